This design comes from an exercise in tuning for small area, a short achievable clock period and few clock cycles on the open sky130 flow, not from production work.
Where RTL was checked, it was by simulation tests only, not by an equivalence proof against the original.
The runs stand in the order in which they began. Some may have run side by side, so a run need not build on the results above it, and the first need not be the original design.
The series may have gaps, and a smaller design here may also do less where the tests do not look.
Only the layout flow was run in runs 2 to 4; the RTL was not checked for function there.
Power figures rest on the tool's default switching activity, not on a simulated workload.

$ cat flow/run.sh
#!/bin/bash
# synth_recipe.tcl (not shown) runs the flow's synth.tcl, then flattens the netlist and writes it again
# the make line also repeats each setting of config.mk as NAME=value (left out here)
make -C /OpenROAD-flow-scripts/flow DESIGN_CONFIG=/design/flow/config.mk WORK_HOME=/design/flow/orfs CLKGATE_MAP_FILE= SYNTH_SCRIPT=/design/flow/synth_recipe.tcl finish
$ cat flow/config.mk
export PLATFORM = sky130hd
export DESIGN_NAME = RV32core
export DESIGN_NICKNAME = RV32core
export VERILOG_FILES = /design/flow/design.v
export SDC_FILE = /design/flow/constraint.sdc
export NUM_CORES = 8
export LEC_CHECK = 0
export CAP_MARGIN = 20
export CELL_PAD_IN_SITES_DETAIL_PLACEMENT = 1
export CORE_MARGIN = 2
export CORE_UTILIZATION = 35
export SETUP_SLACK_MARGIN = 0.2
export SLEW_MARGIN = 20
$ cat flow/constraint.sdc
create_clock -name core_clock -period 13.5 [get_ports {clk}]
set_input_delay 2.7000 -clock core_clock [delete_from_list [all_inputs] [get_ports {clk}]]
set_output_delay 2.7000 -clock core_clock [all_outputs]
set_load 0.01 [all_outputs]
$ cat flow/design.v
`timescale 1ns / 1ps
module REG32(
                    input clk,
					input rst,
					input CE,
					input [31:0]D,
					output reg[31:0]Q
					);
	always @(posedge clk or posedge rst)
		if (rst)  Q <= 32'h00000000;
		else if (CE) Q <= D;
endmodule
`timescale 1ns / 1ps
module add_32(    input [31:0] a, 
				  input [31:0] b, 
				  output [31:0]c
    );
    assign c=a+b;
endmodule
`timescale 1ns / 1ps
module MUX2T1_32(input[31:0]I0,
				 input[31:0]I1,
				 input s,
				 output[31:0]o
    );
    assign o = s ? I1 : I0;
endmodule
`timescale 1ns / 1ps
module MUX2T1_40(input[39:0]I0,
				 input[39:0]I1,
				 input s,
				 output[39:0]o
    );
    assign o = s ? I1 : I0;
endmodule
`timescale 1ns / 1ps
module cmp_32(  input [31:0] a,
                input [31:0] b,
                input [2:0] ctrl,
                output c
    );
    localparam cmp_EQ  = 3'b001;
    localparam cmp_NE  = 3'b010;
    localparam cmp_LT  = 3'b011;
    localparam cmp_LTU = 3'b101;
    localparam cmp_GE  = 3'b100;
    localparam cmp_GEU = 3'b110;
    wire res_EQ  = a == b;
    wire res_NE  = ~res_EQ;
    wire res_LT  = (a[31] & ~b[31]) || (~(a[31] ^ b[31]) && a < b);
    wire res_LTU = a < b;
    wire res_GE  = ~res_LT;
    wire res_GEU = ~res_LTU;
    wire EQ  = ctrl == cmp_EQ ; 
    wire NE  = ctrl == cmp_NE ; 
    wire LT  = ctrl == cmp_LT ; 
    wire LTU = ctrl == cmp_LTU;
    wire GE  = ctrl == cmp_GE ; 
    wire GEU = ctrl == cmp_GEU;
    assign c = EQ  & res_EQ  |
               NE  & res_NE  |
               LT  & res_LT  |
               LTU & res_LTU |
               GE  & res_GE  |
               GEU & res_GEU ;
endmodule
`timescale 1ns / 1ps
module ImmGen(
            input  wire [2:0] ImmSel,
            input  wire [31:0] inst_field,
            output[31:0] Imm_out
    );
    parameter Imm_type_I = 3'b001;
    parameter Imm_type_B = 3'b010;
    parameter Imm_type_J = 3'b011;
    parameter Imm_type_S = 3'b100;
    parameter Imm_type_U = 3'b101;
    wire I = ImmSel == Imm_type_I;
    wire B = ImmSel == Imm_type_B;
    wire J = ImmSel == Imm_type_J;
    wire S = ImmSel == Imm_type_S;
    wire U = ImmSel == Imm_type_U;
    wire[31:0] Imm_I = {{20{inst_field[31]}}, inst_field[31:20]};
    wire[31:0] Imm_B = {{20{inst_field[31]}}, inst_field[7], inst_field[30:25], inst_field[11:8], 1'b0};
    wire[31:0] Imm_J = {{12{inst_field[31]}}, inst_field[19:12], inst_field[20], inst_field[30:21],1'b0};
    wire[31:0] Imm_S = {{20{inst_field[31]}}, inst_field[31:25], inst_field[11:7]};
    wire[31:0] Imm_U = {inst_field[31:12], 12'b0};
    assign Imm_out = {32{I}} & Imm_I |
                     {32{B}} & Imm_B |
                     {32{J}} & Imm_J |
                     {32{S}} & Imm_S |
                     {32{U}} & Imm_U ;
endmodule
`timescale 1ns / 1ps
module DecodeDispatch(
	input[31:0] inst,
	output ALU_dispatch, mul_dispatch, div_dispatch, load_dispatch, store_dispatch,
	output ujump_dispatch, branch_dispatch,  
	output[2:0] ImmSel,
	output[3:0] ALU_op,
	output[3:0] JUMP_op,
	output ALUSrcA,
	output ALUSrcB,
	output FU_regWrite
);
	wire [6:0] funct7 = inst[31:25];
	wire [2:0] funct3 = inst[14:12];
	wire [6:0] opcode = inst[6:0];
	wire [4:0] rd = inst[11:7];
	wire [4:0] rs1 = inst[19:15];
	wire [4:0] rs2 = inst[24:20];
	wire Rop = opcode == 7'b0110011;
	wire Iop = opcode == 7'b0010011;
	wire Bop = opcode == 7'b1100011;
	wire Lop = opcode == 7'b0000011;
	wire Sop = opcode == 7'b0100011;
	wire funct7_0  = funct7 == 7'h0;
	wire funct7_1  = funct7 == 7'h1;
	wire funct7_32 = funct7 == 7'h20;
	wire funct3_0 = funct3 == 3'h0;
	wire funct3_1 = funct3 == 3'h1;
	wire funct3_2 = funct3 == 3'h2;
	wire funct3_3 = funct3 == 3'h3;
	wire funct3_4 = funct3 == 3'h4;
	wire funct3_5 = funct3 == 3'h5;
	wire funct3_6 = funct3 == 3'h6;
	wire funct3_7 = funct3 == 3'h7;
	wire ADD  = Rop & funct3_0 & funct7_0;
	wire SUB  = Rop & funct3_0 & funct7_32;
	wire SLL  = Rop & funct3_1 & funct7_0;
	wire SLT  = Rop & funct3_2 & funct7_0;
	wire SLTU = Rop & funct3_3 & funct7_0;
	wire XOR  = Rop & funct3_4 & funct7_0;
	wire SRL  = Rop & funct3_5 & funct7_0;
	wire SRA  = Rop & funct3_5 & funct7_32;
	wire OR   = Rop & funct3_6 & funct7_0;
	wire AND  = Rop & funct3_7 & funct7_0;
	wire MUL    = Rop & funct3_0 & funct7_1;
	wire MULH   = Rop & funct3_1 & funct7_1;
	wire MULHSU = Rop & funct3_2 & funct7_1;
	wire MULHU  = Rop & funct3_3 & funct7_1;
	wire DIV    = Rop & funct3_4 & funct7_1;
	wire DIVU   = Rop & funct3_5 & funct7_1;
	wire REM    = Rop & funct3_6 & funct7_1;
	wire REMU   = Rop & funct3_7 & funct7_1;
	wire ADDI  = Iop & funct3_0;
	wire SLTI  = Iop & funct3_2;
	wire SLTIU = Iop & funct3_3;
	wire XORI  = Iop & funct3_4;
	wire ORI   = Iop & funct3_6;
	wire ANDI  = Iop & funct3_7;
	wire SLLI  = Iop & funct3_1 & funct7_0;
	wire SRLI  = Iop & funct3_5 & funct7_0;
	wire SRAI  = Iop & funct3_5 & funct7_32;
	wire BEQ = Bop & funct3_0;
	wire BNE = Bop & funct3_1;
	wire BLT = Bop & funct3_4;
	wire BGE = Bop & funct3_5;
	wire BLTU = Bop & funct3_6;
	wire BGEU = Bop & funct3_7;
	wire LB =  Lop & funct3_0;
	wire LH =  Lop & funct3_1;
	wire LW =  Lop & funct3_2;
	wire LBU = Lop & funct3_4;
	wire LHU = Lop & funct3_5;
	wire SB = Sop & funct3_0;
	wire SH = Sop & funct3_1;
	wire SW = Sop & funct3_2;
	wire LUI   = opcode == 7'b0110111;
	wire AUIPC = opcode == 7'b0010111;
	wire JAL  =  opcode == 7'b1101111;
	wire JALR = (opcode == 7'b1100111) && funct3_0;
	wire R_valid = AND | OR | ADD | XOR | SLL | SRL | SRA | SUB | SLT | SLTU
		| MUL | MULH | MULHSU | MULHU | DIV | DIVU | REM | REMU;
	wire I_valid = ANDI | ORI | ADDI | XORI | SLLI | SRLI | SRAI | SLTI | SLTIU;
	wire B_valid = BEQ | BNE | BLT | BGE | BLTU | BGEU;
	wire L_valid = LW | LH | LB | LHU | LBU;
	wire S_valid = SW | SH | SB;
	assign ALU_dispatch = (AND | OR | ADD | XOR | SLL | SRL | SRA | SUB | SLT | SLTU
		| I_valid | LUI | AUIPC) & |rd;
	assign mul_dispatch = (MUL | MULH | MULHSU | MULHU) & |rd;
	assign div_dispatch = (DIV | DIVU | REM | REMU) & |rd;
	assign load_dispatch = L_valid & |rd;
	assign store_dispatch = S_valid;
	assign branch_dispatch = B_valid;
	assign ujump_dispatch = JAL | JALR;
	localparam Imm_type_I = 3'b001;
	localparam Imm_type_B = 3'b010;
	localparam Imm_type_J = 3'b011;
	localparam Imm_type_S = 3'b100;
	localparam Imm_type_U = 3'b101;
	assign ImmSel = {3{JALR | L_valid | I_valid}} & Imm_type_I |
					{3{B_valid}}                  & Imm_type_B |
					{3{JAL}}                      & Imm_type_J |
					{3{S_valid}}                  & Imm_type_S |
					{3{LUI | AUIPC}}              & Imm_type_U ;
	localparam JUMP_BEQ  = 4'b0_001;
	localparam JUMP_BNE  = 4'b0_010;
	localparam JUMP_BLT  = 4'b0_011;
	localparam JUMP_BGE  = 4'b0_100;
	localparam JUMP_BLTU = 4'b0_101;
	localparam JUMP_BGEU = 4'b0_110;
	localparam JUMP_JAL  = 4'b0_000;
	localparam JUMP_JALR = 4'b1_000;
	assign JUMP_op ={4{BEQ}}  & JUMP_BEQ  |
					{4{BNE}}  & JUMP_BNE  |
					{4{BLT}}  & JUMP_BLT  |
					{4{BGE}}  & JUMP_BGE  |
					{4{BLTU}} & JUMP_BLTU |
					{4{BGEU}} & JUMP_BGEU |
					{4{JAL}}  & JUMP_JAL  |
					{4{JALR}} & JUMP_JALR ;
	localparam ALU_ADD  = 4'b0001;
	localparam ALU_SUB  = 4'b0010;
	localparam ALU_AND  = 4'b0011;
	localparam ALU_OR   = 4'b0100;
	localparam ALU_XOR  = 4'b0101;
	localparam ALU_SLL  = 4'b0110;
	localparam ALU_SRL  = 4'b0111;
	localparam ALU_SLT  = 4'b1000;
	localparam ALU_SLTU = 4'b1001;
	localparam ALU_SRA  = 4'b1010;
	localparam ALU_Ap4  = 4'b1011;
	localparam ALU_Bout = 4'b1100;
	assign ALU_op = {4{ADD | ADDI | AUIPC}} & ALU_ADD  |
					{4{SUB}}                & ALU_SUB  |
					{4{AND | ANDI}}         & ALU_AND  |
					{4{OR | ORI}}           & ALU_OR   |
					{4{XOR | XORI}}         & ALU_XOR  |
					{4{SLL | SLLI}}         & ALU_SLL  |
					{4{SRL | SRLI}}         & ALU_SRL  |
					{4{SLT | SLTI}}         & ALU_SLT  |
					{4{SLTU | SLTIU}}       & ALU_SLTU |
					{4{SRA | SRAI}}         & ALU_SRA  |
					{4{LUI}}                & ALU_Bout ;
	assign ALUSrcA = AUIPC;
	assign ALUSrcB = I_valid | LUI | AUIPC;
	assign FU_regWrite = ALU_dispatch | mul_dispatch | div_dispatch | load_dispatch;
endmodule
`timescale 1ns / 1ps
module    REG_ID(
	input clk,
	input rst,
	input EN,
	input flush,
	input [31:0] PCOUT,
	input [31:0] IR,
	output reg[31:0] IR_ID,
	output reg[31:0] PCurrent_ID,
	output reg valid
);
    always @(posedge clk or posedge rst) begin
        if(rst) begin
            IR_ID <= 32'h00000013;                             
            PCurrent_ID <= 32'h00000000;                      
            valid <= 0;
        end
        else if(flush) begin
            PCurrent_ID <= PCOUT;                        
            IR_ID <= 32'h00000013;               
            valid <= 0;
        end
        else if(EN)begin
            IR_ID <= IR;                        
            PCurrent_ID <= PCOUT;              
            valid <= 1;
        end
    end
endmodule
`timescale 1ns / 1ps
module JumpHandle(
	input branch_issue, ujump_issue,
	input[3:0]JUMP_op,
	input[8-1:0] q_rs1_in, q_rs2_in,
	input[31:0] rs1_data_in, rs2_data_in, imm, PC,
	input[41-1:0] cdb,
	output[31:0] PC_jump,
	output to_jump,
	output jump_stall
);
	wire JALR = ujump_issue & JUMP_op[3];
	wire JAL = ujump_issue & ~JUMP_op[3];
	wire cdb_match1 = cdb[40] && q_rs1_in == cdb[39:32];
	wire cdb_match2 = cdb[40] && q_rs2_in == cdb[39:32];
	wire[31:0] rs1_data = cdb_match1 ? cdb[31:0] : rs1_data_in;
	wire[31:0] rs2_data = cdb_match2 ? cdb[31:0] : rs2_data_in;
	wire cmp_res;
	cmp_32 cmp(.a(rs1_data),.b(rs2_data),.ctrl(JUMP_op[2:0]),.c(cmp_res));
	add_32 a(.a(JALR ? rs1_data : PC),.b(imm),.c(PC_jump));
	assign jump_stall = |q_rs1_in & ~cdb_match1 & (branch_issue | JALR) |
						|q_rs2_in & ~cdb_match2 & branch_issue;
	assign to_jump = ujump_issue | branch_issue & cmp_res;
endmodule
`timescale 1ns / 1ps
module taggedRegs(
	input clk, rst, FU_regWrite, ujump_wb,
	input[4:0] raddr_A, raddr_B, waddr,
	input[8-1:0] w_tag,
	input[41-1:0] cdb,
	input[31:0] PC,
	output[41-2:0] rdata_A, rdata_B,
	input[4:0] Debug_addr,
	output[39:0] Debug_regs
);
	reg [31:0] register [1:31];
	reg[8-1:0] tags [1:31];
	assign rdata_A = (raddr_A == 0) ? 40'b0 : {tags[raddr_A], register[raddr_A]};
	assign rdata_B = (raddr_B == 0) ? 40'b0 : {tags[raddr_B], register[raddr_B]};
	wire addr_match[1:31];
	wire cdb_match[1:31];
	genvar i;
	generate
		for(i=1;i<32;i=i+1) begin
			assign addr_match[i] = waddr == i;
			assign cdb_match[i] = (cdb[40] && cdb[39:32] == tags[i]);
			always @(posedge clk or posedge rst) begin
				if(rst) tags[i] <= 8'b0;
				else if(FU_regWrite & addr_match[i]) tags[i] <= w_tag;
				else if(cdb_match[i] | ujump_wb & addr_match[i]) tags[i] <= 8'b0;
			end
			always @(posedge clk or posedge rst) begin
				if(rst) register[i] <= 32'b0;
				else if(ujump_wb & addr_match[i]) register[i] <= PC + 4;
				else if(cdb_match[i]) register[i] <= cdb[31:0];
			end
		end
	endgenerate
	assign Debug_regs = (Debug_addr == 0) ? 40'b0 : {tags[Debug_addr], register[Debug_addr]};
endmodule
`timescale 1ns / 1ps
module common_data_bus(
	input clk, rst,
	input ALU_cdb_request, mul_cdb_request, div_cdb_request, ls_cdb_request,
	input[39:0] ALU_cdb_in, mul_cdb_in, div_cdb_in, ls_cdb_in,
	output reg[40:0] cdb
);
	always @(posedge clk or posedge rst) begin
		if (rst) begin
			cdb <= {1'b0, 40'b0};
		end else if (ALU_cdb_request) begin
			cdb <= {1'b1, ALU_cdb_in};
		end else if (mul_cdb_request) begin
			cdb <= {1'b1, mul_cdb_in};
		end else if (div_cdb_request) begin
			cdb <= {1'b1, div_cdb_in};
		end else if (ls_cdb_request) begin
			cdb <= {1'b1, ls_cdb_in};
		end else begin
			cdb <= {1'b0, 40'b0};
		end
	end
endmodule
`timescale 1ns / 1ps
module RS_generic_line(
    input clk, rst, issue,                 
    input FU_result_taken,                 
    input[40:0] cdb,                       
    input[7:0]  q1_in, q2_in,              
    input[31:0] v1_in, v2_in,              
    output data_ready,                     
    output reg busy,                       
    output reg[31:0] v1, v2                
);
reg[7:0] q1, q2;
wire cdb_match_q1 = cdb[40] && cdb[39:32] == q1;
wire cdb_match_q2 = cdb[40] && cdb[39:32] == q2;
wire init_clk_cdb_match_q1 = cdb[40] && cdb[39:32] == q1_in;
wire init_clk_cdb_match_q2 = cdb[40] && cdb[39:32] == q2_in;
assign data_ready = busy && q1 == 8'b0 && q2 == 8'b0;
always @(posedge clk or posedge rst) begin
    if (rst)            busy <= 1'b0;
    else if (issue)     busy <= 1'b1;
    else if (FU_result_taken) busy <= 1'b0;
end
always @(posedge clk or posedge rst) begin
    if (rst) begin
        q1 <= 8'b0; v1 <= 32'b0;
    end else if (issue) begin
        if (init_clk_cdb_match_q1) begin
            q1 <= 8'b0;
            v1 <= cdb[31:0];
        end else begin
            q1 <= q1_in;
            v1 <= v1_in;
        end
    end else if (cdb_match_q1) begin
        q1 <= 8'b0;
        v1 <= cdb[31:0];
    end
end
always @(posedge clk or posedge rst) begin
    if (rst) begin
        q2 <= 8'b0; v2 <= 32'b0;
    end else if (issue) begin
        if (init_clk_cdb_match_q2) begin
            q2 <= 8'b0;
            v2 <= cdb[31:0];
        end else begin
            q2 <= q2_in;
            v2 <= v2_in;
        end
    end else if (cdb_match_q2) begin
        q2 <= 8'b0;
        v2 <= cdb[31:0];
    end
end
endmodule
`timescale 1ns / 1ps
module RS_ALU_line(
	input clk, rst, issue,
	input FU_result_taken,
	input[40:0] cdb,
	input[3:0] ALUControl_in,
	input[7:0]  q1_in, q2_in,
	input[31:0] v1_in, v2_in,
	output data_ready,
	output busy,
	output reg[3:0] ALUControl,
	output [31:0] v1, v2
);
	RS_generic_line rs_g(.clk(clk),.rst(rst),.issue(issue),.FU_result_taken(FU_result_taken),
		.cdb(cdb),.q1_in(q1_in),.q2_in(q2_in),.v1_in(v1_in),.v2_in(v2_in),
		.data_ready(data_ready),.busy(busy),.v1(v1),.v2(v2));
	always@(posedge clk or posedge rst)begin
		if(rst) ALUControl <= 4'b0;
		else if(issue) ALUControl <= ALUControl_in;
	end
endmodule
`timescale 1ns / 1ps
module RS_load_line(
	input clk, rst, issue,
	input FU_result_taken,
	input[40:0] cdb,
	input[31:0] addr_in,
	input[2:0] mem_u_b_h_w_in,
	output reg busy,
	output reg [31:0] addr,
	output reg[2:0] mem_u_b_h_w
);
always @(posedge clk or posedge rst) begin
    if (rst) begin
        busy <= 1'b0;
        addr <= 32'b0;
        mem_u_b_h_w <= 3'b0;
    end else if (issue) begin
        busy <= 1'b1;
        addr <= addr_in;
        mem_u_b_h_w <= mem_u_b_h_w_in;
    end else if (FU_result_taken) begin
        busy <= 1'b0;
    end
end
endmodule
`timescale 1ns / 1ps
module RS_store_line(
    input clk, rst, issue,           
    input result_taken,              
    input [40:0] cdb,                
    input [7:0] q_data_in,           
    input [31:0] addr_in, data_in,   
    input [2:0] mem_u_b_h_w_in,      
    output data_ready,               
    output reg busy,                 
    output reg [31:0] addr,          
    output reg [31:0] data,          
    output reg [2:0] mem_u_b_h_w     
);
reg [7:0] q_data;                  
wire cdb_match_q   = cdb[40] && cdb[39:32] == q_data;             
wire init_clk_cdb_match_q = cdb[40] && cdb[39:32] == q_data_in;    
assign data_ready = busy && q_data == 8'b0;    
always @(posedge clk or posedge rst) begin     
    if (rst) busy <= 1'b0;                     
    else if (issue) busy <= 1'b1;              
    else if (result_taken) busy <= 1'b0;       
end
always @(posedge clk or posedge rst) begin     
    if (rst) begin
        q_data <= 8'b0;                        
        data   <= 32'b0;                       
    end else if (issue) begin
        if (init_clk_cdb_match_q) begin        
            q_data <= 8'b0;
            data   <= cdb[31:0];
        end else begin
            q_data <= q_data_in;               
            data   <= data_in;                 
        end
    end else if (cdb_match_q) begin             
        q_data <= 8'b0;
        data   <= cdb[31:0];         
    end
end
always @(posedge clk or posedge rst) begin     
    if (rst) begin
        addr        <= 32'b0;                  
        mem_u_b_h_w <= 3'b0;                   
    end else if (issue) begin
        addr        <= addr_in;                
        mem_u_b_h_w <= mem_u_b_h_w_in;         
    end
end
endmodule
`timescale 1ns / 1ps
module FU_ALU(
    input clk, rst, EN,
    input[3:0] ALUControl,
    input[31:0] ALUA, ALUB,
    output[31:0] res,
    output zero, overflow,
    output finish
);
    reg state;
    reg[3:0] Control;
    reg[31:0] A, B;
    assign finish = state == 1'b1;
    always@(posedge clk or posedge rst) begin
        if(rst) begin
            state <= 0;
            A <= 0;
            B <= 0;
            Control <= 0;
        end
        else if(EN & ~state) begin  
            A <= ALUA;
            B <= ALUB;
            Control <= ALUControl;
            state <= 1;
        end
        else state <= 0;
    end
    localparam ALU_ADD  = 4'b0001;
    localparam ALU_SUB  = 4'b0010;
    localparam ALU_AND  = 4'b0011;
    localparam ALU_OR   = 4'b0100;
    localparam ALU_XOR  = 4'b0101;
    localparam ALU_SLL  = 4'b0110;
    localparam ALU_SRL  = 4'b0111;
    localparam ALU_SLT  = 4'b1000;
    localparam ALU_SLTU = 4'b1001;
    localparam ALU_SRA  = 4'b1010;
    localparam ALU_Ap4  = 4'b1011;
    localparam ALU_Bout = 4'b1100;
    wire[4:0] shamt = B[4:0];
    wire[32:0] res_subu = {1'b0,A} - {1'b0,B};
    wire[31:0] res_ADD  = A + B;
    wire[31:0] res_SUB  = A - B;
    wire[31:0] res_AND  = A & B;
    wire[31:0] res_OR   = A | B;
    wire[31:0] res_XOR  = A ^ B;
    wire[31:0] res_SLL  = A << shamt;
    wire[31:0] res_SRL  = A >> shamt;
    wire add_of = A[31] & B[31] & ~res_ADD[31] |  
                  ~A[31] & ~B[31] & res_ADD[31];  
    wire sub_of = ~A[31] & B[31] & res_SUB[31] |  
                  A[31] & ~B[31] & ~res_SUB[31];  
    wire[31:0] res_SLT  = {31'b0, res_SUB[31] ^ sub_of};
    wire[31:0] res_SLTU = {31'b0, res_subu[32]};
    wire[31:0] res_SRA  = {{32{A[31]}}, A} >> shamt;
    wire[31:0] res_Ap4  = A + 4;
    wire[31:0] res_Bout = B;
    wire ADD  = Control == ALU_ADD ;
    wire SUB  = Control == ALU_SUB ;
    wire AND  = Control == ALU_AND ;
    wire OR   = Control == ALU_OR  ;
    wire XOR  = Control == ALU_XOR ;
    wire SLL  = Control == ALU_SLL ;
    wire SRL  = Control == ALU_SRL ;
    wire SLT  = Control == ALU_SLT ;
    wire SLTU = Control == ALU_SLTU;
    wire SRA  = Control == ALU_SRA ;
    wire Ap4  = Control == ALU_Ap4 ;
    wire Bout = Control == ALU_Bout;
    assign zero = ~|res;
    assign overflow = (Control == ALU_ADD && add_of) |
                    (Control == ALU_SUB && sub_of);
    assign res = {32{ADD }} & res_ADD  |
                 {32{SUB }} & res_SUB  |
                 {32{AND }} & res_AND  |
                 {32{OR  }} & res_OR   |
                 {32{XOR }} & res_XOR  |
                 {32{SLL }} & res_SLL  |
                 {32{SRL }} & res_SRL  |
                 {32{SLT }} & res_SLT  |
                 {32{SLTU}} & res_SLTU |
                 {32{SRA }} & res_SRA  |
                 {32{Ap4 }} & res_Ap4  |
                 {32{Bout}} & res_Bout ;
endmodule
`timescale 1ns / 1ps
module FU_mul(
    input clk, rst, EN,
    input[1:0] op,
    input[31:0] A, B,
    output[31:0] res,
    output finish
);
    reg[6:0] state;
    assign finish = state[0] == 1'b1;
    reg[31:0] A_reg, B_reg;
    reg[1:0] op_reg;
    always@(posedge clk or posedge rst) begin
        if(rst) state <= 7'b0;
        else if(EN & ~|state) state <= 7'b100_0000;
        else state <= {1'b0, state[6:1]};
    end
    always@(posedge clk) begin
        if(EN & ~|state) begin
            A_reg <= A;
            B_reg <= B;
            op_reg <= op;
        end
    end
    wire a_signed = op_reg == 2'b01 || op_reg == 2'b10;
    wire b_signed = op_reg == 2'b01;
    wire signed[32:0] a_ext = {a_signed & A_reg[31], A_reg};
    wire signed[32:0] b_ext = {b_signed & B_reg[31], B_reg};
    wire signed[65:0] mulres = a_ext * b_ext;
    reg[31:0] res_reg;
    always@(posedge clk) begin
        res_reg <= op_reg == 2'b00 ? mulres[31:0] : mulres[63:32];
    end
    assign res = res_reg;
endmodule
`timescale 1ns / 1ps
module FU_div(
    input clk, rst, EN,
    input[1:0] op,
    input[31:0] A, B,
    output[31:0] res,
    output finish
);
    reg running, done;
    reg[5:0] cnt;
    reg[31:0] quo, rem, divisor;
    reg q_neg, r_neg, sel_rem, div_zero;
    assign finish = done;
    wire is_signed = ~op[0];
    wire a_neg = is_signed & A[31];
    wire b_neg = is_signed & B[31];
    wire[32:0] rem_sh = {rem, quo[31]};
    wire[32:0] rem_sub = rem_sh - {1'b0, divisor};
    wire fits = ~rem_sub[32];
    always@(posedge clk or posedge rst) begin
        if(rst) begin
            running <= 1'b0;
            done <= 1'b0;
            cnt <= 6'd0;
        end
        else if(EN & ~running & ~done) begin
            running <= 1'b1;
            cnt <= 6'd32;
        end
        else if(running) begin
            cnt <= cnt - 6'd1;
            if(cnt == 6'd1) begin
                running <= 1'b0;
                done <= 1'b1;
            end
        end
        else done <= 1'b0;
    end
    always@(posedge clk) begin
        if(EN & ~running & ~done) begin
            quo <= a_neg ? -A : A;
            divisor <= b_neg ? -B : B;
            rem <= 32'd0;
            div_zero <= B == 32'd0;
            q_neg <= a_neg ^ b_neg;
            r_neg <= a_neg;
            sel_rem <= op[1];
        end
        else if(running) begin
            rem <= fits ? rem_sub[31:0] : rem_sh[31:0];
            quo <= {quo[30:0], fits};
        end
    end
    wire[31:0] q_out = div_zero ? 32'hFFFF_FFFF : (q_neg ? -quo : quo);
    wire[31:0] r_out = r_neg ? -rem : rem;
    assign res = sel_rem ? r_out : q_out;
endmodule
`timescale 1ns / 1ps
module unit_ALU(
    input clk, rst, issue,
    input[41-1:0] cdb,              
    input[3:0]  ALUControl_in,                
    input[7:0]  q1_in, q2_in,                 
    input[31:0] v1_in, v2_in,                 
    output all_busy,                          
    output any_busy,                          
    output cdb_request,                       
    output[41-2:0] cdb_out,         
    output[8-1:0] issue_tag         
);
reg rs1_FU_result_taken, rs2_FU_result_taken, rs3_FU_result_taken;
wire rs1_data_ready, rs2_data_ready, rs3_data_ready;
wire rs1_busy, rs2_busy, rs3_busy;
wire[3:0]  rs1_ALUControl, rs2_ALUControl, rs3_ALUControl;
wire[31:0] rs1_v1, rs1_v2, rs2_v1, rs2_v2, rs3_v1, rs3_v2;
assign all_busy    = rs1_busy & rs2_busy & rs3_busy;
assign any_busy    = rs1_busy | rs2_busy | rs3_busy;
wire rs1_issue     = issue & ~rs1_busy;
wire rs2_issue     = issue &  rs1_busy & ~rs2_busy;
wire rs3_issue     = issue &  rs1_busy &  rs2_busy & ~rs3_busy;
assign issue_tag   = {5'b10000, rs1_issue, rs2_issue, rs3_issue}
                     & {8{issue}};
wire FU_result_taken = cdb[40]
                     && cdb[39:35] == 5'b10000;
RS_ALU_line rs1_alu(
    .clk(clk), .rst(rst), .issue(rs1_issue),
    .FU_result_taken(rs1_FU_result_taken),
    .cdb(cdb),
    .q1_in(q1_in), .q2_in(q2_in),
    .v1_in(v1_in), .v2_in(v2_in),
    .data_ready(rs1_data_ready), .busy(rs1_busy),
    .v1(rs1_v1), .v2(rs1_v2),
    .ALUControl_in(ALUControl_in), .ALUControl(rs1_ALUControl)
);
RS_ALU_line rs2_alu(.clk(clk),.rst(rst),.issue(rs2_issue),.FU_result_taken(rs2_FU_result_taken),
	.cdb(cdb),.q1_in(q1_in),.q2_in(q2_in),.v1_in(v1_in),.v2_in(v2_in),
	.data_ready(rs2_data_ready),.busy(rs2_busy),.v1(rs2_v1),.v2(rs2_v2),
	.ALUControl_in(ALUControl_in),.ALUControl(rs2_ALUControl));
RS_ALU_line rs3_alu(.clk(clk),.rst(rst),.issue(rs3_issue),.FU_result_taken(rs3_FU_result_taken),
	.cdb(cdb),.q1_in(q1_in),.q2_in(q2_in),.v1_in(v1_in),.v2_in(v2_in),
	.data_ready(rs3_data_ready),.busy(rs3_busy),.v1(rs3_v1),.v2(rs3_v2),
	.ALUControl_in(ALUControl_in),.ALUControl(rs3_ALUControl));
reg FU_ALU_EN;
reg[2:0] FU_poi;
reg[3:0]  FU_ALUControl;
reg[31:0] ALUA, ALUB;
wire FU_ALU_finish;
reg  FU_ALU_finish_reg;
wire[31:0] ALUout;
reg[31:0] ALUout_reg;
always @(negedge clk or posedge rst) begin
    if (rst) begin
        FU_poi         <= 3'b000;
        ALUA           <= 0; ALUB <= 0;
        FU_ALUControl  <= 0;
        FU_ALU_EN      <= 0;
    end else if (FU_result_taken || FU_poi == 3'b000) begin
        if (rs1_data_ready && ~FU_poi[2]) begin
            FU_poi        <= 3'b100;
            ALUA          <= rs1_v1; ALUB <= rs1_v2;
            FU_ALUControl <= rs1_ALUControl;
            FU_ALU_EN     <= 1;
        end
        else if (rs2_data_ready && ~FU_poi[1]) begin
            FU_poi        <= 3'b010;
            ALUA          <= rs2_v1; ALUB <= rs2_v2;
            FU_ALUControl <= rs2_ALUControl;
            FU_ALU_EN     <= 1;
        end
        else if (rs3_data_ready && ~FU_poi[0]) begin
            FU_poi        <= 3'b001;
            ALUA          <= rs3_v1; ALUB <= rs3_v2;
            FU_ALUControl <= rs3_ALUControl;
            FU_ALU_EN     <= 1;
        end
        else begin
            FU_poi    <= 3'b000;
            FU_ALU_EN <= 0;
        end
    end
    else FU_ALU_EN <= 0;
end
FU_ALU alu(
    .clk(clk), .rst(rst), .EN(FU_ALU_EN), .finish(FU_ALU_finish),
    .ALUControl(FU_ALUControl), .ALUA(ALUA), .ALUB(ALUB),
    .res(ALUout), .zero(), .overflow()
);
always @(negedge clk or posedge rst) begin
    if (rst) begin
        FU_ALU_finish_reg <= 0;
        ALUout_reg        <= 0;
    end else if (FU_ALU_finish && ~FU_result_taken) begin
        FU_ALU_finish_reg <= 1;
        ALUout_reg        <= ALUout;
    end else if (FU_result_taken) begin
        FU_ALU_finish_reg <= 0;
    end
end
assign cdb_request = FU_ALU_finish | FU_ALU_finish_reg;
assign cdb_out     = { 5'b10000,    
                       FU_poi,          
                       (FU_ALU_finish_reg ? ALUout_reg : ALUout)
                     };
always @(negedge clk or posedge rst) begin
	if(rst) begin
		rs1_FU_result_taken <= 1'b0;
		rs2_FU_result_taken <= 1'b0;
		rs3_FU_result_taken <= 1'b0;
	end else begin
		rs1_FU_result_taken <= cdb[34:32] == 3'b100 && FU_result_taken;
		rs2_FU_result_taken <= cdb[34:32] == 3'b010 && FU_result_taken;
		rs3_FU_result_taken <= cdb[34:32] == 3'b001 && FU_result_taken;
	end
end
endmodule
`timescale 1ns / 1ps
module unit_mul(
	input clk, rst, issue,
	input[41-1:0]cdb,
	input[1:0]  op_in,
	input[7:0]  q1_in, q2_in,
	input[31:0] v1_in, v2_in,
	output all_busy, any_busy,
	output cdb_request,
	output[41-2:0] cdb_out,
	output[8-1:0] issue_tag
);
    reg rs1_FU_result_taken, rs2_FU_result_taken, rs3_FU_result_taken;
    wire rs1_data_ready, rs2_data_ready, rs3_data_ready;
    wire rs1_busy, rs2_busy, rs3_busy;
    wire[31:0] rs1_v1, rs1_v2, rs2_v1, rs2_v2, rs3_v1, rs3_v2;
    wire[3:0] rs1_op, rs2_op, rs3_op;
    assign all_busy = rs1_busy & rs2_busy & rs3_busy;
    assign any_busy = rs1_busy | rs2_busy | rs3_busy;
    wire rs1_issue = issue & ~rs1_busy;
    wire rs2_issue = issue & rs1_busy & ~rs2_busy;
    wire rs3_issue = issue & rs1_busy & rs2_busy & ~rs3_busy;
    assign issue_tag = {5'b01000, rs1_issue, rs2_issue, rs3_issue} & {8{issue}};
    wire FU_result_taken = cdb[40] && cdb[39:35] == 5'b01000;
    RS_ALU_line rs1_mul(.clk(clk),.rst(rst),.issue(rs1_issue),.FU_result_taken(rs1_FU_result_taken),
        .cdb(cdb),.q1_in(q1_in),.q2_in(q2_in),.v1_in(v1_in),.v2_in(v2_in),
        .data_ready(rs1_data_ready),.busy(rs1_busy),.v1(rs1_v1),.v2(rs1_v2),
        .ALUControl_in({2'b00, op_in}), .ALUControl(rs1_op));
    RS_ALU_line rs2_mul(.clk(clk),.rst(rst),.issue(rs2_issue),.FU_result_taken(rs2_FU_result_taken),
        .cdb(cdb),.q1_in(q1_in),.q2_in(q2_in),.v1_in(v1_in),.v2_in(v2_in),
        .data_ready(rs2_data_ready),.busy(rs2_busy),.v1(rs2_v1),.v2(rs2_v2),
        .ALUControl_in({2'b00, op_in}), .ALUControl(rs2_op));
    RS_ALU_line rs3_mul(.clk(clk),.rst(rst),.issue(rs3_issue),.FU_result_taken(rs3_FU_result_taken),
        .cdb(cdb),.q1_in(q1_in),.q2_in(q2_in),.v1_in(v1_in),.v2_in(v2_in),
        .data_ready(rs3_data_ready),.busy(rs3_busy),.v1(rs3_v1),.v2(rs3_v2),
        .ALUControl_in({2'b00, op_in}), .ALUControl(rs3_op));
    reg FU_mul_EN;
    reg[2:0] FU_poi;
    wire FU_mul_finish;
    reg FU_mul_finish_reg;
    reg[31:0] ALUA, ALUB;
    reg[1:0] FU_op;
    wire[31:0] mul_out;
    reg[31:0] mul_out_reg;
    always @(negedge clk or posedge rst) begin
        if (rst) begin
            FU_poi <= 3'b0;
            ALUA <= 32'b0;
            ALUB <= 32'b0;
            FU_op <= 2'b0;
            FU_mul_EN <= 1'b0;
        end else if (FU_result_taken || FU_poi == 3'b0) begin
            if (rs1_data_ready & ~FU_poi[2]) begin
                FU_poi <= 3'b100;
                ALUA <= rs1_v1;
                ALUB <= rs1_v2;
                FU_op <= rs1_op[1:0];
                FU_mul_EN <= 1'b1;
            end else if (rs2_data_ready & ~FU_poi[1]) begin
                FU_poi <= 3'b010;
                ALUA <= rs2_v1;
                ALUB <= rs2_v2;
                FU_op <= rs2_op[1:0];
                FU_mul_EN <= 1'b1;
            end else if (rs3_data_ready & ~FU_poi[0]) begin
                FU_poi <= 3'b001;
                ALUA <= rs3_v1;
                ALUB <= rs3_v2;
                FU_op <= rs3_op[1:0];
                FU_mul_EN <= 1'b1;
            end else begin
                FU_poi <= 3'b0;
                FU_mul_EN <= 1'b0;
            end
        end else
            FU_mul_EN <= 1'b0;
    end
    FU_mul mul(.clk(clk), .rst(rst), .op(FU_op), .EN(FU_mul_EN),.A(ALUA),.B(ALUB),.res(mul_out),.finish(FU_mul_finish));
    always @(negedge clk or posedge rst) begin
        if (rst) begin
            FU_mul_finish_reg <= 1'b0;
            mul_out_reg <= 32'b0;
        end else if (FU_mul_finish & ~FU_result_taken) begin
            FU_mul_finish_reg <= 1'b1;
            mul_out_reg <= mul_out;
        end else if (FU_result_taken) begin
            FU_mul_finish_reg <= 1'b0;
        end
    end
    assign cdb_request = FU_mul_finish | FU_mul_finish_reg;
    assign cdb_out = {5'b01000, FU_poi, FU_mul_finish_reg ? mul_out_reg : mul_out};
    always @(negedge clk or posedge rst) begin
        if (rst) begin
            rs1_FU_result_taken <= 1'b0;
            rs2_FU_result_taken <= 1'b0;
            rs3_FU_result_taken <= 1'b0;
        end else begin
            rs1_FU_result_taken <= cdb[34:32] == 3'b100 && FU_result_taken;
            rs2_FU_result_taken <= cdb[34:32] == 3'b010 && FU_result_taken;
            rs3_FU_result_taken <= cdb[34:32] == 3'b001 && FU_result_taken;
        end
    end
endmodule
`timescale 1ns / 1ps
module unit_div(
	input clk, rst, issue,
	input[41-1:0]cdb,
	input[1:0]  op_in,
	input[7:0]  q1_in, q2_in,
	input[31:0] v1_in, v2_in,
	output all_busy, any_busy,
	output cdb_request,
	output[41-2:0] cdb_out,
	output[8-1:0] issue_tag
);
    reg rs1_FU_result_taken, rs2_FU_result_taken, rs3_FU_result_taken;
    wire rs1_data_ready, rs2_data_ready, rs3_data_ready;
    wire rs1_busy, rs2_busy, rs3_busy;
    wire[31:0] rs1_v1, rs1_v2, rs2_v1, rs2_v2, rs3_v1, rs3_v2;
    wire[3:0] rs1_op, rs2_op, rs3_op;
    assign all_busy = rs1_busy & rs2_busy & rs3_busy;
    assign any_busy = rs1_busy | rs2_busy | rs3_busy;
    wire rs1_issue = issue & ~rs1_busy;
    wire rs2_issue = issue & rs1_busy & ~rs2_busy;
    wire rs3_issue = issue & rs1_busy & rs2_busy & ~rs3_busy;
    assign issue_tag = {5'b00100, rs1_issue, rs2_issue, rs3_issue} & {8{issue}};
    wire FU_result_taken = cdb[40] && cdb[39:35] == 5'b00100;
    RS_ALU_line rs1_div(.clk(clk), .rst(rst), .issue(rs1_issue), .FU_result_taken(rs1_FU_result_taken),
        .cdb(cdb), .q1_in(q1_in), .q2_in(q2_in), .v1_in(v1_in), .v2_in(v2_in),
        .data_ready(rs1_data_ready), .busy(rs1_busy), .v1(rs1_v1), .v2(rs1_v2),
        .ALUControl_in({2'b00, op_in}), .ALUControl(rs1_op));
    RS_ALU_line rs2_div(.clk(clk), .rst(rst), .issue(rs2_issue), .FU_result_taken(rs2_FU_result_taken),
        .cdb(cdb), .q1_in(q1_in), .q2_in(q2_in), .v1_in(v1_in), .v2_in(v2_in),
        .data_ready(rs2_data_ready), .busy(rs2_busy), .v1(rs2_v1), .v2(rs2_v2),
        .ALUControl_in({2'b00, op_in}), .ALUControl(rs2_op));
    RS_ALU_line rs3_div(.clk(clk), .rst(rst), .issue(rs3_issue), .FU_result_taken(rs3_FU_result_taken),
        .cdb(cdb), .q1_in(q1_in), .q2_in(q2_in), .v1_in(v1_in), .v2_in(v2_in),
        .data_ready(rs3_data_ready), .busy(rs3_busy), .v1(rs3_v1), .v2(rs3_v2),
        .ALUControl_in({2'b00, op_in}), .ALUControl(rs3_op));
    reg FU_div_EN;
    reg[2:0] FU_poi;
    wire FU_div_finish;
    reg FU_div_finish_reg;
    reg[31:0] ALUA, ALUB;
    reg[1:0] FU_op;
    wire[31:0] div_out;
    reg[31:0] div_out_reg;
    always @(negedge clk or posedge rst) begin
        if (rst) begin
            FU_poi <= 3'b0;
            ALUA <= 32'b0;
            ALUB <= 32'b0;
            FU_op <= 2'b0;
            FU_div_EN <= 1'b0;
        end else if (FU_result_taken || FU_poi == 3'b0) begin
            if (rs1_data_ready & ~FU_poi[2]) begin
                FU_poi <= 3'b100;
                ALUA <= rs1_v1;
                ALUB <= rs1_v2;
                FU_op <= rs1_op[1:0];
                FU_div_EN <= 1'b1;
            end else if (rs2_data_ready & ~FU_poi[1]) begin
                FU_poi <= 3'b010;
                ALUA <= rs2_v1;
                ALUB <= rs2_v2;
                FU_op <= rs2_op[1:0];
                FU_div_EN <= 1'b1;
            end else if (rs3_data_ready & ~FU_poi[0]) begin
                FU_poi <= 3'b001;
                ALUA <= rs3_v1;
                ALUB <= rs3_v2;
                FU_op <= rs3_op[1:0];
                FU_div_EN <= 1'b1;
            end else begin
                FU_poi <= 3'b0;
                FU_div_EN <= 1'b0;
            end
        end else
            FU_div_EN <= 1'b0;
    end
    FU_div div(.clk(clk), .rst(rst), .op(FU_op), .EN(FU_div_EN), .A(ALUA), .B(ALUB), .res(div_out), .finish(FU_div_finish));
    always @(negedge clk or posedge rst) begin
        if (rst) begin
            FU_div_finish_reg <= 1'b0;
            div_out_reg <= 32'b0;
        end else if (FU_div_finish & ~FU_result_taken) begin
            FU_div_finish_reg <= 1'b1;
            div_out_reg <= div_out;
        end else if (FU_result_taken) begin
            FU_div_finish_reg <= 1'b0;
        end
    end
    assign cdb_request = FU_div_finish | FU_div_finish_reg;
    assign cdb_out = {5'b00100, FU_poi, FU_div_finish_reg ? div_out_reg : div_out};
    always @(negedge clk or posedge rst) begin
        if (rst) begin
            rs1_FU_result_taken <= 1'b0;
            rs2_FU_result_taken <= 1'b0;
            rs3_FU_result_taken <= 1'b0;
        end else begin
            rs1_FU_result_taken <= cdb[34:32] == 3'b100 && FU_result_taken;
            rs2_FU_result_taken <= cdb[34:32] == 3'b010 && FU_result_taken;
            rs3_FU_result_taken <= cdb[34:32] == 3'b001 && FU_result_taken;
        end
    end
endmodule
`timescale 1ns / 1ps
module unit_load_store(
	input clk, rst,
	input[41-1:0]cdb,
	output cdb_request,
	output[41-2:0] cdb_out,
	input[31:0] ls_addr_in,
	input[2:0] ls_u_b_h_w_in,
	input load_issue,
	output load_all_busy,
	output[8-1:0] load_issue_tag,
	input store_issue,
	input[7:0]  store_q_data_in,
	input[31:0] store_data_in,
	output store_all_busy,
	output store_conflict_stall,
	output any_busy,
	output[29:0] dmem_addr,
	output dmem_we,
	output[3:0] dmem_wstrb,
	output[31:0] dmem_wdata,
	input[31:0] dmem_rdata
);
	reg[2:0] load_finish;
	reg[2:0] load_wait [2:0];      
	reg[31:0] load_data [2:0];
	reg[2:0] store_written;        
	wire load_result_taken = cdb[40] && cdb[39:35] == 5'b00010;
	wire rs1_load_busy, rs2_load_busy, rs3_load_busy;
	wire rs1_store_busy, rs2_store_busy, rs3_store_busy;
	wire rs1_store_data_ready, rs2_store_data_ready, rs3_store_data_ready;
	reg rs1_load_result_taken, rs2_load_result_taken, rs3_load_result_taken;
	wire[31:0] rs1_load_addr, rs2_load_addr, rs3_load_addr;
	wire[2:0] rs1_load_u_b_h_w, rs2_load_u_b_h_w, rs3_load_u_b_h_w;
	wire[31:0] rs1_store_addr, rs2_store_addr, rs3_store_addr;
	wire[31:0] rs1_store_data, rs2_store_data, rs3_store_data;
	wire[2:0] rs1_store_u_b_h_w, rs2_store_u_b_h_w, rs3_store_u_b_h_w;
	wire rs1_load_issue = load_issue & ~rs1_load_busy;
	wire rs2_load_issue = load_issue & rs1_load_busy & ~rs2_load_busy;
	wire rs3_load_issue = load_issue & rs1_load_busy & rs2_load_busy & ~rs3_load_busy;
	assign load_all_busy = rs1_load_busy & rs2_load_busy & rs3_load_busy;
	assign load_issue_tag = {5'b00010, rs1_load_issue, rs2_load_issue, rs3_load_issue} &{8{load_issue}};
	RS_load_line rs1_load(.clk(clk),.rst(rst),.issue(rs1_load_issue),.cdb(cdb),
		.FU_result_taken(rs1_load_result_taken),.addr_in(ls_addr_in),.mem_u_b_h_w_in(ls_u_b_h_w_in),
		.busy(rs1_load_busy),.addr(rs1_load_addr),.mem_u_b_h_w(rs1_load_u_b_h_w));
	RS_load_line rs2_load(.clk(clk),.rst(rst),.issue(rs2_load_issue),.cdb(cdb),
		.FU_result_taken(rs2_load_result_taken),.addr_in(ls_addr_in),.mem_u_b_h_w_in(ls_u_b_h_w_in),
		.busy(rs2_load_busy),.addr(rs2_load_addr),.mem_u_b_h_w(rs2_load_u_b_h_w));
	RS_load_line rs3_load(.clk(clk),.rst(rst),.issue(rs3_load_issue),.cdb(cdb),
		.FU_result_taken(rs3_load_result_taken),.addr_in(ls_addr_in),.mem_u_b_h_w_in(ls_u_b_h_w_in),
		.busy(rs3_load_busy),.addr(rs3_load_addr),.mem_u_b_h_w(rs3_load_u_b_h_w));
	wire rs1_store_pending = rs1_store_busy & ~store_written[2];
	wire rs2_store_pending = rs2_store_busy & ~store_written[1];
	wire rs3_store_pending = rs3_store_busy & ~store_written[0];
	wire rs1_s_addr_match = rs1_store_pending && ls_addr_in[31:2] == rs1_store_addr[31:2];
	wire rs2_s_addr_match = rs2_store_pending && ls_addr_in[31:2] == rs2_store_addr[31:2];
	wire rs3_s_addr_match = rs3_store_pending && ls_addr_in[31:2] == rs3_store_addr[31:2];
	wire rs1_store_issue = store_issue & ~rs1_store_busy;
	wire rs2_store_issue = store_issue & rs1_store_busy & ~rs2_store_busy;
	wire rs3_store_issue = store_issue & rs1_store_busy & rs2_store_busy & ~rs3_store_busy;
	assign store_all_busy = rs1_store_busy & rs2_store_busy & rs3_store_busy;
	assign store_conflict_stall = rs1_s_addr_match | rs2_s_addr_match | rs3_s_addr_match;
	assign any_busy = rs1_load_busy | rs2_load_busy | rs3_load_busy |
					rs1_store_busy | rs2_store_busy | rs3_store_busy;
	RS_store_line rs1_store(.clk(clk),.rst(rst),.issue(rs1_store_issue),.result_taken(store_written[2]),
		.cdb(cdb),.q_data_in(store_q_data_in),.addr_in(ls_addr_in),.data_in(store_data_in),
		.mem_u_b_h_w_in(ls_u_b_h_w_in),.data_ready(rs1_store_data_ready),
		.busy(rs1_store_busy),.addr(rs1_store_addr),.data(rs1_store_data),.mem_u_b_h_w(rs1_store_u_b_h_w));
	RS_store_line rs2_store(.clk(clk),.rst(rst),.issue(rs2_store_issue),.result_taken(store_written[1]),
		.cdb(cdb),.q_data_in(store_q_data_in),.addr_in(ls_addr_in),.data_in(store_data_in),
		.mem_u_b_h_w_in(ls_u_b_h_w_in),.data_ready(rs2_store_data_ready),
		.busy(rs2_store_busy),.addr(rs2_store_addr),.data(rs2_store_data),.mem_u_b_h_w(rs2_store_u_b_h_w));
	RS_store_line rs3_store(.clk(clk),.rst(rst),.issue(rs3_store_issue),.result_taken(store_written[0]),
		.cdb(cdb),.q_data_in(store_q_data_in),.addr_in(ls_addr_in),.data_in(store_data_in),
		.mem_u_b_h_w_in(ls_u_b_h_w_in),.data_ready(rs3_store_data_ready),
		.busy(rs3_store_busy),.addr(rs3_store_addr),.data(rs3_store_data),.mem_u_b_h_w(rs3_store_u_b_h_w));
	wire rs1_load_ready = rs1_load_busy & ~load_finish[2] & ~|load_wait[2];
	wire rs2_load_ready = rs2_load_busy & ~load_finish[1] & ~|load_wait[1];
	wire rs3_load_ready = rs3_load_busy & ~load_finish[0] & ~|load_wait[0];
	wire any_load_ready = rs1_load_ready | rs2_load_ready | rs3_load_ready;
	wire rs1_load_out = rs1_load_ready;
	wire rs2_load_out = ~rs1_load_ready & rs2_load_ready;
	wire rs3_load_out = ~rs1_load_ready & ~rs2_load_ready & rs3_load_ready;
	wire rs1_store_ready = rs1_store_data_ready & ~store_written[2];
	wire rs2_store_ready = rs2_store_data_ready & ~store_written[1];
	wire rs3_store_ready = rs3_store_data_ready & ~store_written[0];
	wire rs1_store_out = ~any_load_ready & rs1_store_ready;
	wire rs2_store_out = ~any_load_ready & ~rs1_store_ready & rs2_store_ready;
	wire rs3_store_out = ~any_load_ready & ~rs1_store_ready & ~rs2_store_ready & rs3_store_ready;
	wire rs1_load_on_cdb = load_finish[2];
	wire rs2_load_on_cdb = ~load_finish[2] & load_finish[1];
	wire rs3_load_on_cdb = ~load_finish[2] & ~load_finish[1] & load_finish[0];
	assign cdb_request = |load_finish;
	assign cdb_out = {5'b00010, rs1_load_on_cdb, rs2_load_on_cdb, rs3_load_on_cdb,
					rs1_load_on_cdb ? load_data[2] : rs2_load_on_cdb ? load_data[1] : load_data[0]};
	wire[31:0] mem_addr = rs1_load_out ? rs1_load_addr :
						rs2_load_out ? rs2_load_addr :
						rs3_load_out ? rs3_load_addr :
						rs1_store_out ? rs1_store_addr :
						rs2_store_out ? rs2_store_addr : rs3_store_addr;
	wire[2:0] mem_bhw = rs1_load_out ? rs1_load_u_b_h_w :
						rs2_load_out ? rs2_load_u_b_h_w :
						rs3_load_out ? rs3_load_u_b_h_w :
						rs1_store_out ? rs1_store_u_b_h_w :
						rs2_store_out ? rs2_store_u_b_h_w : rs3_store_u_b_h_w;
	wire[31:0] mem_store_data = rs1_store_out ? rs1_store_data :
						rs2_store_out ? rs2_store_data : rs3_store_data;
	assign dmem_addr = mem_addr[31:2];
	assign dmem_we = rs1_store_out | rs2_store_out | rs3_store_out;
	assign dmem_wstrb = mem_bhw[1] ? 4'b1111 :
						mem_bhw[0] ? (4'b0011 << mem_addr[1:0]) : (4'b0001 << mem_addr[1:0]);
	assign dmem_wdata = mem_bhw[1] ? mem_store_data :
						mem_bhw[0] ? {2{mem_store_data[15:0]}} : {4{mem_store_data[7:0]}};
	wire[31:0] rdata_sh = dmem_rdata >> {mem_addr[1:0], 3'b000};
	wire[31:0] mem_load_data = mem_bhw[1] ? dmem_rdata :
		mem_bhw[0] ? {mem_bhw[2] ? 16'b0 : {16{rdata_sh[15]}}, rdata_sh[15:0]} :
		{mem_bhw[2] ? 24'b0 : {24{rdata_sh[7]}}, rdata_sh[7:0]};
	always@(posedge clk or posedge rst) begin
		if(rst) begin
			load_wait[2] <= 3'b0;
			load_wait[1] <= 3'b0;
			load_wait[0] <= 3'b0;
		end
		else begin
			if(rs1_load_issue)
				load_wait[2] <= {rs1_s_addr_match, rs2_s_addr_match, rs3_s_addr_match};
			else
				load_wait[2] <= load_wait[2] & ~store_written;
			if(rs2_load_issue)
				load_wait[1] <= {rs1_s_addr_match, rs2_s_addr_match, rs3_s_addr_match};
			else
				load_wait[1] <= load_wait[1] & ~store_written;
			if(rs3_load_issue)
				load_wait[0] <= {rs1_s_addr_match, rs2_s_addr_match, rs3_s_addr_match};
			else
				load_wait[0] <= load_wait[0] & ~store_written;
		end
	end
	always@(negedge clk or posedge rst) begin
		if(rst)
			store_written <= 3'b0;
		else
			store_written <= {rs1_store_out, rs2_store_out, rs3_store_out};
	end
	always@(negedge clk or posedge rst) begin
		if(rst) begin
			rs1_load_result_taken <= 1'b0;
			rs2_load_result_taken <= 1'b0;
			rs3_load_result_taken <= 1'b0;
		end
		else begin
			rs1_load_result_taken <= cdb[34:32] == 3'b100 && load_result_taken;
			rs2_load_result_taken <= cdb[34:32] == 3'b010 && load_result_taken;
			rs3_load_result_taken <= cdb[34:32] == 3'b001 && load_result_taken;
		end
	end
	always@(negedge clk or posedge rst) begin
		if(rst)
			load_finish <= 3'b0;
		else begin
			if(rs1_load_out)
				load_finish[2] <= 1'b1;
			else if(cdb[34:32] == 3'b100 && load_result_taken)
				load_finish[2] <= 1'b0;
			if(rs2_load_out)
				load_finish[1] <= 1'b1;
			else if(cdb[34:32] == 3'b010 && load_result_taken)
				load_finish[1] <= 1'b0;
			if(rs3_load_out)
				load_finish[0] <= 1'b1;
			else if(cdb[34:32] == 3'b001 && load_result_taken)
				load_finish[0] <= 1'b0;
		end
	end
	always@(negedge clk or posedge rst) begin
		if(rst) begin
			load_data[2] <= 32'b0;
			load_data[1] <= 32'b0;
			load_data[0] <= 32'b0;
		end
		else begin
			if(rs1_load_out) load_data[2] <= mem_load_data;
			if(rs2_load_out) load_data[1] <= mem_load_data;
			if(rs3_load_out) load_data[0] <= mem_load_data;
		end
	end
endmodule
`timescale 1ns / 1ps
module  RV32core(
		input clk,             
		input rst,             
		output[29:0] imem_addr,   
		input[31:0] imem_rdata,   
		output[29:0] dmem_addr,   
		output dmem_we,           
		output[3:0] dmem_wstrb,   
		output[31:0] dmem_wdata,  
		input[31:0] dmem_rdata,   
		input[4:0] dbg_addr,      
		output[31:0] dbg_data,    
		output halted             
	);
	wire ls_addr_unresolved;   
	wire struct_hazard;        
	wire waw_hazard;           
	wire normal_stall;         
	wire to_jump;              
	wire jump_stall;           
	wire halt_stall;           
	wire[31:0] PC_IF;           
	wire[31:0] next_PC_IF;      
	wire[31:0] PCp4_IF;         
	wire[31:0] PC_jump;         
	wire[31:0] inst_IF;         
	wire ALUSrcA;               
	wire ALUSrcB;               
	wire FU_regWrite;           
	wire ALU_issue;             
	wire mul_issue;             
	wire div_issue;             
	wire load_issue;            
	wire store_issue;           
	wire ujump_issue;           
	wire branch_issue;          
	wire[2:0] ImmSel;           
	wire[3:0] ALU_op;           
	wire[3:0] JUMP_op;          
	wire[31:0] inst_ID;         
	wire[31:0] PC_ID;           
	wire[31:0] Imm;             
	wire[31:0] ls_addr;         
	wire[39:0] rs1_data;        
	wire[39:0] rs2_data;        
	wire[39:0] ALUA;            
	wire[39:0] ALUB;            
	wire ALU_cdb_request;       
	wire mul_cdb_request;       
	wire div_cdb_request;       
	wire load_cdb_request;      
	wire ALU_all_busy;          
	wire mul_all_busy;          
	wire div_all_busy;          
	wire load_all_busy;         
	wire store_all_busy;        
	wire store_conflict_stall;  
	wire ALU_any_busy, mul_any_busy, div_any_busy, ls_any_busy;
	wire[7:0] ALU_issue_tag;    
	wire[7:0] mul_issue_tag;    
	wire[7:0] div_issue_tag;    
	wire[7:0] load_issue_tag;   
	wire[7:0] reg_w_tag;        
	wire[39:0] ALU_cdb_in;      
	wire[39:0] mul_cdb_in;      
	wire[39:0] div_cdb_in;      
	wire[39:0] load_cdb_in;     
	wire[40:0] cdb;             
	REG32 REG_PC(
		.clk(clk),
		.rst(rst),
		.CE(~normal_stall & ~jump_stall & ~halt_stall),   
		.D(next_PC_IF),                     
		.Q(PC_IF)                          
	);
	add_32 add_IF(
		.a(PC_IF),
		.b(32'd4),
		.c(PCp4_IF)                        
	);
	MUX2T1_32 mux_IF(
		.I0(PCp4_IF),                       
		.I1(PC_jump),                       
		.s(to_jump),                        
		.o(next_PC_IF)                      
	);
	assign imem_addr = PC_IF[31:2];
	assign inst_IF = imem_rdata;
	REG_ID reg_ID(
		.clk(clk),
		.rst(rst),
		.EN(~normal_stall & ~jump_stall & ~halt_stall),   
		.flush(to_jump & ~jump_stall),      
		.PCOUT(PC_IF),                      
		.IR(inst_IF),                       
		.IR_ID(inst_ID),                    
		.PCurrent_ID(PC_ID),                
		.valid()                            
	);
	DecodeDispatch dispatch(
		.inst(inst_ID),                     
		.ujump_dispatch(ujump_issue),        
		.branch_dispatch(branch_issue),      
		.ALU_dispatch(ALU_issue),           
		.mul_dispatch(mul_issue),           
		.div_dispatch(div_issue),           
		.load_dispatch(load_issue),         
		.store_dispatch(store_issue),       
		.ImmSel(ImmSel),                    
		.ALU_op(ALU_op),                    
		.JUMP_op(JUMP_op),                  
		.ALUSrcA(ALUSrcA),                 
		.ALUSrcB(ALUSrcB),                 
		.FU_regWrite(FU_regWrite)           
	);
	ImmGen imm_gen(
		.ImmSel(ImmSel),                    
		.inst_field(inst_ID),               
		.Imm_out(Imm)                       
	);
	wire[4:0] raddr_A = halt_stall ? dbg_addr : inst_ID[19:15];
	assign reg_w_tag = ALU_issue_tag | mul_issue_tag | div_issue_tag | load_issue_tag;
	taggedRegs tregs(
		.clk(clk),
		.rst(rst),
		.FU_regWrite(FU_regWrite & ~normal_stall),  
		.ujump_wb(ujump_issue & ~jump_stall),       
		.raddr_A(raddr_A),                  
		.rdata_A(rs1_data),                 
		.raddr_B(inst_ID[24:20]),           
		.rdata_B(rs2_data),                 
		.waddr(inst_ID[11:7]),              
		.w_tag(reg_w_tag),                  
		.cdb(cdb),                          
		.PC(PC_ID),                         
		.Debug_addr(5'd0),                  
		.Debug_regs()                       
	);
	MUX2T1_40 mux_imm_ALU_A(
		.I0(rs1_data),                      
		.I1({8'd0,PC_ID}),                  
		.s(ALUSrcA),                        
		.o(ALUA)                            
	);
	MUX2T1_40 mux_imm_ALU_B(
		.I0(rs2_data),                      
		.I1({8'd0,Imm}),                    
		.s(ALUSrcB),                        
		.o(ALUB)                            
	);
	JumpHandle jh(
		.branch_issue(branch_issue),         
		.ujump_issue(ujump_issue),           
		.JUMP_op(JUMP_op),                  
		.q_rs1_in(rs1_data[39:32]),         
		.q_rs2_in(rs2_data[39:32]),         
		.rs1_data_in(rs1_data[31:0]),       
		.rs2_data_in(rs2_data[31:0]),       
		.imm(Imm),                          
		.PC(PC_ID),                         
		.cdb(cdb),                          
		.PC_jump(PC_jump),                  
		.to_jump(to_jump),                  
		.jump_stall(jump_stall)             
	);
	add_32 add_addr(
		.a(rs1_data[31:0]),                
		.b(Imm),                            
		.c(ls_addr)                         
	);
	assign ls_addr_unresolved = |rs1_data[39:32] & (load_issue | store_issue);
	assign struct_hazard =  ALU_issue & ALU_all_busy |
							mul_issue & mul_all_busy |
							div_issue & div_all_busy |
							load_issue & load_all_busy |
							store_issue & store_all_busy;
	assign waw_hazard = store_issue & store_conflict_stall;
	assign normal_stall = ls_addr_unresolved | struct_hazard | waw_hazard;
	assign halt_stall = inst_ID == 32'h00100073;
	assign halted = halt_stall & ~(ALU_any_busy | mul_any_busy | div_any_busy | ls_any_busy);
	assign dbg_data = rs1_data[31:0];
	unit_ALU alu(
		.clk(clk),
		.rst(rst),
		.issue(ALU_issue & ~normal_stall),   
		.cdb(cdb),                          
		.ALUControl_in(ALU_op),             
		.q1_in(ALUA[39:32]),                
		.v1_in(ALUA[31:0]),                 
		.q2_in(ALUB[39:32]),                
		.v2_in(ALUB[31:0]),                 
		.all_busy(ALU_all_busy),            
		.any_busy(ALU_any_busy),            
		.cdb_request(ALU_cdb_request),      
		.cdb_out(ALU_cdb_in),               
		.issue_tag(ALU_issue_tag)            
	);
	unit_mul mul(
		.clk(clk),
		.rst(rst),
		.issue(mul_issue & ~normal_stall),   
		.cdb(cdb),                          
		.op_in(inst_ID[13:12]),             
		.q1_in(rs1_data[39:32]),            
		.v1_in(rs1_data[31:0]),             
		.q2_in(rs2_data[39:32]),            
		.v2_in(rs2_data[31:0]),             
		.all_busy(mul_all_busy),            
		.any_busy(mul_any_busy),            
		.cdb_request(mul_cdb_request),      
		.cdb_out(mul_cdb_in),               
		.issue_tag(mul_issue_tag)            
	);
	unit_div div(
		.clk(clk),
		.rst(rst),
		.issue(div_issue & ~normal_stall),   
		.cdb(cdb),                          
		.op_in(inst_ID[13:12]),             
		.q1_in(rs1_data[39:32]),            
		.v1_in(rs1_data[31:0]),             
		.q2_in(rs2_data[39:32]),            
		.v2_in(rs2_data[31:0]),             
		.all_busy(div_all_busy),            
		.any_busy(div_any_busy),            
		.cdb_request(div_cdb_request),      
		.cdb_out(div_cdb_in),               
		.issue_tag(div_issue_tag)            
	);
	unit_load_store ls(
		.clk(clk),
		.rst(rst),
		.cdb(cdb),                          
		.cdb_request(load_cdb_request),      
		.cdb_out(load_cdb_in),               
		.ls_addr_in(ls_addr),                
		.ls_u_b_h_w_in(inst_ID[14:12]),      
		.store_issue(store_issue & ~normal_stall),   
		.store_q_data_in(rs2_data[39:32]),   
		.store_data_in(rs2_data[31:0]),      
		.store_all_busy(store_all_busy),     
		.load_issue(load_issue & ~normal_stall),     
		.load_all_busy(load_all_busy),       
		.load_issue_tag(load_issue_tag),     
		.store_conflict_stall(store_conflict_stall),   
		.any_busy(ls_any_busy),              
		.dmem_addr(dmem_addr),
		.dmem_we(dmem_we),
		.dmem_wstrb(dmem_wstrb),
		.dmem_wdata(dmem_wdata),
		.dmem_rdata(dmem_rdata)
	);
	common_data_bus bus(
		.clk(clk),
		.rst(rst),
		.cdb(cdb),                          
		.ALU_cdb_request(ALU_cdb_request),   
		.ALU_cdb_in(ALU_cdb_in),            
		.mul_cdb_request(mul_cdb_request),   
		.mul_cdb_in(mul_cdb_in),            
		.div_cdb_request(div_cdb_request),   
		.div_cdb_in(div_cdb_in),            
		.ls_cdb_request(load_cdb_request),   
		.ls_cdb_in(load_cdb_in)             
	);
endmodule
==> impl_metrics.env, run 1 <==
export IMPL_ys_flop_type="dfrtp_1"
export IMPL_cp_arrival_ns=10.59
export IMPL_gp_congestion=1.088
export IMPL_cts_sinks=3129
export IMPL_h_tree_depth=5
export IMPL_synth_cells=24258
export IMPL_via_per_inst=6.613
export IMPL_synthDistinctLibCells=109
export IMPL_grt_usage_pct=36.08
export IMPL_clkTransAtPathRegs_ns=0.07
export IMPL_drt_wl_total_um=1178000
export IMPL_critPathLaunchType="flop"
export IMPL_reg_largest_list="tregs.register: 992 flops, tregs.tags: 217 flops, ls.load_data: 96 flops"
export IMPL_worstMarginPinSlew_ns=1.361
export IMPL_yosysTopAreaCell="dfrtp_1"
export IMPL_drive_gt1_share_pct=10.38
export IMPL_synthDominantCellAreaShare_pct=28.58
export IMPL_syn_to_final_growth_pct=12.44
export IMPL_io_pins=201
export IMPL_slew_viol_final=0
export IMPL_crit_slowest_cell="clkdlybuf4s50_1"
export IMPL_rsz0062_at_grt="true"
export IMPL_cp_common_cell="a21oi_1"
export IMPL_synthArstFlopShare_pct=93.67
export IMPL_drtIter0Drc=28765
export IMPL_path_delay_family="buffers and inverters"
export IMPL_cts_buffers=361
export IMPL_seq_power_share_pct=33.6
export IMPL_finalSetupViolations=0
export IMPL_synth_area_leaders="dfrtp_1, fa_1, nand2_1, a21oi_1, dfrtn_1"
export IMPL_synth_edff_count=134
export IMPL_peakVddDrop_mv=0.1488
export IMPL_swShare_pct=45.41
export IMPL_dp_hpwl_um=822700
export IMPL_die_y_um=795.3
export IMPL_setup_tns_ns=0
export IMPL_die_w_um=795.3
export IMPL_grt_pass1_wl_um=1655000
export IMPL_crit_path_max_fanout=21
export IMPL_antenna_found_initial=126
export IMPL_critPathBufInv=3
export IMPL_status="timing/DRC/antenna clean"
export IMPL_grt_pass1_vias=215302
export IMPL_clk_latency_ns=1.09
export IMPL_ys_warn_count=59
export IMPL_power_internal_mw=21.43
export IMPL_p_leak_nw=110.0
export IMPL_synth_seq_cells=3129
export IMPL_grt_max_degree=172
export IMPL_drtAntennaViolNets=0
export IMPL_fp_coreArea_um2=623700
export IMPL_netlist_area_um2=219100
export IMPL_syn_nets=25906
export IMPL_worstPathCellList="nor4b_2 > buf_4 > or3_1 > or2_4 > buf_12 > a211oi_1 > a21oi_1 > nor2_1 > a21oi_1 > o21ai_1 > clkdlybuf4s50_1"
export IMPL_dr_pass1_iters=12
export IMPL_combPwrFrac_pct=39.9
export IMPL_p_sw_mw=17.83
export IMPL_fin_worst_skew_ns=0.1542
export IMPL_cp_slowest_stage_delay_ns=0.59
export IMPL_ys_seq_area_share_pct=35.89
export IMPL_cts_tree="done"
export IMPL_clock_power_share_pct=26.6
export IMPL_cp_end_kind="primary output"
export IMPL_initial_core_util_pct=35.13
export IMPL_wl_per_cell_um=36.26
export IMPL_grt_ovfl_total=0
export IMPL_die_area_um2=632500
export IMPL_via_count=214829
export IMPL_cts_root_buf="clkbuf_16"
export IMPL_finalNetCount=25345
export IMPL_hold_violations=0
export IMPL_port_buffer_count=200
export IMPL_cts_hold_buf=0
export IMPL_worstPathRequired_ns=10.80
export IMPL_final_util_pct=39.51
export IMPL_fp_row_count=290
export IMPL_p_per_area_nw_per_um2=159.3
export IMPL_syn_area_per_cell_um2=9.034
export IMPL_drc=0
export IMPL_critical_path_class="reg2out"
export IMPL_hp_class="reg2reg"
export IMPL_largest_reg_flops=992
export IMPL_regMostFlops="tregs.register"
export IMPL_maxCapViolations=0
export IMPL_cts_buffer_depth=4
export IMPL_relSlewSlack_pct=8.554
synth_stat cells, types with 36 or more instances:
library cell,instances
a2111oi_0,45
a211oi_1,1170
a21o_1,107
a21oi_1,2158
a221oi_1,328
a222oi_1,92
a22o_1,437
a22oi_1,507
a31oi_1,52
and2_1,306
and3_1,95
buf_1,145
buf_2,161
buf_4,85
clkbuf_1,1744
dfrtn_1,425
dfrtp_1,2503
dfxtp_1,64
edfxtp_1,134
fa_1,1130
ha_1,447
inv_1,1351
mux2_2,316
mux2i_1,892
nand2_1,2894
nand2b_1,79
nand3_1,369
nand3b_1,95
nand4_1,309
nor2_1,1189
nor2b_1,943
nor3_1,207
nor4_1,110
o211ai_1,65
o21a_1,46
o21ai_0,1559
o21bai_1,36
o221ai_1,36
o22ai_1,151
o31ai_1,58
or2_2,67
or3_1,56
xnor2_1,547
xor2_1,234
worst reg2reg max path, cell delays in order (launching register included):
cell      delay, ns
dfrtp_2        0.39
clkinv_1       0.44
ha_1           0.55
o21bai_1       0.10
a21oi_1        0.32
o21bai_1       0.12
a21oi_1        0.26
o21bai_1       0.16
a211oi_1       0.43
a31oi_1        0.24
a21oi_1        0.53
o211ai_1       0.25
a311oi_1       0.62
nor2_1         0.12
nor3_1         0.21
nor3_1         0.07
or4_1          0.48
o31ai_1        0.19
o21ai_0        0.16
metal layers:
metal	track usage, %	part of all wire, %
met1	42.07	36
met2	52.04	42
met3	12.77	11
met4	32.23	11
met5	1.202	0.12
per-stage QoR:
| stage | total power, mW | cell area, um2 | std cells | setup WS [ns] | hold WS, ns |
|---|---|---|---|---|---|
| floorplan | 20.31 | 219200 | 24258 | -35.80 | 0.4049 |
| global placement | 27.28 | 233000 | 31625 | 0.2881 | 0.3541 |
| detailed placement | 27.71 | 233200 | 31631 | 0.5140 | 0.3704 |
| CTS | 38.11 | 245600 | 32296 | 0.1737 | 0.3776 |
| global route | 39.80 | 246100 | 32371 | 0.04948 | 0.3848 |
| finish | 39.26 | 246400 | 32486 | 0.2147 | 0.3801 |
layout make-up:
type | count | area (um2)
clock buffer | 523 | 10700
multi-input combinational | 17631 | 129000
sequential | 3129 | 78740
antenna | 174 | 435.4
fill | 71273 | 377300
tap | 8322 | 10410
inverter | 1359 | 5110
timing repair buffer | 1214 | 10580
clock inverter | 133 | 1483
timing repair inverter | 1 | 7.507
placed cells by master (no fill, tap or decap), types with 66 or more instances in the layout:
cell,n
nor4_1,104
clkbuf_8,78
inv_1,1340
a221oi_1,325
a222oi_1,92
dfrtp_1,2459
nor2_4,126
mux2i_1,867
nand2b_1,77
a21oi_1,2142
nor3_1,187
nand3_1,362
a211oi_1,1169
fa_1,1130
nand2_1,2884
xor2_1,215
clkbuf_16,376
a22oi_1,507
buf_4,935
clkdlybuf4s50_1,181
and3_1,95
or2_2,66
nand4_1,309
ha_1,445
a21o_1,107
mux2_2,316
diode_2,174
xnor2_1,536
and2_1,307
edfxtp_1,134
a22o_1,437
nor2b_1,937
clkbuf_1,71
dfrtn_1,425
o21ai_0,1510
nand3b_1,95
clkinv_2,68
nor2_1,1066
o22ai_1,143
worst paths after layout:
kind	depth (start not counted)	slack [ns]	to	startpoint
worst max-delay path	11	0.21	dmem_addr[8]	ls.load_finish[0]
worst min-delay path	0	0.38	mul.mul.state[5]	mul.mul.state[6]
worst max register to register	18	0.86	alu.ALUout_reg[29]	alu.alu.B[1]
worst min register to register	0	0.38	mul.mul.state[5]	mul.mul.state[6]
max in group asynchronous	3	3.17	mul.mul_out_reg[19]	rst
min in group asynchronous	2	2.29	mul.rs3_mul.rs_g.v2[17]	rst
cell families (layout without fill, tap and decap cells):
family | count (synthesis) | after routing | share of synthesized area, %
other cells | 0 | 174 | 0
xor+xnor | 799 | 799 | 3.307
flops | 3129 | 3129 | 35.89
fa+ha+maj | 1577 | 1577 | 12.87
compound gates | 7138 | 7138 | 20.93
mux | 1217 | 1217 | 5.785
simple gates | 6900 | 6900 | 14.97
buf+inv | 3498 | 3230 | 6.243
power by group through the flow:
stage               logic, mW  registers, mW  clock network [mW]
detailed placement       14.6           13.1                   0
CTS                      14.7           13.0                10.4
global route             15.8           13.2                10.8
global placement         14.2           13.1                   0
floorplan                8.13           12.2                   0
finish                   15.6           13.2                10.4
what timing repair did:
action | 4_1_cts | 5_1_grt
endpoints found under the setup margin | 65 | 39
pin swaps | 7 | 3
resized for setup | 56 | 40
setup buffers | 8 | 4
cloned | 1 | 3
Testbench counts, summed over its fixed seeds: cycles 36,618.
==> run 2, diff against run 1 <==
==> flow/design.v (replaced) <==
`timescale 1ns / 1ps
module regfile(
	input clk, rst,
	input we,
	input[4:0] waddr,
	input[31:0] wdata,
	input[4:0] raddr_a, raddr_b,
	output[31:0] rdata_a, rdata_b
);
	reg[31:1] valid;
	wire[31:0] vld = {valid, 1'b0};
	wire[31:0] regs [0:31];
	assign regs[0] = 32'b0;
	genvar i;
	generate
		for(i = 1; i < 32; i = i + 1) begin : g_reg
			reg[31:0] r;
			always @(posedge clk)
				if(we && waddr == i) r <= wdata;
			assign regs[i] = r;
		end
	endgenerate
	always @(posedge clk or posedge rst)
		if(rst) valid <= 31'b0;
		else if(we && waddr != 5'd0) valid[waddr] <= 1'b1;
	assign rdata_a = regs[raddr_a] & {32{vld[raddr_a]}};
	assign rdata_b = regs[raddr_b] & {32{vld[raddr_b]}};
endmodule
`timescale 1ns / 1ps
module mul_unit(
	input clk, rst,
	input go,
	input[1:0] op,
	input[31:0] a, b,
	output done,
	output[31:0] res
);
	reg[1:0] cnt;
	reg[33:0] hi;
	reg[23:0] lo;
	wire a_signed = op == 2'b01 || op == 2'b10;
	wire b_signed = op == 2'b01;
	wire[32:0] a_ext = {a_signed & a[31], a};
	reg[8:0] chunk;
	always @* begin
		case(cnt)
			2'd0: chunk = {1'b0, b[7:0]};
			2'd1: chunk = {1'b0, b[15:8]};
			2'd2: chunk = {1'b0, b[23:16]};
			default: chunk = {b_signed & b[31], b[31:24]};
		endcase
	end
	wire signed[41:0] prod = $signed(a_ext) * $signed(chunk);
	wire signed[41:0] acc = (cnt == 2'd0) ? 42'sd0 : {{8{hi[33]}}, hi};
	wire signed[41:0] sum = acc + prod;
	always @(posedge clk or posedge rst)
		if(rst) cnt <= 2'd0;
		else if(go) cnt <= cnt + 2'd1;
	always @(posedge clk)
		if(go) begin
			hi <= sum[41:8];
			lo <= {sum[7:0], lo[23:8]};
		end
	assign done = go && cnt == 2'd3;
	assign res = (op == 2'b00) ? {sum[7:0], lo} : sum[39:8];
endmodule
`timescale 1ns / 1ps
module div_unit(
	input clk, rst,
	input go,
	input[1:0] op,
	input[31:0] a, b,
	output done,
	output[31:0] res
);
	reg busy;
	reg[4:0] cnt;
	reg[31:0] R, D, Q;
	reg q_neg, r_neg;
	wire sgn = ~op[0];
	wire a_neg = sgn & a[31];
	wire b_neg = sgn & b[31];
	wire[31:0] ua = a_neg ? -a : a;
	wire[31:0] ub = b_neg ? -b : b;
	function [5:0] clz32(input[31:0] x);
		integer k;
		begin
			clz32 = 6'd32;
			for(k = 0; k < 32; k = k + 1)
				if(x[k]) clz32 = 6'd31 - k[5:0];
		end
	endfunction
	wire[5:0] za = clz32(ua);
	wire[5:0] zb = clz32(ub);
	wire b_zero = b == 32'd0;
	wire b_big = zb < za;             
	wire[4:0] sh = zb[4:0] - za[4:0];
	wire[32:0] diff = {1'b0, R} - {1'b0, D};
	wire fits = ~diff[32];
	wire[31:0] Rn = fits ? diff[31:0] : R;
	wire[31:0] Qn = {Q[30:0], fits};
	always @(posedge clk or posedge rst)
		if(rst) begin
			busy <= 1'b0;
			cnt <= 5'd0;
		end
		else if(go) begin
			if(!busy) begin
				busy <= ~(b_zero | b_big);
				cnt <= sh;
			end
			else begin
				cnt <= cnt - 5'd1;
				if(cnt == 5'd0) busy <= 1'b0;
			end
		end
	always @(posedge clk)
		if(go) begin
			if(!busy) begin
				R <= ua;
				D <= ub << sh;
				Q <= 32'd0;
				q_neg <= a_neg ^ b_neg;
				r_neg <= a_neg;
			end
			else begin
				R <= Rn;
				D <= {1'b0, D[31:1]};
				Q <= Qn;
			end
		end
	assign done = go & (busy ? cnt == 5'd0 : (b_zero | b_big));
	wire[31:0] q_fin = q_neg ? -Qn : Qn;
	wire[31:0] r_fin = r_neg ? -Rn : Rn;
	assign res = busy ? (op[1] ? r_fin : q_fin) :
	             (op[1] ? a : {32{b_zero}});
endmodule
`timescale 1ns / 1ps
module RV32core(
		input clk,
		input rst,
		output[29:0] imem_addr,
		input[31:0] imem_rdata,
		output[29:0] dmem_addr,
		output dmem_we,
		output[3:0] dmem_wstrb,
		output[31:0] dmem_wdata,
		input[31:0] dmem_rdata,
		input[4:0] dbg_addr,
		output[31:0] dbg_data,
		output halted
	);
	reg ex_valid;
	reg ex_load, ex_store, ex_branch, ex_jal, ex_jalr, ex_md, ex_passb, ex_wr;
	reg ex_sub, ex_alt;
	reg[2:0] ex_f3;
	reg[4:0] ex_rd;
	reg[31:0] ex_a, ex_b, ex_imm;
	reg[29:0] ex_t;
	reg[29:0] pc_f;
	reg halt_r;
	wire redirect;
	wire[29:0] redirect_pc;
	wire ex_hold;
	wire wb_en;
	wire[31:0] wb_data;
	wire[29:0] fpc = redirect ? redirect_pc : pc_f;
	assign imem_addr = fpc;
	wire[31:0] inst = imem_rdata;
	wire[29:0] fpc_p1 = fpc + 30'd1;
	wire[4:0] op5 = inst[6:2];
	wire[2:0] f3 = inst[14:12];
	wire[4:0] rd = inst[11:7];
	wire[4:0] rs1 = inst[19:15];
	wire[4:0] rs2 = inst[24:20];
	wire d_load   = op5 == 5'b00000;
	wire d_store  = op5 == 5'b01000;
	wire d_branch = op5 == 5'b11000;
	wire d_jalr   = op5 == 5'b11001;
	wire d_jal    = op5 == 5'b11011;
	wire d_opimm  = op5 == 5'b00100;
	wire d_op     = op5 == 5'b01100;
	wire d_auipc  = op5 == 5'b00101;
	wire d_lui    = op5 == 5'b01101;
	wire d_system = op5 == 5'b11100;    
	wire d_md     = d_op & inst[25];
	wire[31:0] imm_i = {{20{inst[31]}}, inst[31:20]};
	wire[31:0] imm_s = {{20{inst[31]}}, inst[31:25], inst[11:7]};
	wire[31:0] imm_b = {{20{inst[31]}}, inst[7], inst[30:25], inst[11:8], 1'b0};
	wire[31:0] imm_u = {inst[31:12], 12'b0};
	wire[31:0] imm_j = {{12{inst[31]}}, inst[19:12], inst[20], inst[30:21], 1'b0};
	wire[31:0] pc_rel = {fpc, 2'b00} + (d_jal ? imm_j : d_branch ? imm_b : imm_u);
	wire[31:0] rf_a, rf_b;
	regfile rf(
		.clk(clk), .rst(rst),
		.we(wb_en), .waddr(ex_rd), .wdata(wb_data),
		.raddr_a(halt_r ? dbg_addr : rs1), .raddr_b(rs2),
		.rdata_a(rf_a), .rdata_b(rf_b)
	);
	assign dbg_data = rf_a;
	wire[31:0] rs1v = (wb_en && ex_rd == rs1) ? wb_data : rf_a;
	wire[31:0] rs2v = (wb_en && ex_rd == rs2) ? wb_data : rf_b;
	wire issue = ~ex_hold & ~d_system & ~halt_r;
	always @(posedge clk or posedge rst) begin
		if(rst) begin
			pc_f <= 30'd0;
			halt_r <= 1'b0;
		end
		else begin
			pc_f <= issue ? fpc_p1 : fpc;
			if(d_system & ~ex_hold) halt_r <= 1'b1;
		end
	end
	always @(posedge clk or posedge rst) begin
		if(rst) ex_valid <= 1'b0;
		else if(~ex_hold) ex_valid <= issue;
	end
	always @(posedge clk) begin
		if(issue) begin
			ex_load   <= d_load;
			ex_store  <= d_store;
			ex_branch <= d_branch;
			ex_jal    <= d_jal;
			ex_jalr   <= d_jalr;
			ex_md     <= d_md;
			ex_passb  <= d_lui | d_auipc | d_jal | d_jalr;
			ex_wr     <= ~(d_store | d_branch) & (rd != 5'd0);
			ex_sub    <= d_branch | (d_op & inst[30] & f3 == 3'd0) | ((d_op | d_opimm) & f3[2:1] == 2'b01);
			ex_alt    <= inst[30];
			ex_f3     <= f3;
			ex_rd     <= rd;
			ex_a      <= rs1v;
			ex_b      <= d_opimm ? imm_i :
			             d_lui ? imm_u :
			             d_auipc ? pc_rel :
			             (d_jal | d_jalr) ? {fpc_p1, 2'b00} : rs2v;
			ex_imm    <= d_store ? imm_s : imm_i;
			ex_t      <= pc_rel[31:2];
		end
	end
	wire[31:0] bx = ex_b ^ {32{ex_sub}};
	wire[32:0] sum = {1'b0, ex_a} + {1'b0, bx} + {32'd0, ex_sub};
	wire ltu = ~sum[32];
	wire lt = (ex_a[31] ^ ex_b[31]) ? ex_a[31] : sum[31];
	wire[31:0] xorv = ex_a ^ ex_b;
	wire eq = ~|xorv;
	wire[4:0] shamt = ex_b[4:0];
	wire[31:0] sll = ex_a << shamt;
	wire[31:0] srx = $signed({ex_alt & ex_a[31], ex_a}) >>> shamt;
	reg[31:0] alu;
	always @* begin
		case(ex_f3)
			3'd0: alu = sum[31:0];
			3'd1: alu = sll;
			3'd2: alu = {31'd0, lt};
			3'd3: alu = {31'd0, ltu};
			3'd4: alu = xorv;
			3'd5: alu = srx;
			3'd6: alu = ex_a | ex_b;
			default: alu = ex_a & ex_b;
		endcase
	end
	wire cond = ex_f3[2] ? (ex_f3[1] ? ltu : lt) : eq;
	wire taken = cond ^ ex_f3[0];
	wire[31:0] agu = ex_a + ex_imm;
	assign redirect = ex_valid & (ex_jal | ex_jalr | ex_branch & taken);
	assign redirect_pc = ex_jalr ? agu[31:2] : ex_t;
	wire[1:0] la = agu[1:0];
	assign dmem_addr = agu[31:2];
	assign dmem_we = ex_valid & ex_store;
	assign dmem_wstrb = ex_f3[1] ? 4'b1111 :
	                    ex_f3[0] ? (4'b0011 << la) : (4'b0001 << la);
	assign dmem_wdata = ex_f3[1] ? ex_b :
	                    ex_f3[0] ? {2{ex_b[15:0]}} : {4{ex_b[7:0]}};
	wire[31:0] rsh = dmem_rdata >> {la, 3'b000};
	wire[31:0] ldata = ex_f3[1] ? dmem_rdata :
	                   ex_f3[0] ? {{16{~ex_f3[2] & rsh[15]}}, rsh[15:0]} :
	                              {{24{~ex_f3[2] & rsh[7]}}, rsh[7:0]};
	wire mul_done, div_done;
	wire[31:0] mul_res, div_res;
	wire md_go = ex_valid & ex_md;
	mul_unit mu(.clk(clk), .rst(rst), .go(md_go & ~ex_f3[2]), .op(ex_f3[1:0]),
		.a(ex_a), .b(ex_b), .done(mul_done), .res(mul_res));
	div_unit du(.clk(clk), .rst(rst), .go(md_go & ex_f3[2]), .op(ex_f3[1:0]),
		.a(ex_a), .b(ex_b), .done(div_done), .res(div_res));
	wire md_done = ex_f3[2] ? div_done : mul_done;
	assign ex_hold = md_go & ~md_done;
	assign wb_en = ex_valid & ex_wr & ~ex_hold;
	assign wb_data = ex_passb ? ex_b :
	                 ex_load ? ldata :
	                 ex_md ? (ex_f3[2] ? div_res : mul_res) : alu;
	assign halted = halt_r;
endmodule
==> run 2 against run 1 <==
  * Final area down 58%
  * Via count decreased by 60%
  * Area after synthesis down 58%
  * Still clean on timing, DRC and antenna
  * First-iteration DRC count shrank 45%
  * Critical path type is now in2out
==> impl_metrics.env, run 2 <==
export IMPL_status="timing/DRC/antenna clean"
export IMPL_fp_row_count=187
export IMPL_synthDistinctLibCells=114
export IMPL_cts_tree="done"
export IMPL_finalCritPeriodShare_pct=83.11
export IMPL_fin_worst_skew_ns=0.06427
export IMPL_r2r_start="mu.cnt[0]"
export IMPL_grt_usage_pct=35.69
export IMPL_dr_pass1_iters=10
export IMPL_min_to="mu.lo[3]"
export IMPL_final_cells=12449
export IMPL_synth_cells=8767
export IMPL_drc=0
export IMPL_post_synth_top_count_cell="edfxtp_1"
export IMPL_largest_reg_flops=992
export IMPL_finalNetCount=9495
export IMPL_grt_pass1_wl_um=673300
export IMPL_wl_per_cell_um=39.27
export IMPL_rrSetupSlack_ns=2.67
export IMPL_dp_hpwl_um=328500
export IMPL_postCtsResizedCells=0
export IMPL_synth_seq_cells=1341
export IMPL_drtAntennaViolNets=0
export IMPL_syn_area_per_cell_um2=10.44
export IMPL_cp_end_kind="primary output"
export IMPL_ys_seq_area_share_pct=43.60
export IMPL_cts_sinks=1341
export IMPL_die_area_um2=265700
export IMPL_critical_path_class="in2out"
export IMPL_rsz0062_at_grt="false"
export IMPL_drive_gt1_share_pct=9.900
export IMPL_hold_depth=0
export IMPL_via_count=86928
export IMPL_die_w_um=515.4
export IMPL_reg_largest_list="rf.g.r: 992 flops, mu.hi: 34 flops"
export IMPL_grt_pass1_vias=85813
export IMPL_antenna_found_initial=31
export IMPL_finalSetupViolations=0
export IMPL_drtIter0Drc=15964
export IMPL_port_buffer_count=198
export IMPL_via_per_inst=6.983
export IMPL_synthTopCellsByCount="edfxtp_1, nand2_1, nor2_1"
export IMPL_clk_latency_ns=0.84
export IMPL_layout_commonest_cell="edfxtp_1"
export IMPL_clkTransAtPathRegs_ns=0.06
export IMPL_gp_congestion=1.064
export IMPL_yosysTopAreaCell="edfxtp_1"
export IMPL_cts_hold_buf=0
export IMPL_cts_setup_buffers=0
export IMPL_grt_max_degree=80
export IMPL_hp_class="reg2reg"
export IMPL_ys_flop_type="edfxtp_1"
export IMPL_r2r_cells=26
export IMPL_place_area_um2=98910
export IMPL_cts_buffers=148
export IMPL_hold_violations=0
export IMPL_grt_ovfl_total=0
export IMPL_regMostFlops="rf.g.r"
export IMPL_setup_tns_ns=0
export IMPL_final_cell_mix="edfxtp_1, nand2_1, nor2_1"
export IMPL_synth_edff_count=1270
export IMPL_syn_to_final_growth_pct=13.56
export IMPL_die_y_um=515.4
export IMPL_syn_nets=9439
export IMPL_io_pins=201
export IMPL_drt_wl_total_um=488900
export IMPL_placed_cells=12166
export IMPL_fmax_mhz=89.13
export IMPL_cts_buffer_depth=3
export IMPL_critPathLaunchType="primary input"
export IMPL_hold_path_startpoint="mu.lo[11]"
export IMPL_fin_area_um2=104000
export IMPL_synth_area_leaders="edfxtp_1, fa_1, ha_1, a22oi_1, nand2_1"
export IMPL_synthDominantCellAreaShare_pct=41.66
export IMPL_netlist_area_um2=91540
export IMPL_maxCapViolations=0
export IMPL_fp_coreArea_um2=259900
export IMPL_ys_warn_count=4
export IMPL_crit_path_max_fanout=17
export IMPL_hold_slack_ns=0.4544
export IMPL_synthArstFlopShare_pct=5.295
export IMPL_worstPathRequired_ns=10.80
export IMPL_initial_core_util_pct=35.22
export IMPL_worstMarginPinSlew_ns=1.417
export IMPL_cp_arrival_ns=8.52
export IMPL_slew_viol_final=0
export IMPL_h_tree_depth=4
export IMPL_fin_crit_ns=11.22
export IMPL_relSlewSlack_pct=4.811
export IMPL_cts_root_buf="clkbuf_16"
export IMPL_rr_endpoint="rf.g_reg[27].r[28]"
## run 2: cell count changes after synthesis, moves of 319 or more
cell,delta
a211oi_1,-1096
a21oi_1,-1709
clkbuf_1,-1241
dfrtn_1,-425
dfrtp_1,-2432
edfxtp_1,+1136
fa_1,-850
inv_1,-902
mux2i_1,-696
nand2_1,-2175
nor2_1,-585
nor2b_1,-871
o21ai_0,-1166
xnor2_1,-319
## run 2: how the worst max path moves through the flow
| stage | start | end | cells after the start |
|---|---|---|---|
| 6_report | imem_rdata[17] | dbg_data[5] | 11 |
| 5_1_grt | mu.cnt[0] | rf.g_reg[13].r[28] | 28 |
| 4_1_cts | mu.cnt[0] | rf.g_reg[14].r[28] | 28 |
| 3_5_place_dp | mu.cnt[0] | rf.g_reg[22].r[28] | 28 |
| 3_3_place_gp | imem_rdata[17] | dbg_data[5] | 11 |
| 2_1_floorplan | ex_b[0] | pc_f[9] | 32 |
## run 2: routing by layer
layer / up-vias / wire [um] / track usage [%] / share of wire [%]
met5: - / 708 / 1.169 / 0.14
met4: 38 / 49690 / 28.11 / 10
met3: 2452 / 70460 / 13.36 / 14
met2: 7786 / 201100 / 51.76 / 41
met1: 43112 / 166900 / 42.31 / 34
li1: 33540 / - / - / -
## run 2: cells by family (layout without fill, tap and decap cells)
family / Yosys count / in the layout / synth area share (%)
xor gates and xnor gates: 360 / 360 / 3.453
AOI/OAI and AO/OA: 2654 / 2654 / 20.73
other: 0 / 14 / 0
and+or+nand+nor: 2425 / 2425 / 12.69
buffers and inverters: 1072 / 1244 / 4.490
muxes: 314 / 314 / 4.521
DFF: 1341 / 1341 / 43.60
adders and majority gates: 601 / 601 / 10.51
## run 2: critical path: stages
cell,delay [ns]
clkdlybuf4s50_1,0.65
mux2i_1,0.60
nor2b_1,0.50
nand2b_1,0.43
nor2_4,0.98
buf_4,0.50
a22oi_1,0.15
nand4_1,0.14
nor3_1,0.14
nor2_1,0.93
clkdlybuf4s50_1,0.72
## run 2: cell type report
type                       count  area, um2
fill                       28413     156000
multi-input combinational   6354      48590
sequential                  1341      39920
timing repair buffer         517       4417
tap                         3496       4374
clock buffer                 183       3877
inverter                     461       1739
clock inverter                83       1005
antenna                       14      35.03
## run 2: through the flow
step | util, % | setup slack [ns]
after floorplan | - | 3.742
after global placement | 38.05 | 2.879
after detailed placement | 38.05 | 2.634
after CTS | 39.93 | 2.572
after global routing | 39.98 | 2.464
final | 39.99 | 2.280
Power of run 2 is left out: the tool's default activity adds up to more than one toggle a clock period on the data nets, which glitch-free logic cannot reach.
==> run 3, diff against run 2 <==
==> flow/design.v (replaced) <==
`timescale 1ns / 1ps
module regfile(
	input clk, rst,
	input we,
	input[4:0] waddr,
	input[31:0] wdata,
	input[4:0] raddr_a, raddr_b,
	output[31:0] rdata_a, rdata_b
);
	reg[31:1] valid;
	wire[31:0] vld = {valid, 1'b0};
	wire[31:0] regs [0:31];
	assign regs[0] = 32'b0;
	genvar i;
	generate
		for(i = 1; i < 32; i = i + 1) begin : g_reg
			reg[31:0] r;
			always @(posedge clk)
				if(we && waddr == i) r <= wdata;
			assign regs[i] = r;
		end
	endgenerate
	always @(posedge clk or posedge rst)
		if(rst) valid <= 31'b0;
		else if(we && waddr != 5'd0) valid[waddr] <= 1'b1;
	wire[31:0] sel_a = vld & (32'd1 << raddr_a);
	wire[31:0] sel_b = vld & (32'd1 << raddr_b);
	reg[31:0] ra, rb;
	integer k;
	always @* begin
		ra = 32'd0;
		rb = 32'd0;
		for(k = 1; k < 32; k = k + 1) begin
			ra = ra | (regs[k] & {32{sel_a[k]}});
			rb = rb | (regs[k] & {32{sel_b[k]}});
		end
	end
	assign rdata_a = ra;
	assign rdata_b = rb;
endmodule
`timescale 1ns / 1ps
module md_unit(
	input clk, rst,
	input start,                
	input[2:0] f3_in,
	input[4:0] rd_in,
	input[31:0] a_in, b_in,
	input cancel,               
	input slot_free,            
	output active,              
	output[4:0] rd,
	output wr,                  
	output done,                
	output[31:0] res
);
	reg busy, setup;
	reg is_div;
	reg[1:0] op;
	reg[4:0] cnt;
	reg[4:0] rd_r;
	reg wr_r;
	reg[31:0] X, Y;
	reg[33:0] Z;
	reg q_neg, r_neg;
	reg bp;
	wire a_signed = op == 2'b01 || op == 2'b10;
	wire b_signed = op == 2'b01;
	wire last = cnt[1:0] == 2'd3;
	wire[34:0] ax = {{3{a_signed & X[31]}}, X};
	wire[8:0] cb = {Y[7:0], bp & ~setup};
	reg[41:0] row [0:5];
	integer j;
	always @* begin
		row[0] = setup ? 42'd0 : {{8{Z[33]}}, Z};
		for(j = 0; j < 4; j = j + 1) begin : booth
			reg one, two, neg;
			reg[34:0] mag;
			one = cb[2*j] ^ cb[2*j+1];
			two = (cb[2*j+2] & ~cb[2*j+1] & ~cb[2*j]) | (~cb[2*j+2] & cb[2*j+1] & cb[2*j]);
			neg = cb[2*j+2];
			mag = one ? ax : two ? {ax[33:0], 1'b0} : 35'd0;
			row[j+1] = {{7{mag[34] ^ neg}}, mag ^ {35{neg}}} << (2*j);
		end
		row[5] = (last & ~b_signed & Y[7]) ? ({{7{ax[34]}}, ax} << 8) : 42'd0;
		row[2][0] = cb[2];
		row[3][2] = cb[4];
		row[4][4] = cb[6];
		row[5][6] = cb[8];
	end
	function [83:0] csa(input[41:0] a, input[41:0] b, input[41:0] c);
		csa = {(a & b | a & c | b & c) << 1, a ^ b ^ c};
	endfunction
	wire[83:0] l1a = csa(row[0], row[1], row[2]);
	wire[83:0] l1b = csa(row[3], row[4], row[5]);
	wire[83:0] l2 = csa(l1a[41:0], l1a[83:42], l1b[41:0]);
	wire[83:0] l3 = csa(l2[41:0], l2[83:42], l1b[83:42]);
	wire[41:0] msum = l3[41:0] + l3[83:42];
	wire[31:0] mul_res = (op == 2'b00) ? {msum[7:0], Y[31:8]} : msum[39:8];
	wire sgn = ~op[0];
	wire a_neg = sgn & X[31];
	wire b_neg = sgn & Y[31];
	wire[32:0] diff = {1'b0, Z[31:0]} - {1'b0, X};
	wire fits = ~diff[32];
	wire[31:0] Rn = fits ? diff[31:0] : Z[31:0];
	wire[31:0] Qn = {Y[30:0], fits};
	wire[31:0] n_in = setup ? X : (op[1] ? Rn : Qn);
	wire n_neg = setup ? a_neg : (op[1] ? r_neg : q_neg);
	wire[31:0] n_out = n_neg ? -n_in : n_in;
	wire[31:0] ua = n_out;
	wire[31:0] ub = b_neg ? -Y : Y;
	function [5:0] clz32(input[31:0] x);
		integer k;
		begin
			clz32 = 6'd32;
			for(k = 0; k < 32; k = k + 1)
				if(x[k]) clz32 = 6'd31 - k[5:0];
		end
	endfunction
	wire[5:0] za = clz32(ua);
	wire[5:0] zb = clz32(ub);
	wire b_zero = Y == 32'd0;
	wire b_big = zb < za;
	wire early = b_zero | b_big;
	wire[4:0] sh = zb[4:0] - za[4:0];
	wire[31:0] div_res = setup ? (op[1] ? X : {32{b_zero}}) : n_out;
	wire fin = busy & (is_div ? (setup ? early : cnt == 5'd0) : last);
	wire step = busy & ~(fin & ~slot_free);    
	assign active = busy;
	assign rd = rd_r;
	assign wr = wr_r;
	assign done = fin & slot_free;
	assign res = is_div ? div_res : mul_res;
	always @(posedge clk or posedge rst) begin
		if(rst) begin
			busy <= 1'b0;
			setup <= 1'b0;
			wr_r <= 1'b0;
		end
		else if(start) begin
			busy <= 1'b1;
			setup <= 1'b1;
			wr_r <= rd_in != 5'd0;
		end
		else begin
			if(step) setup <= 1'b0;
			if(done) busy <= 1'b0;
			if(cancel) wr_r <= 1'b0;
		end
	end
	always @(posedge clk) begin
		if(start) begin
			X <= a_in;
			Y <= b_in;
			op <= f3_in[1:0];
			is_div <= f3_in[2];
			rd_r <= rd_in;
			cnt <= 5'd0;
		end
		else if(step) begin
			if(!is_div) begin
				Y <= {msum[7:0], Y[31:8]};
				Z <= msum[41:8];
				bp <= Y[7];
				cnt <= cnt + 5'd1;
			end
			else if(setup) begin
				Z <= {2'b00, ua};
				X <= ub << sh;
				Y <= 32'd0;
				cnt <= sh;
				q_neg <= a_neg ^ b_neg;
				r_neg <= a_neg;
			end
			else begin
				Z <= {2'b00, Rn};
				X <= {1'b0, X[31:1]};
				Y <= Qn;
				cnt <= cnt - 5'd1;
			end
		end
	end
endmodule
`timescale 1ns / 1ps
module RV32core(
		input clk,
		input rst,
		output[29:0] imem_addr,
		input[31:0] imem_rdata,
		output[29:0] dmem_addr,
		output dmem_we,
		output[3:0] dmem_wstrb,
		output[31:0] dmem_wdata,
		input[31:0] dmem_rdata,
		input[4:0] dbg_addr,
		output[31:0] dbg_data,
		output halted
	);
	reg ex_valid;
	reg ex_load, ex_store, ex_branch, ex_jal, ex_jalr, ex_passb, ex_wr;
	reg ex_sub, ex_alt;
	reg[2:0] ex_f3;
	reg[4:0] ex_rd;
	reg[31:0] ex_a, ex_b, ex_imm;
	reg[29:0] ex_t;
	reg[29:0] pc_f;
	reg halt_r;
	wire redirect;
	wire[29:0] redirect_pc;
	wire wb_en;
	wire[4:0] wb_rd;
	wire[31:0] wb_data;
	wire md_active, md_wr, md_done;
	wire[4:0] md_rd;
	wire[31:0] md_res;
	wire[29:0] fpc = redirect ? redirect_pc : pc_f;
	assign imem_addr = fpc;
	wire[31:0] inst = imem_rdata;
	wire[29:0] fpc_p1 = fpc + 30'd1;
	wire[4:0] op5 = inst[6:2];
	wire[2:0] f3 = inst[14:12];
	wire[4:0] rd = inst[11:7];
	wire[4:0] rs1 = inst[19:15];
	wire[4:0] rs2 = inst[24:20];
	wire d_load   = op5 == 5'b00000;
	wire d_store  = op5 == 5'b01000;
	wire d_branch = op5 == 5'b11000;
	wire d_jalr   = op5 == 5'b11001;
	wire d_jal    = op5 == 5'b11011;
	wire d_opimm  = op5 == 5'b00100;
	wire d_op     = op5 == 5'b01100;
	wire d_auipc  = op5 == 5'b00101;
	wire d_lui    = op5 == 5'b01101;
	wire d_system = op5 == 5'b11100;    
	wire d_md     = d_op & inst[25];
	wire[31:0] imm_i = {{20{inst[31]}}, inst[31:20]};
	wire[31:0] imm_s = {{20{inst[31]}}, inst[31:25], inst[11:7]};
	wire[31:0] imm_b = {{20{inst[31]}}, inst[7], inst[30:25], inst[11:8], 1'b0};
	wire[31:0] imm_u = {inst[31:12], 12'b0};
	wire[31:0] imm_j = {{12{inst[31]}}, inst[19:12], inst[20], inst[30:21], 1'b0};
	wire[31:0] pc_rel = {fpc, 2'b00} + (d_jal ? imm_j : d_branch ? imm_b : imm_u);
	wire[31:0] rf_a, rf_b;
	regfile rf(
		.clk(clk), .rst(rst),
		.we(wb_en), .waddr(wb_rd), .wdata(wb_data),
		.raddr_a(halt_r ? dbg_addr : rs1), .raddr_b(rs2),
		.rdata_a(rf_a), .rdata_b(rf_b)
	);
	assign dbg_data = rf_a;
	wire[31:0] rs1v = (wb_en && wb_rd == rs1) ? wb_data : rf_a;
	wire[31:0] rs2v = (wb_en && wb_rd == rs2) ? wb_data : rf_b;
	wire d_use1 = ~(d_lui | d_auipc | d_jal);
	wire d_use2 = d_op | d_store | d_branch;
	wire d_writes = ~(d_store | d_branch) & (rd != 5'd0);
	wire md_pending = md_active & ~md_done;          
	wire md_raw = md_pending & md_wr & (d_use1 & rs1 == md_rd | d_use2 & rs2 == md_rd);
	wire md_busy = md_pending & d_md;
	wire issue = ~md_raw & ~md_busy & ~d_system & ~halt_r;
	wire md_start = issue & d_md;
	wire md_cancel = issue & d_writes & (rd == md_rd);
	always @(posedge clk or posedge rst) begin
		if(rst) begin
			pc_f <= 30'd0;
			halt_r <= 1'b0;
		end
		else begin
			pc_f <= issue ? fpc_p1 : fpc;
			if(d_system & ~md_pending) halt_r <= 1'b1;
		end
	end
	always @(posedge clk or posedge rst) begin
		if(rst) ex_valid <= 1'b0;
		else ex_valid <= issue & ~d_md;
	end
	always @(posedge clk) begin
		begin
			ex_load   <= d_load;
			ex_store  <= d_store;
			ex_branch <= d_branch;
			ex_jal    <= d_jal;
			ex_jalr   <= d_jalr;
			ex_passb  <= d_lui | d_auipc | d_jal | d_jalr;
			ex_wr     <= d_writes;
			ex_sub    <= d_branch | (d_op & inst[30] & f3 == 3'd0) | ((d_op | d_opimm) & f3[2:1] == 2'b01);
			ex_alt    <= inst[30];
			ex_f3     <= f3;
			ex_rd     <= rd;
			ex_a      <= rs1v;
			ex_b      <= d_opimm ? imm_i :
			             d_lui ? imm_u :
			             d_auipc ? pc_rel :
			             (d_jal | d_jalr) ? {fpc_p1, 2'b00} : rs2v;
			ex_imm    <= d_store ? imm_s : imm_i;
			ex_t      <= pc_rel[31:2];
		end
	end
	wire[31:0] bx = ex_b ^ {32{ex_sub}};
	wire[32:0] sum = {1'b0, ex_a} + {1'b0, bx} + {32'd0, ex_sub};
	wire ltu = ~sum[32];
	wire lt = (ex_a[31] ^ ex_b[31]) ? ex_a[31] : sum[31];
	wire[31:0] xorv = ex_a ^ ex_b;
	wire eq = ~|xorv;
	wire[4:0] shamt = ex_b[4:0];
	wire[31:0] sll = ex_a << shamt;
	wire[31:0] srx = $signed({ex_alt & ex_a[31], ex_a}) >>> shamt;
	reg[31:0] alu;
	always @* begin
		case(ex_f3)
			3'd0: alu = sum[31:0];
			3'd1: alu = sll;
			3'd2: alu = {31'd0, lt};
			3'd3: alu = {31'd0, ltu};
			3'd4: alu = xorv;
			3'd5: alu = srx;
			3'd6: alu = ex_a | ex_b;
			default: alu = ex_a & ex_b;
		endcase
	end
	wire cond = ex_f3[2] ? (ex_f3[1] ? ltu : lt) : eq;
	wire taken = cond ^ ex_f3[0];
	wire[31:0] agu = ex_a + ex_imm;
	assign redirect = ex_valid & (ex_jal | ex_jalr | ex_branch & taken);
	assign redirect_pc = ex_jalr ? agu[31:2] : ex_t;
	wire[1:0] la = agu[1:0];
	assign dmem_addr = agu[31:2];
	assign dmem_we = ex_valid & ex_store;
	assign dmem_wstrb = ex_f3[1] ? 4'b1111 :
	                    ex_f3[0] ? (4'b0011 << la) : (4'b0001 << la);
	assign dmem_wdata = ex_f3[1] ? ex_b :
	                    ex_f3[0] ? {2{ex_b[15:0]}} : {4{ex_b[7:0]}};
	wire[31:0] rsh = dmem_rdata >> {la, 3'b000};
	wire[31:0] ldata = ex_f3[1] ? dmem_rdata :
	                   ex_f3[0] ? {{16{~ex_f3[2] & rsh[15]}}, rsh[15:0]} :
	                              {{24{~ex_f3[2] & rsh[7]}}, rsh[7:0]};
	wire ex_wen = ex_valid & ex_wr;
	md_unit md(.clk(clk), .rst(rst), .start(md_start), .f3_in(f3), .rd_in(rd),
		.a_in(rs1v), .b_in(rs2v), .cancel(md_cancel), .slot_free(~ex_wen),
		.active(md_active), .rd(md_rd), .wr(md_wr), .done(md_done), .res(md_res));
	wire md_wen = md_done & md_wr;
	assign wb_en = ex_wen | md_wen;
	assign wb_rd = ex_wen ? ex_rd : md_rd;
	assign wb_data = ~ex_wen ? md_res :
	                 ex_passb ? ex_b :
	                 ex_load ? ldata : alu;
	assign halted = halt_r;
endmodule
--- a/flow/config.mk
+++ b/flow/config.mk
@@ -6,8 +6,9 @@
 export NUM_CORES = 8
 export LEC_CHECK = 0
+export ABC_CLOCK_PERIOD_IN_PS = 7000
 export CAP_MARGIN = 20
 export CELL_PAD_IN_SITES_DETAIL_PLACEMENT = 1
 export CORE_MARGIN = 2
 export CORE_UTILIZATION = 35
-export SETUP_SLACK_MARGIN = 0.2
+export SETUP_SLACK_MARGIN = 5.0
 export SLEW_MARGIN = 20
==> run 3 against run 2 <==
  * Still clean on timing, DRC and antenna
  * Critical path depth rose by 24
  * Core utilization rose by 2.8 points
  * Register-to-register slack improved by 2.1 ns
==> impl_metrics.env, run 3 <==
export IMPL_status="timing/DRC/antenna clean"
export IMPL_cp_common_cell="o21ai_0"
export IMPL_synth_seq_cells=1294
export IMPL_reg_largest_list="rf.g.r: 992 flops, md.Z: 34 flops"
export IMPL_grt_pass1_vias=85684
export IMPL_grt_usage_pct=38.38
export IMPL_largest_reg_flops=992
export IMPL_gp_congestion=1.008
export IMPL_hp_class="reg2reg"
export IMPL_drt_met1_wl_um=172900
export IMPL_syn_area_per_cell_um2=10.13
export IMPL_cts_buffers=142
export IMPL_met3_length_um=75320
export IMPL_clkTransAtPathRegs_ns=0.07
export IMPL_min_to="rf.valid[17]"
export IMPL_critical_path_class="reg2reg"
export IMPL_synthDistinctLibCells=114
export IMPL_synthTopCellsByCount="edfxtp_1, nor2_1, clkbuf_1"
export IMPL_synthArstFlopShare_pct=5.100
export IMPL_finalNetCount=9381
export IMPL_drtIter0Drc=16525
export IMPL_hold_depth=1
export IMPL_fmax_mhz=114.6
export IMPL_wl_per_cell_um=41.14
export IMPL_io_pins=201
export IMPL_cp_slowest_stage_delay_ns=0.57
export IMPL_slew_viol_final=0
export IMPL_die_y_um=502.2
export IMPL_via_count=89223
export IMPL_synth_edff_count=1101
export IMPL_place_area_um2=93440
export IMPL_crit_path_max_fanout=8
export IMPL_regMostFlops="rf.g.r"
export IMPL_die_area_um2=252200
export IMPL_fin_area_um2=105400
export IMPL_cts_hold_buf=0
export IMPL_yosysTopAreaCell="edfxtp_1"
export IMPL_synth_cells=8579
export IMPL_drtAntennaViolNets=0
export IMPL_r2r_cells=35
export IMPL_cts_tree="done"
export IMPL_critPathBufInv=8
export IMPL_finalCritPeriodShare_pct=64.66
export IMPL_finalSetupViolations=0
export IMPL_die_w_um=502.2
export IMPL_grt_max_degree=94
export IMPL_fp_row_count=182
export IMPL_maxCapViolations=0
export IMPL_cts_root_buf="clkbuf_16"
export IMPL_worstPathRequired_ns=14.02
export IMPL_clk_latency_ns=0.85
export IMPL_drc=0
export IMPL_dp_hpwl_um=319900
export IMPL_ys_seq_area_share_pct=42.89
export IMPL_final_cell_mix="edfxtp_1, nor2_1, nand2_1"
export IMPL_port_buffer_count=198
export IMPL_synth_area_leaders="edfxtp_1, ha_1, a22oi_1, fa_1, a221oi_1"
export IMPL_drive_gt1_share_pct=18.24
export IMPL_layout_commonest_cell="edfxtp_1"
export IMPL_ys_flop_type="edfxtp_1"
export IMPL_dr_pass1_iters=12
export IMPL_ys_warn_count=4
export IMPL_crit_slowest_cell="or4_4"
export IMPL_fp_coreArea_um2=246400
export IMPL_cp_arrival_ns=9.24
export IMPL_grt_ovfl_total=0
export IMPL_netlist_area_um2=86870
export IMPL_fin_crit_ns=8.729
export IMPL_antenna_found_initial=47
export IMPL_setup_tns_ns=0
export IMPL_post_synth_top_count_cell="edfxtp_1"
export IMPL_initial_core_util_pct=35.26
export IMPL_worstMarginPinSlew_ns=1.340
export IMPL_cts_sinks=1294
export IMPL_rsz0062_at_grt="true"
export IMPL_grt_pass1_wl_um=685000
export IMPL_hold_violations=0
export IMPL_fin_worst_skew_ns=0.1058
export IMPL_rrSetupSlack_ns=4.77
export IMPL_r2r_start="md.X[13]"
export IMPL_highest_layer="met5"
export IMPL_rr_endpoint="md.Y[17]"
export IMPL_h_tree_depth=4
export IMPL_hold_path_startpoint="rf.valid[17]"
export IMPL_drt_wl_total_um=507900
export IMPL_met2_wirelength_um=206900
export IMPL_via_per_inst=7.227
export IMPL_synthDominantCellAreaShare_pct=38.06
export IMPL_relSlewSlack_pct=10.27
export IMPL_path_delay_family="simple AND/OR/NAND/NOR gates"
export IMPL_syn_to_final_growth_pct=21.38
export IMPL_cts_buffer_depth=3
export IMPL_cp_end_kind="flop"
export IMPL_critPathLaunchType="flop"
export IMPL_n_fill_cell=26812
export IMPL_syn_nets=9063
## run 3: how the worst max path moves through the flow
stage             start            endpoint  slack, ns  cells past startpoint
3_3_place_gp    md.X[0]  rf.g_reg[25].r[26]       1.78                     33
2_1_floorplan   ex_b[1]            ex_b[22]       5.02                     35
6_report       md.X[13]            md.Y[17]       4.77                     35
4_1_cts          ex_sub        imem_addr[9]       4.95                     16
3_5_place_dp    md.X[0]  rf.g_reg[25].r[26]       1.67                     33
5_1_grt         md.X[8]            md.Y[17]       4.63                     35
## run 3: per-layer routing
layer	up-vias	global-route usage, %
li1	33849	-
met1	44134	45.53
met2	8346	55.11
met3	2856	14.97
met4	38	30.47
met5	-	0.05788
## run 3: cell families (layout without fill, tap and decap cells)
| group | after synthesis | in the layout | synth area share, % |
|---|---|---|---|
| XOR/XNOR | 452 | 452 | 4.557 |
| other | 0 | 24 | 0 |
| buffers and inverters | 1016 | 1440 | 4.488 |
| adder cells (fa/ha/maj) | 413 | 413 | 7.210 |
| flip-flops | 1294 | 1294 | 42.89 |
| AND/OR/NAND/NOR | 2240 | 2244 | 12.47 |
| AO/OA/AOI/OAI | 2772 | 2774 | 22.98 |
| multiplexers | 392 | 392 | 5.405 |
## run 3: area by class of cell
type / instances / area (um2) / area share (%)
inverters: 330 / 1306 / 1.239
flip-flops and latches: 1294 / 37290 / 35.36
diodes: 24 / 60.06 / 0.05696
multi-input cells: 6275 / 49310 / 46.77
repair inverters: 3 / 21.27 / 0.02017
clock buffers: 168 / 3744 / 3.550
repair buffers: 851 / 8463 / 8.026
clock inverters: 88 / 1107 / 1.050
well taps: 3312 / 4144 / 3.930
## run 3: worst register-to-register path: cells and delay by family, from the launching register on
kind / cells / cell delay, ns
fa+ha+maj: 3 / 0.85
flops: 1 / 0.48
buf+inv: 8 / 1.34
simple gates: 10 / 2.75
compound gates: 12 / 2.38
mux: 2 / 0.59
## run 3: metrics by stage
step / hold slack, ns / instances / setup slack, ns / utilization (%)
after floorplan: 0.4244 / 8579 / 5.017 / -
after global placement: 0.4879 / 11712 / 1.784 / 37.90
after detailed placement: 0.4790 / 11714 / 1.672 / 37.92
after CTS: 0.5012 / 12216 / 4.955 / 41.75
after global routing: 0.5193 / 12327 / 4.627 / 42.78
final: 0.5201 / 12345 / 4.771 / 42.80
## run 3: what timing repair did
item | in CTS | in global routing
gates cloned | 15 | 9
setup buffers | 231 | 93
pin swaps | 134 | 112
gates resized for setup | 558 | 342
endpoints found under the setup margin | 2173 | 1569
Power of run 3 is left out for the same reason.
==> run 4, diff against run 3 <==
--- a/flow/config.mk
+++ b/flow/config.mk
@@ -6,4 +6,5 @@
 export NUM_CORES = 8
 export LEC_CHECK = 0
+export ABC_AREA = 1
 export ABC_CLOCK_PERIOD_IN_PS = 7000
 export CAP_MARGIN = 20
==> run 4 against run 3 <==
  * The layout now fails its checks (max-capacitance violations, max-slew violations)
  * Global-route usage increased by 1.5 points
  * Critical path depth decreased by 20
  * Cell count increased by 15%
  * Clock skew decreased by 0.041 ns
  * Largest cell class unchanged
  * Core utilization increased by 0.36 points
  * Critical path type is now in2out
  * Register-to-register slack improved by 0.09 ns
==> impl_metrics.env, run 4 <==
export IMPL_crit_slowest_cell="nor3_4"
export IMPL_grt_ovfl_total=0
export IMPL_cts_buffer_depth=3
export IMPL_synth_cells=10342
export IMPL_cts_sinks=1294
export IMPL_clk_latency_ns=0.89
export IMPL_cp_arrival_ns=5.99
export IMPL_synth_edff_count=1101
export IMPL_cts_buffers=148
export IMPL_crit_cells=15
export IMPL_relSlewSlack_pct=-4.860
export IMPL_fin_crit_ns=8.692
export IMPL_via_per_inst=6.793
export IMPL_syn_area_per_cell_um2=8.313
export IMPL_finalSetupViolations=0
export IMPL_hold_path_startpoint="md.cnt[0]"
export IMPL_synthDominantCellAreaShare_pct=38.46
export IMPL_netlist_area_um2=85970
export IMPL_rrSetupSlack_ns=4.86
export IMPL_grt_max_degree=79
export IMPL_hold_violations=0
export IMPL_cp_end_kind="primary output"
export IMPL_hp_class="reg2reg"
export IMPL_port_buffer_count=198
export IMPL_cp_slowest_stage_delay_ns=0.42
export IMPL_status="failed layout checks"
export IMPL_synthDistinctLibCells=79
export IMPL_worstPathRequired_ns=10.80
export IMPL_fmax_mhz=115.0
export IMPL_layout_commonest_cell="nand2_1"
export IMPL_grt_usage_pct=39.87
export IMPL_synthArstFlopShare_pct=5.100
export IMPL_drtIter0Drc=17720
export IMPL_io_pins=201
export IMPL_yosysTopAreaCell="edfxtp_1"
export IMPL_fp_coreArea_um2=243700
export IMPL_synth_seq_cells=1294
export IMPL_post_synth_top_count_cell="nand2_1"
export IMPL_r2r_start="md.Y[7]"
export IMPL_ys_flop_type="edfxtp_1"
export IMPL_cts_hold_buf=0
export IMPL_grt_pass1_vias=91685
export IMPL_die_y_um=499.6
export IMPL_cts_root_buf="clkbuf_16"
export IMPL_worstMarginPinSlew_ns=1.553
export IMPL_regMostFlops="rf.g.r"
export IMPL_slew_viol_final=3
export IMPL_synthTopCellsByCount="nand2_1, inv_1, edfxtp_1"
export IMPL_dr_pass1_iters=12
export IMPL_maxCapViolations=1
export IMPL_setup_tns_ns=0
export IMPL_initial_core_util_pct=35.28
export IMPL_critical_path_class="in2out"
export IMPL_hold_depth=2
export IMPL_synth_area_leaders="edfxtp_1, nand2_1, o21ai_0, inv_1, ha_1"
export IMPL_r2r_cells=33
export IMPL_rsz0062_at_grt="true"
export IMPL_gp_congestion=1.043
export IMPL_antenna_found_initial=55
export IMPL_via_count=96731
export IMPL_rr_endpoint="md.X[27]"
export IMPL_reg_largest_list="rf.g.r: 992 flops, md.Z: 34 flops"
export IMPL_min_to="md.cnt[0]"
export IMPL_drt_wl_total_um=528200
export IMPL_wl_per_cell_um=37.09
export IMPL_syn_nets=10826
export IMPL_die_area_um2=249600
export IMPL_h_tree_depth=4
export IMPL_fin_worst_skew_ns=0.06487
export IMPL_crit_path_max_fanout=9
export IMPL_ys_warn_count=4
export IMPL_drc=0
export IMPL_drive_gt1_share_pct=13.75
export IMPL_die_w_um=499.6
export IMPL_syn_to_final_growth_pct=22.33
export IMPL_largest_reg_flops=992
export IMPL_clkTransAtPathRegs_ns=0.07
export IMPL_fp_row_count=181
export IMPL_worstPathCellList="dlygate4sd2_1 > o21ai_4 > buf_12 > nor2_4 > nand2_2 > nor3_4 > buf_12 > buf_8 > clkinvlp_4 > buf_6 > o21ai_1 > nor4_2 > nand4_1 > buf_4 > dlygate4sd2_1"
export IMPL_final_cell_mix="nand2_1, inv_1, edfxtp_1"
export IMPL_so_faults="max-capacitance violations, max-slew violations"
export IMPL_grt_pass1_wl_um=705600
export IMPL_finalNetCount=11305
export IMPL_drtAntennaViolNets=0
export IMPL_path_delay_family="buffers and inverters"
export IMPL_critPathLaunchType="primary input"
export IMPL_finalCritPeriodShare_pct=64.39
export IMPL_cts_tree="done"
export IMPL_critPathBufInv=8
export IMPL_ys_seq_area_share_pct=43.33
export IMPL_dp_hpwl_um=332100
-- run 4: changes by cell type in the layout (fill, tap and decap cells not counted), sizes merged, moves of 222 or more --
cell,previous run,this run
a22o,277,32
xnor2,282,60
o21ai,376,1017
a22oi,396,68
inv,323,1228
mux2i,264,22
nand2,548,2560
-- run 4: worst max-delay path by stage --
stage,start,end,slack [ns]
2_1_floorplan,md.X[31],rf.g_reg[12].r[0],4.75
3_3_place_gp,md.X[31],md.X[31],2.27
3_5_place_dp,md.X[31],md.X[26],2.17
4_1_cts,dbg_addr[1],dbg_data[26],4.81
5_1_grt,md.Z[0],ex_b[19],4.74
6_report,imem_rdata[17],dbg_data[22],4.81
-- run 4: cell type report --
class / count / area [um2]
antenna: 94 / 235.2
clock buffer: 199 / 4113
clock inverter: 73 / 1042
fill: 28350 / 138500
inverter: 1292 / 5126
multi-input combinational: 7251 / 44820
sequential: 1294 / 37280
tap: 3202 / 4006
timing repair buffer: 827 / 8498
timing repair inverter: 7 / 48.80
-- run 4: layer usage --
metal,vias to the layer above,part of all wire (%),track usage (%)
met5,-,0.30,2.933
met4,47,11,33.42
met3,3265,15,17.66
met2,9566,40,55.53
met1,46737,33,46.56
li1,37116,-,-
-- run 4: kinds of logic after synthesis --
kind of cell	count (synthesis)	synth area share, %
multiplexers	22	0.2561
AND/OR/NAND/NOR	3835	18.34
AO/OA/AOI/OAI	2621	19.17
adder cells (fa/ha/maj)	413	7.285
XOR/XNOR	354	3.615
flip-flops	1294	43.33
buffers and inverters	1803	7.999
-- run 4: metrics by stage --
stage	utilization, %	worst slack [ns]	hold WS (ns)	cell area [um2]	std cells
3_5_place_dp	38.14	2.173	0.4890	92940	13522
5_1_grt	43.09	4.741	0.5603	105000	14168
4_1_cts	41.97	4.810	0.5091	102300	14025
2_1_floorplan	-	4.749	0.4244	85970	10342
6_report	43.16	4.808	0.5310	105200	14239
3_3_place_gp	38.12	2.265	0.4802	92900	13520
-- run 4: worst reg2reg max path: cells and delay by family, from the launching register on --
kind	cells	cell delay [ns]
AOI/OAI and AO/OA	13	2.38
xor gates and xnor gates	1	0.16
adders and majority gates	4	1.87
buffers and inverters	7	1.19
DFF	1	0.60
and+or+nand+nor	8	2.14
-- run 4: repair_timing --
action / in CTS / in global routing
setup buffers: 213 / 105
pin swaps: 87 / 86
setup endpoints to repair: 2028 / 1620
hold endpoints to repair: 0 / 0
gates resized for setup: 564 / 366
gates cloned: 18 / 12
Power of run 4 is not shown: the default activity estimate is doubtful for this run.
==> run 5, diff against run 4 <==
--- a/flow/design.v
+++ b/flow/design.v
@@ -6,4 +6,6 @@
 	input[31:0] wdata,
 	input[4:0] raddr_a, raddr_b,
+	input[4:0] raddr_d,
+	input dbg_en,
 	output[31:0] rdata_a, rdata_b
 );
@@ -24,5 +26,5 @@
 		if(rst) valid <= 31'b0;
 		else if(we && waddr != 5'd0) valid[waddr] <= 1'b1;
-	wire[31:0] sel_a = vld & (32'd1 << raddr_a);
+	wire[31:0] sel_a = vld & ((32'd1 << raddr_a) | ({32{dbg_en}} & (32'd1 << raddr_d)));
 	wire[31:0] sel_b = vld & (32'd1 << raddr_b);
 	reg[31:0] ra, rb;
@@ -57,8 +59,9 @@
 	reg is_div;
 	reg[1:0] op;
-	reg[4:0] cnt;
+	reg[5:0] cnt;
 	reg[4:0] rd_r;
 	reg wr_r;
-	reg[31:0] X, Y;
+	reg[33:0] X;
+	reg[31:0] Y;
 	reg[33:0] Z;
 	reg q_neg, r_neg;
@@ -67,6 +70,6 @@
 	wire b_signed = op == 2'b01;
 	wire last = cnt[1:0] == 2'd3;
-	wire[34:0] ax = {{3{a_signed & X[31]}}, X};
-	wire[8:0] cb = {Y[7:0], bp & ~setup};
+	wire[34:0] ax = {{3{a_signed & X[31]}}, X[31:0]};
+	wire[8:0] bw = {Y[7:0], bp & ~setup};
 	reg[41:0] row [0:5];
 	integer j;
@@ -76,15 +79,15 @@
 			reg one, two, neg;
 			reg[34:0] mag;
-			one = cb[2*j] ^ cb[2*j+1];
-			two = (cb[2*j+2] & ~cb[2*j+1] & ~cb[2*j]) | (~cb[2*j+2] & cb[2*j+1] & cb[2*j]);
-			neg = cb[2*j+2];
+			one = bw[2*j] ^ bw[2*j+1];
+			two = (bw[2*j+2] & ~bw[2*j+1] & ~bw[2*j]) | (~bw[2*j+2] & bw[2*j+1] & bw[2*j]);
+			neg = bw[2*j+2];
 			mag = one ? ax : two ? {ax[33:0], 1'b0} : 35'd0;
 			row[j+1] = {{7{mag[34] ^ neg}}, mag ^ {35{neg}}} << (2*j);
 		end
 		row[5] = (last & ~b_signed & Y[7]) ? ({{7{ax[34]}}, ax} << 8) : 42'd0;
-		row[2][0] = cb[2];
-		row[3][2] = cb[4];
-		row[4][4] = cb[6];
-		row[5][6] = cb[8];
+		row[2][0] = bw[2];
+		row[3][2] = bw[4];
+		row[4][4] = bw[6];
+		row[5][6] = bw[8];
 	end
 	function [83:0] csa(input[41:0] a, input[41:0] b, input[41:0] c);
@@ -100,9 +103,9 @@
 	wire a_neg = sgn & X[31];
 	wire b_neg = sgn & Y[31];
-	wire[32:0] diff = {1'b0, Z[31:0]} - {1'b0, X};
-	wire fits = ~diff[32];
+	wire[34:0] diff = {3'b000, Z[31:0]} - {1'b0, X};
+	wire fits = ~diff[34];
 	wire[31:0] Rn = fits ? diff[31:0] : Z[31:0];
 	wire[31:0] Qn = {Y[30:0], fits};
-	wire[31:0] n_in = setup ? X : (op[1] ? Rn : Qn);
+	wire[31:0] n_in = setup ? X[31:0] : (op[1] ? Rn : Qn);
 	wire n_neg = setup ? a_neg : (op[1] ? r_neg : q_neg);
 	wire[31:0] n_out = n_neg ? -n_in : n_in;
@@ -110,19 +113,44 @@
 	wire[31:0] ub = b_neg ? -Y : Y;
 	function [5:0] clz32(input[31:0] x);
-		integer k;
+		reg[15:0] h;
+		reg[7:0] q;
+		reg[3:0] e;
+		reg[1:0] t;
+		begin
+			clz32[5] = x == 32'd0;
+			clz32[4] = x[31:16] == 16'd0;
+			h = clz32[4] ? x[15:0] : x[31:16];
+			clz32[3] = h[15:8] == 8'd0;
+			q = clz32[3] ? h[7:0] : h[15:8];
+			clz32[2] = q[7:4] == 4'd0;
+			e = clz32[2] ? q[3:0] : q[7:4];
+			clz32[1] = e[3:2] == 2'd0;
+			t = clz32[1] ? e[1:0] : e[3:2];
+			clz32[0] = ~t[1];
+			if(clz32[5]) clz32[4:0] = 5'd0;
+		end
+	endfunction
+	function [31:0] smear(input[31:0] x);
+		reg[31:0] y;
 		begin
-			clz32 = 6'd32;
-			for(k = 0; k < 32; k = k + 1)
-				if(x[k]) clz32 = 6'd31 - k[5:0];
+			y = x | (x >> 1);
+			y = y | (y >> 2);
+			y = y | (y >> 4);
+			y = y | (y >> 8);
+			smear = y | (y >> 16);
 		end
 	endfunction
-	wire[5:0] za = clz32(ua);
-	wire[5:0] zb = clz32(ub);
+	wire[31:0] ca = X[31:0] ^ {32{a_neg}};
+	wire[31:0] cb = Y ^ {32{b_neg}};
+	wire[5:0] lza = clz32(ca);
+	wire[5:0] lzb = clz32(cb);
+	wire[6:0] sdiff = {1'b0, lzb} - {1'b0, lza} + {6'd0, a_neg};
 	wire b_zero = Y == 32'd0;
-	wire b_big = zb < za;
+	wire[31:0] ta = smear(ca);
+	wire b_big = |(smear(cb) & ~(a_neg ? {ta[30:0], 1'b1} : ta));
 	wire early = b_zero | b_big;
-	wire[4:0] sh = zb[4:0] - za[4:0];
-	wire[31:0] div_res = setup ? (op[1] ? X : {32{b_zero}}) : n_out;
-	wire fin = busy & (is_div ? (setup ? early : cnt == 5'd0) : last);
+	wire[5:0] sh = sdiff[5:0];
+	wire[31:0] div_res = setup ? (op[1] ? X[31:0] : {32{b_zero}}) : n_out;
+	wire fin = busy & (is_div ? (setup ? early : cnt == 6'd0) : last);
 	wire step = busy & ~(fin & ~slot_free);    
 	assign active = busy;
@@ -150,10 +178,10 @@
 	always @(posedge clk) begin
 		if(start) begin
-			X <= a_in;
+			X <= {2'b00, a_in};
 			Y <= b_in;
 			op <= f3_in[1:0];
 			is_div <= f3_in[2];
 			rd_r <= rd_in;
-			cnt <= 5'd0;
+			cnt <= 6'd0;
 		end
 		else if(step) begin
@@ -162,9 +190,9 @@
 				Z <= msum[41:8];
 				bp <= Y[7];
-				cnt <= cnt + 5'd1;
+				cnt <= cnt + 6'd1;
 			end
 			else if(setup) begin
 				Z <= {2'b00, ua};
-				X <= ub << sh;
+				X <= {2'b00, ub} << sh;
 				Y <= 32'd0;
 				cnt <= sh;
@@ -174,7 +202,7 @@
 			else begin
 				Z <= {2'b00, Rn};
-				X <= {1'b0, X[31:1]};
+				X <= {1'b0, X[33:1]};
 				Y <= Qn;
-				cnt <= cnt - 5'd1;
+				cnt <= cnt - 6'd1;
 			end
 		end
@@ -197,10 +225,9 @@
 	);
 	reg ex_valid;
-	reg ex_load, ex_store, ex_branch, ex_jal, ex_jalr, ex_passb, ex_wr;
+	reg ex_load, ex_store, ex_taken, ex_jump, ex_passb, ex_wr;
 	reg ex_sub, ex_alt;
 	reg[2:0] ex_f3;
 	reg[4:0] ex_rd;
-	reg[31:0] ex_a, ex_b, ex_imm;
-	reg[29:0] ex_t;
+	reg[31:0] ex_a, ex_b, ex_c;
 	reg[29:0] pc_f;
 	reg halt_r;
@@ -238,22 +265,30 @@
 	wire[31:0] imm_u = {inst[31:12], 12'b0};
 	wire[31:0] imm_j = {{12{inst[31]}}, inst[19:12], inst[20], inst[30:21], 1'b0};
-	wire[31:0] pc_rel = {fpc, 2'b00} + (d_jal ? imm_j : d_branch ? imm_b : imm_u);
 	wire[31:0] rf_a, rf_b;
 	regfile rf(
 		.clk(clk), .rst(rst),
 		.we(wb_en), .waddr(wb_rd), .wdata(wb_data),
-		.raddr_a(halt_r ? dbg_addr : rs1), .raddr_b(rs2),
+		.raddr_a(rs1), .raddr_b(rs2), .raddr_d(dbg_addr), .dbg_en(halt_r),
 		.rdata_a(rf_a), .rdata_b(rf_b)
 	);
 	assign dbg_data = rf_a;
-	wire[31:0] rs1v = (wb_en && wb_rd == rs1) ? wb_data : rf_a;
-	wire[31:0] rs2v = (wb_en && wb_rd == rs2) ? wb_data : rf_b;
+	wire ex_wen, md_wen;
+	wire[31:0] ex_res;
+	wire[31:0] rs1e = (ex_wen && ex_rd == rs1) ? ex_res : rf_a;
+	wire[31:0] rs2e = (ex_wen && ex_rd == rs2) ? ex_res : rf_b;
+	wire[31:0] rs1v = (md_wen && md_rd == rs1) ? md_res : rs1e;
+	wire[31:0] rs2v = (md_wen && md_rd == rs2) ? md_res : rs2e;
 	wire d_use1 = ~(d_lui | d_auipc | d_jal);
 	wire d_use2 = d_op | d_store | d_branch;
 	wire d_writes = ~(d_store | d_branch) & (rd != 5'd0);
 	wire md_pending = md_active & ~md_done;          
-	wire md_raw = md_pending & md_wr & (d_use1 & rs1 == md_rd | d_use2 & rs2 == md_rd);
+	wire md_raw = (md_pending | d_branch & md_active) & md_wr & (d_use1 & rs1 == md_rd | d_use2 & rs2 == md_rd);
 	wire md_busy = md_pending & d_md;
 	wire issue = ~md_raw & ~md_busy & ~d_system & ~halt_r;
+	wire[32:0] bdiff = {1'b0, rs1e} - {1'b0, rs2e};
+	wire b_eq = rs1e == rs2e;
+	wire b_ltu = bdiff[32];
+	wire b_lt = (rs1e[31] ^ rs2e[31]) ? rs1e[31] : bdiff[31];
+	wire b_taken = ((f3[2] ? (f3[1] ? b_ltu : b_lt) : b_eq) ^ f3[0]) & d_branch;
 	wire md_start = issue & d_md;
 	wire md_cancel = issue & d_writes & (rd == md_rd);
@@ -276,20 +311,20 @@
 			ex_load   <= d_load;
 			ex_store  <= d_store;
-			ex_branch <= d_branch;
-			ex_jal    <= d_jal;
-			ex_jalr   <= d_jalr;
-			ex_passb  <= d_lui | d_auipc | d_jal | d_jalr;
+			ex_taken  <= b_taken;
+			ex_jump   <= d_jal | d_jalr;
+			ex_passb  <= d_lui | d_jal | d_jalr;
 			ex_wr     <= d_writes;
-			ex_sub    <= d_branch | (d_op & inst[30] & f3 == 3'd0) | ((d_op | d_opimm) & f3[2:1] == 2'b01);
+			ex_sub    <= (d_op & inst[30] & f3 == 3'd0) | ((d_op | d_opimm) & f3[2:1] == 2'b01);
 			ex_alt    <= inst[30];
-			ex_f3     <= f3;
+			ex_f3     <= d_auipc ? 3'd0 : f3;
 			ex_rd     <= rd;
-			ex_a      <= rs1v;
-			ex_b      <= d_opimm ? imm_i :
-			             d_lui ? imm_u :
-			             d_auipc ? pc_rel :
-			             (d_jal | d_jalr) ? {fpc_p1, 2'b00} : rs2v;
-			ex_imm    <= d_store ? imm_s : imm_i;
-			ex_t      <= pc_rel[31:2];
+			ex_a      <= (d_branch | d_jal | d_auipc) ? {fpc, 2'b00} : rs1v;
+			ex_b      <= (d_opimm | d_load | d_jalr) ? imm_i :
+			             d_store ? imm_s :
+			             d_branch ? imm_b :
+			             d_jal ? imm_j :
+			             d_auipc ? imm_u : rs2v;
+			ex_c      <= d_store ? rs2v :
+			             d_lui ? imm_u : {fpc_p1, 2'b00};
 		end
 	end
@@ -299,8 +334,16 @@
 	wire lt = (ex_a[31] ^ ex_b[31]) ? ex_a[31] : sum[31];
 	wire[31:0] xorv = ex_a ^ ex_b;
-	wire eq = ~|xorv;
 	wire[4:0] shamt = ex_b[4:0];
-	wire[31:0] sll = ex_a << shamt;
-	wire[31:0] srx = $signed({ex_alt & ex_a[31], ex_a}) >>> shamt;
+	function [31:0] rev32(input[31:0] x);
+		integer k;
+		for(k = 0; k < 32; k = k + 1) rev32[k] = x[31-k];
+	endfunction
+	wire shl = ~ex_f3[2];
+	wire[31:0] sh_in = shl ? rev32(ex_a) : ex_a;
+	wire signed[32:0] sh_ext = {ex_alt & ~shl & ex_a[31], sh_in};
+	wire[32:0] sh_res = sh_ext >>> shamt;
+	wire[31:0] sh_out = sh_res[31:0];
+	wire[31:0] sll = rev32(sh_out);
+	wire[31:0] srx = sh_out;
 	reg[31:0] alu;
 	always @* begin
@@ -316,30 +359,27 @@
 		endcase
 	end
-	wire cond = ex_f3[2] ? (ex_f3[1] ? ltu : lt) : eq;
-	wire taken = cond ^ ex_f3[0];
-	wire[31:0] agu = ex_a + ex_imm;
-	assign redirect = ex_valid & (ex_jal | ex_jalr | ex_branch & taken);
-	assign redirect_pc = ex_jalr ? agu[31:2] : ex_t;
-	wire[1:0] la = agu[1:0];
-	assign dmem_addr = agu[31:2];
+	assign redirect = ex_valid & (ex_jump | ex_taken);
+	assign redirect_pc = sum[31:2];
+	wire[1:0] la = sum[1:0];
+	assign dmem_addr = sum[31:2];
 	assign dmem_we = ex_valid & ex_store;
 	assign dmem_wstrb = ex_f3[1] ? 4'b1111 :
 	                    ex_f3[0] ? (4'b0011 << la) : (4'b0001 << la);
-	assign dmem_wdata = ex_f3[1] ? ex_b :
-	                    ex_f3[0] ? {2{ex_b[15:0]}} : {4{ex_b[7:0]}};
+	assign dmem_wdata = ex_f3[1] ? ex_c :
+	                    ex_f3[0] ? {2{ex_c[15:0]}} : {4{ex_c[7:0]}};
 	wire[31:0] rsh = dmem_rdata >> {la, 3'b000};
 	wire[31:0] ldata = ex_f3[1] ? dmem_rdata :
 	                   ex_f3[0] ? {{16{~ex_f3[2] & rsh[15]}}, rsh[15:0]} :
 	                              {{24{~ex_f3[2] & rsh[7]}}, rsh[7:0]};
-	wire ex_wen = ex_valid & ex_wr;
+	assign ex_wen = ex_valid & ex_wr;
 	md_unit md(.clk(clk), .rst(rst), .start(md_start), .f3_in(f3), .rd_in(rd),
 		.a_in(rs1v), .b_in(rs2v), .cancel(md_cancel), .slot_free(~ex_wen),
 		.active(md_active), .rd(md_rd), .wr(md_wr), .done(md_done), .res(md_res));
-	wire md_wen = md_done & md_wr;
+	assign md_wen = md_done & md_wr;
 	assign wb_en = ex_wen | md_wen;
 	assign wb_rd = ex_wen ? ex_rd : md_rd;
-	assign wb_data = ~ex_wen ? md_res :
-	                 ex_passb ? ex_b :
-	                 ex_load ? ldata : alu;
+	assign ex_res = ex_passb ? ex_c :
+	                ex_load ? ldata : alu;
+	assign wb_data = ex_wen ? ex_res : md_res;
 	assign halted = halt_r;
 endmodule
--- a/flow/config.mk
+++ b/flow/config.mk
@@ -6,6 +6,4 @@
 export NUM_CORES = 8
 export LEC_CHECK = 0
-export ABC_AREA = 1
-export ABC_CLOCK_PERIOD_IN_PS = 7000
 export CAP_MARGIN = 20
 export CELL_PAD_IN_SITES_DETAIL_PLACEMENT = 1
==> run 5 against run 4 <==
  * Now clean on timing, DRC and antenna
  * Worst hold slack worse by 0.045 ns
  * Highest routed layer unchanged
  * Clock-buffer cell count is 21 lower
  * Synthesized cell count down 15%
  * Non-clock buffer count is 154 lower
  * Core utilization fell by 2.7 points
  * Via count decreased by 7.7%
  * Register-to-register slack improved by 0.11 ns
  * Setup slack improved by 0.17 ns
  * Maximum frequency rose by 1.9%
  * Flip-flop and latch count fell by 7
  * Critical path depth grew 9
==> impl_metrics.env, run 5 <==
export IMPL_grt_max_degree=84
export IMPL_synth_cells=8819
export IMPL_port_buffer_count=198
export IMPL_grt_usage_pct=39.72
export IMPL_synth_xor_xnor_area_share_pct=4.246
export IMPL_netlist_area_um2=87250
export IMPL_place_area_um2=94240
export IMPL_dr_pass1_iters=12
export IMPL_synth_compound_area_share_pct=23.33
export IMPL_yosysTopAreaCell="edfxtp_1"
export IMPL_finalNetCount=9340
export IMPL_initial_core_util_pct=35.15
export IMPL_synthMuxAreaShare_pct=5.115
export IMPL_hold_path_startpoint="rf.valid[6]"
export IMPL_dp_slack_ns=3.497
export IMPL_final_cell_mix="edfxtp_1, nand2_1, nor2_1"
export IMPL_ys_flop_type="edfxtp_1"
export IMPL_reg_largest_list="rf.g.r: 992 flops, md.X: 34 flops, md.Z: 34 flops"
export IMPL_synthDominantCellAreaShare_pct=37.89
export IMPL_fin_worst_skew_ns=0.08369
export IMPL_relSlewSlack_pct=9.976
export IMPL_post_synth_top_count_cell="edfxtp_1"
export IMPL_drtIter0Drc=17004
export IMPL_fin_crit_ns=8.526
export IMPL_fin_area_um2=100500
export IMPL_gp_congestion=1.026
export IMPL_rsz0062_at_grt="true"
export IMPL_drive_gt1_share_pct=13.01
export IMPL_cp_end_kind="flop"
export IMPL_clkTransAtPathRegs_ns=0.07
export IMPL_cts_buffer_depth=3
export IMPL_finalSetupViolations=0
export IMPL_grt_pass1_vias=86077
export IMPL_largest_reg_flops=992
export IMPL_syn_nets=9276
export IMPL_synth_area_leaders="edfxtp_1, a221oi_1, ha_1, fa_1, nand2_1"
export IMPL_rrSetupSlack_ns=4.97
export IMPL_io_pins=201
export IMPL_dp_hpwl_um=350000
export IMPL_grt_pass1_wl_um=706200
export IMPL_crit_start="md.Y[2]"
export IMPL_antenna_found_initial=69
export IMPL_synthArstFlopShare_pct=5.128
export IMPL_critPathLaunchType="flop"
export IMPL_cts_hold_buf=0
export IMPL_drtAntennaViolNets=0
export IMPL_drt_wl_total_um=520600
export IMPL_cts_tree="done"
export IMPL_h_tree_depth=4
export IMPL_critical_path_class="reg2reg"
export IMPL_fin_ws_ns=4.974
export IMPL_status="timing/DRC/antenna clean"
export IMPL_worstMarginPinSlew_ns=1.341
export IMPL_ys_seq_area_share_pct=42.54
export IMPL_cts_root_buf="clkbuf_16"
export IMPL_wl_per_cell_um=42.12
export IMPL_ys_warn_count=4
export IMPL_maxCapViolations=0
export IMPL_drc=0
export IMPL_hold_violations=0
export IMPL_layout_commonest_cell="edfxtp_1"
export IMPL_fp_coreArea_um2=248200
export IMPL_cts_sinks=1287
export IMPL_synthTopCellsByCount="edfxtp_1, nand2_1, clkbuf_1"
export IMPL_crit_path_max_fanout=21
export IMPL_yosys_area_share_simple_pct=13.19
export IMPL_syn_to_final_growth_pct=15.16
export IMPL_via_count=89254
export IMPL_finalCritPeriodShare_pct=63.16
export IMPL_clk_latency_ns=0.85
export IMPL_syn_area_per_cell_um2=9.893
export IMPL_setup_tns_ns=0
export IMPL_regMostFlops="rf.g.r"
export IMPL_cp_arrival_ns=9.09
export IMPL_fmax_mhz=117.3
export IMPL_worstPathRequired_ns=14.06
export IMPL_synth_seq_cells=1287
export IMPL_synthDistinctLibCells=108
export IMPL_die_w_um=503.3
export IMPL_r2r_start="md.Y[2]"
export IMPL_synth_top_family_by_area="compound AO/OA/AOI/OAI gates"
export IMPL_slew_viol_final=0
export IMPL_hp_class="reg2reg"
export IMPL_via_per_inst=7.221
export IMPL_cts_buffers=140
export IMPL_grt_ovfl_total=0
export IMPL_synth_fa_ha_area_share_pct=6.783
export IMPL_die_area_um2=253300
export IMPL_die_y_um=503.3
export IMPL_fp_row_count=183
export IMPL_synth_edff_count=1101
==> run 5: changes by cell type in the layout (fill, tap and decap cells not counted), sizes merged, moves of 242 or more <==
cell / before / now
a22oi: 68 / 362
o21ai: 1017 / 401
nand2: 2560 / 730
inv: 1228 / 322
a22o: 32 / 288
mux2i: 22 / 264
==> run 5: routing by layer <==
metal  GRT usage [%]  part of all wire [%]
met1           48.29                    35
met2           57.61                    41
met4           28.41                   9.3
met3           14.79                    14
met5          0.7233                  0.15
==> run 5: worst paths after layout <==
check | endpoint | cells past startpoint
max | md.X[15] | 24
min in group asynchronous | rf.valid[2] | 2
max in group asynchronous | pc_f[8] | 3
max reg2reg | md.X[15] | 24
min | rf.valid[6] | 1
min reg2reg | rf.valid[6] | 1
==> run 5: critical path, cell delays in order, from the launching register on <==
cell and delay [ns]:
edfxtp_1 0.39, clkinvlp_4 0.39, ha_4 0.66, buf_6 0.36, mux2i_1 0.23, nor2_1 0.07
xnor2_1 0.17, fa_1 0.55, fa_1 0.51, inv_1 0.05, fa_1 0.48, ha_1 0.38
a21o_1 0.23, a221o_1 0.37, o21bai_1 0.29, a31oi_4 0.19, a21o_1 0.21, or2_2 0.31
xnor2_1 0.70, o21ai_0 0.18, a21oi_1 0.20, o41a_1 0.44, a21oi_1 0.13, a21oi_1 0.53
a21oi_1 0.14
==> run 5: cell type report <==
cell class	instances	area, um2
Timing Repair Buffer	673	5889
Tap cell	3330	4167
Clock buffer	178	3699
Clock inverter	75	815.8
Multi-Input combinational cell	6450	47430
Sequential cell	1287	37130
Inverter	331	1257
Fill cell	27641	147700
Antenna cell	37	92.59
==> run 5: cells by family after synthesis <==
kind of cell             after synthesis
XOR/XNOR                             423
buffers and inverters               1086
multiplexers                         384
AO/OA/AOI/OAI                       2837
flip-flops                          1287
AND/OR/NAND/NOR                     2416
adder cells (fa/ha/maj)              386
==> run 5: per-stage QoR <==
step	hold WS, ns	instances	utilization (%)
3_3_place_gp	0.4709	11994	37.95
5_1_grt	0.5057	12337	40.46
3_5_place_dp	0.4729	11995	37.97
2_1_floorplan	0.4331	8819	-
6_report	0.4859	12361	40.48
4_1_cts	0.4837	12301	40.20
==> run 5: timing repair <==
action / CTS / global route
resized for setup: 208 / 96
pin swaps: 9 / 11
buffers inserted: 51 / 20
gates cloned: 2 / 2
setup endpoints to repair: 776 / 502
Testbench counts for the RTL of run 5, summed over its fixed seeds: cycles 22,691.
Power of run 5 is not shown: the default activity estimate is doubtful for this run.
==> run 6, diff against run 5 <==
==> flow/flow/run.sh (new file) <==
#!/bin/bash
set -euo pipefail
MARGIN=6.0
sed "s/SETUP_SLACK_MARGIN=[0-9.]*/SETUP_SLACK_MARGIN=$MARGIN/" standard.sh > standard_margin.sh
grep -q "SETUP_SLACK_MARGIN=$MARGIN" standard_margin.sh
bash standard_margin.sh > flow.log 2>&1
==> flow/standard.sh (new file) <==
#!/bin/bash
# synth_recipe.tcl (not shown) runs the flow's synth.tcl, then flattens the netlist and writes it again
# the make line also repeats each setting of config.mk as NAME=value (left out here)
make -C /OpenROAD-flow-scripts/flow DESIGN_CONFIG=/design/flow/config.mk WORK_HOME=/design/flow/orfs CLKGATE_MAP_FILE= SYNTH_SCRIPT=/design/flow/synth_recipe.tcl "${@:-finish}"
--- a/flow/config.mk
+++ b/flow/config.mk
@@ -10,4 +10,6 @@
 export CORE_MARGIN = 2
 export CORE_UTILIZATION = 35
+export CTS_CLUSTER_DIAMETER = 120
+export CTS_CLUSTER_SIZE = 20
 export SETUP_SLACK_MARGIN = 5.0
 export SLEW_MARGIN = 20
removed: flow/run.sh
==> run 6 against run 5 <==
  * Wire length up 2.0%
  * Area after synthesis is the same
  * Clock-buffer cell count fell by 81
  * Setup slack gained 0.61 ns
  * Via count grew 3.7%
  * Core utilization grew 1.6 points
  * Cell count is 0.86% higher
  * Register-to-register slack improved by 0.85 ns
  * Maximum frequency increased by 7.7%
  * Worst hold slack better by 0.016 ns
  * Final area rose by 3.9%
  * First-iteration DRC count rose by 13%
==> impl_metrics.env, run 6 <==
export IMPL_drt_wl_total_um=530700
export IMPL_finalNetCount=9522
export IMPL_syn_area_per_cell_um2=9.893
export IMPL_die_area_um2=253300
export IMPL_post_synth_top_count_cell="edfxtp_1"
export IMPL_synthDominantCellAreaShare_pct=37.89
export IMPL_fin_crit_ns=7.916
export IMPL_crit_path_max_fanout=5
export IMPL_cts_buffer_depth=3
export IMPL_synth_xor_xnor_area_share_pct=4.246
export IMPL_status="timing/DRC/antenna clean"
export IMPL_ys_warn_count=4
export IMPL_synth_fa_ha_area_share_pct=6.783
export IMPL_finalCritPeriodShare_pct=58.64
export IMPL_cp_slowest_stage_delay_ns=0.27
export IMPL_final_cell_mix="edfxtp_1, nand2_1, nor2_1"
export IMPL_drive_gt1_share_pct=18.40
export IMPL_worstPathCellList="buf_12 > nand3b_1 > buf_4 > o22ai_4 > and2_4 > buf_8 > buf_12 > a22o_1 > a221oi_2 > nand4_1 > nor3_2 > nand2_2 > buf_6"
export IMPL_crit_slowest_cell="nand2_2"
export IMPL_dp_hpwl_um=330100
export IMPL_gp_congestion=1.042
export IMPL_setup_tns_ns=0
export IMPL_rr_endpoint="md.X[0]"
export IMPL_cp_arrival_ns=5.22
export IMPL_rrSetupSlack_ns=5.82
export IMPL_synthArstFlopShare_pct=5.128
export IMPL_largest_reg_flops=992
export IMPL_initial_core_util_pct=35.15
export IMPL_r2r_cells=25
export IMPL_hp_class="reg2reg"
export IMPL_synth_compound_area_share_pct=23.33
export IMPL_io_pins=201
export IMPL_critPathLaunchType="primary input"
export IMPL_clkTransAtPathRegs_ns=0.11
export IMPL_synthMuxAreaShare_pct=5.115
export IMPL_antenna_found_initial=43
export IMPL_r2r_start="md.Y[1]"
export IMPL_synth_area_leaders="edfxtp_1, a221oi_1, ha_1, fa_1, nand2_1"
export IMPL_port_buffer_count=198
export IMPL_reg_largest_list="rf.g.r: 992 flops, md.X: 34 flops, md.Z: 34 flops"
export IMPL_yosysTopAreaCell="edfxtp_1"
export IMPL_synthDistinctLibCells=108
export IMPL_drtAntennaViolNets=0
export IMPL_grt_ovfl_total=0
export IMPL_fin_worst_skew_ns=0.05650
export IMPL_regMostFlops="rf.g.r"
export IMPL_critical_path_class="in2out"
export IMPL_rsz0062_at_grt="true"
export IMPL_drtIter0Drc=19131
export IMPL_cp_end_kind="primary output"
export IMPL_dr_pass1_iters=14
export IMPL_fmax_mhz=126.3
export IMPL_via_per_inst=7.422
export IMPL_synth_cells=8819
export IMPL_clk_latency_ns=0.82
export IMPL_cts_tree="done"
export IMPL_slew_viol_final=0
export IMPL_grt_usage_pct=39.73
export IMPL_hold_path_startpoint="rf.valid[15]"
export IMPL_min_to="rf.valid[15]"
export IMPL_cts_buffers=76
export IMPL_synth_seq_cells=1287
export IMPL_die_y_um=503.3
export IMPL_cts_root_buf="clkbuf_16"
export IMPL_die_w_um=503.3
export IMPL_synth_edff_count=1101
export IMPL_fp_row_count=183
export IMPL_via_count=92535
export IMPL_cp_common_cell="buf_12"
export IMPL_ys_seq_area_share_pct=42.54
export IMPL_drc=0
export IMPL_worstMarginPinSlew_ns=1.343
export IMPL_path_delay_family="simple AND/OR/NAND/NOR gates"
export IMPL_cts_hold_buf=0
export IMPL_syn_to_final_growth_pct=19.65
export IMPL_fp_coreArea_um2=248200
export IMPL_netlist_area_um2=87250
export IMPL_maxCapViolations=0
export IMPL_grt_pass1_wl_um=709400
export IMPL_grt_max_degree=70
export IMPL_h_tree_depth=3
export IMPL_cts_sinks=1287
export IMPL_grt_pass1_vias=87374
export IMPL_hold_violations=0
export IMPL_critPathBufInv=5
export IMPL_syn_nets=9276
export IMPL_ys_flop_type="edfxtp_1"
export IMPL_hold_depth=1
export IMPL_worstPathRequired_ns=10.80
export IMPL_relSlewSlack_pct=10.49
export IMPL_finalSetupViolations=0
export IMPL_synthTopCellsByCount="edfxtp_1, nand2_1, clkbuf_1"
export IMPL_yosys_area_share_simple_pct=13.19
export IMPL_wl_per_cell_um=42.57
export IMPL_layout_commonest_cell="edfxtp_1"
export IMPL_synth_top_family_by_area="compound AO/OA/AOI/OAI gates"
## run 6: cell counts after synthesis
No cell type changed its count.
## run 6: cells by family (layout without fill, tap and decap cells)
family / after synthesis / count (layout)
other: 0 / 39
and+or+nand+nor: 2416 / 2422
adders and majority gates: 386 / 386
AOI/OAI and AO/OA: 2837 / 2842
buffers and inverters: 1086 / 1354
muxes: 384 / 384
DFF: 1287 / 1287
xor gates and xnor gates: 423 / 423
## run 6: layer usage
layer  part of all wire (%)  vias up  track usage [%]  wire (um)
met3                     16     3233            18.64      85230
met2                     39     9306            54.91     207400
met1                     34    45538            46.63     179400
met4                     11       45            32.09      57620
li1                       -    34413                -          -
met5                   0.19        -            1.960       1020
## run 6: through the flow
step / std cells / setup slack, ns / area [um2] / hold slack [ns] / utilization [%]
floorplan: 8819 / 6.002 / 87370 / 0.4331 / -
global placement: 11942 / 3.330 / 93790 / 0.4466 / 37.79
detailed placement: 11942 / 3.291 / 93830 / 0.4638 / 37.80
CTS: 12299 / 5.849 / 101700 / 0.4980 / 40.99
global route: 12435 / 5.601 / 104300 / 0.5086 / 42.03
finish: 12467 / 5.584 / 104400 / 0.5015 / 42.06
## run 6: what timing repair did
action | 4_1_cts | 5_1_grt
pin swaps | 168 | 160
endpoints found under the setup margin | 1179 | 978
resized for setup | 931 | 264
setup buffers | 218 | 115
endpoints found under the hold margin | 0 | 0
cloned | 28 | 14
## run 6: cell type report
class                      count  area (um2)
fill                       27241      143800
inverter                     331        1309
clock inverter                14       232.7
multi-input combinational   6457       49750
timing repair buffer         912        9709
antenna                       39       97.59
clock buffer                  97        2002
tap                         3330        4167
sequential                  1287       37130
## run 6: how the worst max path moves through the flow
stage	from	to	slack, ns	depth (start not counted)
2_1_floorplan	imem_rdata[19]	ex_taken	6.00	34
3_3_place_gp	imem_rdata[16]	dbg_data[25]	3.33	11
3_5_place_dp	imem_rdata[15]	dbg_data[25]	3.29	11
4_1_cts	dbg_addr[4]	dbg_data[11]	5.85	12
5_1_grt	dbg_addr[1]	dbg_data[6]	5.60	13
6_report	dbg_addr[1]	dbg_data[6]	5.58	13
## run 6: worst reg2reg max path, cell delays in order (launching register included)
cell and delay, ns:
edfxtp_1 0.46, buf_12 0.18, inv_1 0.10, buf_12 0.17
ha_4 0.26, buf_12 0.16, nor3_4 0.16, buf_12 0.17
bufbuf_16 0.34, nor2_1 0.09, xnor2_1 0.15, fa_1 0.56
inv_1 0.05, fa_1 0.45, ha_1 0.33, ha_1 0.31
a21o_1 0.17, a21oi_2 0.26, o21bai_1 0.11, a21oi_1 0.18
xnor2_1 0.23, mux2i_1 0.21, nor2_1 0.06, a21oi_1 1.03
mux2i_1 0.76, mux2_2 0.51
Power of run 6 is not shown: the default activity estimate is doubtful for this run.
==> run 7, diff against run 6 <==
==> flow/run.sh (new file) <==
#!/bin/bash
# synth_recipe.tcl (not shown) runs the flow's synth.tcl, then flattens the netlist and writes it again
# the make line also repeats each setting of config.mk as NAME=value (left out here)
make -C /OpenROAD-flow-scripts/flow DESIGN_CONFIG=/design/flow/config.mk WORK_HOME=/design/flow/orfs CLKGATE_MAP_FILE= SYNTH_SCRIPT=/design/flow/synth_recipe.tcl finish
removed: flow/flow/run.sh
removed: flow/standard.sh
==> run 7 against run 6 <==
  * Core utilization decreased by 2.5 points
  * Maximum frequency decreased by 7.7%
  * Synthesized cell count unchanged
  * Flip-flop and latch count unchanged
  * Critical endpoint is now dbg_data[26]
  * Clock skew decreased by 0.014 ns
  * Still clean
==> impl_metrics.env, run 7 <==
export IMPL_status="timing/DRC/antenna clean"
export IMPL_grt_max_degree=84
export IMPL_antenna_found_initial=67
export IMPL_netlist_area_um2=87250
export IMPL_ys_seq_area_share_pct=42.54
export IMPL_synthTopCellsByCount="edfxtp_1, nand2_1, clkbuf_1"
export IMPL_grt_pass1_vias=85321
export IMPL_synth_cells=8819
export IMPL_die_y_um=503.3
export IMPL_io_pins=201
export IMPL_syn_nets=9276
export IMPL_regMostFlops="rf.g.r"
export IMPL_via_count=88302
export IMPL_crit_path_max_fanout=21
export IMPL_dr_pass1_iters=8
export IMPL_drt_wl_total_um=518100
export IMPL_drt_met1_wl_um=181200
export IMPL_finalSetupViolations=0
export IMPL_initial_core_util_pct=35.15
export IMPL_met3_length_um=74050
export IMPL_layout_commonest_cell="edfxtp_1"
export IMPL_cts_hold_buf=0
export IMPL_highest_layer="met5"
export IMPL_cts_tree="done"
export IMPL_cts_buffer_depth=3
export IMPL_cts_buffers=77
export IMPL_fin_worst_skew_ns=0.04218
export IMPL_via_per_inst=7.217
export IMPL_grt_usage_pct=39.46
export IMPL_slew_viol_final=0
export IMPL_drive_gt1_share_pct=12.18
export IMPL_cts_sinks=1287
export IMPL_gp_congestion=1.026
export IMPL_clk_latency_ns=0.78
export IMPL_synth_edff_count=1101
export IMPL_final_cells=12236
export IMPL_fmax_mhz=116.6
export IMPL_setup_tns_ns=0
export IMPL_ys_flop_type="edfxtp_1"
export IMPL_synthArstFlopShare_pct=5.128
export IMPL_fin_area_um2=98290
export IMPL_syn_to_final_growth_pct=12.66
export IMPL_ys_warn_count=4
export IMPL_port_buffer_count=198
export IMPL_synth_seq_cells=1287
export IMPL_met2_wirelength_um=215500
export IMPL_place_area_um2=94240
export IMPL_fp_coreArea_um2=248200
export IMPL_finalNetCount=9286
export IMPL_clkTransAtPathRegs_ns=0.10
export IMPL_cp_end_kind="primary output"
export IMPL_reg_largest_list="rf.g.r: 992 flops, md.X: 34 flops, md.Z: 34 flops"
export IMPL_finalCritPeriodShare_pct=63.52
export IMPL_critical_path_class="in2out"
export IMPL_synth_area_leaders="edfxtp_1, a221oi_1, ha_1, fa_1, nand2_1"
export IMPL_final_cell_mix="edfxtp_1, nand2_1, nor2_1"
export IMPL_die_area_um2=253300
export IMPL_grt_pass1_wl_um=701700
export IMPL_fp_row_count=183
export IMPL_grt_ovfl_total=0
export IMPL_critPathLaunchType="primary input"
export IMPL_maxCapViolations=0
export IMPL_yosysTopAreaCell="edfxtp_1"
export IMPL_dp_hpwl_um=350000
export IMPL_hp_class="reg2reg"
export IMPL_drc=0
export IMPL_drtAntennaViolNets=0
export IMPL_rsz0062_at_grt="true"
export IMPL_worstMarginPinSlew_ns=1.306
export IMPL_relSlewSlack_pct=11.98
export IMPL_largest_reg_flops=992
export IMPL_worstPathRequired_ns=10.80
export IMPL_placed_cells=11995
export IMPL_h_tree_depth=3
export IMPL_synthDominantCellAreaShare_pct=37.89
export IMPL_syn_area_per_cell_um2=9.893
export IMPL_synthDistinctLibCells=108
export IMPL_die_w_um=503.3
export IMPL_cts_root_buf="clkbuf_16"
export IMPL_wl_per_cell_um=42.34
export IMPL_cp_arrival_ns=5.87
export IMPL_post_synth_top_count_cell="edfxtp_1"
export IMPL_hold_violations=0
export IMPL_fin_crit_ns=8.575
export IMPL_drtIter0Drc=16409
-- run 7: worst paths after layout --
path	start	end	slack, ns	depth (start not counted)
max in group asynchronous	rst	pc_f[8]	10.04	3
max reg2reg	md.Y[3]	md.X[15]	4.98	25
max	imem_rdata[19]	dbg_data[26]	4.93	12
min	rf.valid[6]	rf.valid[6]	0.49	1
min in group asynchronous	rst	rf.valid[6]	2.35	2
min reg2reg	rf.valid[6]	rf.valid[6]	0.49	1
-- run 7: timing repair --
action	CTS	global route
setup endpoints to repair	774	493
buffers inserted	51	27
cloned	2	3
pin swaps	12	16
endpoints found under the hold margin	0	0
resized for setup	204	89
-- run 7: area by class of cell --
type                       count  area (um2)
antenna                       41       102.6
clock buffer                 103        2067
clock inverter                12       185.2
fill                       27773      149900
inverter                     331        1255
multi-input combinational   6451       47460
sequential                  1287       37130
tap                         3330        4167
timing repair buffer         681        5928
-- run 7: metrics by stage --
step,util [%],hold slack (ns),worst slack [ns]
global placement,37.95,0.4709,3.528
detailed placement,37.97,0.4729,3.497
global route,39.57,0.5136,4.957
finish,39.60,0.4946,4.925
CTS,39.28,0.4907,4.967
floorplan,-,0.4331,5.276
-- run 7: kinds of logic (layout without fill, tap and decap cells) --
family | Yosys count | count (layout) | synth area share, %
compound gates | 2837 | 2840 | 23.33
xor+xnor | 423 | 423 | 4.246
fa+ha+maj | 386 | 386 | 6.783
buf+inv | 1086 | 1127 | 4.793
flops | 1287 | 1287 | 42.54
mux | 384 | 384 | 5.115
other cells | 0 | 41 | 0
simple gates | 2416 | 2418 | 13.19
-- run 7: critical path, stage by stage --
cell and delay, ns:
buf_2 0.36, nand2b_2 0.32, o22ai_1 0.15, and2_2 0.22
buf_4 0.24, buf_12 0.26, a22o_1 0.21, a221oi_1 0.31
nand4_1 0.14, nor3_1 0.21, nand2_2 0.28, dlygate4sd2_1 0.43
-- run 7: per-layer routing --
metal | vias up | track usage [%]
li1 | 33914 | -
met1 | 43626 | 48.22
met2 | 8173 | 57.46
met3 | 2541 | 14.09
met4 | 48 | 28.14
met5 | - | 0.6281
Power of run 7 is not shown: the default activity estimate is doubtful for this run.
==> run 8, diff against run 7 <==
==> flow/flow/run.sh (new file) <==
#!/bin/bash
set -euo pipefail
MARGIN=5.5
sed "s/SETUP_SLACK_MARGIN=[0-9.]*/SETUP_SLACK_MARGIN=$MARGIN/" standard.sh > standard_margin.sh
grep -q "SETUP_SLACK_MARGIN=$MARGIN" standard_margin.sh
bash standard_margin.sh > flow.log 2>&1
==> flow/standard.sh (new file) <==
#!/bin/bash
# synth_recipe.tcl (not shown) runs the flow's synth.tcl, then flattens the netlist and writes it again
# the make line also repeats each setting of config.mk as NAME=value (left out here)
make -C /OpenROAD-flow-scripts/flow DESIGN_CONFIG=/design/flow/config.mk WORK_HOME=/design/flow/orfs CLKGATE_MAP_FILE= SYNTH_SCRIPT=/design/flow/synth_recipe.tcl "${@:-finish}"
removed: flow/run.sh
==> run 8 against run 7 <==
  * Global-route usage shrank 0.66 points
  * First-iteration DRC count grew 4.4%
  * Largest cell class unchanged
  * Via count increased by 2.0%
  * Flip-flop and latch count is the same
==> impl_metrics.env, run 8 <==
export IMPL_synthTopCellsByCount="edfxtp_1, nand2_1, clkbuf_1"
export IMPL_crit_start="md.Y[1]"
export IMPL_io_pins=201
export IMPL_die_y_um=503.3
export IMPL_fin_worst_skew_ns=0.07420
export IMPL_critPathLaunchType="flop"
export IMPL_grt_pass1_vias=86502
export IMPL_rr_endpoint="ex_a[4]"
export IMPL_grt_pass1_wl_um=694900
export IMPL_setup_tns_ns=0
export IMPL_initial_core_util_pct=35.15
export IMPL_hold_violations=0
export IMPL_worstMarginPinSlew_ns=1.292
export IMPL_syn_area_per_cell_um2=9.893
export IMPL_drive_gt1_share_pct=13.81
export IMPL_dr_pass1_iters=10
export IMPL_fin_crit_ns=8.114
export IMPL_setup_worst_path_end="ex_a[4]"
export IMPL_cp_common_cell="a21oi_1"
export IMPL_reg_largest_list="rf.g.r: 992 flops, md.X: 34 flops, md.Z: 34 flops"
export IMPL_relSlewSlack_pct=13.69
export IMPL_netlist_area_um2=87250
export IMPL_drc=0
export IMPL_status="timing/DRC/antenna clean"
export IMPL_crit_path_max_fanout=33
export IMPL_ys_flop_type="edfxtp_1"
export IMPL_worstPathRequired_ns=14.06
export IMPL_rsz0062_at_grt="true"
export IMPL_drt_wl_total_um=512700
export IMPL_h_tree_depth=3
export IMPL_via_count=90059
export IMPL_fmax_mhz=123.2
export IMPL_drtAntennaViolNets=0
export IMPL_finalSetupViolations=0
export IMPL_die_area_um2=253300
export IMPL_fp_row_count=183
export IMPL_wl_per_cell_um=41.74
export IMPL_cp_end_kind="flop"
export IMPL_yosysTopAreaCell="edfxtp_1"
export IMPL_post_synth_top_count_cell="edfxtp_1"
export IMPL_syn_to_final_growth_pct=14.60
export IMPL_cp_arrival_ns=8.68
export IMPL_maxCapViolations=0
export IMPL_cts_sinks=1287
export IMPL_synth_cells=8819
export IMPL_crit_cells=23
export IMPL_grt_ovfl_total=0
export IMPL_synthDistinctLibCells=108
export IMPL_finalNetCount=9329
export IMPL_critical_path_class="reg2reg"
export IMPL_slew_viol_final=0
export IMPL_critPathBufInv=3
export IMPL_r2r_start="md.Y[1]"
export IMPL_placed_cells=11966
export IMPL_layout_commonest_cell="edfxtp_1"
export IMPL_final_cells=12284
export IMPL_largest_reg_flops=992
export IMPL_drtIter0Drc=17135
export IMPL_fin_area_um2=99990
export IMPL_cts_buffer_depth=3
export IMPL_synth_area_leaders="edfxtp_1, a221oi_1, ha_1, fa_1, nand2_1"
export IMPL_n_fill_cell=27516
export IMPL_clkTransAtPathRegs_ns=0.11
export IMPL_cts_buffers=77
export IMPL_synthDominantCellAreaShare_pct=37.89
export IMPL_synth_edff_count=1101
export IMPL_grt_usage_pct=38.80
export IMPL_dp_hpwl_um=337000
export IMPL_synthArstFlopShare_pct=5.128
export IMPL_ys_warn_count=4
export IMPL_grt_max_degree=71
export IMPL_cts_root_buf="clkbuf_16"
export IMPL_via_per_inst=7.331
export IMPL_worstPathCellList="buf_4 > ha_1 > o31ai_4 > buf_6 > a21oi_1 > xnor2_1 > fa_1 > fa_1 > inv_1 > fa_1 > ha_1 > or3_1 > nor2_1 > o21ai_2 > a31o_2 > a21oi_1 > xor2_1 > o21ai_0 > o21ai_0 > or2_2 > nor2_1 > a21oi_1 > a21oi_1"
export IMPL_gp_congestion=1.055
export IMPL_syn_nets=9276
export IMPL_fp_coreArea_um2=248200
export IMPL_regMostFlops="rf.g.r"
export IMPL_hp_class="reg2reg"
export IMPL_antenna_found_initial=68
export IMPL_port_buffer_count=198
export IMPL_place_area_um2=93970
export IMPL_clk_latency_ns=0.80
export IMPL_ys_seq_area_share_pct=42.54
export IMPL_cts_hold_buf=0
export IMPL_crit_slowest_cell="a21oi_1"
export IMPL_final_cell_mix="edfxtp_1, nand2_1, nor2_1"
export IMPL_cts_tree="done"
export IMPL_path_delay_family="compound AO/OA/AOI/OAI gates"
export IMPL_cp_slowest_stage_delay_ns=0.88
export IMPL_rrSetupSlack_ns=5.39
export IMPL_r2r_cells=23
export IMPL_finalCritPeriodShare_pct=60.10
export IMPL_synth_seq_cells=1287
export IMPL_final_util_pct=40.29
export IMPL_die_w_um=503.3
## run 8: cell counts after synthesis
Identical to the previous run, type by type.
## run 8: worst min path at each step
stage                      start           end  slack (ns)  cells after the start
floorplan           rf.valid[10]  rf.valid[10]        0.43                      1
global placement    rf.valid[23]  rf.valid[23]        0.45                      1
detailed placement  rf.valid[15]  rf.valid[15]        0.46                      1
CTS                 rf.valid[15]  rf.valid[15]        0.49                      1
global route        rf.valid[25]  rf.valid[25]        0.52                      1
finish              rf.valid[25]  rf.valid[25]        0.49                      1
## run 8: layout make-up
class / instances / area (um2) / area share (%)
clock buffers: 98 / 2006 / 2.006
multi-input cells: 6448 / 47960 / 47.96
well taps: 3330 / 4167 / 4.167
diodes: 48 / 120.1 / 0.1201
clock inverters: 15 / 289.0 / 0.2891
repair buffers: 727 / 7049 / 7.050
flip-flops and latches: 1287 / 37130 / 37.13
inverters: 331 / 1269 / 1.269
## run 8: timing repair
item,in CTS,in global routing
setup endpoints to repair,1030,676
gates resized for setup,421,184
gates cloned,6,3
pin swaps,35,42
setup buffers,84,64
hold endpoints to repair,0,0
## run 8: worst register-to-register path: cells and delay by family, from the launching register on
family	cells	cell delay (ns)
compound gates	9	2.84
flops	1	0.40
xor+xnor	2	0.77
simple gates	4	0.93
fa+ha+maj	5	2.16
buf+inv	3	0.78
## run 8: metrics by stage
stage	hold slack, ns	setup WS [ns]
final	0.4946	5.386
after global routing	0.5193	5.338
after CTS	0.4889	5.466
after detailed placement	0.4584	3.385
after global placement	0.4500	3.346
after floorplan	0.4331	5.543
## run 8: metal layers
layer  vias to the layer above  wire, um  global-route usage [%]
met3                      2820     79650                   15.47
met4                        40     51440                   29.73
met1                     44405    174500                   46.69
met5                         -       367                  0.3426
li1                      34002         -                       -
met2                      8792    206700                   55.21
## run 8: cell families (layout without fill, tap and decap cells)
family,after synthesis,after routing,share of synthesized area (%)
multiplexers,384,384,5.115
other,0,48,0
AO/OA/AOI/OAI,2837,2838,23.33
AND/OR/NAND/NOR,2416,2417,13.19
buffers and inverters,1086,1171,4.793
adder cells (fa/ha/maj),386,386,6.783
flip-flops,1287,1287,42.54
XOR/XNOR,423,423,4.246
Power of run 8 is not shown: the default activity estimate is doubtful for this run.
==> run 9, diff against run 8 <==
==> flow/flow/run.sh (replaced) <==
#!/bin/bash
set -euo pipefail
MARGIN=6.5
sed "s/SETUP_SLACK_MARGIN=[0-9.]*/SETUP_SLACK_MARGIN=$MARGIN/" standard.sh > standard_margin.sh
grep -q "SETUP_SLACK_MARGIN=$MARGIN" standard_margin.sh
bash standard_margin.sh > flow.log 2>&1
==> run 9 against run 8 <==
  * The layout now fails its checks (max-capacitance violations, max-slew violations)
  * Core utilization rose by 4.9 points
  * Wire length rose by 15%
  * Global-route usage rose by 4.2 points
  * Maximum frequency fell by 1.0%
  * Non-clock buffer count rose by 574
  * Setup slack got worse by 0.083 ns
  * Worst hold slack improved by 0.00074 ns
  * Final area rose by 12%
  * Flip-flop and latch count did not move
  * Via count rose by 10%
  * Largest cell class unchanged
==> impl_metrics.env, run 9 <==
export IMPL_status="failed layout checks"
export IMPL_so_faults="max-capacitance violations, max-slew violations"
export IMPL_largest_reg_flops=992
export IMPL_r2r_start="md.Y[1]"
export IMPL_synthDistinctLibCells=108
export IMPL_grt_pass1_wl_um=759000
export IMPL_die_area_um2=253300
export IMPL_ys_warn_count=4
export IMPL_place_area_um2=94320
export IMPL_maxCapViolations=2
export IMPL_crit_slowest_cell="fa_1"
export IMPL_placed_cells=11955
export IMPL_synthArstFlopShare_pct=5.128
export IMPL_grt_ovfl_total=0
export IMPL_die_y_um=503.3
export IMPL_critPathLaunchType="flop"
export IMPL_initial_core_util_pct=35.15
export IMPL_reg_largest_list="rf.g.r: 992 flops, md.X: 34 flops, md.Z: 34 flops"
export IMPL_cts_root_buf="clkbuf_16"
export IMPL_ys_flop_type="edfxtp_1"
export IMPL_synth_seq_cells=1287
export IMPL_hp_class="reg2reg"
export IMPL_dp_hpwl_um=341600
export IMPL_fp_coreArea_um2=248200
export IMPL_cts_buffers=78
export IMPL_via_count=99381
export IMPL_hold_slack_ns=0.4954
export IMPL_ys_seq_area_share_pct=42.54
export IMPL_cts_buffer_depth=3
export IMPL_cp_end_kind="flop"
export IMPL_grt_usage_pct=43.04
export IMPL_cts_hold_buf=0
export IMPL_critical_path_class="reg2reg"
export IMPL_synth_cells=8819
export IMPL_crit_path_max_fanout=8
export IMPL_dr_pass1_iters=15
export IMPL_fmax_mhz=122.0
export IMPL_cp_arrival_ns=8.75
export IMPL_cts_tree="done"
export IMPL_antenna_found_initial=93
export IMPL_via_per_inst=7.696
export IMPL_synth_edff_count=1101
export IMPL_clk_latency_ns=0.81
export IMPL_hold_path_startpoint="rf.valid[30]"
export IMPL_wl_per_cell_um=45.55
export IMPL_finalNetCount=9926
export IMPL_layout_commonest_cell="edfxtp_1"
export IMPL_worstMarginPinSlew_ns=1.982
export IMPL_cp_slowest_stage_delay_ns=0.54
export IMPL_io_pins=201
export IMPL_cts_sinks=1287
export IMPL_drt_wl_total_um=588200
export IMPL_final_cell_mix="edfxtp_1, buf_4, nand2_1"
export IMPL_setup_tns_ns=0
export IMPL_netlist_area_um2=87250
export IMPL_fin_area_um2=112300
export IMPL_fin_worst_skew_ns=0.06476
export IMPL_port_buffer_count=198
export IMPL_grt_max_degree=75
export IMPL_drtAntennaViolNets=0
export IMPL_grt_pass1_vias=91121
export IMPL_hold_violations=0
export IMPL_drtIter0Drc=21843
export IMPL_syn_area_per_cell_um2=9.893
export IMPL_synthTopCellsByCount="edfxtp_1, nand2_1, clkbuf_1"
export IMPL_rsz0062_at_grt="true"
export IMPL_finalSetupViolations=0
export IMPL_fp_row_count=183
export IMPL_synth_area_leaders="edfxtp_1, a221oi_1, ha_1, fa_1, nand2_1"
export IMPL_finalCritPeriodShare_pct=60.72
export IMPL_final_cells=12913
export IMPL_relSlewSlack_pct=-32.61
export IMPL_drc=0
export IMPL_fin_crit_ns=8.197
export IMPL_drive_gt1_share_pct=25.06
export IMPL_synthDominantCellAreaShare_pct=37.89
export IMPL_yosysTopAreaCell="edfxtp_1"
export IMPL_regMostFlops="rf.g.r"
export IMPL_syn_to_final_growth_pct=28.68
export IMPL_clkTransAtPathRegs_ns=0.10
export IMPL_cp_common_cell="buf_12"
export IMPL_syn_nets=9276
export IMPL_crit_start="md.Y[1]"
export IMPL_post_synth_top_count_cell="edfxtp_1"
export IMPL_h_tree_depth=3
export IMPL_gp_congestion=1.071
export IMPL_worstPathRequired_ns=14.06
export IMPL_slew_viol_final=8
export IMPL_die_w_um=503.3
run 9: cell types whose count changed in the layout (fill, tap and decap cells not counted), sizes merged, moves of 6 or more:
cell	previous run	this run
inv	327	315
diode	48	80
and2	91	97
dlymetal6s2s	3	16
buf	533	1111
bufbuf	3	22
dlygate4sd2	20	6
clkdlybuf4s50	152	127
clkinvlp	2	12
clkbuf	107	117
run 9: timing repair:
item,in CTS,in global routing
pin swaps,311,279
gates cloned,62,31
setup buffers,446,225
gates resized for setup,1273,561
endpoints found under the setup margin,1907,1371
run 9: path summary, 6_finish.rpt:
| check | endpoint | slack [ns] | depth (start not counted) |
|---|---|---|---|
| worst max register to register | rf.g_reg[19].r[31] | 5.30 | 33 |
| max in group asynchronous | pc_f[0] | 9.91 | 3 |
| worst min-delay path | rf.valid[30] | 0.50 | 1 |
| worst max-delay path | rf.g_reg[19].r[31] | 5.30 | 33 |
| worst min register to register | rf.valid[30] | 0.50 | 1 |
| min in group asynchronous | rf.valid[3] | 2.28 | 2 |
run 9: critical path, delay by kind of cell (launching register included):
family	cells	cell delay, ns
fa+ha+maj	5	2.18
buf+inv	12	1.95
xor+xnor	2	0.55
flops	1	0.39
compound gates	8	1.89
simple gates	6	0.93
run 9: final cells by class:
cell class                      count  area [um2]
Fill cell                       26827      135900
Multi-Input combinational cell   6470       52300
Tap cell                         3330        4167
Timing Repair Buffer             1301       14780
Antenna cell                       80       200.2
Clock inverter                     15       282.8
Clock buffer                       99        2051
Sequential cell                  1287       37150
Inverter                          331        1348
run 9: cells by family after synthesis:
family          Yosys count  share of synthesized area (%)
fa+ha+maj               386                          6.783
buf+inv                1086                          4.793
flops                  1287                          42.54
compound gates         2837                          23.33
xor+xnor                423                          4.246
simple gates           2416                          13.19
mux                     384                          5.115
run 9: stage by stage:
step	worst slack (ns)	util [%]
6_report	5.303	45.23
5_1_grt	5.438	45.18
4_1_cts	5.910	43.07
3_5_place_dp	3.326	38.00
3_3_place_gp	3.303	37.98
2_1_floorplan	6.283	-
run 9: routing by layer:
layer | track usage (%) | routed length (um) | up-vias
li1 | - | - | 35314
met1 | 49.09 | 186500 | 47984
met2 | 58.25 | 224500 | 11626
met3 | 21.96 | 102200 | 4393
met4 | 37.97 | 73050 | 64
met5 | 3.045 | 1967 | -
Power of run 9 is not shown: the default activity estimate is doubtful for this run.
==> run 10, diff against run 9 <==
==> flow/flow/run.sh (replaced) <==
#!/bin/bash
set -euo pipefail
MARGIN=5.75
sed "s/SETUP_SLACK_MARGIN=[0-9.]*/SETUP_SLACK_MARGIN=$MARGIN/" standard.sh > standard_margin.sh
grep -q "SETUP_SLACK_MARGIN=$MARGIN" standard_margin.sh
bash standard_margin.sh > flow.log 2>&1
==> run 10 against run 9 <==
  * Now clean on timing, DRC and antenna
  * Worst hold slack improved by 0.023 ns
  * Cell count shrank 4.3%
  * Via count is 9.5% lower
  * Clock-buffer cell count rose by 9
  * Maximum frequency grew 4.2%
  * Area after synthesis is the same
  * Register-to-register slack gained 0.38 ns
==> impl_metrics.env, run 10 <==
export IMPL_status="timing/DRC/antenna clean"
export IMPL_die_area_um2=253300
export IMPL_drt_wl_total_um=532000
export IMPL_fp_row_count=183
export IMPL_cp_slowest_stage_delay_ns=0.89
export IMPL_path_delay_family="compound AO/OA/AOI/OAI gates"
export IMPL_hold_violations=0
export IMPL_syn_nets=9276
export IMPL_fin_ws_ns=5.632
export IMPL_die_y_um=503.3
export IMPL_clk_latency_ns=0.82
export IMPL_synth_area_leaders="edfxtp_1, a221oi_1, ha_1, fa_1, nand2_1"
export IMPL_reg_largest_list="rf.g.r: 992 flops, md.X: 34 flops, md.Z: 34 flops"
export IMPL_io_pins=201
export IMPL_maxCapViolations=0
export IMPL_cp_end_kind="primary output"
export IMPL_cts_buffers=77
export IMPL_hold_slack_ns=0.5186
export IMPL_die_w_um=503.3
export IMPL_gp_congestion=1.053
export IMPL_worstPathRequired_ns=10.80
export IMPL_n_fill_cell=27414
export IMPL_synth_edff_count=1101
export IMPL_cts_root_buf="clkbuf_16"
export IMPL_grt_ovfl_total=0
export IMPL_ys_seq_area_share_pct=42.54
export IMPL_synthArstFlopShare_pct=5.128
export IMPL_via_count=89891
export IMPL_relSlewSlack_pct=7.824
export IMPL_h_tree_depth=3
export IMPL_synthTopCellsByCount="edfxtp_1, nand2_1, clkbuf_1"
export IMPL_synth_cells=8819
export IMPL_wl_per_cell_um=43.04
export IMPL_synthDistinctLibCells=108
export IMPL_layout_commonest_cell="edfxtp_1"
export IMPL_grt_pass1_wl_um=713400
export IMPL_finalCritPeriodShare_pct=58.28
export IMPL_antenna_found_initial=47
export IMPL_cp_arrival_ns=5.17
export IMPL_crit_path_max_fanout=20
export IMPL_cts_tree="done"
export IMPL_drc=0
export IMPL_rsz0062_at_grt="true"
export IMPL_final_util_pct=41.01
export IMPL_regMostFlops="rf.g.r"
export IMPL_setup_tns_ns=0
export IMPL_dr_pass1_iters=10
export IMPL_port_buffer_count=198
export IMPL_finalNetCount=9404
export IMPL_slew_viol_final=0
export IMPL_syn_to_final_growth_pct=16.65
export IMPL_initial_core_util_pct=35.15
export IMPL_syn_area_per_cell_um2=9.893
export IMPL_cts_buffer_depth=3
export IMPL_dp_slack_ns=3.342
export IMPL_crit_slowest_cell="a222oi_1"
export IMPL_grt_usage_pct=40.44
export IMPL_grt_pass1_vias=86061
export IMPL_critPathLaunchType="primary input"
export IMPL_ys_flop_type="edfxtp_1"
export IMPL_grt_max_degree=83
export IMPL_critPathBufInv=3
export IMPL_post_synth_top_count_cell="edfxtp_1"
export IMPL_netlist_area_um2=87250
export IMPL_ys_warn_count=4
export IMPL_cts_sinks=1287
export IMPL_worstMarginPinSlew_ns=1.376
export IMPL_fin_crit_ns=7.868
export IMPL_fmax_mhz=127.1
export IMPL_synth_seq_cells=1287
export IMPL_via_per_inst=7.272
export IMPL_clkTransAtPathRegs_ns=0.10
export IMPL_fin_worst_skew_ns=0.06414
export IMPL_drtIter0Drc=16457
export IMPL_fp_coreArea_um2=248200
export IMPL_critical_path_class="in2out"
export IMPL_drtAntennaViolNets=0
export IMPL_hp_class="reg2reg"
export IMPL_yosysTopAreaCell="edfxtp_1"
export IMPL_synthDominantCellAreaShare_pct=37.89
export IMPL_dp_hpwl_um=356700
export IMPL_final_cell_mix="edfxtp_1, nand2_1, nor2_1"
export IMPL_largest_reg_flops=992
export IMPL_worstPathCellList="buf_2 > nor2b_2 > nand2b_2 > or2_2 > o22ai_1 > and2_4 > buf_12 > a222oi_1 > nand2_4 > buf_6"
export IMPL_finalSetupViolations=0
export IMPL_drive_gt1_share_pct=16.20
[run 10: cell count changes in the layout (fill, tap and decap cells not counted), sizes merged, moves of 3 or more]
| cell | before | now |
|---|---|---|
| dlymetal6s2s | 16 | 5 |
| o21ai | 405 | 401 |
| clkdlybuf4s50 | 127 | 151 |
| clkinv | 19 | 14 |
| inv | 315 | 326 |
| and2 | 97 | 91 |
| clkinvlp | 12 | 6 |
| diode | 80 | 39 |
| clkdlybuf4s15 | 1 | 4 |
| buf | 1111 | 619 |
| bufbuf | 22 | 4 |
[run 10: final cells by class]
cell class                 instances  area, um2  share of cell area, %
antenna                           39      97.59                0.09589
clock buffer                     108       2043                  2.008
clock inverter                    17      281.5                 0.2766
inverter                         331       1309                  1.286
multi-input combinational       6451      48970                  48.12
sequential                      1287      37140                  36.49
tap                             3330       4167                  4.094
timing repair buffer             799       7767                  7.632
[run 10: final timing paths]
check / from / endpoint / slack [ns] / depth (start not counted)
worst max-delay path: dbg_addr[1] / dbg_data[19] / 5.63 / 10
worst min-delay path: rf.valid[6] / rf.valid[6] / 0.52 / 1
worst max register to register: md.X[0] / ex_b[2] / 5.68 / 20
worst min register to register: rf.valid[6] / rf.valid[6] / 0.52 / 1
max in group asynchronous: rst / rf.valid[26] / 10.21 / 4
min in group asynchronous: rst / pc_f[17] / 2.37 / 3
[run 10: timing repair]
action                                  CTS  global route
cloned                                    8             5
hold buffers                              0             0
setup buffers                           118            61
pin swaps                                64            96
endpoints found under the setup margin  979           728
gates resized for setup                 607           282
[run 10: kinds of logic after synthesis]
family / synth area share, %
AOI/OAI and AO/OA: 23.33
xor gates and xnor gates: 4.246
adders and majority gates: 6.783
buffers and inverters: 4.793
DFF: 42.54
muxes: 5.115
and+or+nand+nor: 13.19
[run 10: metrics by stage]
step | instances | area [um2]
after detailed placement | 11998 | 94290
final | 12362 | 101800
after floorplan | 8819 | 87300
after CTS | 12249 | 99720
after global placement | 11998 | 94250
after global routing | 12324 | 101700
[run 10: per-layer routing]
layer  up-vias  track usage (%)  wire [um]
met1     44167            44.32     171600
met2      8441            58.74     221000
met3      3085            15.67      71590
li1      34163                -          -
met4        35            40.50      67590
met5         -                0        296
Power of run 10 is not shown: the default activity estimate is doubtful for this run.
==> run 11, diff against run 10 <==
--- a/flow/design.v
+++ b/flow/design.v
@@ -62,5 +62,5 @@
 	reg[4:0] rd_r;
 	reg wr_r;
-	reg[33:0] X;
+	reg[34:0] X;
 	reg[31:0] Y;
 	reg[33:0] Z;
@@ -103,5 +103,6 @@
 	wire a_neg = sgn & X[31];
 	wire b_neg = sgn & Y[31];
-	wire[34:0] diff = {3'b000, Z[31:0]} - {1'b0, X};
+	wire d_add = q_neg ^ r_neg;
+	wire[34:0] diff = {3'b000, Z[31:0]} + (X ^ {35{~d_add}}) + {34'd0, ~d_add};
 	wire fits = ~diff[34];
 	wire[31:0] Rn = fits ? diff[31:0] : Z[31:0];
@@ -111,5 +112,4 @@
 	wire[31:0] n_out = n_neg ? -n_in : n_in;
 	wire[31:0] ua = n_out;
-	wire[31:0] ub = b_neg ? -Y : Y;
 	function [5:0] clz32(input[31:0] x);
 		reg[15:0] h;
@@ -178,5 +178,5 @@
 	always @(posedge clk) begin
 		if(start) begin
-			X <= {2'b00, a_in};
+			X <= {3'b000, a_in};
 			Y <= b_in;
 			op <= f3_in[1:0];
@@ -194,5 +194,5 @@
 			else if(setup) begin
 				Z <= {2'b00, ua};
-				X <= {2'b00, ub} << sh;
+				X <= {{3{b_neg}}, Y} << sh;
 				Y <= 32'd0;
 				cnt <= sh;
@@ -202,5 +202,5 @@
 			else begin
 				Z <= {2'b00, Rn};
-				X <= {1'b0, X[33:1]};
+				X <= {X[34], X[34:1]};
 				Y <= Qn;
 				cnt <= cnt - 6'd1;
==> run 11 against run 10 <==
  * Still clean
  * Flip-flop and latch count increased by 1
  * Non-clock buffer count increased by 34
  * Clock skew decreased by 0.0065 ns
  * Final area increased by 0.56%
  * Register-to-register slack about the same
  * First-iteration DRC count increased by 14%
  * Die area increased by 0.49%
  * Setup slack got worse by 0.16 ns
  * Maximum frequency decreased by 2.0%
  * Core utilization increased by 0.12 points
  * Synthesized cell count increased by 3.2%
  * Worst hold slack got worse by 0.025 ns
  * Largest cell class unchanged
  * Highest routed layer unchanged
==> impl_metrics.env, run 11 <==
export IMPL_status="timing/DRC/antenna clean"
export IMPL_worstMarginPinSlew_ns=1.243
export IMPL_critPathLaunchType="primary input"
export IMPL_setup_tns_ns=0
export IMPL_regMostFlops="rf.g.r"
export IMPL_final_util_pct=41.12
export IMPL_die_area_um2=254500
export IMPL_via_per_inst=7.412
export IMPL_hold_violations=0
export IMPL_reg_largest_list="rf.g.r: 992 flops, md.X: 35 flops, md.Z: 34 flops"
export IMPL_finalSetupViolations=0
export IMPL_fp_coreArea_um2=248900
export IMPL_r2r_cells=19
export IMPL_grt_usage_pct=38.46
export IMPL_hold_slack_ns=0.4938
export IMPL_via_count=93150
export IMPL_grt_pass1_wl_um=699900
export IMPL_ys_warn_count=4
export IMPL_cts_hold_buf=0
export IMPL_drc=0
export IMPL_synth_cells=9100
export IMPL_grt_pass1_vias=87119
export IMPL_layout_commonest_cell="edfxtp_1"
export IMPL_cts_buffers=77
export IMPL_synthArstFlopShare_pct=5.124
export IMPL_grt_max_degree=84
export IMPL_dp_hpwl_um=329100
export IMPL_rrSetupSlack_ns=5.68
export IMPL_h_tree_depth=3
export IMPL_cp_arrival_ns=5.33
export IMPL_io_pins=201
export IMPL_rsz0062_at_grt="true"
export IMPL_synth_edff_count=1101
export IMPL_placed_cells=12128
export IMPL_synthTopCellsByCount="edfxtp_1, nor2_1, nand2_1"
export IMPL_clk_latency_ns=0.79
export IMPL_synth_seq_cells=1288
export IMPL_die_w_um=504.5
export IMPL_syn_to_final_growth_pct=16.73
export IMPL_port_buffer_count=198
export IMPL_worstPathRequired_ns=10.80
export IMPL_ys_flop_type="edfxtp_1"
export IMPL_cts_sinks=1288
export IMPL_finalCritPeriodShare_pct=59.45
export IMPL_hold_path_startpoint="rf.valid[10]"
export IMPL_slew_viol_final=0
export IMPL_antenna_found_initial=31
export IMPL_yosysTopAreaCell="edfxtp_1"
export IMPL_finalNetCount=9621
export IMPL_relSlewSlack_pct=17.12
export IMPL_critical_path_class="in2out"
export IMPL_cts_root_buf="clkbuf_16"
export IMPL_drtIter0Drc=18796
export IMPL_crit_path_max_fanout=12
export IMPL_fin_worst_skew_ns=0.05767
export IMPL_hold_depth=1
export IMPL_synth_area_leaders="edfxtp_1, a22oi_1, a21oi_1, a221oi_1, ha_1"
export IMPL_fp_row_count=183
export IMPL_grt_ovfl_total=0
export IMPL_dr_pass1_iters=13
export IMPL_fin_crit_ns=8.026
export IMPL_fmax_mhz=124.6
export IMPL_synthDominantCellAreaShare_pct=37.71
export IMPL_final_cell_mix="edfxtp_1, nand2_1, nor2_1"
export IMPL_initial_core_util_pct=35.23
export IMPL_syn_nets=9550
export IMPL_post_synth_top_count_cell="edfxtp_1"
export IMPL_ys_seq_area_share_pct=42.35
export IMPL_cp_end_kind="primary output"
export IMPL_wl_per_cell_um=41.30
export IMPL_netlist_area_um2=87680
export IMPL_die_y_um=504.5
export IMPL_gp_congestion=1.019
export IMPL_drtAntennaViolNets=0
export IMPL_synthDistinctLibCells=103
export IMPL_cts_tree="done"
export IMPL_hp_class="reg2reg"
export IMPL_r2r_start="md.q_neg"
export IMPL_rr_endpoint="ex_b[14]"
export IMPL_syn_area_per_cell_um2=9.635
export IMPL_largest_reg_flops=992
export IMPL_drive_gt1_share_pct=15.69
export IMPL_final_cells=12567
export IMPL_maxCapViolations=0
export IMPL_cts_buffer_depth=3
export IMPL_drt_wl_total_um=519000
export IMPL_clkTransAtPathRegs_ns=0.09
export IMPL_min_to="rf.valid[10]"
run 11: cell count changes in the layout (fill, tap and decap cells not counted), sizes merged, moves of 31 or more:
cell   delta
a21oi   +112
a31oi    -31
mux2i    -78
nor3     -59
nand3    +37
a22o     -53
o21ai    +73
nor2    +138
xnor2    -67
buf      +35
or4      +34
xor2     -47
o22ai    +75
a22oi   +150
run 11: cells by family after synthesis:
kind of cell	synth area share [%]
buffers and inverters	5.033
multiplexers	4.144
flip-flops	42.35
AND/OR/NAND/NOR	13.52
adder cells (fa/ha/maj)	6.753
XOR/XNOR	3.085
AO/OA/AOI/OAI	25.11
run 11: layer usage:
layer | GRT usage [%] | up-vias | share of wire, %
met1 | 46.76 | 45784 | 34
met2 | 54.78 | 9325 | 40
met3 | 15.52 | 2897 | 16
li1 | - | 35116 | -
met4 | 27.46 | 28 | 9.7
met5 | 1.483 | - | 0.16
run 11: worst max-delay path, stage by stage:
cell and delay [ns]:
buf_12 0.13, nand3b_1 0.20, buf_4 0.15, o22ai_2 0.07
and2_4 0.22, buf_12 0.16, buf_16 0.17, a222oi_1 0.52
nand3_1 0.18, or4_4 0.63, buf_6 0.17
run 11: through the flow:
| step | instance area (um2) | worst slack, ns |
|---|---|---|
| 2_1_floorplan | 87730 | 5.648 |
| 3_3_place_gp | 93870 | 3.529 |
| 3_5_place_dp | 93900 | 3.333 |
| 4_1_cts | 99890 | 5.660 |
| 5_1_grt | 102300 | 5.540 |
| 6_report | 102300 | 5.474 |
run 11: how the worst max path moves through the flow:
stage | startpoint | endpoint | slack [ns] | cells past startpoint
detailed placement | md.op[0] | md.X[30] | 3.33 | 35
global placement | imem_rdata[19] | ex_taken | 3.53 | 29
CTS | ex_sub | imem_addr[29] | 5.66 | 16
floorplan | md.setup | md.Y[25] | 5.65 | 30
global route | imem_rdata[16] | dbg_data[22] | 5.54 | 11
finish | imem_rdata[16] | dbg_data[22] | 5.47 | 11
run 11: area by class of cell:
cell class              instances  area, um2
clock inverters                13      185.2
inverters                     305       1175
fillers                     27577     146500
diodes                         35      87.58
clock buffers                  97       2012
flip-flops and latches       1288      37160
multi-input cells            6666      49020
well taps                    3330       4167
repair buffers                833       8551
run 11: repair_timing:
action | CTS | global route
setup buffers | 154 | 109
resized for setup | 631 | 287
hold endpoints to repair | 0 | 0
gates cloned | 22 | 7
pin swaps | 81 | 102
setup endpoints to repair | 1026 | 888
Testbench counts for the RTL of run 11, summed over its fixed seeds: cycles 22,691.
Power of run 11 is not shown: default switching activity piles up to over one toggle a cycle in this logic, so the estimate is an artifact.
==> run 12, diff against run 11 <==
--- a/flow/design.v
+++ b/flow/design.v
@@ -62,5 +62,5 @@
 	reg[4:0] rd_r;
 	reg wr_r;
-	reg[34:0] X;
+	reg[33:0] X;
 	reg[31:0] Y;
 	reg[33:0] Z;
@@ -103,6 +103,5 @@
 	wire a_neg = sgn & X[31];
 	wire b_neg = sgn & Y[31];
-	wire d_add = q_neg ^ r_neg;
-	wire[34:0] diff = {3'b000, Z[31:0]} + (X ^ {35{~d_add}}) + {34'd0, ~d_add};
+	wire[34:0] diff = {3'b000, Z[31:0]} - {1'b0, X};
 	wire fits = ~diff[34];
 	wire[31:0] Rn = fits ? diff[31:0] : Z[31:0];
@@ -112,4 +111,5 @@
 	wire[31:0] n_out = n_neg ? -n_in : n_in;
 	wire[31:0] ua = n_out;
+	wire[31:0] ub = b_neg ? -Y : Y;
 	function [5:0] clz32(input[31:0] x);
 		reg[15:0] h;
@@ -178,5 +178,5 @@
 	always @(posedge clk) begin
 		if(start) begin
-			X <= {3'b000, a_in};
+			X <= {2'b00, a_in};
 			Y <= b_in;
 			op <= f3_in[1:0];
@@ -194,5 +194,5 @@
 			else if(setup) begin
 				Z <= {2'b00, ua};
-				X <= {{3{b_neg}}, Y} << sh;
+				X <= {2'b00, ub} << sh;
 				Y <= 32'd0;
 				cnt <= sh;
@@ -202,5 +202,5 @@
 			else begin
 				Z <= {2'b00, Rn};
-				X <= {X[34], X[34:1]};
+				X <= {1'b0, X[33:1]};
 				Y <= Qn;
 				cnt <= cnt - 6'd1;
--- a/flow/config.mk
+++ b/flow/config.mk
@@ -6,4 +6,5 @@
 export NUM_CORES = 8
 export LEC_CHECK = 0
+export ABC_AREA = 1
 export CAP_MARGIN = 20
 export CELL_PAD_IN_SITES_DETAIL_PLACEMENT = 1
==> run 12 against run 11 <==
  * Core utilization up 1.1 points
  * Cell count up 20%
  * Global-route usage down 0.28 points
  * Worst hold slack better by 0.024 ns
  * Wire length up 1.4%
  * Via count up 4.6%
  * Die area up 1.0%
  * Clock-buffer cell count down 4
  * Synthesized cell count up 23%
  * Clock skew up 0.013 ns
  * Highest routed layer unchanged
==> impl_metrics.env, run 12 <==
export IMPL_status="timing/DRC/antenna clean"
export IMPL_die_w_um=507.1
export IMPL_crit_path_max_fanout=13
export IMPL_finalSetupViolations=0
export IMPL_ys_warn_count=4
export IMPL_regMostFlops="rf.g.r"
export IMPL_syn_area_per_cell_um2=7.929
export IMPL_cts_buffer_depth=3
export IMPL_grt_max_degree=74
export IMPL_drive_gt1_share_pct=13.43
export IMPL_hp_class="reg2reg"
export IMPL_critPathLaunchType="primary input"
export IMPL_antenna_found_initial=36
export IMPL_min_to="rf.valid[13]"
export IMPL_grt_usage_pct=38.18
export IMPL_path_delay_family="compound AO/OA/AOI/OAI gates"
export IMPL_wl_per_cell_um=34.98
export IMPL_r2r_start="md.Y[1]"
export IMPL_drc=0
export IMPL_grt_ovfl_total=0
export IMPL_fin_worst_skew_ns=0.07074
export IMPL_cts_tree="done"
export IMPL_worstPathRequired_ns=10.80
export IMPL_synthTopCellsByCount="nand2_1, inv_1, edfxtp_1"
export IMPL_hold_path_startpoint="rf.valid[13]"
export IMPL_drt_wl_total_um=526200
export IMPL_ys_seq_area_share_pct=41.90
export IMPL_fp_coreArea_um2=251600
export IMPL_critPathBufInv=7
export IMPL_synth_cells=11173
export IMPL_post_synth_top_count_cell="nand2_1"
export IMPL_port_buffer_count=198
export IMPL_critical_path_class="in2out"
export IMPL_fmax_mhz=115.9
export IMPL_cp_common_cell="nand2_1"
export IMPL_cts_hold_buf=0
export IMPL_hold_depth=2
export IMPL_worstMarginPinSlew_ns=1.426
export IMPL_crit_slowest_cell="a221oi_2"
export IMPL_drtAntennaViolNets=0
export IMPL_grt_pass1_wl_um=700500
export IMPL_die_area_um2=257200
export IMPL_die_y_um=507.1
export IMPL_syn_nets=11630
export IMPL_synthArstFlopShare_pct=5.128
export IMPL_cts_root_buf="clkbuf_16"
export IMPL_cp_end_kind="primary output"
export IMPL_yosysTopAreaCell="edfxtp_1"
export IMPL_gp_congestion=1.086
export IMPL_dp_hpwl_um=355600
export IMPL_fin_crit_ns=8.627
export IMPL_clkTransAtPathRegs_ns=0.10
export IMPL_io_pins=201
export IMPL_h_tree_depth=3
export IMPL_worstPathCellList="buf_12 > clkinvlp_4 > buf_4 > nand2_1 > o22ai_1 > nand2_1 > buf_12 > clkinv_4 > buf_8 > nand2_1 > o211ai_1 > a221oi_2 > nand3_2 > buf_6"
export IMPL_r2r_cells=33
export IMPL_syn_to_final_growth_pct=20.04
export IMPL_dr_pass1_iters=7
export IMPL_initial_core_util_pct=35.21
export IMPL_rsz0062_at_grt="true"
export IMPL_synth_area_leaders="edfxtp_1, nand2_1, inv_1, o21ai_0, ha_1"
export IMPL_rrSetupSlack_ns=5.47
export IMPL_via_count=97453
export IMPL_cp_arrival_ns=5.93
export IMPL_clk_latency_ns=0.81
export IMPL_finalNetCount=12098
export IMPL_synth_edff_count=1101
export IMPL_layout_commonest_cell="nand2_1"
export IMPL_netlist_area_um2=88590
export IMPL_reg_largest_list="rf.g.r: 992 flops, md.X: 34 flops, md.Z: 34 flops"
export IMPL_relSlewSlack_pct=4.963
export IMPL_cp_slowest_stage_delay_ns=1.05
export IMPL_rr_endpoint="ex_b[18]"
export IMPL_via_per_inst=6.478
export IMPL_synthDistinctLibCells=73
export IMPL_grt_pass1_vias=92728
export IMPL_cts_buffers=77
export IMPL_maxCapViolations=0
export IMPL_final_cell_mix="nand2_1, inv_1, edfxtp_1"
export IMPL_setup_tns_ns=0
export IMPL_cts_sinks=1287
export IMPL_drtIter0Drc=16062
export IMPL_synth_seq_cells=1287
export IMPL_finalCritPeriodShare_pct=63.90
export IMPL_hold_violations=0
export IMPL_slew_viol_final=0
export IMPL_largest_reg_flops=992
export IMPL_ys_flop_type="edfxtp_1"
export IMPL_fp_row_count=184
export IMPL_synthDominantCellAreaShare_pct=37.32
-- run 12: cell count changes after synthesis, moves of 161 or more --
cell	previous run	this run
o21ai_0	459	795
a22o_1	235	49
a22oi_1	511	43
xor2_1	104	288
inv_1	296	1252
a21oi_1	627	451
nand2_1	710	3170
nand3_1	250	600
mux2i_1	183	22
xnor2_1	203	41
clkbuf_1	709	418
-- run 12: repair_timing --
action / CTS / global route
pin swaps: 160 / 135
gates resized for setup: 919 / 294
gates cloned: 16 / 15
buffers inserted: 283 / 114
endpoints found under the setup margin: 1095 / 924
-- run 12: kinds of logic (layout without fill, tap and decap cells) --
group / after synthesis / in the layout / synth area share (%)
flops: 1287 / 1287 / 41.90
compound gates: 2345 / 2354 / 16.54
simple gates: 4923 / 4927 / 22.98
xor+xnor: 334 / 334 / 3.344
fa+ha+maj: 386 / 386 / 6.680
other cells: 0 / 26 / 0
buf+inv: 1876 / 2359 / 8.307
mux: 22 / 22 / 0.2486
-- run 12: metal layers --
layer / vias to the layer above / track usage, % / wire length [um]
met5: - / 0.5741 / 320
met4: 30 / 32.19 / 56410
met3: 2423 / 14.66 / 80370
met2: 8065 / 54.53 / 210500
met1: 47698 / 45.00 / 178600
li1: 39237 / - / -
-- run 12: cell type report --
type | instances | area [um2]
Tap cell | 3348 | 4189
Timing Repair Buffer | 923 | 9371
Clock buffer | 93 | 1987
Inverter | 1326 | 5320
Sequential cell | 1287 | 37130
Fill cell | 29900 | 145300
Multi-Input combinational cell | 8023 | 48080
Clock inverter | 14 | 187.7
Antenna cell | 26 | 65.06
Timing Repair inverter | 3 | 20.02
-- run 12: how the worst max path moves through the flow --
stage	from	endpoint	slack, ns	cells past startpoint
detailed placement	imem_rdata[19]	dbg_data[18]	2.12	12
global placement	imem_rdata[19]	dbg_data[24]	2.12	14
floorplan	md.Y[3]	rf.g_reg[10].r[14]	6.02	28
CTS	imem_rdata[17]	dbg_data[24]	5.38	16
finish	dbg_addr[3]	dbg_data[5]	4.87	14
global route	imem_rdata[17]	dbg_data[2]	4.91	16
-- run 12: per-stage QoR --
stage / cells / cell area [um2] / setup slack (ns) / hold slack, ns / util (%)
4_1_cts: 14884 / 103800 / 5.384 / 0.4939 / 41.25
6_report: 15043 / 106300 / 4.873 / 0.5174 / 42.26
3_5_place_dp: 14478 / 95640 / 2.117 / 0.4716 / 38.01
2_1_floorplan: 11173 / 88590 / 6.015 / 0.4244 / -
5_1_grt: 15023 / 106300 / 4.909 / 0.5654 / 42.24
3_3_place_gp: 14475 / 95580 / 2.118 / 0.4662 / 37.99
-- run 12: worst register-to-register path: cells and delay by family, from the launching register on --
| family | cells | cell delay, ns |
|---|---|---|
| AO/OA/AOI/OAI | 9 | 1.63 |
| XOR/XNOR | 2 | 0.44 |
| adder cells (fa/ha/maj) | 5 | 2.26 |
| buffers and inverters | 8 | 1.40 |
| flip-flops | 1 | 0.45 |
| AND/OR/NAND/NOR | 9 | 1.73 |
Testbench counts for the RTL of run 12, summed over its fixed seeds: cycles 22,691.
Power of run 12 is not shown: the default activity estimate is doubtful for this run.

re-timing with driven ports:
The flow's constraints put no driver on any port. The routed layouts listed below were extracted and timed again, unchanged, in two steps. Step 1: set_driving_cell puts a clkbuf_16 on clk and a buf_2 on each other input, an assumption about the parent block. Step 2, shift: input delay + t, output delay - t, t = (earliest + latest rising clock arrival at the registers) / 2. This alone moves slack from input paths to output paths. Slacks: ideal ports / drivers / drivers and shift; pairs: ideal ports / drivers.
| run | shift t [ns] | setup WS [ns] | worst register clock-pin slew, ns | worst slew at a driven data input, ns | pins driven straight from the clock port |
|---|---|---|---|---|---|
| run 2 | 0.898 | 2.280 / 2.257 / 2.257 | 0.07 / 0.07 | 0.06 | 1 |
| run 3 | 0.897 | 4.771 / 4.771 / 4.322 | 0.07 / 0.07 | 0.05 | 1 |
| run 4 | 0.943 | 4.808 / 4.770 / 4.763 | 0.08 / 0.08 | 0.10 | 1 |
| run 5 | 0.901 | 4.974 / 4.811 / 4.173 | 0.07 / 0.07 | 0.25 | 1 |
| run 6 | 0.881 | 5.584 / 5.494 / 4.851 | 0.11 / 0.11 | 0.21 | 1 |
| run 7 | 0.848 | 4.925 / 4.750 / 4.267 | 0.10 / 0.10 | 0.27 | 1 |
| run 8 | 0.847 | 5.386 / 5.290 / 4.616 | 0.11 / 0.11 | 0.28 | 1 |
| run 9 | 0.877 | 5.303 / 5.303 / 4.563 | 0.11 / 0.11 | 0.22 | 1 |
| run 10 | 0.877 | 5.632 / 5.573 / 5.036 | 0.10 / 0.10 | 0.10 | 1 |
| run 11 | 0.868 | 5.474 / 5.363 / 4.830 | 0.11 / 0.11 | 0.23 | 1 |
| run 12 | 0.871 | 4.873 / 4.812 / 4.480 | 0.12 / 0.12 | 0.09 | 1 |
The setup slack of run 5, which loses most, moves by -0.163 ns with the drivers and by -0.801 ns with both steps.
